Source: an optimization exercise on an open RTL-to-GDS flow (aim: small area). Production flows keep margins and buffers that such runs may drop. At most, simulation tests tie the RTL to the original design; equivalence was not proved. The runs stand in the order in which they began. Some may have run side by side, so a run need not build on the results above it, and the first need not be the original design. Some runs may be left out. An edit can pass the tests and still lose a function that they never use. Function not checked in runs 1 and 3: the RTL went through the layout flow alone. Power figures rest on the tool's default switching activity, not on a simulated workload.

### flow/design.v
`timescale 1ns/1ps
`default_nettype none
module adc_stream_fifo #(
    parameter integer DEPTH_WORDS = 64
) (
    input  wire        clk,
    input  wire        rst,
    input  wire        push_valid,
    input  wire [31:0] push_data,
    output wire        push_ready,
    output wire        pop_valid,
    output wire [31:0] pop_data,
    input  wire        pop_ready,
    output wire [$clog2(DEPTH_WORDS+1)-1:0] level_words,
    output wire        overrun_sticky,
    input  wire        overrun_clear
);
    localparam integer COUNT_W = $clog2(DEPTH_WORDS+1);
    initial begin
        if (DEPTH_WORDS < 2) $fatal(1, "DEPTH_WORDS must be >= 2");
    end
    localparam integer ADDR_W = $clog2(DEPTH_WORDS);
    reg [31:0] mem [0:DEPTH_WORDS-1];
    reg [ADDR_W-1:0] rd_ptr;
    reg [ADDR_W-1:0] wr_ptr;
    reg [COUNT_W-1:0] count;
    reg overrun;
    wire full  = (count == DEPTH_WORDS[COUNT_W-1:0]);
    wire empty = (count == {COUNT_W{1'b0}});
    assign push_ready = ~full;
    assign pop_valid  = ~empty;
    assign pop_data   = mem[rd_ptr];
    assign level_words    = count;
    assign overrun_sticky = overrun;
    wire do_push = push_valid && push_ready;
    wire do_pop  = pop_valid && pop_ready;
    always @(posedge clk) begin
        if (rst) begin
            rd_ptr  <= {ADDR_W{1'b0}};
            wr_ptr  <= {ADDR_W{1'b0}};
            count   <= {COUNT_W{1'b0}};
            overrun <= 1'b0;
        end else begin
            if (overrun_clear) overrun <= 1'b0;
            if (push_valid && ~push_ready) overrun <= 1'b1;
            if (do_push) begin
                mem[wr_ptr] <= push_data;
                wr_ptr <= wr_ptr + {{(ADDR_W-1){1'b0}}, 1'b1};
            end
            if (do_pop) begin
                rd_ptr <= rd_ptr + {{(ADDR_W-1){1'b0}}, 1'b1};
            end
            case ({do_push, do_pop})
                2'b10: count <= count + {{(COUNT_W-1){1'b0}}, 1'b1};
                2'b01: count <= count - {{(COUNT_W-1){1'b0}}, 1'b1};
                default: count <= count;
            endcase
        end
    end
endmodule
`default_nettype wire
`timescale 1ns/1ps
`default_nettype none
module adc_spi_frame_capture #(
    parameter int unsigned BITS_PER_WORD   = 24,
    parameter int unsigned WORDS_PER_FRAME = 9,
    parameter int unsigned SCLK_DIV        = 4,
    parameter bit          CPOL            = 1'b0,
    parameter bit          CPHA            = 1'b1
) (
    input  wire                          clk,
    input  wire                          rst,
    input  wire                          start,
    output wire                          adc_sclk,
    output wire                          adc_cs_n,
    output wire                          adc_mosi,
    input  wire                          adc_miso,
    output wire                          frame_valid,
    output wire [32*WORDS_PER_FRAME-1:0]  frame_words_packed,
    output wire                          busy
);
    initial begin
        if (BITS_PER_WORD == 0) begin
            $error("adc_spi_frame_capture: BITS_PER_WORD must be > 0");
        end
        if (WORDS_PER_FRAME == 0) begin
            $error("adc_spi_frame_capture: WORDS_PER_FRAME must be > 0");
        end
        if (BITS_PER_WORD > 32) begin
            $error("adc_spi_frame_capture: BITS_PER_WORD must be <= 32 for 32b packing");
        end
        if (SCLK_DIV < 2) begin
            $error("adc_spi_frame_capture: SCLK_DIV must be >= 2");
        end
    end
    localparam int unsigned WORD_BITS_W = (BITS_PER_WORD < 2) ? 1 : $clog2(BITS_PER_WORD);
    localparam int unsigned WORDS_W     = (WORDS_PER_FRAME < 2) ? 1 : $clog2(WORDS_PER_FRAME);
    reg                         busy_r;
    reg                         frame_valid_r;
    reg                         cs_n_r;
    reg                         sclk_r;
    reg [$clog2(SCLK_DIV)-1:0]   div_ctr_r;
    reg [WORD_BITS_W:0]          bit_idx_r;    
    reg [WORDS_W:0]              word_idx_r;   
    reg [BITS_PER_WORD-1:0]      word_shift_r;
    reg [32*WORDS_PER_FRAME-1:0] frame_words_r;
    wire next_sclk = ~sclk_r;
    wire is_leading_edge  = (sclk_r == 1'b0) && (next_sclk == 1'b1);
    wire is_trailing_edge = (sclk_r == 1'b1) && (next_sclk == 1'b0);
    wire sclk_idle = CPOL;
    wire leaving_idle  = (sclk_r == sclk_idle) && (next_sclk != sclk_idle);
    wire returning_idle = (sclk_r != sclk_idle) && (next_sclk == sclk_idle);
    wire is_spi_leading  = leaving_idle;
    wire is_spi_trailing = returning_idle;
    wire sample_on_toggle = (CPHA == 1'b0) ? is_spi_leading : is_spi_trailing;
    assign adc_cs_n          = cs_n_r;
    assign adc_sclk          = sclk_r;
    assign adc_mosi          = 1'b0;   
    assign frame_valid       = frame_valid_r;
    assign frame_words_packed = frame_words_r;
    assign busy              = busy_r;
    always @(posedge clk) begin
        if (rst) begin
            busy_r        <= 1'b0;
            frame_valid_r <= 1'b0;
            cs_n_r        <= 1'b1;
            sclk_r        <= sclk_idle;
            div_ctr_r     <= '0;
            bit_idx_r     <= '0;
            word_idx_r    <= '0;
            word_shift_r  <= '0;
            frame_words_r <= '0;
        end else begin
            frame_valid_r <= 1'b0;  
            if (!busy_r) begin
                cs_n_r    <= 1'b1;
                sclk_r    <= sclk_idle;
                div_ctr_r <= '0;
                bit_idx_r  <= '0;
                word_idx_r <= '0;
                word_shift_r <= '0;
                if (start) begin
                    busy_r        <= 1'b1;
                    cs_n_r        <= 1'b0;
                    frame_words_r <= '0;
                end
            end else begin
                if (div_ctr_r == SCLK_DIV-1) begin
                    div_ctr_r <= '0;
                    sclk_r    <= next_sclk;
                    if (sample_on_toggle) begin
                        word_shift_r <= {word_shift_r[BITS_PER_WORD-2:0], adc_miso};
                        bit_idx_r    <= bit_idx_r + 1'b1;
                        if (bit_idx_r == BITS_PER_WORD-1) begin
                            frame_words_r[32*word_idx_r +: 32] <= {{(32-BITS_PER_WORD){1'b0}}, {word_shift_r[BITS_PER_WORD-2:0], adc_miso}};
                            bit_idx_r    <= '0;
                            word_shift_r <= '0;
                            word_idx_r   <= word_idx_r + 1'b1;
                            if (word_idx_r == WORDS_PER_FRAME-1) begin
                                busy_r        <= 1'b0;
                                cs_n_r        <= 1'b1;
                                sclk_r        <= sclk_idle;
                                frame_valid_r <= 1'b1;
                            end
                        end
                    end
                end else begin
                    div_ctr_r <= div_ctr_r + 1'b1;
                end
            end
        end
    end
endmodule
`default_nettype wire
`timescale 1ns/1ps
`default_nettype none
module adc_soc_frame_unpack #(
    parameter int unsigned BITS_PER_WORD   = 32,
    parameter int unsigned WORDS_PER_FRAME = 10
) (
    input  wire [32*WORDS_PER_FRAME-1:0] frame_words_packed,
    output wire [31:0] status_word,
    output wire [31:0] ch0,
    output wire [31:0] ch1,
    output wire [31:0] ch2,
    output wire [31:0] ch3,
    output wire [31:0] ch4,
    output wire [31:0] ch5,
    output wire [31:0] ch6,
    output wire [31:0] ch7
);
    initial begin
        if (BITS_PER_WORD < 1)   $fatal(1, "BITS_PER_WORD must be >= 1");
        if (BITS_PER_WORD > 32)  $fatal(1, "BITS_PER_WORD must be <= 32");
        if (WORDS_PER_FRAME < 9) $fatal(1, "WORDS_PER_FRAME must be >= 9 (STATUS + 8 channels)");
    end
    function automatic [31:0] sx_to_32(input [31:0] w);
        reg sign;
        begin
            sign = w[BITS_PER_WORD-1];
            if (BITS_PER_WORD == 32) begin
                sx_to_32 = w;
            end else begin
                sx_to_32 = {{(32-BITS_PER_WORD){sign}}, w[BITS_PER_WORD-1:0]};
            end
        end
    endfunction
    wire [31:0] w0 = frame_words_packed[ 32*0 +: 32];
    wire [31:0] w1 = frame_words_packed[ 32*1 +: 32];
    wire [31:0] w2 = frame_words_packed[ 32*2 +: 32];
    wire [31:0] w3 = frame_words_packed[ 32*3 +: 32];
    wire [31:0] w4 = frame_words_packed[ 32*4 +: 32];
    wire [31:0] w5 = frame_words_packed[ 32*5 +: 32];
    wire [31:0] w6 = frame_words_packed[ 32*6 +: 32];
    wire [31:0] w7 = frame_words_packed[ 32*7 +: 32];
    wire [31:0] w8 = frame_words_packed[ 32*8 +: 32];
    assign status_word = w0;
    assign ch0 = sx_to_32(w1);
    assign ch1 = sx_to_32(w2);
    assign ch2 = sx_to_32(w3);
    assign ch3 = sx_to_32(w4);
    assign ch4 = sx_to_32(w5);
    assign ch5 = sx_to_32(w6);
    assign ch6 = sx_to_32(w7);
    assign ch7 = sx_to_32(w8);
endmodule
`default_nettype wire
`timescale 1ns/1ps
`default_nettype none
module adc_frame_to_fifo #(
    parameter integer WORDS_IN  = 10,   
    parameter integer WORDS_OUT = 9,    
    parameter bit     SIGN_EXTEND_EN        = 1'b0,
    parameter integer SIGN_EXTEND_BITS      = 24,
    parameter integer SIGN_EXTEND_START_IDX = 1,
    parameter integer SIGN_EXTEND_END_IDX   = WORDS_OUT-1
) (
    input  wire                     clk,
    input  wire                     rst,
    input  wire                     frame_valid,   
    input  wire [32*WORDS_IN-1:0]    frame_words_packed,
    output wire                     push_valid,
    output wire [31:0]              push_data,
    input  wire                     push_ready,
    output wire                     busy,
    output reg                      frame_dropped
);
    reg [32*WORDS_OUT-1:0] latched_words;
    initial begin
        if (WORDS_IN < 1) $fatal(1, "adc_frame_to_fifo: WORDS_IN must be >= 1");
        if (WORDS_OUT < 1) $fatal(1, "adc_frame_to_fifo: WORDS_OUT must be >= 1");
        if (WORDS_OUT > WORDS_IN) $fatal(1, "adc_frame_to_fifo: WORDS_OUT must be <= WORDS_IN");
        if (SIGN_EXTEND_EN) begin
            if (SIGN_EXTEND_BITS < 1)  $fatal(1, "adc_frame_to_fifo: SIGN_EXTEND_BITS must be >= 1");
            if (SIGN_EXTEND_BITS > 32) $fatal(1, "adc_frame_to_fifo: SIGN_EXTEND_BITS must be <= 32");
            if (SIGN_EXTEND_START_IDX < 0) $fatal(1, "adc_frame_to_fifo: SIGN_EXTEND_START_IDX must be >= 0");
            if (SIGN_EXTEND_END_IDX < SIGN_EXTEND_START_IDX) $fatal(1, "adc_frame_to_fifo: SIGN_EXTEND_END_IDX must be >= SIGN_EXTEND_START_IDX");
        end
    end
    reg                   pending_valid;
    reg [32*WORDS_OUT-1:0] pending_words;
    localparam integer IDX_W = (WORDS_OUT <= 2) ? 1 : $clog2(WORDS_OUT);
    reg                  active;
    reg [IDX_W-1:0]       idx;
    assign busy = active | pending_valid;
    wire [31:0] cur_word = latched_words[32*idx +: 32];
    wire in_signext_range = (idx >= SIGN_EXTEND_START_IDX[IDX_W-1:0]) && (idx <= SIGN_EXTEND_END_IDX[IDX_W-1:0]);
    wire sign_bit = (SIGN_EXTEND_BITS >= 1) ? cur_word[SIGN_EXTEND_BITS-1] : 1'b0;
    wire [31:0] signext_word = (SIGN_EXTEND_BITS >= 32) ? cur_word
        : {{(32-SIGN_EXTEND_BITS){sign_bit}}, cur_word[SIGN_EXTEND_BITS-1:0]};
    assign push_data  = (SIGN_EXTEND_EN && in_signext_range) ? signext_word : cur_word;
    assign push_valid = active;
    always @(posedge clk) begin
        if (rst) begin
            latched_words  <= {32*WORDS_OUT{1'b0}};
            pending_valid  <= 1'b0;
            pending_words  <= {32*WORDS_OUT{1'b0}};
            active         <= 1'b0;
            idx            <= {IDX_W{1'b0}};
            frame_dropped  <= 1'b0;
        end else begin
            frame_dropped <= 1'b0;
            if (frame_valid) begin
                if (!active) begin
                    latched_words <= frame_words_packed[32*WORDS_OUT-1:0];
                    active        <= 1'b1;
                    idx           <= {IDX_W{1'b0}};
                end else if (!pending_valid) begin
                    pending_words <= frame_words_packed[32*WORDS_OUT-1:0];
                    pending_valid <= 1'b1;
                end else begin
                    frame_dropped <= 1'b1;
                end
            end
            if (active) begin
                if (idx == WORDS_OUT-1) begin
                    if (pending_valid) begin
                        latched_words <= pending_words;
                        pending_valid <= 1'b0;
                        idx           <= {IDX_W{1'b0}};
                        active        <= 1'b1;
                    end else begin
                        active <= 1'b0;
                        idx    <= {IDX_W{1'b0}};
                    end
                end else begin
                    idx <= idx + 1'b1;
                end
            end
        end
    end
endmodule
`default_nettype wire
`timescale 1ns/1ps
`default_nettype none
module adc_streaming_ingest #(
    parameter int unsigned BITS_PER_WORD   = 24,
    parameter int unsigned WORDS_PER_FRAME = 9,
    parameter int unsigned WORDS_OUT       = WORDS_PER_FRAME,
    parameter int unsigned SCLK_DIV        = 4,
    parameter bit          CPOL            = 1'b0,
    parameter bit          CPHA            = 1'b1,
    parameter int unsigned FIFO_DEPTH_WORDS = 64
) (
    input  wire        clk,
    input  wire        rst,
    input  wire        start,
    output wire        adc_sclk,
    output wire        adc_cs_n,
    output wire        adc_mosi,
    input  wire        adc_miso,
    output wire        pop_valid,
    output wire [31:0] pop_data,
    input  wire        pop_ready,
    output wire        capture_busy,
    output wire        fifo_overrun_sticky,
    input  wire        fifo_overrun_clear,
    output wire [$clog2(FIFO_DEPTH_WORDS+1)-1:0] fifo_level_words,
    output wire        tap_valid,
    output wire [32*WORDS_OUT-1:0] tap_words_packed
);
    wire                           frame_valid;
    wire [32*WORDS_PER_FRAME-1:0]  frame_words_packed;
    assign tap_valid = frame_valid;
    genvar gi;
    generate
        for (gi = 0; gi < WORDS_OUT; gi = gi + 1) begin : gen_tap_words
            wire [31:0] w_raw = frame_words_packed[32*gi +: 32];
            if (gi == 0) begin : gen_status
                assign tap_words_packed[32*gi +: 32] = w_raw;
            end else begin : gen_ch
                if (BITS_PER_WORD < 32) begin : gen_sext
                    assign tap_words_packed[32*gi +: 32] = {{(32-BITS_PER_WORD){w_raw[BITS_PER_WORD-1]}}, w_raw[BITS_PER_WORD-1:0]};
                end else begin : gen_nosext
                    assign tap_words_packed[32*gi +: 32] = w_raw;
                end
            end
        end
    endgenerate
    adc_spi_frame_capture #(
        .BITS_PER_WORD(BITS_PER_WORD),
        .WORDS_PER_FRAME(WORDS_PER_FRAME),
        .SCLK_DIV(SCLK_DIV),
        .CPOL(CPOL),
        .CPHA(CPHA)
    ) u_cap (
        .clk(clk),
        .rst(rst),
        .start(start),
        .adc_sclk(adc_sclk),
        .adc_cs_n(adc_cs_n),
        .adc_mosi(adc_mosi),
        .adc_miso(adc_miso),
        .frame_valid(frame_valid),
        .frame_words_packed(frame_words_packed),
        .busy(capture_busy)
    );
    wire        push_valid;
    wire [31:0] push_data;
    wire        push_ready;
    wire        push_seq_busy;
    wire        frame_dropped;
    initial begin
        if (WORDS_OUT < 1) $fatal(1, "WORDS_OUT must be >= 1");
        if (WORDS_OUT > WORDS_PER_FRAME) $fatal(1, "WORDS_OUT must be <= WORDS_PER_FRAME");
    end
    adc_frame_to_fifo #(
        .WORDS_IN(WORDS_PER_FRAME),
        .WORDS_OUT(WORDS_OUT),
        .SIGN_EXTEND_EN(BITS_PER_WORD < 32),
        .SIGN_EXTEND_BITS(BITS_PER_WORD),
        .SIGN_EXTEND_START_IDX(1),
        .SIGN_EXTEND_END_IDX(WORDS_OUT-1)
    ) u_frame_to_fifo (
        .clk(clk),
        .rst(rst),
        .frame_valid(frame_valid),
        .frame_words_packed(frame_words_packed),
        .push_valid(push_valid),
        .push_data(push_data),
        .push_ready(push_ready),
        .busy(push_seq_busy),
        .frame_dropped(frame_dropped)
    );
    adc_stream_fifo #(
        .DEPTH_WORDS(FIFO_DEPTH_WORDS)
    ) u_fifo (
        .clk(clk),
        .rst(rst),
        .push_valid(push_valid),
        .push_data(push_data),
        .push_ready(push_ready),
        .pop_valid(pop_valid),
        .pop_data(pop_data),
        .pop_ready(pop_ready),
        .level_words(fifo_level_words),
        .overrun_sticky(fifo_overrun_sticky),
        .overrun_clear(fifo_overrun_clear)
    );
    wire _unused_frame_dropped = frame_dropped;
    wire _unused_push_seq_busy = push_seq_busy;
endmodule
`default_nettype wire
`timescale 1ns/1ps
`default_nettype none
module home_inventory_event_detector (
    input  wire        clk,
    input  wire        rst,
    input  wire        sample_valid,
    input  wire [31:0] ts_now,
    input  wire [7:0]  evt_en,
    input  wire        clear_counts,
    input  wire        clear_history,
    input  wire [7:0]  count_wr,
    input  wire [31:0] count_wr_data,
    input  wire [31:0] thresh_ch0,
    input  wire [31:0] thresh_ch1,
    input  wire [31:0] thresh_ch2,
    input  wire [31:0] thresh_ch3,
    input  wire [31:0] thresh_ch4,
    input  wire [31:0] thresh_ch5,
    input  wire [31:0] thresh_ch6,
    input  wire [31:0] thresh_ch7,
    input  wire [31:0] sample_ch0,
    input  wire [31:0] sample_ch1,
    input  wire [31:0] sample_ch2,
    input  wire [31:0] sample_ch3,
    input  wire [31:0] sample_ch4,
    input  wire [31:0] sample_ch5,
    input  wire [31:0] sample_ch6,
    input  wire [31:0] sample_ch7,
    output reg  [31:0] evt_count_ch0,
    output reg  [31:0] evt_count_ch1,
    output reg  [31:0] evt_count_ch2,
    output reg  [31:0] evt_count_ch3,
    output reg  [31:0] evt_count_ch4,
    output reg  [31:0] evt_count_ch5,
    output reg  [31:0] evt_count_ch6,
    output reg  [31:0] evt_count_ch7,
    output reg  [31:0] last_delta_ch0,
    output reg  [31:0] last_delta_ch1,
    output reg  [31:0] last_delta_ch2,
    output reg  [31:0] last_delta_ch3,
    output reg  [31:0] last_delta_ch4,
    output reg  [31:0] last_delta_ch5,
    output reg  [31:0] last_delta_ch6,
    output reg  [31:0] last_delta_ch7,
    output reg  [31:0] last_ts,
    output reg  [31:0] last_ts_ch0,
    output reg  [31:0] last_ts_ch1,
    output reg  [31:0] last_ts_ch2,
    output reg  [31:0] last_ts_ch3,
    output reg  [31:0] last_ts_ch4,
    output reg  [31:0] last_ts_ch5,
    output reg  [31:0] last_ts_ch6,
    output reg  [31:0] last_ts_ch7
);
    reg [7:0] prev_evt_en;
    reg [7:0] en_rise_pending;
    reg [7:0] seen_event;
    function automatic [31:0] sat_inc32(input [31:0] v);
        begin
            sat_inc32 = (v == 32'hFFFF_FFFF) ? 32'hFFFF_FFFF : (v + 32'h1);
        end
    endfunction
    wire hit0 = evt_en[0] && ($signed(sample_ch0) >= $signed(thresh_ch0));
    wire hit1 = evt_en[1] && ($signed(sample_ch1) >= $signed(thresh_ch1));
    wire hit2 = evt_en[2] && ($signed(sample_ch2) >= $signed(thresh_ch2));
    wire hit3 = evt_en[3] && ($signed(sample_ch3) >= $signed(thresh_ch3));
    wire hit4 = evt_en[4] && ($signed(sample_ch4) >= $signed(thresh_ch4));
    wire hit5 = evt_en[5] && ($signed(sample_ch5) >= $signed(thresh_ch5));
    wire hit6 = evt_en[6] && ($signed(sample_ch6) >= $signed(thresh_ch6));
    wire hit7 = evt_en[7] && ($signed(sample_ch7) >= $signed(thresh_ch7));
    always @(posedge clk) begin
        if (rst) begin
            prev_evt_en     <= 8'h00;
            en_rise_pending <= 8'h00;
            seen_event      <= 8'h00;
            evt_count_ch0 <= 32'h0; evt_count_ch1 <= 32'h0; evt_count_ch2 <= 32'h0; evt_count_ch3 <= 32'h0;
            evt_count_ch4 <= 32'h0; evt_count_ch5 <= 32'h0; evt_count_ch6 <= 32'h0; evt_count_ch7 <= 32'h0;
            last_delta_ch0 <= 32'h0; last_delta_ch1 <= 32'h0; last_delta_ch2 <= 32'h0; last_delta_ch3 <= 32'h0;
            last_delta_ch4 <= 32'h0; last_delta_ch5 <= 32'h0; last_delta_ch6 <= 32'h0; last_delta_ch7 <= 32'h0;
            last_ts <= 32'h0;
            last_ts_ch0 <= 32'h0; last_ts_ch1 <= 32'h0; last_ts_ch2 <= 32'h0; last_ts_ch3 <= 32'h0;
            last_ts_ch4 <= 32'h0; last_ts_ch5 <= 32'h0; last_ts_ch6 <= 32'h0; last_ts_ch7 <= 32'h0;
        end else begin
            if (clear_counts || clear_history) begin
                if (clear_counts) begin
                    evt_count_ch0 <= 32'h0; evt_count_ch1 <= 32'h0; evt_count_ch2 <= 32'h0; evt_count_ch3 <= 32'h0;
                    evt_count_ch4 <= 32'h0; evt_count_ch5 <= 32'h0; evt_count_ch6 <= 32'h0; evt_count_ch7 <= 32'h0;
                end
                if (clear_history) begin
                    en_rise_pending <= 8'h00;
                    seen_event      <= 8'h00;
                    last_delta_ch0 <= 32'h0; last_delta_ch1 <= 32'h0; last_delta_ch2 <= 32'h0; last_delta_ch3 <= 32'h0;
                    last_delta_ch4 <= 32'h0; last_delta_ch5 <= 32'h0; last_delta_ch6 <= 32'h0; last_delta_ch7 <= 32'h0;
                    last_ts <= 32'h0;
                    last_ts_ch0 <= 32'h0; last_ts_ch1 <= 32'h0; last_ts_ch2 <= 32'h0; last_ts_ch3 <= 32'h0;
                    last_ts_ch4 <= 32'h0; last_ts_ch5 <= 32'h0; last_ts_ch6 <= 32'h0; last_ts_ch7 <= 32'h0;
                end
                prev_evt_en <= evt_en;
            end else begin
                begin : en_rise_track
                reg [7:0] en_rise_new;
                reg [7:0] en_rise_pending_next;
                en_rise_new          = (~prev_evt_en) & evt_en;
                en_rise_pending_next = (en_rise_pending | en_rise_new) & evt_en;
                if (sample_valid) begin
                    if (en_rise_pending_next[0]) begin
                        seen_event[0]  <= 1'b0;
                        last_ts_ch0    <= 32'h0;
                        last_delta_ch0 <= 32'h0;
                    end
                    if (hit0) begin
                        evt_count_ch0  <= sat_inc32(evt_count_ch0);
                        last_delta_ch0 <= (en_rise_pending_next[0]) ? 32'h0 : (seen_event[0] ? (ts_now - last_ts_ch0) : 32'h0);
                        last_ts_ch0    <= ts_now;
                        seen_event[0]  <= 1'b1;
                    end
                    if (en_rise_pending_next[1]) begin
                        seen_event[1]  <= 1'b0;
                        last_ts_ch1    <= 32'h0;
                        last_delta_ch1 <= 32'h0;
                    end
                    if (hit1) begin
                        evt_count_ch1  <= sat_inc32(evt_count_ch1);
                        last_delta_ch1 <= (en_rise_pending_next[1]) ? 32'h0 : (seen_event[1] ? (ts_now - last_ts_ch1) : 32'h0);
                        last_ts_ch1    <= ts_now;
                        seen_event[1]  <= 1'b1;
                    end
                    if (en_rise_pending_next[2]) begin
                        seen_event[2]  <= 1'b0;
                        last_ts_ch2    <= 32'h0;
                        last_delta_ch2 <= 32'h0;
                    end
                    if (hit2) begin
                        evt_count_ch2  <= sat_inc32(evt_count_ch2);
                        last_delta_ch2 <= (en_rise_pending_next[2]) ? 32'h0 : (seen_event[2] ? (ts_now - last_ts_ch2) : 32'h0);
                        last_ts_ch2    <= ts_now;
                        seen_event[2]  <= 1'b1;
                    end
                    if (en_rise_pending_next[3]) begin
                        seen_event[3]  <= 1'b0;
                        last_ts_ch3    <= 32'h0;
                        last_delta_ch3 <= 32'h0;
                    end
                    if (hit3) begin
                        evt_count_ch3  <= sat_inc32(evt_count_ch3);
                        last_delta_ch3 <= (en_rise_pending_next[3]) ? 32'h0 : (seen_event[3] ? (ts_now - last_ts_ch3) : 32'h0);
                        last_ts_ch3    <= ts_now;
                        seen_event[3]  <= 1'b1;
                    end
                    if (en_rise_pending_next[4]) begin
                        seen_event[4]  <= 1'b0;
                        last_ts_ch4    <= 32'h0;
                        last_delta_ch4 <= 32'h0;
                    end
                    if (hit4) begin
                        evt_count_ch4  <= sat_inc32(evt_count_ch4);
                        last_delta_ch4 <= (en_rise_pending_next[4]) ? 32'h0 : (seen_event[4] ? (ts_now - last_ts_ch4) : 32'h0);
                        last_ts_ch4    <= ts_now;
                        seen_event[4]  <= 1'b1;
                    end
                    if (en_rise_pending_next[5]) begin
                        seen_event[5]  <= 1'b0;
                        last_ts_ch5    <= 32'h0;
                        last_delta_ch5 <= 32'h0;
                    end
                    if (hit5) begin
                        evt_count_ch5  <= sat_inc32(evt_count_ch5);
                        last_delta_ch5 <= (en_rise_pending_next[5]) ? 32'h0 : (seen_event[5] ? (ts_now - last_ts_ch5) : 32'h0);
                        last_ts_ch5    <= ts_now;
                        seen_event[5]  <= 1'b1;
                    end
                    if (en_rise_pending_next[6]) begin
                        seen_event[6]  <= 1'b0;
                        last_ts_ch6    <= 32'h0;
                        last_delta_ch6 <= 32'h0;
                    end
                    if (hit6) begin
                        evt_count_ch6  <= sat_inc32(evt_count_ch6);
                        last_delta_ch6 <= (en_rise_pending_next[6]) ? 32'h0 : (seen_event[6] ? (ts_now - last_ts_ch6) : 32'h0);
                        last_ts_ch6    <= ts_now;
                        seen_event[6]  <= 1'b1;
                    end
                    if (en_rise_pending_next[7]) begin
                        seen_event[7]  <= 1'b0;
                        last_ts_ch7    <= 32'h0;
                        last_delta_ch7 <= 32'h0;
                    end
                    if (hit7) begin
                        evt_count_ch7  <= sat_inc32(evt_count_ch7);
                        last_delta_ch7 <= (en_rise_pending_next[7]) ? 32'h0 : (seen_event[7] ? (ts_now - last_ts_ch7) : 32'h0);
                        last_ts_ch7    <= ts_now;
                        seen_event[7]  <= 1'b1;
                    end
                    if (hit0 | hit1 | hit2 | hit3 | hit4 | hit5 | hit6 | hit7) begin
                        last_ts <= ts_now;
                    end
                    en_rise_pending_next = en_rise_pending_next & ~evt_en;
                end
                en_rise_pending <= en_rise_pending_next;
            end
            prev_evt_en <= evt_en;
            end
            if (count_wr[0]) evt_count_ch0 <= count_wr_data;
            if (count_wr[1]) evt_count_ch1 <= count_wr_data;
            if (count_wr[2]) evt_count_ch2 <= count_wr_data;
            if (count_wr[3]) evt_count_ch3 <= count_wr_data;
            if (count_wr[4]) evt_count_ch4 <= count_wr_data;
            if (count_wr[5]) evt_count_ch5 <= count_wr_data;
            if (count_wr[6]) evt_count_ch6 <= count_wr_data;
            if (count_wr[7]) evt_count_ch7 <= count_wr_data;
        end
    end
endmodule
`default_nettype wire
`timescale 1ns/1ps
`default_nettype none
module home_inventory_wb (
    input  wire        wb_clk_i,
    input  wire        wb_rst_i,
    input  wire        wbs_stb_i,
    input  wire        wbs_cyc_i,
    input  wire        wbs_we_i,
    input  wire [3:0]  wbs_sel_i,
    input  wire [31:0] wbs_dat_i,
    input  wire [31:0] wbs_adr_i,
    output reg         wbs_ack_o,
    output reg  [31:0] wbs_dat_o,
    input  wire [7:0]  core_status,
    output wire        ctrl_enable,
    output wire        ctrl_start,
    output wire [2:0]  irq_en
    ,
    output wire        adc_sclk,
    output wire        adc_cs_n,
    output wire        adc_mosi,
    input  wire        adc_miso
);
localparam [31:0] ADR_ID                 = 32'h00000000;
localparam [31:0] ADR_VERSION            = 32'h00000004;
localparam [31:0] ADR_CTRL               = 32'h00000100;
localparam [31:0] ADR_IRQ_EN             = 32'h00000104;
localparam [31:0] ADR_STATUS             = 32'h00000108;
localparam [31:0] ADR_TIME_NOW           = 32'h0000010C;
localparam [31:0] ADR_ADC_CFG            = 32'h00000200;
localparam [31:0] ADR_ADC_CMD            = 32'h00000204;
localparam [31:0] ADR_ADC_FIFO_STATUS    = 32'h00000208;
localparam [31:0] ADR_ADC_FIFO_DATA      = 32'h0000020C;
localparam [31:0] ADR_ADC_RAW_CH0        = 32'h00000210;
localparam [31:0] ADR_ADC_RAW_CH1        = 32'h00000214;
localparam [31:0] ADR_ADC_RAW_CH2        = 32'h00000218;
localparam [31:0] ADR_ADC_RAW_CH3        = 32'h0000021C;
localparam [31:0] ADR_ADC_RAW_CH4        = 32'h00000220;
localparam [31:0] ADR_ADC_RAW_CH5        = 32'h00000224;
localparam [31:0] ADR_ADC_RAW_CH6        = 32'h00000228;
localparam [31:0] ADR_ADC_RAW_CH7        = 32'h0000022C;
localparam [31:0] ADR_ADC_SNAPSHOT_COUNT = 32'h00000230;
localparam [31:0] ADR_TARE_CH0           = 32'h00000300;
localparam [31:0] ADR_TARE_CH1           = 32'h00000304;
localparam [31:0] ADR_TARE_CH2           = 32'h00000308;
localparam [31:0] ADR_TARE_CH3           = 32'h0000030C;
localparam [31:0] ADR_TARE_CH4           = 32'h00000310;
localparam [31:0] ADR_TARE_CH5           = 32'h00000314;
localparam [31:0] ADR_TARE_CH6           = 32'h00000318;
localparam [31:0] ADR_TARE_CH7           = 32'h0000031C;
localparam [31:0] ADR_SCALE_CH0          = 32'h00000320;
localparam [31:0] ADR_SCALE_CH1          = 32'h00000324;
localparam [31:0] ADR_SCALE_CH2          = 32'h00000328;
localparam [31:0] ADR_SCALE_CH3          = 32'h0000032C;
localparam [31:0] ADR_SCALE_CH4          = 32'h00000330;
localparam [31:0] ADR_SCALE_CH5          = 32'h00000334;
localparam [31:0] ADR_SCALE_CH6          = 32'h00000338;
localparam [31:0] ADR_SCALE_CH7          = 32'h0000033C;
localparam [31:0] ADR_EVT_COUNT_CH0      = 32'h00000400;
localparam [31:0] ADR_EVT_COUNT_CH1      = 32'h00000404;
localparam [31:0] ADR_EVT_COUNT_CH2      = 32'h00000408;
localparam [31:0] ADR_EVT_COUNT_CH3      = 32'h0000040C;
localparam [31:0] ADR_EVT_COUNT_CH4      = 32'h00000410;
localparam [31:0] ADR_EVT_COUNT_CH5      = 32'h00000414;
localparam [31:0] ADR_EVT_COUNT_CH6      = 32'h00000418;
localparam [31:0] ADR_EVT_COUNT_CH7      = 32'h0000041C;
localparam [31:0] ADR_EVT_LAST_DELTA_CH0 = 32'h00000420;
localparam [31:0] ADR_EVT_LAST_DELTA_CH1 = 32'h00000424;
localparam [31:0] ADR_EVT_LAST_DELTA_CH2 = 32'h00000428;
localparam [31:0] ADR_EVT_LAST_DELTA_CH3 = 32'h0000042C;
localparam [31:0] ADR_EVT_LAST_DELTA_CH4 = 32'h00000430;
localparam [31:0] ADR_EVT_LAST_DELTA_CH5 = 32'h00000434;
localparam [31:0] ADR_EVT_LAST_DELTA_CH6 = 32'h00000438;
localparam [31:0] ADR_EVT_LAST_DELTA_CH7 = 32'h0000043C;
localparam [31:0] ADR_EVT_LAST_TS        = 32'h00000440;
localparam [31:0] ADR_EVT_CFG            = 32'h00000444;
localparam [31:0] ADR_EVT_LAST_TS_CH0    = 32'h00000448;
localparam [31:0] ADR_EVT_LAST_TS_CH1    = 32'h0000044C;
localparam [31:0] ADR_EVT_LAST_TS_CH2    = 32'h00000450;
localparam [31:0] ADR_EVT_LAST_TS_CH3    = 32'h00000454;
localparam [31:0] ADR_EVT_LAST_TS_CH4    = 32'h00000458;
localparam [31:0] ADR_EVT_LAST_TS_CH5    = 32'h0000045C;
localparam [31:0] ADR_EVT_LAST_TS_CH6    = 32'h00000460;
localparam [31:0] ADR_EVT_LAST_TS_CH7    = 32'h00000464;
localparam [31:0] ADR_EVT_THRESH_CH0     = 32'h00000480;
localparam [31:0] ADR_EVT_THRESH_CH1     = 32'h00000484;
localparam [31:0] ADR_EVT_THRESH_CH2     = 32'h00000488;
localparam [31:0] ADR_EVT_THRESH_CH3     = 32'h0000048C;
localparam [31:0] ADR_EVT_THRESH_CH4     = 32'h00000490;
localparam [31:0] ADR_EVT_THRESH_CH5     = 32'h00000494;
localparam [31:0] ADR_EVT_THRESH_CH6     = 32'h00000498;
localparam [31:0] ADR_EVT_THRESH_CH7     = 32'h0000049C;
    reg        r_enable;
    reg        r_start_pulse;
    reg        r_start_pending;
    reg [31:0] r_irq_en;
    reg [31:0] r_time_now;
    reg [3:0]  r_adc_num_ch;
    reg [31:0] r_adc_snapshot_count;
    reg [31:0] r_adc_raw [0:7];
    localparam integer ADC_FIFO_DEPTH   = 16;
    localparam integer ADC_FIFO_LEVEL_W = $clog2(ADC_FIFO_DEPTH+1);
    wire        adc_fifo_push_valid;
    wire [31:0] adc_fifo_push_data;
    wire        adc_fifo_push_ready;
    wire        adc_fifo_pop_valid;
    wire [31:0] adc_fifo_pop_data;
    wire        adc_fifo_pop_ready;
    wire [ADC_FIFO_LEVEL_W-1:0] adc_fifo_level_words;
    wire        adc_fifo_overrun_sticky;
    wire        adc_fifo_overrun_clear;
    reg [31:0] r_tare  [0:7];
    reg [31:0] r_scale [0:7];
    wire [31:0] evt_count_ch0, evt_count_ch1, evt_count_ch2, evt_count_ch3;
    wire [31:0] evt_count_ch4, evt_count_ch5, evt_count_ch6, evt_count_ch7;
    wire [31:0] last_delta_ch0, last_delta_ch1, last_delta_ch2, last_delta_ch3;
    wire [31:0] last_delta_ch4, last_delta_ch5, last_delta_ch6, last_delta_ch7;
    wire [31:0] evt_last_ts;
    wire [31:0] evt_last_ts_ch0, evt_last_ts_ch1, evt_last_ts_ch2, evt_last_ts_ch3;
    wire [31:0] evt_last_ts_ch4, evt_last_ts_ch5, evt_last_ts_ch6, evt_last_ts_ch7;
    reg [7:0]  r_evt_en;            
    reg [31:0] r_evt_thresh [0:7];  
    assign ctrl_enable = r_enable;
    assign ctrl_start  = r_start_pulse;
    assign irq_en      = r_irq_en[2:0];
    wire wb_valid = wbs_cyc_i & wbs_stb_i;
    wire wb_fire  = wb_valid & ~wbs_ack_o;  
    function automatic [31:0] apply_wstrb(
        input [31:0] oldv,
        input [31:0] newv,
        input [3:0]  sel
    );
        begin
            apply_wstrb = oldv;
            if (sel[0]) apply_wstrb[7:0]   = newv[7:0];
            if (sel[1]) apply_wstrb[15:8]  = newv[15:8];
            if (sel[2]) apply_wstrb[23:16] = newv[23:16];
            if (sel[3]) apply_wstrb[31:24] = newv[31:24];
        end
    endfunction
wire adc_capture_busy;
    wire        adc_tap_valid;
    wire [32*9-1:0] adc_tap_words_packed;  
    adc_streaming_ingest #(
        .BITS_PER_WORD(24),
        .WORDS_PER_FRAME(10),
        .WORDS_OUT(9),
        .FIFO_DEPTH_WORDS(ADC_FIFO_DEPTH)
    ) u_adc_ingest (
        .clk(wb_clk_i),
        .rst(wb_rst_i),
        .start(ctrl_start),
        .adc_sclk(adc_sclk),
        .adc_cs_n(adc_cs_n),
        .adc_mosi(adc_mosi),
        .adc_miso(adc_miso),
        .pop_valid(adc_fifo_pop_valid),
        .pop_data(adc_fifo_pop_data),
        .pop_ready(adc_fifo_pop_ready),
        .capture_busy(adc_capture_busy),
        .fifo_overrun_sticky(adc_fifo_overrun_sticky),
        .fifo_overrun_clear(adc_fifo_overrun_clear),
        .fifo_level_words(adc_fifo_level_words),
        .tap_valid(adc_tap_valid),
        .tap_words_packed(adc_tap_words_packed)
    );
    assign adc_fifo_push_ready = 1'b0;
    wire [31:0] wb_adr_aligned = {wbs_adr_i[31:2], 2'b00};
    wire ctrl_start_fire   = (wb_fire && wbs_we_i && (wb_adr_aligned == ADR_CTRL)    && wbs_sel_i[0] && wbs_dat_i[1]);
    wire adc_snapshot_fire = (wb_fire && wbs_we_i && (wb_adr_aligned == ADR_ADC_CMD) && wbs_sel_i[0] && wbs_dat_i[0]);
    wire evt_clear_counts_fire  = (wb_fire && wbs_we_i && (wb_adr_aligned == ADR_EVT_CFG) && wbs_sel_i[1] && wbs_dat_i[8]);
    wire evt_clear_history_fire = (wb_fire && wbs_we_i && (wb_adr_aligned == ADR_EVT_CFG) && wbs_sel_i[1] && wbs_dat_i[9]);
    assign adc_fifo_pop_ready     = (wb_fire && ~wbs_we_i && (wb_adr_aligned == ADR_ADC_FIFO_DATA));
    assign adc_fifo_overrun_clear = (wb_fire && wbs_we_i  && (wb_adr_aligned == ADR_ADC_FIFO_STATUS) && wbs_sel_i[2] && wbs_dat_i[16]);
    wire [31:0] evt_ts_now = r_time_now;
    wire [31:0] adc_tap_status_word;
    wire [31:0] adc_tap_ch0;
    wire [31:0] adc_tap_ch1;
    wire [31:0] adc_tap_ch2;
    wire [31:0] adc_tap_ch3;
    wire [31:0] adc_tap_ch4;
    wire [31:0] adc_tap_ch5;
    wire [31:0] adc_tap_ch6;
    wire [31:0] adc_tap_ch7;
    adc_soc_frame_unpack #(
        .BITS_PER_WORD(32),
        .WORDS_PER_FRAME(9)
    ) u_adc_tap_unpack (
        .frame_words_packed(adc_tap_words_packed),
        .status_word(adc_tap_status_word),
        .ch0(adc_tap_ch0),
        .ch1(adc_tap_ch1),
        .ch2(adc_tap_ch2),
        .ch3(adc_tap_ch3),
        .ch4(adc_tap_ch4),
        .ch5(adc_tap_ch5),
        .ch6(adc_tap_ch6),
        .ch7(adc_tap_ch7)
    );
    wire        evt_sample_valid_stub = adc_tap_valid;
    wire [31:0] evt_sample_ch0_stub   = adc_tap_ch0;
    wire [31:0] evt_sample_ch1_stub   = adc_tap_ch1;
    wire [31:0] evt_sample_ch2_stub   = adc_tap_ch2;
    wire [31:0] evt_sample_ch3_stub   = adc_tap_ch3;
    wire [31:0] evt_sample_ch4_stub   = adc_tap_ch4;
    wire [31:0] evt_sample_ch5_stub   = adc_tap_ch5;
    wire [31:0] evt_sample_ch6_stub   = adc_tap_ch6;
    wire [31:0] evt_sample_ch7_stub   = adc_tap_ch7;
    assign adc_fifo_push_valid = 1'b0;
    assign adc_fifo_push_data  = 32'h0;
    wire        evt_sample_valid = evt_sample_valid_stub;
    wire [31:0] evt_sample_ch0   = evt_sample_ch0_stub;
    wire [31:0] evt_sample_ch1   = evt_sample_ch1_stub;
    wire [31:0] evt_sample_ch2   = evt_sample_ch2_stub;
    wire [31:0] evt_sample_ch3   = evt_sample_ch3_stub;
    wire [31:0] evt_sample_ch4   = evt_sample_ch4_stub;
    wire [31:0] evt_sample_ch5   = evt_sample_ch5_stub;
    wire [31:0] evt_sample_ch6   = evt_sample_ch6_stub;
    wire [31:0] evt_sample_ch7   = evt_sample_ch7_stub;
    wire       evt_count_wr_any = wb_fire && wbs_we_i && (wb_adr_aligned[31:5] == ADR_EVT_COUNT_CH0[31:5]);
    wire [7:0] evt_count_wr     = evt_count_wr_any ? (8'h01 << wb_adr_aligned[4:2]) : 8'h00;
    reg [31:0] evt_count_cur;
    always @(*) begin
        case (wb_adr_aligned[4:2])
            3'd0: evt_count_cur = evt_count_ch0;
            3'd1: evt_count_cur = evt_count_ch1;
            3'd2: evt_count_cur = evt_count_ch2;
            3'd3: evt_count_cur = evt_count_ch3;
            3'd4: evt_count_cur = evt_count_ch4;
            3'd5: evt_count_cur = evt_count_ch5;
            3'd6: evt_count_cur = evt_count_ch6;
            default: evt_count_cur = evt_count_ch7;
        endcase
    end
    wire [31:0] evt_count_wr_data = apply_wstrb(evt_count_cur, wbs_dat_i, wbs_sel_i);
    home_inventory_event_detector u_evt (
        .clk(wb_clk_i),
        .rst(wb_rst_i),
        .sample_valid(evt_sample_valid),
        .ts_now(evt_ts_now),
        .evt_en(r_evt_en),
        .clear_counts(evt_clear_counts_fire),
        .clear_history(evt_clear_history_fire),
        .count_wr(evt_count_wr),
        .count_wr_data(evt_count_wr_data),
        .thresh_ch0(r_evt_thresh[0]),
        .thresh_ch1(r_evt_thresh[1]),
        .thresh_ch2(r_evt_thresh[2]),
        .thresh_ch3(r_evt_thresh[3]),
        .thresh_ch4(r_evt_thresh[4]),
        .thresh_ch5(r_evt_thresh[5]),
        .thresh_ch6(r_evt_thresh[6]),
        .thresh_ch7(r_evt_thresh[7]),
        .sample_ch0(evt_sample_ch0),
        .sample_ch1(evt_sample_ch1),
        .sample_ch2(evt_sample_ch2),
        .sample_ch3(evt_sample_ch3),
        .sample_ch4(evt_sample_ch4),
        .sample_ch5(evt_sample_ch5),
        .sample_ch6(evt_sample_ch6),
        .sample_ch7(evt_sample_ch7),
        .evt_count_ch0(evt_count_ch0),
        .evt_count_ch1(evt_count_ch1),
        .evt_count_ch2(evt_count_ch2),
        .evt_count_ch3(evt_count_ch3),
        .evt_count_ch4(evt_count_ch4),
        .evt_count_ch5(evt_count_ch5),
        .evt_count_ch6(evt_count_ch6),
        .evt_count_ch7(evt_count_ch7),
        .last_delta_ch0(last_delta_ch0),
        .last_delta_ch1(last_delta_ch1),
        .last_delta_ch2(last_delta_ch2),
        .last_delta_ch3(last_delta_ch3),
        .last_delta_ch4(last_delta_ch4),
        .last_delta_ch5(last_delta_ch5),
        .last_delta_ch6(last_delta_ch6),
        .last_delta_ch7(last_delta_ch7),
        .last_ts(evt_last_ts),
        .last_ts_ch0(evt_last_ts_ch0),
        .last_ts_ch1(evt_last_ts_ch1),
        .last_ts_ch2(evt_last_ts_ch2),
        .last_ts_ch3(evt_last_ts_ch3),
        .last_ts_ch4(evt_last_ts_ch4),
        .last_ts_ch5(evt_last_ts_ch5),
        .last_ts_ch6(evt_last_ts_ch6),
        .last_ts_ch7(evt_last_ts_ch7)
    );
    reg [31:0] rd_data;
    always @(*) begin
        rd_data = 32'h0;
        case (wb_adr_aligned)
            ADR_ID:      rd_data = 32'h4849_4348;  
            ADR_VERSION: rd_data = 32'h0000_0001;
            ADR_CTRL:    rd_data = {30'h0, 1'b0, r_enable};
            ADR_IRQ_EN:  rd_data = {29'h0, r_irq_en[2:0]};
            ADR_STATUS:    rd_data = {24'h0, core_status};
            ADR_TIME_NOW:  rd_data = r_time_now;
            ADR_ADC_CFG:        rd_data = {28'h0, r_adc_num_ch};
            ADR_ADC_CMD:        rd_data = 32'h0;  
            ADR_ADC_FIFO_STATUS: rd_data = {14'h0, adc_capture_busy, adc_fifo_overrun_sticky, {{(16-ADC_FIFO_LEVEL_W){1'b0}}, adc_fifo_level_words}};
            ADR_ADC_FIFO_DATA:   rd_data = adc_fifo_pop_valid ? adc_fifo_pop_data : 32'h0;
            ADR_ADC_RAW_CH0:    rd_data = r_adc_raw[0];
            ADR_ADC_RAW_CH1:    rd_data = r_adc_raw[1];
            ADR_ADC_RAW_CH2:    rd_data = r_adc_raw[2];
            ADR_ADC_RAW_CH3:    rd_data = r_adc_raw[3];
            ADR_ADC_RAW_CH4:    rd_data = r_adc_raw[4];
            ADR_ADC_RAW_CH5:    rd_data = r_adc_raw[5];
            ADR_ADC_RAW_CH6:           rd_data = r_adc_raw[6];
            ADR_ADC_RAW_CH7:           rd_data = r_adc_raw[7];
            ADR_ADC_SNAPSHOT_COUNT:    rd_data = r_adc_snapshot_count;
            ADR_TARE_CH0:  rd_data = r_tare[0];
            ADR_TARE_CH1:  rd_data = r_tare[1];
            ADR_TARE_CH2:  rd_data = r_tare[2];
            ADR_TARE_CH3:  rd_data = r_tare[3];
            ADR_TARE_CH4:  rd_data = r_tare[4];
            ADR_TARE_CH5:  rd_data = r_tare[5];
            ADR_TARE_CH6:  rd_data = r_tare[6];
            ADR_TARE_CH7:  rd_data = r_tare[7];
            ADR_SCALE_CH0: rd_data = r_scale[0];
            ADR_SCALE_CH1: rd_data = r_scale[1];
            ADR_SCALE_CH2: rd_data = r_scale[2];
            ADR_SCALE_CH3: rd_data = r_scale[3];
            ADR_SCALE_CH4: rd_data = r_scale[4];
            ADR_SCALE_CH5: rd_data = r_scale[5];
            ADR_SCALE_CH6: rd_data = r_scale[6];
            ADR_SCALE_CH7: rd_data = r_scale[7];
            ADR_EVT_COUNT_CH0:      rd_data = evt_count_ch0;
            ADR_EVT_COUNT_CH1:      rd_data = evt_count_ch1;
            ADR_EVT_COUNT_CH2:      rd_data = evt_count_ch2;
            ADR_EVT_COUNT_CH3:      rd_data = evt_count_ch3;
            ADR_EVT_COUNT_CH4:      rd_data = evt_count_ch4;
            ADR_EVT_COUNT_CH5:      rd_data = evt_count_ch5;
            ADR_EVT_COUNT_CH6:      rd_data = evt_count_ch6;
            ADR_EVT_COUNT_CH7:      rd_data = evt_count_ch7;
            ADR_EVT_LAST_DELTA_CH0: rd_data = last_delta_ch0;
            ADR_EVT_LAST_DELTA_CH1: rd_data = last_delta_ch1;
            ADR_EVT_LAST_DELTA_CH2: rd_data = last_delta_ch2;
            ADR_EVT_LAST_DELTA_CH3: rd_data = last_delta_ch3;
            ADR_EVT_LAST_DELTA_CH4: rd_data = last_delta_ch4;
            ADR_EVT_LAST_DELTA_CH5: rd_data = last_delta_ch5;
            ADR_EVT_LAST_DELTA_CH6: rd_data = last_delta_ch6;
            ADR_EVT_LAST_DELTA_CH7: rd_data = last_delta_ch7;
            ADR_EVT_LAST_TS:        rd_data = evt_last_ts;
            ADR_EVT_LAST_TS_CH0:    rd_data = evt_last_ts_ch0;
            ADR_EVT_LAST_TS_CH1:    rd_data = evt_last_ts_ch1;
            ADR_EVT_LAST_TS_CH2:    rd_data = evt_last_ts_ch2;
            ADR_EVT_LAST_TS_CH3:    rd_data = evt_last_ts_ch3;
            ADR_EVT_LAST_TS_CH4:    rd_data = evt_last_ts_ch4;
            ADR_EVT_LAST_TS_CH5:    rd_data = evt_last_ts_ch5;
            ADR_EVT_LAST_TS_CH6:    rd_data = evt_last_ts_ch6;
            ADR_EVT_LAST_TS_CH7:    rd_data = evt_last_ts_ch7;
            ADR_EVT_CFG:            rd_data = {24'h0, r_evt_en};
            ADR_EVT_THRESH_CH0:     rd_data = r_evt_thresh[0];
            ADR_EVT_THRESH_CH1:     rd_data = r_evt_thresh[1];
            ADR_EVT_THRESH_CH2:     rd_data = r_evt_thresh[2];
            ADR_EVT_THRESH_CH3:     rd_data = r_evt_thresh[3];
            ADR_EVT_THRESH_CH4:     rd_data = r_evt_thresh[4];
            ADR_EVT_THRESH_CH5:     rd_data = r_evt_thresh[5];
            ADR_EVT_THRESH_CH6:     rd_data = r_evt_thresh[6];
            ADR_EVT_THRESH_CH7:     rd_data = r_evt_thresh[7];
            default:     rd_data = 32'h0;
        endcase
    end
    integer i;
    always @(posedge wb_clk_i) begin
        if (wb_rst_i) begin
            wbs_ack_o       <= 1'b0;
            wbs_dat_o       <= 32'h0;
            r_enable        <= 1'b0;
            r_start_pulse   <= 1'b0;
            r_start_pending <= 1'b0;
            r_irq_en        <= 32'h0;
            r_time_now      <= 32'h0;
            r_adc_num_ch    <= 4'h8;
            r_adc_snapshot_count <= 32'h0;
            r_evt_en      <= 8'h00;
            for (i = 0; i < 8; i = i + 1) begin
                r_adc_raw[i] <= 32'h0;
                r_tare[i]    <= 32'h0;
                r_scale[i]   <= 32'h0001_0000;  
                r_evt_thresh[i] <= 32'h0;
            end
        end else begin
            r_start_pulse   <= r_start_pending;
            r_start_pending <= ctrl_start_fire;
            r_time_now <= r_time_now + 32'h1;
            wbs_ack_o <= wb_valid & ~wbs_ack_o;
            if (wb_fire) begin
                wbs_dat_o <= rd_data;
            end
            if (wb_fire && wbs_we_i) begin
                case (wb_adr_aligned)
                    ADR_CTRL: begin
                        if (wbs_sel_i[0]) r_enable <= wbs_dat_i[0];
                    end
                    ADR_TIME_NOW:  r_time_now <= apply_wstrb(r_time_now, wbs_dat_i, wbs_sel_i);
                    ADR_IRQ_EN: begin
                        r_irq_en <= apply_wstrb(r_irq_en, wbs_dat_i, wbs_sel_i) & 32'h0000_0007;
                    end
                    ADR_ADC_CFG: begin
                        if (wbs_sel_i[0]) r_adc_num_ch <= wbs_dat_i[3:0];
                    end
                    ADR_ADC_CMD: begin
                    end
                    ADR_ADC_FIFO_STATUS: begin
                    end
                    ADR_TARE_CH0:  r_tare[0]  <= apply_wstrb(r_tare[0],  wbs_dat_i, wbs_sel_i);
                    ADR_TARE_CH1:  r_tare[1]  <= apply_wstrb(r_tare[1],  wbs_dat_i, wbs_sel_i);
                    ADR_TARE_CH2:  r_tare[2]  <= apply_wstrb(r_tare[2],  wbs_dat_i, wbs_sel_i);
                    ADR_TARE_CH3:  r_tare[3]  <= apply_wstrb(r_tare[3],  wbs_dat_i, wbs_sel_i);
                    ADR_TARE_CH4:  r_tare[4]  <= apply_wstrb(r_tare[4],  wbs_dat_i, wbs_sel_i);
                    ADR_TARE_CH5:  r_tare[5]  <= apply_wstrb(r_tare[5],  wbs_dat_i, wbs_sel_i);
                    ADR_TARE_CH6:  r_tare[6]  <= apply_wstrb(r_tare[6],  wbs_dat_i, wbs_sel_i);
                    ADR_TARE_CH7:  r_tare[7]  <= apply_wstrb(r_tare[7],  wbs_dat_i, wbs_sel_i);
                    ADR_SCALE_CH0: r_scale[0] <= apply_wstrb(r_scale[0], wbs_dat_i, wbs_sel_i);
                    ADR_SCALE_CH1: r_scale[1] <= apply_wstrb(r_scale[1], wbs_dat_i, wbs_sel_i);
                    ADR_SCALE_CH2: r_scale[2] <= apply_wstrb(r_scale[2], wbs_dat_i, wbs_sel_i);
                    ADR_SCALE_CH3: r_scale[3] <= apply_wstrb(r_scale[3], wbs_dat_i, wbs_sel_i);
                    ADR_SCALE_CH4: r_scale[4] <= apply_wstrb(r_scale[4], wbs_dat_i, wbs_sel_i);
                    ADR_SCALE_CH5: r_scale[5] <= apply_wstrb(r_scale[5], wbs_dat_i, wbs_sel_i);
                    ADR_SCALE_CH6: r_scale[6] <= apply_wstrb(r_scale[6], wbs_dat_i, wbs_sel_i);
                    ADR_SCALE_CH7: r_scale[7] <= apply_wstrb(r_scale[7], wbs_dat_i, wbs_sel_i);
                    ADR_EVT_CFG: begin
                        if (wbs_sel_i[0]) begin
                            r_evt_en <= wbs_dat_i[7:0];
                        end
                    end
                    ADR_EVT_THRESH_CH0: r_evt_thresh[0] <= apply_wstrb(r_evt_thresh[0], wbs_dat_i, wbs_sel_i);
                    ADR_EVT_THRESH_CH1: r_evt_thresh[1] <= apply_wstrb(r_evt_thresh[1], wbs_dat_i, wbs_sel_i);
                    ADR_EVT_THRESH_CH2: r_evt_thresh[2] <= apply_wstrb(r_evt_thresh[2], wbs_dat_i, wbs_sel_i);
                    ADR_EVT_THRESH_CH3: r_evt_thresh[3] <= apply_wstrb(r_evt_thresh[3], wbs_dat_i, wbs_sel_i);
                    ADR_EVT_THRESH_CH4: r_evt_thresh[4] <= apply_wstrb(r_evt_thresh[4], wbs_dat_i, wbs_sel_i);
                    ADR_EVT_THRESH_CH5: r_evt_thresh[5] <= apply_wstrb(r_evt_thresh[5], wbs_dat_i, wbs_sel_i);
                    ADR_EVT_THRESH_CH6: r_evt_thresh[6] <= apply_wstrb(r_evt_thresh[6], wbs_dat_i, wbs_sel_i);
                    ADR_EVT_THRESH_CH7: r_evt_thresh[7] <= apply_wstrb(r_evt_thresh[7], wbs_dat_i, wbs_sel_i);
                    default: ;
                endcase
            end
            if (adc_tap_valid) begin
                r_adc_snapshot_count <= r_adc_snapshot_count + 32'h1;
                r_adc_raw[0] <= adc_tap_ch0;
                r_adc_raw[1] <= adc_tap_ch1;
                r_adc_raw[2] <= adc_tap_ch2;
                r_adc_raw[3] <= adc_tap_ch3;
                r_adc_raw[4] <= adc_tap_ch4;
                r_adc_raw[5] <= adc_tap_ch5;
                r_adc_raw[6] <= adc_tap_ch6;
                r_adc_raw[7] <= adc_tap_ch7;
            end
            if (wb_fire && wbs_we_i && (wb_adr_aligned == ADR_ADC_SNAPSHOT_COUNT)) begin
                r_adc_snapshot_count <= apply_wstrb(r_adc_snapshot_count, wbs_dat_i, wbs_sel_i);
            end
        end
    end
endmodule
`default_nettype wire
`timescale 1ns/1ps
`default_nettype none
module home_inventory_top (
    input  wire        wb_clk_i,
    input  wire        wb_rst_i,
    input  wire        wbs_stb_i,
    input  wire        wbs_cyc_i,
    input  wire        wbs_we_i,
    input  wire [3:0]  wbs_sel_i,
    input  wire [31:0] wbs_dat_i,
    input  wire [31:0] wbs_adr_i,
    output wire        wbs_ack_o,
    output wire [31:0] wbs_dat_o,
    input  wire [7:0]  core_status,
    output wire        ctrl_enable,
    output wire        ctrl_start,
    output wire [2:0]  irq_en
    ,
    output wire        adc_sclk,
    output wire        adc_cs_n,
    output wire        adc_mosi,
    input  wire        adc_miso
);
    home_inventory_wb u_wb (
        .wb_clk_i(wb_clk_i),
        .wb_rst_i(wb_rst_i),
        .wbs_stb_i(wbs_stb_i),
        .wbs_cyc_i(wbs_cyc_i),
        .wbs_we_i (wbs_we_i),
        .wbs_sel_i(wbs_sel_i),
        .wbs_dat_i(wbs_dat_i),
        .wbs_adr_i(wbs_adr_i),
        .wbs_ack_o(wbs_ack_o),
        .wbs_dat_o(wbs_dat_o),
        .core_status(core_status),
        .ctrl_enable(ctrl_enable),
        .ctrl_start (ctrl_start),
        .irq_en     (irq_en)
        ,
        .adc_sclk(adc_sclk),
        .adc_cs_n(adc_cs_n),
        .adc_mosi(adc_mosi),
        .adc_miso(adc_miso)
    );
endmodule
`default_nettype wire
localparam [31:0] ADR_ID                 = 32'h00000000;
localparam [31:0] ADR_VERSION            = 32'h00000004;
localparam [31:0] ADR_CTRL               = 32'h00000100;
localparam [31:0] ADR_IRQ_EN             = 32'h00000104;
localparam [31:0] ADR_STATUS             = 32'h00000108;
localparam [31:0] ADR_TIME_NOW           = 32'h0000010C;
localparam [31:0] ADR_ADC_CFG            = 32'h00000200;
localparam [31:0] ADR_ADC_CMD            = 32'h00000204;
localparam [31:0] ADR_ADC_FIFO_STATUS    = 32'h00000208;
localparam [31:0] ADR_ADC_FIFO_DATA      = 32'h0000020C;
localparam [31:0] ADR_ADC_RAW_CH0        = 32'h00000210;
localparam [31:0] ADR_ADC_RAW_CH1        = 32'h00000214;
localparam [31:0] ADR_ADC_RAW_CH2        = 32'h00000218;
localparam [31:0] ADR_ADC_RAW_CH3        = 32'h0000021C;
localparam [31:0] ADR_ADC_RAW_CH4        = 32'h00000220;
localparam [31:0] ADR_ADC_RAW_CH5        = 32'h00000224;
localparam [31:0] ADR_ADC_RAW_CH6        = 32'h00000228;
localparam [31:0] ADR_ADC_RAW_CH7        = 32'h0000022C;
localparam [31:0] ADR_ADC_SNAPSHOT_COUNT = 32'h00000230;
localparam [31:0] ADR_TARE_CH0           = 32'h00000300;
localparam [31:0] ADR_TARE_CH1           = 32'h00000304;
localparam [31:0] ADR_TARE_CH2           = 32'h00000308;
localparam [31:0] ADR_TARE_CH3           = 32'h0000030C;
localparam [31:0] ADR_TARE_CH4           = 32'h00000310;
localparam [31:0] ADR_TARE_CH5           = 32'h00000314;
localparam [31:0] ADR_TARE_CH6           = 32'h00000318;
localparam [31:0] ADR_TARE_CH7           = 32'h0000031C;
localparam [31:0] ADR_SCALE_CH0          = 32'h00000320;
localparam [31:0] ADR_SCALE_CH1          = 32'h00000324;
localparam [31:0] ADR_SCALE_CH2          = 32'h00000328;
localparam [31:0] ADR_SCALE_CH3          = 32'h0000032C;
localparam [31:0] ADR_SCALE_CH4          = 32'h00000330;
localparam [31:0] ADR_SCALE_CH5          = 32'h00000334;
localparam [31:0] ADR_SCALE_CH6          = 32'h00000338;
localparam [31:0] ADR_SCALE_CH7          = 32'h0000033C;
localparam [31:0] ADR_EVT_COUNT_CH0      = 32'h00000400;
localparam [31:0] ADR_EVT_COUNT_CH1      = 32'h00000404;
localparam [31:0] ADR_EVT_COUNT_CH2      = 32'h00000408;
localparam [31:0] ADR_EVT_COUNT_CH3      = 32'h0000040C;
localparam [31:0] ADR_EVT_COUNT_CH4      = 32'h00000410;
localparam [31:0] ADR_EVT_COUNT_CH5      = 32'h00000414;
localparam [31:0] ADR_EVT_COUNT_CH6      = 32'h00000418;
localparam [31:0] ADR_EVT_COUNT_CH7      = 32'h0000041C;
localparam [31:0] ADR_EVT_LAST_DELTA_CH0 = 32'h00000420;
localparam [31:0] ADR_EVT_LAST_DELTA_CH1 = 32'h00000424;
localparam [31:0] ADR_EVT_LAST_DELTA_CH2 = 32'h00000428;
localparam [31:0] ADR_EVT_LAST_DELTA_CH3 = 32'h0000042C;
localparam [31:0] ADR_EVT_LAST_DELTA_CH4 = 32'h00000430;
localparam [31:0] ADR_EVT_LAST_DELTA_CH5 = 32'h00000434;
localparam [31:0] ADR_EVT_LAST_DELTA_CH6 = 32'h00000438;
localparam [31:0] ADR_EVT_LAST_DELTA_CH7 = 32'h0000043C;
localparam [31:0] ADR_EVT_LAST_TS        = 32'h00000440;
localparam [31:0] ADR_EVT_CFG            = 32'h00000444;
localparam [31:0] ADR_EVT_LAST_TS_CH0    = 32'h00000448;
localparam [31:0] ADR_EVT_LAST_TS_CH1    = 32'h0000044C;
localparam [31:0] ADR_EVT_LAST_TS_CH2    = 32'h00000450;
localparam [31:0] ADR_EVT_LAST_TS_CH3    = 32'h00000454;
localparam [31:0] ADR_EVT_LAST_TS_CH4    = 32'h00000458;
localparam [31:0] ADR_EVT_LAST_TS_CH5    = 32'h0000045C;
localparam [31:0] ADR_EVT_LAST_TS_CH6    = 32'h00000460;
localparam [31:0] ADR_EVT_LAST_TS_CH7    = 32'h00000464;
localparam [31:0] ADR_EVT_THRESH_CH0     = 32'h00000480;
localparam [31:0] ADR_EVT_THRESH_CH1     = 32'h00000484;
localparam [31:0] ADR_EVT_THRESH_CH2     = 32'h00000488;
localparam [31:0] ADR_EVT_THRESH_CH3     = 32'h0000048C;
localparam [31:0] ADR_EVT_THRESH_CH4     = 32'h00000490;
localparam [31:0] ADR_EVT_THRESH_CH5     = 32'h00000494;
localparam [31:0] ADR_EVT_THRESH_CH6     = 32'h00000498;
localparam [31:0] ADR_EVT_THRESH_CH7     = 32'h0000049C;
### flow/run.sh
#!/bin/bash
# synth_recipe.tcl (not shown) runs the flow's synth.tcl, then flattens the netlist and writes it again
# the make line also repeats each setting of config.mk as NAME=value (left out here)
make -C /OpenROAD-flow-scripts/flow DESIGN_CONFIG=/design/flow/config.mk WORK_HOME=/design/flow/orfs CLKGATE_MAP_FILE= SYNTH_SCRIPT=/design/flow/synth_recipe.tcl finish
### flow/config.mk
export PLATFORM = sky130hd
export DESIGN_NAME = home_inventory_top
export DESIGN_NICKNAME = home_inventory_top
export VERILOG_FILES = /design/flow/design.v
export SDC_FILE = /design/flow/constraint.sdc
export NUM_CORES = 8
export LEC_CHECK = 0
export CAP_MARGIN = 30
export CORE_MARGIN = 2
export CORE_UTILIZATION = 40
export PLACE_DENSITY = 0.6
export SLEW_MARGIN = 35
### flow/constraint.sdc
create_clock -name core_clock -period 15.0 [get_ports {wb_clk_i}]
set_input_delay 3.0000 -clock core_clock [delete_from_list [all_inputs] [get_ports {wb_clk_i}]]
set_output_delay 3.0000 -clock core_clock [all_outputs]
set_load 0.01 [all_outputs]
==> out/metrics.yaml, run 1 <==
status:
  status: "finished clean"
yosys:
  avgSynthCellArea_um2: 8.49
  synth-main-ff-cell: "dfxtp_1"
  synth_edf_count: 512
  synth_xor_area_frac: 0.0220
  ys_seq_elements: 3243
  synth_nets: 19200
  syn_inst: 18600
  synth_top_family_by_area: "compound AO/OA/AOI/OAI gates"
  synth-adder-area-share: 0.0433
  yosys_warnings: 15
  synth_simple_gate_area_frac: 0.188
  postSynth.asyncResetShare: 0
  synth_compound_area_frac: 0.204
  synth_cell_types: 97
  ys_seq_area_frac: 0.444
  mappedNetlistArea_um2: 158000
  muxShareOfSynthArea: 0.0498
floorplanning:
  core_um2: 393000
  die_h_um: 632
  io_pins: 123
  rows: 230
  start_util: 0.402
  die_x_um: 632
  dieArea_um2: 400000
worst_setup_path:
  critical_path.startpoint_type: "input port"
  cp_slowest_cell: "nor2_4"
  worst-setup-path-type: "in2reg"
  cp_max_fo: 23
  path_cells: "clkdlybuf4s50_1 > nor4_2 > nor2b_1 > nand3_2 > nor2_4 > buf_4 > a222oi_1 > nand4_1 > nor4_1 > and3_1 > o21ai_0"
  cp.required_ns: 15.91
  cpLargestDelayFamily: "simple AND/OR/NAND/NOR gates"
  arrival_ns: 9.50
  max_stage_delay_ns: 1.05
  crit_path_end_kind: "flop"
  path_buf_inv: 2
pwr:
  p_int_mw: 14.3
  power.switching_mw: 4.54
  p_per_area_nw_per_um2: 105
  power_frac_seq: 0.468
  p_leak_nw: 60.8
  swShare: 0.241
  comb_power_share: 0.036
  total_power_mw: 18.8
  ir_worst_vdd_v: 0.0000983
  power_frac_clock: 0.496
grt:
  gr-total-overflow: 0
  grt_usage: 0.415
  grt_max_degree: 207
  grt_pass1_wl_mm: 1160
  grt_pass1_vias: 138000
  antenna_found_initial: 121
clock_network:
  htreeDepth: 5
  cts_tree: "yes"
  cts.sinks: 3243
  cts.reportedPaths.clkPinSlew_ns: 0.06
  cts_hold_buf: 0
  cts_buffers: 364
  postCtsSetupRepairBufs: 0
  post_cts_resized: 0
  cts.path.max_buffers: 4
  clock-root-buffer: "clkbuf_16"
  clk_latency_ns: 1.06
route:
  drt-total-wl_mm: 862
  vias_per_cell: 6.66
  first_iter_violations: 28100
  wire_per_inst_um: 36.2
  drc: 0
  drtAntennaViolNets: 0
  vias: 159000
  first_pass_iters: 13
final_layout:
  final_cell_mix: "nand2_1 (3717), dfxtp_1 (2717), a21oi_1 (1774), nor2_1 (1408), a22oi_1 (793)"
  drive_gt1_frac: 0.0923
  fin_nets: 18800
  layout_commonest_cell: "nand2_1"
  fin_area_um2: 179000
  utilization: 0.456
  area_growth_pct: 13.4
sta:
  period_share: 0.573
  hold_viol: 0
  max_freq_mhz: 116
  rsz0062_at_grt: "false"
  whs_ns: 0.425
  skew_ns: 0.115
  slew_headroom: 0.215
  period_needed_ns: 8.59
  worstMarginPinSlew_ns: 1.17
  setup_tns_ns: 0
  finalMaxSlewViolations: 0
  finalSetupViolations: 0
hold_path:
  min_path_type: "reg2reg"
place:
  dpl.hpwl_mm: 610
  dpl_cell_area_um2: 166000
  place_congestion: 1.11
  port_buffers: 119
flow_run:
  maxCapViolCount: 0
worst reg2reg max path, stage by stage (launching register included):
cell	delay (ns)
dfxtp_1	0.52
buf_4	0.38
ha_1	0.62
nand4_1	0.93
nor4_1	0.67
nand2_1	0.57
a21oi_1	1.03
or3_1	0.22
o221a_2	0.43
and3_2	0.24
buf_4	0.68
and2_1	0.72
buf_4	0.54
a22oi_1	0.16
nor2_1	0.14
flip-flops by register name (all words and copies together) (netlist names), 192 cells and up, named ones only:
register,count
u_wb.r_adc_raw,192
u_wb.u_adc_ingest.u_frame_to_fifo.latched_words,256
u_wb.r_scale,256
u_wb.u_adc_ingest.u_frame_to_fifo.pending_words,256
u_wb.r_evt_thresh,256
u_wb.u_adc_ingest.u_fifo.mem,512
u_wb.r_tare,256
u_wb.u_adc_ingest.u_cap.frame_words_r,256
cell families (layout without fill, tap and decap cells):
family | after synthesis | in the layout
AND/OR/NAND/NOR | 6966 | 6966
other | 1 | 126
multiplexers | 512 | 512
buffers and inverters | 2000 | 1916
flip-flops | 3243 | 3243
AO/OA/AOI/OAI | 4938 | 4938
adder cells (fa/ha/maj) | 541 | 541
XOR/XNOR | 396 | 396
per-layer routing:
metal | vias up | share of wire | routed length [um] | global-route usage
met3 | 3372 | 0.14 | 118000 | 0.156
met2 | 12500 | 0.39 | 336000 | 0.563
met1 | 77100 | 0.36 | 313000 | 0.508
met5 | - | 0.00078 | 669 | 0.00411
met4 | 58 | 0.11 | 95200 | 0.366
li1 | 66000 | - | - | -
final cells by class:
type / count / area (um2)
Multi-Input combinational cell: 13400 / 81900
Clock buffer: 525 / 10500
Tap cell: 5220 / 6530
Sequential cell: 3243 / 70100
Inverter: 608 / 2280
Clock inverter: 141 / 1640
Timing Repair Buffer: 642 / 5650
Antenna cell: 125 / 313
Fill cell: 38400 / 214000
synthesized netlist by cell type, drive strengths merged (273+ instances only):
cell type	count	area (um2)
nand3	680	3410
inv	608	2280
buf	285	1270
a221oi	274	2400
dfxtp	2731	54700
mux2i	273	2730
ha	532	6660
o21ai	640	3210
clkbuf	1107	4160
nor2	1520	5740
nand2	3735	14000
edfxtp	512	15400
a21oi	1785	8930
a22oi	793	5950
power by group through the flow:
stage               Sequential [mW]  Combinational [mW]  Clock, mW
floorplan                      9.00               0.339          0
global placement               8.99               0.626          0
detailed placement             8.99               0.630          0
CTS                            8.80               0.632       9.33
global route                   8.80               0.677       9.67
finish                         8.80               0.679       9.34
worst paths after layout:
path	from	end	slack, ns	cells past startpoint
setup reg to reg	u_wb.u_adc_ingest.u_cap.frame_words_r[183]	u_wb.u_evt.last_delta_ch4[7]	7.04	14
hold reg to reg	u_wb.u_adc_ingest.u_cap.div_ctr_r[0]	u_wb.u_adc_ingest.u_cap.div_ctr_r[0]	0.43	1
setup / recovery	wbs_adr_i[27]	u_wb.wbs_dat_o[2]	6.41	11
hold / removal	u_wb.u_adc_ingest.u_cap.div_ctr_r[0]	u_wb.u_adc_ingest.u_cap.div_ctr_r[0]	0.43	1
per-stage QoR:
step                      worst slack (ns)  instances
after floorplan                       8.04      18600
after global placement                6.09      23000
after detailed placement              6.07      23000
after CTS                             7.06      23700
after global routing                  6.73      23700
final                                 6.41      23900
==> run 2, diff against run 1 <==
==> flow/design.v (replaced) <==
`timescale 1ns/1ps
`default_nettype none
module home_inventory_top (
    input  wire        wb_clk_i,
    input  wire        wb_rst_i,
    input  wire        wbs_stb_i,
    input  wire        wbs_cyc_i,
    input  wire        wbs_we_i,
    input  wire [3:0]  wbs_sel_i,
    input  wire [31:0] wbs_dat_i,
    input  wire [31:0] wbs_adr_i,
    output wire        wbs_ack_o,
    output wire [31:0] wbs_dat_o,
    input  wire [7:0]  core_status,
    output wire        ctrl_enable,
    output wire        ctrl_start,
    output wire [2:0]  irq_en
    ,
    output wire        adc_sclk,
    output wire        adc_cs_n,
    output wire        adc_mosi,
    input  wire        adc_miso
);
    wire clk = wb_clk_i;
    wire rst = wb_rst_i;
    reg         ack_r;
    reg  [31:0] dat_r;
    wire        wb_valid = wbs_cyc_i & wbs_stb_i;
    wire        wb_fire  = wb_valid & ~ack_r;
    wire        hi_ok    = (wbs_adr_i[31:11] == 21'h0);
    wire [8:0]  wa       = wbs_adr_i[10:2];           
    wire        wr       = wb_fire & wbs_we_i & hi_ok;
    wire        rd       = wb_fire & ~wbs_we_i & hi_ok;
    wire [3:0]  sel      = wbs_sel_i;
    wire [31:0] din      = wbs_dat_i;
    wire wr_ctrl   = wr & (wa == 9'h040);
    wire wr_irq    = wr & (wa == 9'h041);
    wire wr_time   = wr & (wa == 9'h043);
    wire wr_adccfg = wr & (wa == 9'h080);
    wire wr_fstat  = wr & (wa == 9'h082);
    wire wr_snap   = wr & (wa == 9'h08C);
    wire wr_evtcfg = wr & (wa == 9'h111);
    wire rd_fdata  = rd & (wa == 9'h083);
    wire start_fire = wr_ctrl & sel[0] & din[1];
    wire clr_cnt    = wr_evtcfg & sel[1] & din[8];
    wire clr_hist   = wr_evtcfg & sel[1] & din[9];
    wire any_clr    = clr_cnt | clr_hist;
    wire [31:0] wdat = rst ? 32'h0 : din;
    reg        enable_r;
    reg  [2:0] irq_r;
    reg  [3:0] numch_r;
    reg        st_pend_r;
    reg        st_pulse_r;
    reg  [7:0] evt_en_r;
    assign ctrl_enable = enable_r;
    assign ctrl_start  = st_pulse_r;
    assign irq_en      = irq_r;
    assign wbs_ack_o   = ack_r;
    assign wbs_dat_o   = dat_r;
    always @(posedge clk) begin
        if (rst | (wr_ctrl & sel[0]))   enable_r <= wdat[0];
        if (rst | (wr_irq & sel[0]))    irq_r    <= wdat[2:0];
        if (rst | (wr_adccfg & sel[0])) numch_r  <= rst ? 4'h8 : din[3:0];
        if (rst | (wr_evtcfg & sel[0])) evt_en_r <= wdat[7:0];
    end
    always @(posedge clk) begin
        if (rst) begin
            ack_r      <= 1'b0;
            st_pend_r  <= 1'b0;
            st_pulse_r <= 1'b0;
        end else begin
            ack_r      <= wb_valid & ~ack_r;
            st_pend_r  <= start_fire;
            st_pulse_r <= st_pend_r;
        end
    end
    reg [31:0] time_r;
    always @(posedge clk) begin
        if (rst)
            time_r <= 32'h0;
        else if (wr_time) begin
            if (sel[0]) time_r[ 7: 0] <= din[ 7: 0];
            if (sel[1]) time_r[15: 8] <= din[15: 8];
            if (sel[2]) time_r[23:16] <= din[23:16];
            if (sel[3]) time_r[31:24] <= din[31:24];
        end else
            time_r <= time_r + 32'h1;
    end
    reg [255:0] tare_r;
    reg [255:0] scale_r;
    reg [255:0] thr_r;
    genvar gk, gb;
    generate
        for (gk = 0; gk < 8; gk = gk + 1) begin : g_cal
            wire wr_tare  = wr & (wa == (9'h0C0 + gk));
            wire wr_scale = wr & (wa == (9'h0C8 + gk));
            wire wr_thr   = wr & (wa == (9'h120 + gk));
            for (gb = 0; gb < 4; gb = gb + 1) begin : g_byte
                always @(posedge clk) begin
                    if (rst | (wr_tare & sel[gb]))
                        tare_r[32*gk + 8*gb +: 8] <= wdat[8*gb +: 8];
                    if (rst | (wr_thr & sel[gb]))
                        thr_r[32*gk + 8*gb +: 8]  <= wdat[8*gb +: 8];
                    if (rst | (wr_scale & sel[gb]))
                        scale_r[32*gk + 8*gb +: 8] <= (gb == 2) ? {wdat[23:17], rst | din[16]} : wdat[8*gb +: 8];
                end
            end
        end
    endgenerate
    reg          busy_r;
    reg          fv_r;
    reg  [10:0]  cap_cnt;
    reg  [215:0] frame_r;
    assign adc_sclk = cap_cnt[2];
    assign adc_cs_n = ~busy_r;
    assign adc_mosi = 1'b0;
    wire cap_last = (cap_cnt == 11'd1919);
    always @(posedge clk) begin
        if (rst) begin
            busy_r  <= 1'b0;
            fv_r    <= 1'b0;
            cap_cnt <= 11'd0;
        end else begin
            fv_r <= busy_r & cap_last;
            if (!busy_r) begin
                if (st_pulse_r) busy_r <= 1'b1;
            end else if (cap_last) begin
                busy_r  <= 1'b0;
                cap_cnt <= 11'd0;
            end else begin
                cap_cnt <= cap_cnt + 11'd1;
            end
        end
    end
    always @(posedge clk) begin
        if (busy_r && (cap_cnt[2:0] == 3'd7) && (cap_cnt[10:3] < 8'd216))
            frame_r <= {frame_r[214:0], adc_miso};
    end
    wire [23:0] f_status = frame_r[215:192];
    wire [23:0] f_ch [0:7];
    generate
        for (gk = 0; gk < 8; gk = gk + 1) begin : g_fch
            assign f_ch[gk] = frame_r[191 - 24*gk -: 24];
        end
    endgenerate
    reg [191:0] raw_r;
    reg         raw_ok;
    always @(posedge clk) begin
        if (fv_r) raw_r <= frame_r[191:0];
        if (rst)       raw_ok <= 1'b0;
        else if (fv_r) raw_ok <= 1'b1;
    end
    reg [31:0] snap_r;
    always @(posedge clk) begin
        if (rst)
            snap_r <= 32'h0;
        else if (wr_snap) begin
            if (sel[0]) snap_r[ 7: 0] <= din[ 7: 0];
            if (sel[1]) snap_r[15: 8] <= din[15: 8];
            if (sel[2]) snap_r[23:16] <= din[23:16];
            if (sel[3]) snap_r[31:24] <= din[31:24];
        end else if (fv_r)
            snap_r <= snap_r + 32'h1;
    end
    reg [3:0] seq_r;    
    always @(posedge clk) begin
        if (rst)                 seq_r <= 4'd0;
        else if (fv_r)           seq_r <= 4'd1;
        else if (seq_r == 4'd9)  seq_r <= 4'd0;
        else if (seq_r != 4'd0)  seq_r <= seq_r + 4'd1;
    end
    reg [24:0] push_w;
    always @(*) begin
        case (seq_r)
            4'd2:    push_w = {raw_r[191], raw_r[191:168]};
            4'd3:    push_w = {raw_r[167], raw_r[167:144]};
            4'd4:    push_w = {raw_r[143], raw_r[143:120]};
            4'd5:    push_w = {raw_r[119], raw_r[119: 96]};
            4'd6:    push_w = {raw_r[ 95], raw_r[ 95: 72]};
            4'd7:    push_w = {raw_r[ 71], raw_r[ 71: 48]};
            4'd8:    push_w = {raw_r[ 47], raw_r[ 47: 24]};
            4'd9:    push_w = {raw_r[ 23], raw_r[ 23:  0]};
            default: push_w = {1'b0, f_status};
        endcase
    end
    reg [24:0] fifo_mem [0:15];
    reg [3:0]  rp_r, wp_r;
    reg [4:0]  lvl_r;
    reg        ovr_r;
    wire push_v  = (seq_r != 4'd0);
    wire f_full  = lvl_r[4];
    wire f_empty = (lvl_r == 5'd0);
    wire do_push = push_v & ~f_full;
    wire do_pop  = rd_fdata & ~f_empty;
    always @(posedge clk) begin
        if (do_push) fifo_mem[wp_r] <= push_w;
    end
    always @(posedge clk) begin
        if (rst) begin
            rp_r  <= 4'd0;
            wp_r  <= 4'd0;
            lvl_r <= 5'd0;
            ovr_r <= 1'b0;
        end else begin
            if (wr_fstat & sel[2] & din[16]) ovr_r <= 1'b0;
            if (push_v & f_full)             ovr_r <= 1'b1;
            if (do_push) wp_r <= wp_r + 4'd1;
            if (do_pop)  rp_r <= rp_r + 4'd1;
            if (do_push & ~do_pop)      lvl_r <= lvl_r + 5'd1;
            else if (~do_push & do_pop) lvl_r <= lvl_r - 5'd1;
        end
    end
    wire [24:0] fifo_out = fifo_mem[rp_r];
    reg [7:0]   prev_en_r;
    reg [7:0]   pend_r;
    reg [7:0]   seen_r;
    reg [7:0]   zd_r;        
    reg         lts_ok;      
    reg [31:0]  lts_r;
    reg [255:0] ts_r;        
    reg [255:0] pts_r;       
    reg [255:0] cnt_r;
    wire [7:0] hit;
    generate
        for (gk = 0; gk < 8; gk = gk + 1) begin : g_hit
            assign hit[gk] = evt_en_r[gk] &
                ($signed({{8{f_ch[gk][23]}}, f_ch[gk]}) >= $signed(thr_r[32*gk +: 32]));
        end
    endgenerate
    wire       smp      = fv_r & ~any_clr;
    wire [7:0] pend_nx  = (pend_r | (~prev_en_r & evt_en_r)) & evt_en_r;
    wire [7:0] evt      = hit & {8{smp}};
    integer k;
    always @(posedge clk) begin
        if (rst) begin
            prev_en_r <= 8'h00;
            pend_r    <= 8'h00;
            seen_r    <= 8'h00;
            zd_r      <= 8'hFF;
            lts_ok    <= 1'b0;
        end else begin
            prev_en_r <= evt_en_r;
            if (any_clr) begin
                if (clr_hist) begin
                    pend_r <= 8'h00;
                    seen_r <= 8'h00;
                    zd_r   <= 8'hFF;
                    lts_ok <= 1'b0;
                end
            end else if (fv_r) begin
                pend_r <= 8'h00;
                for (k = 0; k < 8; k = k + 1) begin
                    if (hit[k]) begin
                        seen_r[k] <= 1'b1;
                        zd_r[k]   <= pend_nx[k] | ~seen_r[k];
                    end else if (pend_nx[k]) begin
                        seen_r[k] <= 1'b0;
                        zd_r[k]   <= 1'b1;
                    end
                end
                if (|hit) lts_ok <= 1'b1;
            end else begin
                pend_r <= pend_nx;
            end
        end
    end
    always @(posedge clk) begin
        if (|evt) lts_r <= time_r;
    end
    wire cnt_wr = wr & (wa[8:3] == 6'b100000);
    generate
        for (gk = 0; gk < 8; gk = gk + 1) begin : g_evt
            always @(posedge clk) begin
                if (evt[gk]) begin
                    ts_r[32*gk +: 32]  <= time_r;
                    pts_r[32*gk +: 32] <= ts_r[32*gk +: 32];
                end
            end
            wire [31:0] c    = cnt_r[32*gk +: 32];
            wire        cwr  = cnt_wr & (wa[2:0] == gk);
            always @(posedge clk) begin
                if (rst)
                    cnt_r[32*gk +: 32] <= 32'h0;
                else if (cwr) begin
                    if (sel[0]) cnt_r[32*gk +  0 +: 8] <= din[ 7: 0];
                    if (sel[1]) cnt_r[32*gk +  8 +: 8] <= din[15: 8];
                    if (sel[2]) cnt_r[32*gk + 16 +: 8] <= din[23:16];
                    if (sel[3]) cnt_r[32*gk + 24 +: 8] <= din[31:24];
                end else if (clr_cnt)
                    cnt_r[32*gk +: 32] <= 32'h0;
                else if (evt[gk] && !clr_hist && (c != 32'hFFFF_FFFF))
                    cnt_r[32*gk +: 32] <= c + 32'h1;
            end
        end
    endgenerate
    wire [2:0]  dch   = wa[2:0];
    wire [31:0] d_ts  = ts_r[32*dch +: 32];
    wire [31:0] d_pts = pts_r[32*dch +: 32];
    wire [31:0] delta = zd_r[dch] ? 32'h0 : (d_ts - d_pts);
    reg [31:0] rdata;
    always @(*) begin
        rdata = 32'h0;
        casez (wa)
            9'h000: rdata = 32'h4849_4348;
            9'h001: rdata = 32'h0000_0001;
            9'h040: rdata = {31'h0, enable_r};
            9'h041: rdata = {29'h0, irq_r};
            9'h042: rdata = {24'h0, core_status};
            9'h043: rdata = time_r;
            9'h080: rdata = {28'h0, numch_r};
            9'h082: rdata = {14'h0, busy_r, ovr_r, 11'h0, lvl_r};
            9'h083: rdata = f_empty ? 32'h0 : {{8{fifo_out[24]}}, fifo_out[23:0]};
            9'h084, 9'h085, 9'h086, 9'h087,
            9'h088, 9'h089, 9'h08A, 9'h08B: begin
                rdata = raw_ok ? {{8{raw_r[191 - 24*(wa[3:0]-4'd4)]}}, raw_r[191 - 24*(wa[3:0]-4'd4) -: 24]} : 32'h0;
            end
            9'h08C: rdata = snap_r;
            9'b0_1100_0???: rdata = tare_r[32*wa[2:0] +: 32];
            9'b0_1100_1???: rdata = scale_r[32*wa[2:0] +: 32];
            9'b1_0000_0???: rdata = cnt_r[32*wa[2:0] +: 32];
            9'b1_0000_1???: rdata = delta;
            9'h110: rdata = lts_ok ? lts_r : 32'h0;
            9'h111: rdata = {24'h0, evt_en_r};
            9'h112, 9'h113, 9'h114, 9'h115,
            9'h116, 9'h117, 9'h118, 9'h119: begin
                rdata = seen_r[wa[3:0]-4'd2] ? ts_r[32*(wa[3:0]-4'd2) +: 32] : 32'h0;
            end
            9'b1_0010_0???: rdata = thr_r[32*wa[2:0] +: 32];
            default: rdata = 32'h0;
        endcase
        if (!hi_ok) rdata = 32'h0;
    end
    always @(posedge clk) begin
        if (rst | wb_fire) dat_r <= rst ? 32'h0 : rdata;
    end
endmodule
`default_nettype wire
localparam [31:0] ADR_ID                 = 32'h00000000;
localparam [31:0] ADR_VERSION            = 32'h00000004;
localparam [31:0] ADR_CTRL               = 32'h00000100;
localparam [31:0] ADR_IRQ_EN             = 32'h00000104;
localparam [31:0] ADR_STATUS             = 32'h00000108;
localparam [31:0] ADR_TIME_NOW           = 32'h0000010C;
localparam [31:0] ADR_ADC_CFG            = 32'h00000200;
localparam [31:0] ADR_ADC_CMD            = 32'h00000204;
localparam [31:0] ADR_ADC_FIFO_STATUS    = 32'h00000208;
localparam [31:0] ADR_ADC_FIFO_DATA      = 32'h0000020C;
localparam [31:0] ADR_ADC_RAW_CH0        = 32'h00000210;
localparam [31:0] ADR_ADC_RAW_CH1        = 32'h00000214;
localparam [31:0] ADR_ADC_RAW_CH2        = 32'h00000218;
localparam [31:0] ADR_ADC_RAW_CH3        = 32'h0000021C;
localparam [31:0] ADR_ADC_RAW_CH4        = 32'h00000220;
localparam [31:0] ADR_ADC_RAW_CH5        = 32'h00000224;
localparam [31:0] ADR_ADC_RAW_CH6        = 32'h00000228;
localparam [31:0] ADR_ADC_RAW_CH7        = 32'h0000022C;
localparam [31:0] ADR_ADC_SNAPSHOT_COUNT = 32'h00000230;
localparam [31:0] ADR_TARE_CH0           = 32'h00000300;
localparam [31:0] ADR_TARE_CH1           = 32'h00000304;
localparam [31:0] ADR_TARE_CH2           = 32'h00000308;
localparam [31:0] ADR_TARE_CH3           = 32'h0000030C;
localparam [31:0] ADR_TARE_CH4           = 32'h00000310;
localparam [31:0] ADR_TARE_CH5           = 32'h00000314;
localparam [31:0] ADR_TARE_CH6           = 32'h00000318;
localparam [31:0] ADR_TARE_CH7           = 32'h0000031C;
localparam [31:0] ADR_SCALE_CH0          = 32'h00000320;
localparam [31:0] ADR_SCALE_CH1          = 32'h00000324;
localparam [31:0] ADR_SCALE_CH2          = 32'h00000328;
localparam [31:0] ADR_SCALE_CH3          = 32'h0000032C;
localparam [31:0] ADR_SCALE_CH4          = 32'h00000330;
localparam [31:0] ADR_SCALE_CH5          = 32'h00000334;
localparam [31:0] ADR_SCALE_CH6          = 32'h00000338;
localparam [31:0] ADR_SCALE_CH7          = 32'h0000033C;
localparam [31:0] ADR_EVT_COUNT_CH0      = 32'h00000400;
localparam [31:0] ADR_EVT_COUNT_CH1      = 32'h00000404;
localparam [31:0] ADR_EVT_COUNT_CH2      = 32'h00000408;
localparam [31:0] ADR_EVT_COUNT_CH3      = 32'h0000040C;
localparam [31:0] ADR_EVT_COUNT_CH4      = 32'h00000410;
localparam [31:0] ADR_EVT_COUNT_CH5      = 32'h00000414;
localparam [31:0] ADR_EVT_COUNT_CH6      = 32'h00000418;
localparam [31:0] ADR_EVT_COUNT_CH7      = 32'h0000041C;
localparam [31:0] ADR_EVT_LAST_DELTA_CH0 = 32'h00000420;
localparam [31:0] ADR_EVT_LAST_DELTA_CH1 = 32'h00000424;
localparam [31:0] ADR_EVT_LAST_DELTA_CH2 = 32'h00000428;
localparam [31:0] ADR_EVT_LAST_DELTA_CH3 = 32'h0000042C;
localparam [31:0] ADR_EVT_LAST_DELTA_CH4 = 32'h00000430;
localparam [31:0] ADR_EVT_LAST_DELTA_CH5 = 32'h00000434;
localparam [31:0] ADR_EVT_LAST_DELTA_CH6 = 32'h00000438;
localparam [31:0] ADR_EVT_LAST_DELTA_CH7 = 32'h0000043C;
localparam [31:0] ADR_EVT_LAST_TS        = 32'h00000440;
localparam [31:0] ADR_EVT_CFG            = 32'h00000444;
localparam [31:0] ADR_EVT_LAST_TS_CH0    = 32'h00000448;
localparam [31:0] ADR_EVT_LAST_TS_CH1    = 32'h0000044C;
localparam [31:0] ADR_EVT_LAST_TS_CH2    = 32'h00000450;
localparam [31:0] ADR_EVT_LAST_TS_CH3    = 32'h00000454;
localparam [31:0] ADR_EVT_LAST_TS_CH4    = 32'h00000458;
localparam [31:0] ADR_EVT_LAST_TS_CH5    = 32'h0000045C;
localparam [31:0] ADR_EVT_LAST_TS_CH6    = 32'h00000460;
localparam [31:0] ADR_EVT_LAST_TS_CH7    = 32'h00000464;
localparam [31:0] ADR_EVT_THRESH_CH0     = 32'h00000480;
localparam [31:0] ADR_EVT_THRESH_CH1     = 32'h00000484;
localparam [31:0] ADR_EVT_THRESH_CH2     = 32'h00000488;
localparam [31:0] ADR_EVT_THRESH_CH3     = 32'h0000048C;
localparam [31:0] ADR_EVT_THRESH_CH4     = 32'h00000490;
localparam [31:0] ADR_EVT_THRESH_CH5     = 32'h00000494;
localparam [31:0] ADR_EVT_THRESH_CH6     = 32'h00000498;
localparam [31:0] ADR_EVT_THRESH_CH7     = 32'h0000049C;
==> run 2 against run 1 <==
  * Critical path depth increased by 4
  * Largest cell class is now flip-flops and latches
  * Total power decreased by 13%
  * Routed wire length decreased by 44%
  * Area after synthesis decreased by 22%
  * Non-clock buffer count decreased by 176
  * Synthesized cell count decreased by 50%
  * First-iteration DRC count decreased by 46%
==> out/metrics.yaml, run 2 <==
status:
  status: "finished clean"
floorplanning:
  dieArea_um2: 310000  # -22%
  rows: 203  # -12%
  core_um2: 305000  # -22%
  die_h_um: 557  # -12%
  die_x_um: 557  # -12%
  start_util: 0.401  # -0.000774
  io_pins: 123  # unchanged
route:
  vias_per_cell: 6.59  # -1.0%
  first_iter_violations: 15200  # -46%
  wire_per_inst_um: 35.1  # -2.8%
  drc: 0  # unchanged
  drt-total-wl_mm: 486  # -44%
  vias: 91100  # -43%
  drtAntennaViolNets: 0  # unchanged
  first_pass_iters: 11  # -2
yosys:
  synth_area_leaders: "edfxtp_1 (53%), mux4_2 (8.4%), dfxtp_1 (6.4%)"
  synth-main-ff-cell: "edfxtp_1"
  yosys_warnings: 1  # -14
  netlist_top_cells_count: "edfxtp_1 (2168), nand2_1 (627), a21oi_1 (587)"
  syn_inst: 9320  # -50%
  synth.top_cell.area_share: 0.532  # +0.186
  ys_seq_elements: 2560  # -21%
  synth_top_area_cell: "edfxtp_1"
  avgSynthCellArea_um2: 13.1  # +55%
  synth_nets: 9733  # -49%
  synth_cell_types: 107  # +10%
  synth.most_common_cell: "edfxtp_1"
  synth_edf_count: 2168  # +320%
  mappedNetlistArea_um2: 122000  # -22%
  ys_seq_area_frac: 0.596  # +0.152
  postSynth.asyncResetShare: 0  # unchanged
pwr:
  power_frac_clock: 0.428  # -0.068
  ir_worst_vdd_v: 0.0000918  # -6.6%
  p_leak_nw: 44.8  # -26%
  p_per_area_nw_per_um2: 118  # +12%
  p_int_mw: 12.4  # -13%
  power.switching_mw: 4.00  # -12%
  comb_power_share: 0.086  # +0.050
  swShare: 0.244  # +0.00286
  power_frac_seq: 0.487  # +0.019
  total_power_mw: 16.4  # -13%
sta:
  skew_ns: 0.0529  # -0.0621 ns
  worstMarginPinSlew_ns: 1.11  # -0.0612 ns
  setup_tns_ns: 0  # unchanged
  period_needed_ns: 9.15  # +0.552 ns
  period_share: 0.610  # +0.0368
  whs_ns: 0.447  # +0.0220 ns
  finalSetupViolations: 0  # unchanged
  max_freq_mhz: 109  # -6.0%
  rsz0062_at_grt: "false"
  hold_viol: 0  # unchanged
  finalMaxSlewViolations: 0  # unchanged
  slew_headroom: 0.254  # +0.0392
grt:
  grt_pass1_vias: 85800  # -38%
  grt_pass1_wl_mm: 669  # -42%
  grt_max_degree: 137  # -34%
  gr-total-overflow: 0  # unchanged
  antenna_found_initial: 59  # -51%
  grt_usage: 0.305  # -0.109
worst_setup_path:
  r2r_slack_ns: 9.22  # +2.18 ns
  critical_path.startpoint_type: "input port"
  cp_max_fo: 45  # +96%
  ff2ff_path_depth: 11  # -3
  crit_path_end_kind: "flop"
  worst-setup-path-type: "in2reg"
  reg2reg_to: "lts_r[14]"
  startpoint: "wbs_adr_i[4]"
  arrival_ns: 9.76  # +0.26 ns
  cp.required_ns: 15.61  # -0.30 ns
  reg2reg_from: "frame_r[167]"
clock_network:
  htreeDepth: 5  # unchanged
  cts.path.max_buffers: 4  # unchanged
  postCtsSetupRepairBufs: 0  # unchanged
  cts_buffers: 283  # -22%
  cts_hold_buf: 0  # unchanged
  cts.sinks: 2560  # -21%
  cts.reportedPaths.clkPinSlew_ns: 0.06  # about the same
  cts_tree: "yes"
  clock-root-buffer: "clkbuf_16"
  post_cts_resized: 0  # unchanged
  clk_latency_ns: 0.92  # -0.14 ns
final_layout:
  top_register: "fifo_mem"
  largest_reg_flops: 400  # -22%
  final_cell_mix: "edfxtp_1 (2168), nand2_1 (625), a21oi_1 (578), nor2_1 (515), mux4_2 (458)"
  drive_gt1_frac: 0.151  # +0.0590
  layout_commonest_cell: "edfxtp_1"
  area_growth_pct: 13.8
  fin_nets: 9888  # -48%
hold_path:
  min_to: "frame_r[209]"
  min_path_type: "reg2reg"
  hp-start: "frame_r[208]"
  hold-path-cell-count: 0  # -1
place:
  port_buffers: 119  # unchanged
  place_congestion: 1.03  # -6.6%
  dpl.hpwl_mm: 349  # -43%
flow_run:
  maxCapViolCount: 0  # unchanged
## run 2: cell count changes in the layout (fill, tap and decap cells not counted), moves of 477 or more
cell / before / now
nand3_1: 670 / 193
nand2_1: 3717 / 625
dfxtp_1: 2717 / 387
edfxtp_1: 512 / 2168
a22oi_1: 793 / 211
a21oi_1: 1774 / 578
nor2_1: 1408 / 515
## run 2: worst max path at each step
| stage | to | cells after the start |
|---|---|---|
| finish | lts_r[14] | 15 |
| global route | lts_r[6] | 15 |
| CTS | dat_r[15] | 21 |
| detailed placement | dat_r[15] | 21 |
| global placement | dat_r[22] | 14 |
| floorplan | lts_r[0] | 14 |
## run 2: cell families after synthesis
kind of cell    Yosys count  synth area share
flops                  2560             0.596
compound gates         2378             0.134
simple gates           2218            0.0874
buf+inv                 958            0.0311
mux                     714             0.106
fa+ha+maj               331            0.0340
xor+xnor                160            0.0117
other cells               1         0.0000306
## run 2: final cells by class
cell class              count  area (um2)
diodes                     25        62.6
clock buffers             358        7620
clock inverters           149        1540
fillers                 26900      166000
inverters                 362        1380
multi-input cells        5802       46300
flip-flops and latches   2560       73000
well taps                4100        5130
repair buffers            466        4170
## run 2: stage by stage
| step | setup WS [ns] | util | cells | instance area [um2] |
|---|---|---|---|---|
| 2_1_floorplan | 5.22 | - | 9320 | 122000 |
| 3_3_place_gp | 4.85 | 0.424 | 13300 | 129000 |
| 3_5_place_dp | 5.05 | 0.425 | 13300 | 130000 |
| 4_1_cts | 5.99 | 0.455 | 13800 | 139000 |
| 5_1_grt | 5.79 | 0.456 | 13800 | 139000 |
| 6_report | 5.85 | 0.456 | 13800 | 139000 |
## run 2: metal layers
layer  vias to the layer above  GRT usage  part of all wire
li1                      37500          -                 -
met4                        38      0.192             0.075
met5                         -          0           0.00052
met2                      6439      0.446              0.43
met3                      1341     0.0902              0.12
met1                     45800      0.397              0.37
## run 2: critical path, stage by stage
cell and delay [ns]:
buf_4 0.21, inv_6 0.48, buf_4 0.60, ha_1 0.75
nand2_1 0.10, buf_4 0.32, nor3_2 0.72, nand3_1 0.65
nand2_1 0.43, buf_4 0.40, nor2_4 0.06, buf_4 0.27
nor4_1 0.43, nand4_1 0.61, buf_4 0.49
## run 2: power by group through the flow
stage / logic (mW) / registers (mW) / clock network [mW]
after detailed placement: 1.34 / 8.13 / 0
after CTS: 1.34 / 7.98 / 7.07
after global routing: 1.45 / 7.99 / 7.35
after global placement: 1.32 / 8.12 / 0
after floorplan: 0.763 / 8.07 / 0
final: 1.40 / 7.98 / 7.02
==> run 3, diff against run 2 <==
--- a/flow/design.v
+++ b/flow/design.v
@@ -24,4 +24,12 @@
     wire clk = wb_clk_i;
     wire rst = wb_rst_i;
+    function automatic [2:0] lowest8(input [7:0] v);
+        integer i;
+        begin
+            lowest8 = 3'd0;
+            for (i = 7; i >= 0; i = i - 1)
+                if (v[i]) lowest8 = i[2:0];
+        end
+    endfunction
     reg         ack_r;
     reg  [31:0] dat_r;
@@ -42,4 +50,6 @@
     wire wr_evtcfg = wr & (wa == 9'h111);
     wire rd_fdata  = rd & (wa == 9'h083);
+    wire wr_cnt    = wr & (wa[8:3] == 6'b100000);
+    wire wr_thr    = wr & (wa[8:3] == 6'b100100);
     wire start_fire = wr_ctrl & sel[0] & din[1];
     wire clr_cnt    = wr_evtcfg & sel[1] & din[8];
@@ -95,10 +105,10 @@
             wire wr_tare  = wr & (wa == (9'h0C0 + gk));
             wire wr_scale = wr & (wa == (9'h0C8 + gk));
-            wire wr_thr   = wr & (wa == (9'h120 + gk));
+            wire wr_thr_k = wr_thr & (wa[2:0] == gk);
             for (gb = 0; gb < 4; gb = gb + 1) begin : g_byte
                 always @(posedge clk) begin
                     if (rst | (wr_tare & sel[gb]))
                         tare_r[32*gk + 8*gb +: 8] <= wdat[8*gb +: 8];
-                    if (rst | (wr_thr & sel[gb]))
+                    if (rst | (wr_thr_k & sel[gb]))
                         thr_r[32*gk + 8*gb +: 8]  <= wdat[8*gb +: 8];
                     if (rst | (wr_scale & sel[gb]))
@@ -116,4 +126,5 @@
     assign adc_mosi = 1'b0;
     wire cap_last = (cap_cnt == 11'd1919);
+    wire cap_chans_done = busy_r & (cap_cnt == 11'd1727);
     always @(posedge clk) begin
         if (rst) begin
@@ -138,10 +149,4 @@
     end
     wire [23:0] f_status = frame_r[215:192];
-    wire [23:0] f_ch [0:7];
-    generate
-        for (gk = 0; gk < 8; gk = gk + 1) begin : g_fch
-            assign f_ch[gk] = frame_r[191 - 24*gk -: 24];
-        end
-    endgenerate
     reg [191:0] raw_r;
     reg         raw_ok;
@@ -211,5 +216,25 @@
         end
     end
-    wire [24:0] fifo_out = fifo_mem[rp_r];
+    reg  [7:0] dirty_r;
+    reg  [7:0] cmp_r;
+    wire [2:0] cmp_ch = lowest8(dirty_r);
+    wire [7:0] cmp_oh = 8'h01 << cmp_ch;
+    reg [23:0] cmp_s;
+    reg [31:0] cmp_t;
+    always @(*) begin
+        cmp_s = frame_r[191 - 24*cmp_ch -: 24];
+        cmp_t = thr_r[32*cmp_ch +: 32];
+    end
+    wire cmp_ge = $signed({{8{cmp_s[23]}}, cmp_s}) >= $signed(cmp_t);
+    wire [7:0] thr_wr_oh = wr_thr ? (8'h01 << wa[2:0]) : 8'h00;
+    always @(posedge clk) begin
+        if (cap_chans_done)
+            dirty_r <= 8'hFF;
+        else
+            dirty_r <= (dirty_r & ~cmp_oh) | thr_wr_oh;
+        if (|dirty_r)
+            cmp_r[cmp_ch] <= cmp_ge;
+    end
+    wire [7:0] ge_now = (dirty_r & cmp_oh) ? (cmp_oh & {8{cmp_ge}}) | (cmp_r & ~cmp_oh) : cmp_r;
     reg [7:0]   prev_en_r;
     reg [7:0]   pend_r;
@@ -217,15 +242,8 @@
     reg [7:0]   zd_r;        
     reg         lts_ok;      
-    reg [31:0]  lts_r;
+    reg [2:0]   lts_ch;      
     reg [255:0] ts_r;        
     reg [255:0] pts_r;       
-    reg [255:0] cnt_r;
-    wire [7:0] hit;
-    generate
-        for (gk = 0; gk < 8; gk = gk + 1) begin : g_hit
-            assign hit[gk] = evt_en_r[gk] &
-                ($signed({{8{f_ch[gk][23]}}, f_ch[gk]}) >= $signed(thr_r[32*gk +: 32]));
-        end
-    endgenerate
+    wire [7:0] hit      = evt_en_r & ge_now;
     wire       smp      = fv_r & ~any_clr;
     wire [7:0] pend_nx  = (pend_r | (~prev_en_r & evt_en_r)) & evt_en_r;
@@ -266,9 +284,8 @@
     end
     always @(posedge clk) begin
-        if (|evt) lts_r <= time_r;
+        if (|evt) lts_ch <= lowest8(evt);
     end
-    wire cnt_wr = wr & (wa[8:3] == 6'b100000);
     generate
-        for (gk = 0; gk < 8; gk = gk + 1) begin : g_evt
+        for (gk = 0; gk < 8; gk = gk + 1) begin : g_ts
             always @(posedge clk) begin
                 if (evt[gk]) begin
@@ -277,56 +294,93 @@
                 end
             end
-            wire [31:0] c    = cnt_r[32*gk +: 32];
-            wire        cwr  = cnt_wr & (wa[2:0] == gk);
+        end
+    endgenerate
+    reg [255:0] cnt_r;
+    reg [7:0]   cinc_r;      
+    wire        commit  = ~wb_fire & (|cinc_r);
+    wire [2:0]  cpend   = lowest8(cinc_r);
+    wire [2:0]  cidx    = wb_fire ? wa[2:0] : cpend;
+    reg  [31:0] cm;
+    wire [7:0]  cidx_oh = 8'h01 << cidx;
+    integer jc;
+    always @(*) begin
+        cm = 32'h0;
+        for (jc = 0; jc < 8; jc = jc + 1)
+            if (cidx_oh[jc]) cm = cm | cnt_r[32*jc +: 32];
+    end
+    wire [31:0] cm_inc  = (&cm) ? cm : cm + 32'h1;
+    wire [31:0] cvis    = cinc_r[cidx] ? cm_inc : cm;
+    wire [31:0] cnt_wmerge = {sel[3] ? din[31:24] : cvis[31:24],
+                              sel[2] ? din[23:16] : cvis[23:16],
+                              sel[1] ? din[15: 8] : cvis[15: 8],
+                              sel[0] ? din[ 7: 0] : cvis[ 7: 0]};
+    wire [31:0] cnt_bus = (rst | clr_cnt) ? 32'h0 : (wr_cnt ? cnt_wmerge : cm_inc);
+    wire [7:0] cwr_oh = wr_cnt ? (8'h01 << wa[2:0]) : 8'h00;
+    wire [7:0] ccm_oh = commit ? (8'h01 << cpend) : 8'h00;
+    generate
+        for (gk = 0; gk < 8; gk = gk + 1) begin : g_cnt
             always @(posedge clk) begin
-                if (rst)
-                    cnt_r[32*gk +: 32] <= 32'h0;
-                else if (cwr) begin
-                    if (sel[0]) cnt_r[32*gk +  0 +: 8] <= din[ 7: 0];
-                    if (sel[1]) cnt_r[32*gk +  8 +: 8] <= din[15: 8];
-                    if (sel[2]) cnt_r[32*gk + 16 +: 8] <= din[23:16];
-                    if (sel[3]) cnt_r[32*gk + 24 +: 8] <= din[31:24];
-                end else if (clr_cnt)
-                    cnt_r[32*gk +: 32] <= 32'h0;
-                else if (evt[gk] && !clr_hist && (c != 32'hFFFF_FFFF))
-                    cnt_r[32*gk +: 32] <= c + 32'h1;
+                if (rst | clr_cnt | cwr_oh[gk] | ccm_oh[gk])
+                    cnt_r[32*gk +: 32] <= cnt_bus;
             end
         end
     endgenerate
-    wire [2:0]  dch   = wa[2:0];
-    wire [31:0] d_ts  = ts_r[32*dch +: 32];
-    wire [31:0] d_pts = pts_r[32*dch +: 32];
-    wire [31:0] delta = zd_r[dch] ? 32'h0 : (d_ts - d_pts);
-    reg [31:0] rdata;
+    always @(posedge clk) begin
+        if (rst | clr_cnt)
+            cinc_r <= 8'h00;
+        else
+            cinc_r <= ((cinc_r & ~ccm_oh) | evt) & ~cwr_oh;
+    end
+    wire [7:0] wa_oh = 8'h01 << wa[2:0];
+    wire        is_delta = (wa[8:3] == 6'b100001);
+    wire        is_lts   = (wa == 9'h110);
+    wire [7:0]  lts_oh   = 8'h01 << lts_ch;
+    wire [7:0]  tsch_oh;
+    genvar gr;
+    generate
+        for (gr = 0; gr < 8; gr = gr + 1) begin : g_tsch
+            assign tsch_oh[gr] = (wa == 9'h112 + gr);
+        end
+    endgenerate
+    wire [7:0]  tsel_oh  = ({8{is_delta}} & wa_oh) | ({8{is_lts}} & lts_oh) | tsch_oh;
+    reg  [31:0] ts_sel, pts_sel;
+    reg  [31:0] rdata;
+    integer j;
+    always @(*) begin
+        ts_sel = 32'h0;
+        pts_sel = 32'h0;
+        for (j = 0; j < 8; j = j + 1) begin
+            if (tsel_oh[j]) ts_sel = ts_sel | ts_r[32*j +: 32];
+            if (wa_oh[j])   pts_sel = pts_sel | pts_r[32*j +: 32];
+        end
+    end
+    wire [31:0] delta    = ts_sel - pts_sel;
+    wire        delta_ok = is_delta & ~(|(zd_r & wa_oh));
+    wire        ts_ok    = (is_lts & lts_ok) | (|(tsch_oh & seen_r));
     always @(*) begin
         rdata = 32'h0;
-        casez (wa)
-            9'h000: rdata = 32'h4849_4348;
-            9'h001: rdata = 32'h0000_0001;
-            9'h040: rdata = {31'h0, enable_r};
-            9'h041: rdata = {29'h0, irq_r};
-            9'h042: rdata = {24'h0, core_status};
-            9'h043: rdata = time_r;
-            9'h080: rdata = {28'h0, numch_r};
-            9'h082: rdata = {14'h0, busy_r, ovr_r, 11'h0, lvl_r};
-            9'h083: rdata = f_empty ? 32'h0 : {{8{fifo_out[24]}}, fifo_out[23:0]};
-            9'h084, 9'h085, 9'h086, 9'h087,
-            9'h088, 9'h089, 9'h08A, 9'h08B: begin
-                rdata = raw_ok ? {{8{raw_r[191 - 24*(wa[3:0]-4'd4)]}}, raw_r[191 - 24*(wa[3:0]-4'd4) -: 24]} : 32'h0;
-            end
-            9'h08C: rdata = snap_r;
-            9'b0_1100_0???: rdata = tare_r[32*wa[2:0] +: 32];
-            9'b0_1100_1???: rdata = scale_r[32*wa[2:0] +: 32];
-            9'b1_0000_0???: rdata = cnt_r[32*wa[2:0] +: 32];
-            9'b1_0000_1???: rdata = delta;
-            9'h110: rdata = lts_ok ? lts_r : 32'h0;
-            9'h111: rdata = {24'h0, evt_en_r};
-            9'h112, 9'h113, 9'h114, 9'h115,
-            9'h116, 9'h117, 9'h118, 9'h119: begin
-                rdata = seen_r[wa[3:0]-4'd2] ? ts_r[32*(wa[3:0]-4'd2) +: 32] : 32'h0;
-            end
-            9'b1_0010_0???: rdata = thr_r[32*wa[2:0] +: 32];
-            default: rdata = 32'h0;
-        endcase
+        if (wa == 9'h000) rdata = rdata | 32'h4849_4348;
+        if (wa == 9'h001) rdata = rdata | 32'h0000_0001;
+        if (wa == 9'h040) rdata = rdata | {31'h0, enable_r};
+        if (wa == 9'h041) rdata = rdata | {29'h0, irq_r};
+        if (wa == 9'h042) rdata = rdata | {24'h0, core_status};
+        if (wa == 9'h043) rdata = rdata | time_r;
+        if (wa == 9'h080) rdata = rdata | {28'h0, numch_r};
+        if (wa == 9'h082) rdata = rdata | {14'h0, busy_r, ovr_r, 11'h0, lvl_r};
+        for (j = 0; j < 16; j = j + 1)
+            if ((wa == 9'h083) && !f_empty && (rp_r == j))
+                rdata = rdata | {{8{fifo_mem[j][24]}}, fifo_mem[j][23:0]};
+        for (j = 0; j < 8; j = j + 1) begin
+            if ((wa == 9'h084 + j) && raw_ok)
+                rdata = rdata | {{8{raw_r[191 - 24*j]}}, raw_r[191 - 24*j -: 24]};
+            if (wa == 9'h0C0 + j) rdata = rdata | tare_r[32*j +: 32];
+            if (wa == 9'h0C8 + j) rdata = rdata | scale_r[32*j +: 32];
+            if (wa == 9'h120 + j) rdata = rdata | thr_r[32*j +: 32];
+        end
+        if (wa == 9'h08C) rdata = rdata | snap_r;
+        if (wa[8:3] == 6'b100000) rdata = rdata | cvis;
+        if (delta_ok) rdata = rdata | delta;
+        if (ts_ok) rdata = rdata | ts_sel;
+        if (wa == 9'h111) rdata = rdata | {24'h0, evt_en_r};
         if (!hi_ok) rdata = 32'h0;
     end
--- a/flow/config.mk
+++ b/flow/config.mk
@@ -6,7 +6,8 @@
 export NUM_CORES = 8
 export LEC_CHECK = 0
-export CAP_MARGIN = 30
+export CAP_MARGIN = 20
 export CORE_MARGIN = 2
-export CORE_UTILIZATION = 40
-export PLACE_DENSITY = 0.6
-export SLEW_MARGIN = 35
+export CORE_UTILIZATION = 60
+export CTS_BUF_LIST = sky130_fd_sc_hd__clkbuf_4 sky130_fd_sc_hd__clkbuf_8
+export PLACE_DENSITY = 0.75
+export SLEW_MARGIN = 20
==> run 3 against run 2 <==
  * Fmax decreased by 25%
  * Highest routed layer unchanged
  * Critical path depth increased by 20
  * Clock-buffer cell count increased by 209
  * Core utilization increased by 22 points
==> out/metrics.yaml, run 3 <==
place:
  pre_cts_ws_ns: 3.33  # -1.72 ns
  dpl.hpwl_mm: 290  # -17%
  port_buffers: 119  # unchanged
  place_congestion: 1.09  # +5.2%
final_layout:
  largest_reg_flops: 400  # unchanged
  area_growth_pct: 12.5
  drive_gt1_frac: 0.175  # +0.0233
  top_register: "fifo_mem"
  final_cell_mix: "edfxtp_1 (2403), a22oi_1 (544), nand2_1 (496), clkbuf_8 (426), buf_4 (336)"
  fin_nets: 8084  # -18%
  layout_commonest_cell: "edfxtp_1"
grt:
  grt_pass1_wl_mm: 596  # -11%
  gr-total-overflow: 0  # unchanged
  grt_usage: 0.465  # +0.160
  grt_pass1_vias: 75800  # -12%
  antenna_found_initial: 61  # +3.4%
  grt_max_degree: 169  # +23%
worst_setup_path:
  arrival_ns: 12.96  # +3.20 ns
  cp_slowest_cell: "nor2_1"
  max_stage_delay_ns: 0.94  # +0.19 ns
  cp.required_ns: 15.82  # +0.21 ns
  crit_path_end_kind: "flop"
  cp_max_fo: 93  # +110%
  critical_path.startpoint_type: "flop"
  crit_top_cell: "a21oi_1"
  worst-setup-path-type: "reg2reg"
clock_network:
  post_cts_resized: 0  # unchanged
  cts.reportedPaths.clkPinSlew_ns: 0.06  # about the same
  cts.sinks: 2551  # -0.35%
  postCtsSetupRepairBufs: 0  # unchanged
  clk_latency_ns: 1.14  # +0.22 ns
  cts.path.max_buffers: 4  # unchanged
  cts_buffers: 406  # +43%
  htreeDepth: 5  # unchanged
  cts_tree: "yes"
  clock-root-buffer: "clkbuf_8"
  cts_hold_buf: 0  # unchanged
floorplanning:
  core_um2: 181000  # -41%
  die_x_um: 432  # -23%
  start_util: 0.605  # +0.204
  die_h_um: 432  # -23%
  rows: 156  # -23%
  io_pins: 123  # unchanged
  dieArea_um2: 186000  # -40%
pwr:
  swShare: 0.231  # -0.0129
  p_int_mw: 11.4  # -7.6%
  p_per_area_nw_per_um2: 121  # +2.3%
  power.switching_mw: 3.44  # -14%
  ir_worst_vdd_v: 0.000113  # +23%
  comb_power_share: 0.053  # -0.033
  power_frac_clock: 0.400  # -0.028
  p_leak_nw: 39.7  # -11%
  power_frac_seq: 0.547  # +0.060
sta:
  worst_slack_ns: 2.85  # -3.00 ns
  skew_ns: 0.0885  # +0.0356 ns
  hold_viol: 0  # unchanged
  finalSetupViolations: 0  # unchanged
  setup_tns_ns: 0  # unchanged
  period_needed_ns: 12.15  # +3.00 ns
  finalMaxSlewViolations: 0  # unchanged
  rsz0062_at_grt: "false"
  worstMarginPinSlew_ns: 1.43  # +0.313 ns
  slew_headroom: 0.0416  # -0.212
  max_freq_mhz: 82.3  # -25%
  period_share: 0.810  # +0.200
route:
  drc: 0  # unchanged
  wire_per_inst_um: 41.2  # +17%
  drtAntennaViolNets: 0  # unchanged
  first_iter_violations: 15700  # +3.6%
  vias_per_cell: 7.72  # +17%
  vias: 82200  # -9.8%
  drt-total-wl_mm: 439  # -9.6%
  first_pass_iters: 9  # -2
yosys:
  synth_cell_types: 107  # unchanged
  syn_inst: 7530  # -19%
  ys_seq_elements: 2551  # -0.35%
  synth.most_common_cell: "edfxtp_1"
  ys_seq_area_frac: 0.684  # +0.0883
  netlist_top_cells_count: "edfxtp_1 (2403), a22oi_1 (544), nand2_1 (500)"
  synth-main-ff-cell: "edfxtp_1"
  mappedNetlistArea_um2: 110000  # -10%
  yosys_warnings: 1  # unchanged
  synth.top_cell.area_share: 0.657  # +0.125
  synth_edf_count: 2403  # +11%
  avgSynthCellArea_um2: 14.6  # +11%
  synth_nets: 7711  # -21%
  postSynth.asyncResetShare: 0  # unchanged
  synth_top_area_cell: "edfxtp_1"
  synth_area_leaders: "edfxtp_1 (66%), a22oi_1 (3.7%), mux4_2 (3.6%)"
flow_run:
  maxCapViolCount: 0  # unchanged
status:
  status: "finished clean"
hold_path:
  min_path_type: "reg2reg"
==> run 3: area by class of cell <==
cell class	instances	area, um2
Fill cell	12300	57800
Timing Repair Buffer	461	3760
Antenna cell	61	153
Clock buffer	567	6920
Tap cell	2370	2970
Clock inverter	151	1020
Sequential cell	2551	75100
Inverter	87	343
Multi-Input combinational cell	4396	33200
==> run 3: path summary, 6_finish.rpt <==
path | slack [ns] | cells past startpoint | to | start
setup reg to reg | 2.85 | 35 | lts_ch[2] | dirty_r[6]
hold / removal | 0.41 | 0 | pts_r[147] | ts_r[147]
setup / recovery | 2.85 | 35 | lts_ch[2] | dirty_r[6]
hold reg to reg | 0.41 | 0 | pts_r[147] | ts_r[147]
==> run 3: kinds of logic (layout without fill, tap and decap cells) <==
family | count (synthesis) | after routing | synth area share
DFF | 2551 | 2551 | 0.684
AOI/OAI and AO/OA | 2110 | 2110 | 0.141
and+or+nand+nor | 1697 | 1697 | 0.0771
buffers and inverters | 583 | 1266 | 0.0213
muxes | 393 | 393 | 0.0566
adders and majority gates | 99 | 99 | 0.0115
xor gates and xnor gates | 96 | 96 | 0.00766
other | 1 | 62 | 0.0000342
==> run 3: critical path: cells and delay by family (launching register included) <==
kind,cells,cell delay [ns]
compound gates,13,3.49
xor+xnor,1,0.16
fa+ha+maj,4,1.65
buf+inv,6,2.41
flops,1,0.41
simple gates,11,3.61
==> run 3: power groups by stage <==
| stage | clock network (mW) | logic, mW | registers [mW] |
|---|---|---|---|
| global placement | 0 | 0.736 | 8.26 |
| floorplan | 0 | 0.402 | 8.23 |
| global route | 6.23 | 0.808 | 8.15 |
| finish | 5.96 | 0.793 | 8.14 |
| detailed placement | 0 | 0.751 | 8.28 |
| CTS | 5.93 | 0.755 | 8.13 |
==> run 3: per-stage QoR <==
stage | area (um2) | hold WS [ns] | power [mW] | utilization | instances
finish | 123000 | 0.412 | 14.9 | 0.681 | 10600
global route | 123000 | 0.421 | 15.2 | 0.681 | 10600
CTS | 123000 | 0.409 | 14.8 | 0.680 | 10600
detailed placement | 115000 | 0.432 | 9.03 | 0.636 | 9862
global placement | 115000 | 0.429 | 9.00 | 0.636 | 9860
floorplan | 110000 | 0.414 | 8.64 | - | 7530
==> run 3: metal layers <==
metal	part of all wire	global-route usage	vias up
met4	0.10	0.360	48
met1	0.31	0.566	39800
met3	0.17	0.196	2147
li1	-	-	31800
met2	0.42	0.655	8465
met5	0.0014	0.0190	-
==> run 4, diff against run 3 <==
--- a/flow/design.v
+++ b/flow/design.v
@@ -223,6 +223,14 @@
     reg [31:0] cmp_t;
     always @(*) begin
-        cmp_s = frame_r[191 - 24*cmp_ch -: 24];
-        cmp_t = thr_r[32*cmp_ch +: 32];
+        case (cmp_ch)
+            3'd0:    begin cmp_s = frame_r[191:168]; cmp_t = thr_r[ 31:  0]; end
+            3'd1:    begin cmp_s = frame_r[167:144]; cmp_t = thr_r[ 63: 32]; end
+            3'd2:    begin cmp_s = frame_r[143:120]; cmp_t = thr_r[ 95: 64]; end
+            3'd3:    begin cmp_s = frame_r[119: 96]; cmp_t = thr_r[127: 96]; end
+            3'd4:    begin cmp_s = frame_r[ 95: 72]; cmp_t = thr_r[159:128]; end
+            3'd5:    begin cmp_s = frame_r[ 71: 48]; cmp_t = thr_r[191:160]; end
+            3'd6:    begin cmp_s = frame_r[ 47: 24]; cmp_t = thr_r[223:192]; end
+            default: begin cmp_s = frame_r[ 23:  0]; cmp_t = thr_r[255:224]; end
+        endcase
     end
     wire cmp_ge = $signed({{8{cmp_s[23]}}, cmp_s}) >= $signed(cmp_t);
==> flow/flow/run.sh (new file) <==
#!/bin/bash
set -euo pipefail
W=$PWD
S=$W/orfs_scripts
rm -rf "$S"
cp -r "$FLOW_HOME/scripts" "$S"
cp "$W/flow/abc_area.script" "$S/abc_speed.script"
sed -i 's/-sink_clustering_enable \\/-sink_clustering_enable -dont_use_dummy_load \\/' "$S/cts.tcl"
grep -q dont_use_dummy_load "$S/cts.tcl"
bash standard.sh SCRIPTS_DIR="$S" RECOVER_POWER=100 finish > "$W/standard_finish.log" 2>&1
==> flow/flow/abc_area.script (new file) <==
&get -n
&st
&dch
&nf
&st
&dch
&nf
&st
&dch
&nf
&st
&dch
&nf
&put
topo
stime -c
==> flow/standard.sh (new file) <==
#!/bin/bash
# synth_recipe.tcl (not shown) runs the flow's synth.tcl, then flattens the netlist and writes it again
# the make line also repeats each setting of config.mk as NAME=value (left out here)
make -C /OpenROAD-flow-scripts/flow DESIGN_CONFIG=/design/flow/config.mk WORK_HOME=/design/flow/orfs CLKGATE_MAP_FILE= SYNTH_SCRIPT=/design/flow/synth_recipe.tcl "${@:-finish}"
--- a/flow/config.mk
+++ b/flow/config.mk
@@ -9,5 +9,7 @@
 export CORE_MARGIN = 2
 export CORE_UTILIZATION = 60
-export CTS_BUF_LIST = sky130_fd_sc_hd__clkbuf_4 sky130_fd_sc_hd__clkbuf_8
+export CTS_BUF_LIST = sky130_fd_sc_hd__clkbuf_16
+export CTS_CLUSTER_DIAMETER = 60
+export CTS_CLUSTER_SIZE = 24
 export PLACE_DENSITY = 0.75
 export SLEW_MARGIN = 20
removed: flow/run.sh
==> run 4 against run 3 <==
  * First-iteration DRC count rose by 4.5%
  * Worst hold slack better by 0.013 ns
  * Area after synthesis shrank 8.9%
  * Fmax decreased by 5.7%
  * Clock skew increased by 0.00099 ns
  * Now fails the layout checks on capacitance limit, slew limit
  * Critical endpoint is now lts_ch[1]
  * Largest power group unchanged
  * Register-to-register slack worse by 0.73 ns
==> out/metrics.yaml, run 4 <==
clock_network:
  clock-root-buffer: "clkbuf_16"
  clk_latency_ns: 0.87  # -0.27 ns
  cts.reportedPaths.clkPinSlew_ns: 0.09  # +0.03 ns
  cts_buffers: 150  # -63%
  postCtsSetupRepairBufs: 0  # unchanged
  cts_hold_buf: 0  # unchanged
  cts.sinks: 2551  # unchanged
  cts.path.max_buffers: 3  # -1
  post_cts_resized: 0  # unchanged
  htreeDepth: 4  # -1
  cts_tree: "yes"
sta:
  skew_ns: 0.0895  # +0.000988 ns
  slew_headroom: -3.26  # -3.31
  period_share: 0.858  # +0.0485
  finalSetupViolations: 0  # unchanged
  period_needed_ns: 12.87  # +0.727 ns
  worst_slack_ns: 2.13  # -0.727 ns
  hold_viol: 0  # unchanged
  max_freq_mhz: 77.7  # -5.7%
  worstMarginPinSlew_ns: 6.40  # +4.97 ns
  setup_tns_ns: 0  # unchanged
  finalMaxSlewViolations: 2267  # +2267
  rsz0062_at_grt: "false"
worst_setup_path:
  crit_path_end_kind: "flop"
  cp.required_ns: 15.48  # -0.34 ns
  worst-setup-path-type: "reg2reg"
  ff2ff_path_depth: 26  # -26%
  arrival_ns: 13.35  # +0.39 ns
  critical_path.startpoint_type: "flop"
  reg2reg_to: "lts_ch[1]"
  cp_max_fo: 56  # -40%
  reg2reg_from: "dirty_r[4]"
  r2r_slack_ns: 2.13  # -0.73 ns
floorplanning:
  core_um2: 165000  # -8.9%
  start_util: 0.605  # about the same
  die_h_um: 412  # -4.5%
  rows: 149  # -4.5%
  dieArea_um2: 170000  # -8.8%
  die_x_um: 412  # -4.5%
  io_pins: 123  # unchanged
yosys:
  ys_seq_elements: 2551  # unchanged
  ys_seq_area_frac: 0.751  # +0.0669
  synth.top_cell.area_share: 0.722  # +0.0643
  synth_nets: 6511  # -16%
  netlist_top_cells_count: "edfxtp_1 (2403), nand2_1 (602), a22oi_1 (430)"
  mappedNetlistArea_um2: 100000  # -8.9%
  synth_top_area_cell: "edfxtp_1"
  yosys_warnings: 1  # unchanged
  avgSynthCellArea_um2: 15.8  # +8.2%
  synth.most_common_cell: "edfxtp_1"
  syn_inst: 6337  # -16%
  synth_edf_count: 2403  # unchanged
  postSynth.asyncResetShare: 0  # unchanged
  synth-main-ff-cell: "edfxtp_1"
  synth_area_leaders: "edfxtp_1 (72%), a222oi_1 (4.1%), a22oi_1 (3.2%)"
  synth_cell_types: 67  # -37%
route:
  first_pass_iters: 14  # +5
  vias: 71400  # -13%
  drtAntennaViolNets: 0  # unchanged
  vias_per_cell: 7.84  # +1.5%
  first_iter_violations: 16400  # +4.5%
  drc: 0  # unchanged
  wire_per_inst_um: 39.8  # -3.5%
  drt-total-wl_mm: 362  # -17%
grt:
  antenna_found_initial: 36  # -41%
  gr-total-overflow: 0  # unchanged
  grt_max_degree: 91  # -46%
  grt_pass1_wl_mm: 496  # -17%
  grt_usage: 0.421  # -0.0446
  grt_pass1_vias: 66100  # -13%
place:
  port_buffers: 119  # unchanged
  pre_cts_ws_ns: 3.16  # -0.172 ns
  placed_cells: 8906  # -9.7%
  dpl_cell_area_um2: 107000  # -7.6%
  place_congestion: 1.02  # -6.0%
  dpl.hpwl_mm: 228  # -21%
final_layout:
  fin_cells: 9106  # -14%
  drive_gt1_frac: 0.0641  # -0.110
  largest_reg_flops: 400  # unchanged
  layout_commonest_cell: "edfxtp_1"
  final_cell_mix: "edfxtp_1 (2403), nand2_1 (600), a22oi_1 (430), a222oi_1 (410), nor2_1 (243)"
  top_register: "fifo_mem"
  fin_area_um2: 110000  # -11%
  area_growth_pct: 9.99
  fin_nets: 7051  # -13%
pwr:
  p_per_area_nw_per_um2: 123  # +2.3%
  total_power_mw: 13.6  # -8.9%
  ir_worst_vdd_v: 0.000148  # +31%
  p_leak_nw: 34.4  # -13%
status:
  status: "complete, but fails checks"
  check.faults: "capacitance limit, slew limit"
hold_path:
  hold-path-cell-count: 0  # unchanged
  min_path_type: "reg2reg"
  min_to: "pts_r[97]"
  hp-start: "ts_r[97]"
flow_run:
  maxCapViolCount: 76  # +76
-- run 4: changes by cell type after synthesis, sizes merged, moves of 104 or more --
cell,before,now
clkbuf,391,0
a222oi,63,410
mux4,176,0
o21ai,296,147
mux2i,158,29
a22oi,544,430
buf,105,1
-- run 4: logic make-up (layout without fill, tap and decap cells) --
| group | count (synthesis) | count (layout) | synth area share |
|---|---|---|---|
| DFF | 2551 | 2551 | 0.751 |
| AOI/OAI and AO/OA | 1841 | 1841 | 0.144 |
| and+or+nand+nor | 1699 | 1699 | 0.0814 |
| adders and majority gates | 92 | 92 | 0.0117 |
| xor gates and xnor gates | 68 | 68 | 0.00596 |
| buffers and inverters | 52 | 590 | 0.00199 |
| muxes | 33 | 33 | 0.00335 |
| other | 1 | 43 | 0.0000375 |
-- run 4: area by class of cell --
| class | count | area, um2 |
|---|---|---|
| inverter | 51 | 193 |
| timing repair buffer | 389 | 2860 |
| sequential | 2551 | 75100 |
| tap | 2189 | 2740 |
| antenna | 42 | 105 |
| clock buffer | 150 | 3750 |
| fill | 11400 | 55200 |
| multi-input combinational | 3734 | 25200 |
-- run 4: stage by stage --
stage,hold slack [ns],util
6_report,0.425,0.666
2_1_floorplan,0.414,-
3_3_place_gp,0.430,0.645
4_1_cts,0.418,0.668
5_1_grt,0.431,0.665
3_5_place_dp,0.434,0.645
-- run 4: report_power, final --
group | switching, mW | internal [mW] | leakage (nW)
Sequential | 0.137 | 8.33 | 23.2
Combinational | 0.938 | 0.241 | 9.35
Clock | 2.15 | 1.77 | 1.85
Total | 3.22 | 10.3 | 34.4
-- run 4: per-layer routing --
| metal | routed length [um] | up-vias | global-route usage |
|---|---|---|---|
| met4 | 30700 | 40 | 0.282 |
| met2 | 150000 | 7294 | 0.585 |
| li1 | - | 28000 | - |
| met1 | 116000 | 34500 | 0.542 |
| met5 | 555 | - | 0.00763 |
| met3 | 64700 | 1512 | 0.173 |
-- run 4: critical path, stage by stage (launching register included) --
cell,delay [ns]
dfxtp_1,0.35
nor4_1,0.40
nand2b_1,0.41
clkinv_1,0.47
ha_1,0.37
nor4_1,0.42
and2_2,0.24
clkbuf_1,1.94
a221o_1,0.29
a221oi_1,0.06
a21oi_1,0.58
ha_1,0.39
nand4_1,0.12
nand3_1,0.09
a21o_1,0.19
a21oi_1,0.37
o21ai_0,0.24
a221oi_1,0.51
o21ai_0,0.23
o21ai_0,0.54
clkbuf_1,0.56
o211ai_1,0.36
nor2_1,1.20
clkbuf_2,1.61
nor2_1,0.24
o21ai_0,0.20
a211oi_1,0.12
-- run 4: how the worst max path moves through the flow --
stage	start	end	slack, ns	depth (start not counted)
6_report	dirty_r[4]	lts_ch[1]	2.13	26
5_1_grt	dirty_r[4]	lts_ch[1]	2.01	26
4_1_cts	wbs_adr_i[7]	dat_r[26]	3.99	32
3_5_place_dp	wbs_adr_i[7]	dat_r[28]	3.16	32
3_3_place_gp	wbs_adr_i[7]	dat_r[26]	3.23	32
2_1_floorplan	cap_cnt[7]	frame_r[0]	2.10	1
==> run 5, diff against run 4 <==
==> flow/run.sh (new file) <==
#!/bin/bash
# synth_recipe.tcl (not shown) runs the flow's synth.tcl, then flattens the netlist and writes it again
# the make line also repeats each setting of config.mk as NAME=value (left out here)
make -C /OpenROAD-flow-scripts/flow DESIGN_CONFIG=/design/flow/config.mk WORK_HOME=/design/flow/orfs CLKGATE_MAP_FILE= SYNTH_SCRIPT=/design/flow/synth_recipe.tcl finish
removed: flow/flow/run.sh
removed: flow/flow/abc_area.script
removed: flow/standard.sh
==> run 5 against run 4 <==
  * Now clean on timing, DRC and antenna
  * Clock power up 18%
  * Final cell count up 6.3%
  * Fmax up 30%
  * Combinational power down 36%
  * Total power down 0.45%
  * Cell area up 4.4%
  * Worst setup slack better by 3.0 ns
  * Sequential share of layout area down 2.9 points
  * Routed wire length down 1.7%
  * Die area up 4.9%
  * Non-clock buffer count down 45
  * Clock-buffer cell count up 8
  * Largest power group unchanged
==> out/metrics.yaml, run 5 <==
status:
  status: "finished clean"
sta:
  worstMarginPinSlew_ns: 1.27  # -5.12 ns
  finalSetupViolations: 0  # unchanged
  rsz0062_at_grt: "false"
  slew_headroom: 0.148  # +3.41
  period_needed_ns: 9.89  # -2.98 ns
  skew_ns: 0.0325  # -0.0570 ns
  hold_viol: 0  # unchanged
  max_freq_mhz: 101  # +30%
  finalMaxSlewViolations: 0  # -100%
  worst_slack_ns: 5.11  # +2.98 ns
  period_share: 0.659  # -0.199
  setup_tns_ns: 0  # unchanged
place:
  port_buffers: 119  # unchanged
  place_congestion: 0.991  # -3.1%
  dpl.hpwl_mm: 231  # +1.3%
  pre_cts_ws_ns: 4.78  # +1.62 ns
route:
  drc: 0  # unchanged
  wire_per_inst_um: 36.8  # -7.5%
  drtAntennaViolNets: 0  # unchanged
  first_pass_iters: 10  # -4
  drt-total-wl_mm: 356  # -1.7%
  first_iter_violations: 14600  # -11%
  vias_per_cell: 7.53  # -4.0%
  vias: 72900  # +2.0%
final_layout:
  drive_gt1_frac: 0.102  # +0.0378
  largest_reg_flops: 400  # unchanged
  fill_cells: 12000  # +5.8%
  top_register: "fifo_mem"
  final_cell_mix: "edfxtp_1 (2403), nand2_1 (617), a22oi_1 (559), nor2_1 (249), a221oi_1 (230)"
  layout_commonest_cell: "edfxtp_1"
  fin_nets: 7381  # +4.7%
  area_growth_pct: 9.36
worst_setup_path:
  max_stage_delay_ns: 0.90  # -1.04 ns
  crit_path_end_kind: "flop"
  cp_slowest_cell: "ha_2"
  cpLargestDelayFamily: "buffers and inverters"
  crit_top_cell: "buf_4"
  cp_max_fo: 71  # +27%
  arrival_ns: 10.48  # -2.87 ns
  worst-setup-path-type: "reg2reg"
  critical_path.startpoint_type: "flop"
  path_buf_inv: 7  # +3
  cp.required_ns: 15.59  # +0.11 ns
yosys:
  synth_cell_types: 107  # +60%
  synth-main-ff-cell: "edfxtp_1"
  postSynth.asyncResetShare: 0  # unchanged
  synth.most_common_cell: "edfxtp_1"
  ys_seq_elements: 2551  # unchanged
  avgSynthCellArea_um2: 14.6  # -7.2%
  synth_top_area_cell: "edfxtp_1"
  synth_edf_count: 2403  # unchanged
  synth.top_cell.area_share: 0.688  # -0.0341
  synth_nets: 7339  # +13%
  yosys_warnings: 1  # unchanged
  synth_area_leaders: "edfxtp_1 (69%), a22oi_1 (4.0%), dfxtp_1 (2.8%)"
  syn_inst: 7165  # +13%
  ys_seq_area_frac: 0.716  # -0.0355
  netlist_top_cells_count: "edfxtp_1 (2403), nand2_1 (617), a22oi_1 (559)"
  mappedNetlistArea_um2: 105000  # +5.0%
pwr:
  ir_worst_vdd_v: 0.000111  # -25%
  p_per_area_nw_per_um2: 118  # -4.6%
  p_leak_nw: 36.8  # +7.2%
grt:
  grt_max_degree: 182  # +100%
  grt_pass1_wl_mm: 497  # about the same
  antenna_found_initial: 38  # +5.6%
  gr-total-overflow: 0  # unchanged
  grt_pass1_vias: 68000  # +2.8%
  grt_usage: 0.391  # -0.0298
floorplanning:
  die_x_um: 422  # +2.4%
  dieArea_um2: 178000  # +4.9%
  rows: 153  # +2.7%
  io_pins: 123  # unchanged
  core_um2: 174000  # +5.2%
  die_h_um: 422  # +2.4%
  start_util: 0.604  # -0.00157
clock_network:
  clock-root-buffer: "clkbuf_16"
  cts_buffers: 153  # +2.0%
  postCtsSetupRepairBufs: 0  # unchanged
  post_cts_resized: 0  # unchanged
  cts_hold_buf: 0  # unchanged
  clk_latency_ns: 0.85  # -0.02 ns
  cts_tree: "yes"
  htreeDepth: 4  # unchanged
  cts.sinks: 2551  # unchanged
  cts.reportedPaths.clkPinSlew_ns: 0.10  # about the same
  cts.path.max_buffers: 3  # unchanged
flow_run:
  maxCapViolCount: 0  # -100%
hold_path:
  min_path_type: "reg2reg"
-- run 5: cell types whose count changed after synthesis, sizes merged, moves of 46 or more --
| cell | delta |
|---|---|
| clkbuf | +373 |
| a222oi | -291 |
| a22oi | +130 |
| a22o | +94 |
| mux2i | +89 |
| buf | +83 |
| mux2 | +65 |
| a21o | +64 |
| inv | +62 |
| o21bai | +52 |
| clkinv | -51 |
| a221oi | +46 |
-- run 5: path summary, 6_finish.rpt --
kind / slack, ns / depth (start not counted) / endpoint / startpoint
setup / recovery: 5.11 / 27 / lts_ch[1] / dirty_r[3]
hold / removal: 0.44 / 0 / frame_r[205] / frame_r[204]
setup reg to reg: 5.11 / 27 / lts_ch[1] / dirty_r[3]
hold reg to reg: 0.44 / 0 / frame_r[205] / frame_r[204]
-- run 5: area by class of cell --
type,count,area (um2),share of cell area
sequential,2551,75100,0.655
multi-input combinational,4095,28400,0.247
clock buffer,158,3950,0.0344
tap,2325,2910,0.0253
timing repair buffer,344,2900,0.0252
clock inverter,117,1190,0.0104
inverter,62,238,0.00207
antenna,24,60.1,0.000523
-- run 5: cell families (layout without fill, tap and decap cells) --
family | count (synthesis) | after routing | share of synthesized area
fa+ha+maj | 92 | 92 | 0.0111
compound gates | 2031 | 2031 | 0.147
simple gates | 1692 | 1692 | 0.0783
flops | 2551 | 2551 | 0.716
other cells | 1 | 25 | 0.0000357
mux | 194 | 194 | 0.0202
xor+xnor | 85 | 85 | 0.00709
buf+inv | 519 | 681 | 0.0204
-- run 5: routing by layer --
layer	GRT usage	vias up	part of all wire
li1	-	29200	-
met1	0.508	35300	0.33
met2	0.567	6888	0.43
met3	0.126	1435	0.16
met4	0.258	38	0.080
met5	0	-	0.0010
-- run 5: power by group --
group,leakage (nW),internal (mW),switching [mW]
combinational,11.3,0.221,0.529
sequential,23.0,8.01,0.109
clock,2.57,2.14,2.50
-- run 5: stage by stage --
step | power, mW | hold slack (ns) | cells | util | instance area, um2
after floorplan | 8.65 | 0.414 | 7165 | - | 105000
after global placement | 8.96 | 0.422 | 9374 | 0.630 | 109000
after detailed placement | 8.99 | 0.430 | 9375 | 0.630 | 110000
after CTS | 13.4 | 0.439 | 9650 | 0.660 | 115000
after global routing | 13.8 | 0.441 | 9657 | 0.660 | 115000
final | 13.5 | 0.439 | 9676 | 0.660 | 115000
==> run 6, diff against run 5 <==
--- a/flow/design.v
+++ b/flow/design.v
@@ -156,16 +156,4 @@
         else if (fv_r) raw_ok <= 1'b1;
     end
-    reg [31:0] snap_r;
-    always @(posedge clk) begin
-        if (rst)
-            snap_r <= 32'h0;
-        else if (wr_snap) begin
-            if (sel[0]) snap_r[ 7: 0] <= din[ 7: 0];
-            if (sel[1]) snap_r[15: 8] <= din[15: 8];
-            if (sel[2]) snap_r[23:16] <= din[23:16];
-            if (sel[3]) snap_r[31:24] <= din[31:24];
-        end else if (fv_r)
-            snap_r <= snap_r + 32'h1;
-    end
     reg [3:0] seq_r;    
     always @(posedge clk) begin
@@ -305,25 +293,34 @@
     endgenerate
     reg [255:0] cnt_r;
-    reg [7:0]   cinc_r;      
+    reg [31:0]  snap_r;
+    reg [8:0]   cinc_r;      
+    function automatic [3:0] lowest9(input [8:0] v);
+        integer i;
+        begin
+            lowest9 = 4'd0;
+            for (i = 8; i >= 0; i = i - 1)
+                if (v[i]) lowest9 = i[3:0];
+        end
+    endfunction
     wire        commit  = ~wb_fire & (|cinc_r);
-    wire [2:0]  cpend   = lowest8(cinc_r);
-    wire [2:0]  cidx    = wb_fire ? wa[2:0] : cpend;
+    wire [3:0]  cpend   = lowest9(cinc_r);
+    wire [3:0]  cidx    = wb_fire ? (wr_snap | (wa == 9'h08C) ? 4'd8 : {1'b0, wa[2:0]}) : cpend;
+    wire [8:0]  cidx_oh = 9'h001 << cidx;
     reg  [31:0] cm;
-    wire [7:0]  cidx_oh = 8'h01 << cidx;
     integer jc;
     always @(*) begin
-        cm = 32'h0;
+        cm = cidx_oh[8] ? snap_r : 32'h0;
         for (jc = 0; jc < 8; jc = jc + 1)
             if (cidx_oh[jc]) cm = cm | cnt_r[32*jc +: 32];
     end
-    wire [31:0] cm_inc  = (&cm) ? cm : cm + 32'h1;
-    wire [31:0] cvis    = cinc_r[cidx] ? cm_inc : cm;
+    wire [31:0] cm_inc  = ((&cm) & ~cidx_oh[8]) ? cm : cm + 32'h1;
+    wire [31:0] cvis    = (|(cinc_r & cidx_oh)) ? cm_inc : cm;
     wire [31:0] cnt_wmerge = {sel[3] ? din[31:24] : cvis[31:24],
                               sel[2] ? din[23:16] : cvis[23:16],
                               sel[1] ? din[15: 8] : cvis[15: 8],
                               sel[0] ? din[ 7: 0] : cvis[ 7: 0]};
-    wire [31:0] cnt_bus = (rst | clr_cnt) ? 32'h0 : (wr_cnt ? cnt_wmerge : cm_inc);
-    wire [7:0] cwr_oh = wr_cnt ? (8'h01 << wa[2:0]) : 8'h00;
-    wire [7:0] ccm_oh = commit ? (8'h01 << cpend) : 8'h00;
+    wire [31:0] cnt_bus = (rst | clr_cnt) ? 32'h0 : ((wr_cnt | wr_snap) ? cnt_wmerge : cm_inc);
+    wire [8:0] cwr_oh = {wr_snap, wr_cnt ? (8'h01 << wa[2:0]) : 8'h00};
+    wire [8:0] ccm_oh = commit ? cidx_oh : 9'h000;
     generate
         for (gk = 0; gk < 8; gk = gk + 1) begin : g_cnt
@@ -335,8 +332,14 @@
     endgenerate
     always @(posedge clk) begin
-        if (rst | clr_cnt)
-            cinc_r <= 8'h00;
-        else
-            cinc_r <= ((cinc_r & ~ccm_oh) | evt) & ~cwr_oh;
+        if (rst | cwr_oh[8] | ccm_oh[8])
+            snap_r <= cnt_bus;
+    end
+    always @(posedge clk) begin
+        if (rst)
+            cinc_r <= 9'h000;
+        else begin
+            cinc_r <= ((cinc_r & ~ccm_oh) | {fv_r, evt}) & ~cwr_oh;
+            if (clr_cnt) cinc_r[7:0] <= 8'h00;
+        end
     end
     wire [7:0] wa_oh = 8'h01 << wa[2:0];
@@ -386,6 +389,5 @@
             if (wa == 9'h120 + j) rdata = rdata | thr_r[32*j +: 32];
         end
-        if (wa == 9'h08C) rdata = rdata | snap_r;
-        if (wa[8:3] == 6'b100000) rdata = rdata | cvis;
+        if ((wa == 9'h08C) || (wa[8:3] == 6'b100000)) rdata = rdata | cvis;
         if (delta_ok) rdata = rdata | delta;
         if (ts_ok) rdata = rdata | ts_sel;
==> run 6 against run 5 <==
  * Still clean on timing, DRC and antenna
  * Total power rose by 1.1%
  * Routed wire length rose by 1.1%
  * Clock skew is 0.0089 ns higher
  * Die area is 0.82% lower
  * First-iteration DRC count up 0.34%
  * Non-clock buffer count up 21
  * Clock power increased by 3%
  * Critical endpoint is now snap_r[21]
  * Largest cell class unchanged
  * Largest power group unchanged
==> out/metrics.yaml, run 6 <==
status:
  status: "finished clean"
route:
  first_iter_violations: 14700  # +0.34%
  vias: 72400  # -0.64%
  drt-total-wl_mm: 360  # +1.1%
  wire_per_inst_um: 37.7  # +2.5%
  drtAntennaViolNets: 0  # unchanged
  drc: 0  # unchanged
  first_pass_iters: 9  # -1
  vias_per_cell: 7.59  # +0.81%
yosys:
  synth_top_area_cell: "edfxtp_1"
  netlist_top_cells_count: "edfxtp_1 (2435), nand2_1 (594), a22oi_1 (575)"
  mappedNetlistArea_um2: 104000  # -0.83%
  synth_edf_count: 2435  # +1.3%
  yosys_warnings: 1  # unchanged
  synth_area_leaders: "edfxtp_1 (70%), a22oi_1 (4.1%), dfxtp_1 (2.3%)"
  synth.most_common_cell: "edfxtp_1"
  postSynth.asyncResetShare: 0  # unchanged
  synth_nets: 7171  # -2.3%
  synth.top_cell.area_share: 0.703  # +0.0150
  ys_seq_elements: 2552  # +0.039%
  synth-main-ff-cell: "edfxtp_1"
  syn_inst: 6998  # -2.3%
  ys_seq_area_frac: 0.725  # +0.00923
  avgSynthCellArea_um2: 14.9  # +1.5%
  synth_cell_types: 105  # -1.9%
worst_setup_path:
  worst-setup-path-type: "in2reg"
  reg2reg_from: "dirty_r[7]"
  arrival_ns: 10.66  # +0.18 ns
  critical_path.startpoint_type: "input port"
  crit_path_end_kind: "flop"
  startpoint: "wbs_adr_i[2]"
  ff2ff_path_depth: 24  # -11%
  crit_end: "snap_r[21]"
  cp.required_ns: 15.54  # -0.05 ns
  cp_max_fo: 35  # -51%
  r2r_slack_ns: 5.62  # +0.51 ns
  reg2reg_to: "lts_ch[0]"
final_layout:
  fin_nets: 7256  # -1.7%
  final_cell_mix: "edfxtp_1 (2435), nand2_1 (594), a22oi_1 (575), a221oi_1 (244), buf_4 (241)"
  top_register: "fifo_mem"
  fill_cells: 11800  # -2.2%
  fin_cells: 9536  # -1.4%
  layout_commonest_cell: "edfxtp_1"
  area_growth_pct: 10.0
  drive_gt1_frac: 0.107  # +0.00510
  largest_reg_flops: 400  # unchanged
hold_path:
  min_path_type: "reg2reg"
clock_network:
  clk_latency_ns: 0.86  # about the same
  cts_tree: "yes"
  clock-root-buffer: "clkbuf_16"
  cts_buffers: 157  # +2.6%
  cts.reportedPaths.clkPinSlew_ns: 0.08  # -0.02 ns
  post_cts_resized: 0  # unchanged
  htreeDepth: 4  # unchanged
  cts.path.max_buffers: 3  # unchanged
  cts_hold_buf: 0  # unchanged
  cts.sinks: 2552  # +0.039%
  postCtsSetupRepairBufs: 0  # unchanged
pwr:
  ir_worst_vdd_v: 0.000121  # +9.1%
  power.switching_mw: 3.18  # +1.6%
  swShare: 0.233  # +0.00117
  power_frac_seq: 0.597  # -0.004
  p_int_mw: 10.5  # +0.93%
  p_leak_nw: 36.3  # -1.5%
  p_per_area_nw_per_um2: 119  # +1.3%
  power_frac_clock: 0.350  # +0.007
  comb_power_share: 0.053  # -0.003
floorplanning:
  start_util: 0.605  # +0.00162
  io_pins: 123  # unchanged
  core_um2: 172000  # -1.1%
  die_h_um: 420  # -0.41%
  rows: 152  # -0.65%
  dieArea_um2: 177000  # -0.82%
  die_x_um: 420  # -0.41%
grt:
  antenna_found_initial: 39  # +2.6%
  grt_pass1_wl_mm: 497  # about the same
  gr-total-overflow: 0  # unchanged
  grt_usage: 0.402  # +0.0109
  grt_pass1_vias: 67100  # -1.2%
  grt_max_degree: 105  # -42%
sta:
  max_freq_mhz: 98.8  # -2.2%
  rsz0062_at_grt: "false"
  finalSetupViolations: 0  # unchanged
  skew_ns: 0.0413  # +0.00889 ns
  slew_headroom: 0.122  # -0.0264
  setup_tns_ns: 0  # unchanged
  worst_slack_ns: 4.88  # -0.227 ns
  worstMarginPinSlew_ns: 1.31  # +0.0319 ns
  period_share: 0.675  # +0.0151
  period_needed_ns: 10.12  # +0.227 ns
  finalMaxSlewViolations: 0  # unchanged
  hold_viol: 0  # unchanged
place:
  placed_cells: 9231  # -1.5%
  dpl.hpwl_mm: 231  # about the same
  port_buffers: 119  # unchanged
  place_congestion: 0.982  # -0.90%
  pre_cts_ws_ns: 4.33  # -0.444 ns
flow_run:
  maxCapViolCount: 0  # unchanged
[run 6: worst max-delay path, stage by stage]
cell	delay [ns]
clkdlybuf4s50_1	0.39
buf_4	0.23
or2_1	0.43
o311ai_4	0.70
nand2_4	0.33
buf_4	0.40
nor4_4	0.68
a22o_1	0.23
or4_1	0.27
ha_1	0.29
a21boi_0	0.31
nand4bb_1	0.22
nor2_1	0.43
nand3_1	0.79
o21ai_1	0.70
nor3_1	0.22
or2_2	0.32
a31oi_1	0.62
[run 6: metrics by stage]
stage / area [um2] / hold WS [ns] / power [mW] / util
2_1_floorplan: 104000 / 0.414 / 8.64 / -
3_3_place_gp: 109000 / 0.423 / 8.96 / 0.634
3_5_place_dp: 109000 / 0.433 / 9.00 / 0.634
4_1_cts: 114000 / 0.442 / 13.6 / 0.665
5_1_grt: 114000 / 0.450 / 13.9 / 0.666
6_report: 115000 / 0.449 / 13.7 / 0.666
[run 6: worst min path at each step]
stage	start	slack [ns]	end	depth (start not counted)
final	frame_r[198]	0.45	frame_r[199]	0
after detailed placement	ts_r[44]	0.43	pts_r[44]	0
after CTS	ts_r[37]	0.44	pts_r[37]	0
after global placement	st_pend_r	0.42	st_pulse_r	1
after global routing	ts_r[168]	0.45	pts_r[168]	0
after floorplan	st_pend_r	0.41	st_pulse_r	1
[run 6: cell families after synthesis]
logic type / count (synthesis) / synth area share
DFF: 2552 / 0.725
AOI/OAI and AO/OA: 1995 / 0.146
and+or+nand+nor: 1668 / 0.0801
buffers and inverters: 498 / 0.0190
muxes: 111 / 0.0113
adders and majority gates: 91 / 0.0111
xor gates and xnor gates: 82 / 0.00690
other: 1 / 0.0000360
[run 6: power groups by stage]
stage | sequential [mW] | clock (mW) | combinational, mW
after floorplan | 8.26 | 0 | 0.383
after global placement | 8.28 | 0 | 0.681
after detailed placement | 8.30 | 0 | 0.697
after CTS | 8.14 | 4.76 | 0.700
after global routing | 8.16 | 5.00 | 0.751
final | 8.15 | 4.78 | 0.730
[run 6: per-layer routing]
layer	GRT usage	vias to the layer above	routed length [um]
li1	-	28800	-
met1	0.508	35100	115000
met2	0.584	6949	154000
met3	0.130	1489	58500
met4	0.291	32	32000
met5	0	-	202
[run 6: layout make-up]
type                            instances  area (um2)  share of cell area
Sequential cell                      2552       75500               0.659
Multi-Input combinational cell       3948       27400               0.240
Clock buffer                          162        4050              0.0354
Timing Repair Buffer                  365        3050              0.0266
Tap cell                             2310        2890              0.0252
Clock inverter                        116        1340              0.0117
Inverter                               59         229             0.00200
Antenna cell                           24        60.1            0.000524
==> run 7, diff against run 6 <==
==> flow/flow/run.sh (new file) <==
#!/bin/bash
set -euo pipefail
W=$PWD
S=$W/orfs_scripts
rm -rf "$S"
cp -r "$FLOW_HOME/scripts" "$S"
cp "$W/flow/abc_area.script" "$S/abc_speed.script"
sed -i 's/-sink_clustering_enable \\/-sink_clustering_enable -dont_use_dummy_load \\/' "$S/cts.tcl"
grep -q dont_use_dummy_load "$S/cts.tcl"
bash standard.sh SCRIPTS_DIR="$S" "BUFFER_PORTS_ARGS=-buffer_cell sky130_fd_sc_hd__buf_2" finish > "$W/standard_finish.log" 2>&1
==> flow/flow/abc_area.script (new file) <==
&get -n
&st
&dch
&nf
&st
&dch
&nf
&st
&dch
&nf
&st
&dch
&nf
&put
topo
stime -c
==> flow/standard.sh (new file) <==
#!/bin/bash
# synth_recipe.tcl (not shown) runs the flow's synth.tcl, then flattens the netlist and writes it again
# the make line also repeats each setting of config.mk as NAME=value (left out here)
make -C /OpenROAD-flow-scripts/flow DESIGN_CONFIG=/design/flow/config.mk WORK_HOME=/design/flow/orfs CLKGATE_MAP_FILE= SYNTH_SCRIPT=/design/flow/synth_recipe.tcl "${@:-finish}"
removed: flow/run.sh
==> run 7 against run 6 <==
  * Clock skew is 0.058 ns higher
  * Die area decreased by 4.7%
  * Fmax decreased by 10%
  * Final cell count shrank 8.6%
  * Total power rose by 0.40%
  * Clock power shrank 17%
  * Register-to-register slack worse by 1.9 ns
  * Area after synthesis is 4.8% lower
  * Critical path type is now reg2reg
  * Largest cell class unchanged
==> out/metrics.yaml, run 7 <==
clock_network:
  cts_tree: "yes"
  clk_latency_ns: 0.85  # about the same
  cts_hold_buf: 0  # unchanged
  cts_buffers: 151  # -3.8%
  cts.reportedPaths.clkPinSlew_ns: 0.09  # about the same
  cts.sinks: 2552  # unchanged
  cts.path.max_buffers: 3  # unchanged
  htreeDepth: 4  # unchanged
  postCtsSetupRepairBufs: 0  # unchanged
  post_cts_resized: 0  # unchanged
  clock-root-buffer: "clkbuf_16"
floorplanning:
  die_x_um: 410  # -2.4%
  start_util: 0.603  # -0.00250
  rows: 149  # -2.0%
  io_pins: 123  # unchanged
  die_h_um: 410  # -2.4%
  dieArea_um2: 168000  # -4.7%
  core_um2: 164000  # -4.4%
sta:
  hold_viol: 0  # unchanged
  finalMaxSlewViolations: 0  # unchanged
  period_share: 0.753  # +0.0784
  finalSetupViolations: 0  # unchanged
  slew_headroom: 0.105  # -0.0165
  skew_ns: 0.0994  # +0.0580 ns
  max_freq_mhz: 88.5  # -10%
  rsz0062_at_grt: "false"
  whs_ns: 0.424  # -0.0256 ns
  worstMarginPinSlew_ns: 1.33  # +0.0283 ns
  period_needed_ns: 11.29  # +1.18 ns
  setup_tns_ns: 0  # unchanged
grt:
  gr-total-overflow: 0  # unchanged
  grt_max_degree: 82  # -22%
  grt_usage: 0.417  # +0.0156
  grt_pass1_vias: 63600  # -5.2%
  antenna_found_initial: 33  # -15%
  grt_pass1_wl_mm: 489  # -1.7%
yosys:
  synth_top_area_cell: "edfxtp_1"
  postSynth.asyncResetShare: 0  # unchanged
  synth_cell_types: 66  # -37%
  yosys_warnings: 1  # unchanged
  ys_seq_area_frac: 0.761  # +0.0362
  synth-main-ff-cell: "edfxtp_1"
  ys_seq_elements: 2552  # unchanged
  synth_area_leaders: "edfxtp_1 (74%), a222oi_1 (4.6%), a22oi_1 (2.6%)"
  avgSynthCellArea_um2: 16.5  # +11%
  synth_nets: 6179  # -14%
  synth.most_common_cell: "edfxtp_1"
  syn_inst: 6006  # -14%
  synth_edf_count: 2435  # unchanged
  netlist_top_cells_count: "edfxtp_1 (2435), a222oi_1 (458), a22oi_1 (344)"
  synth.top_cell.area_share: 0.738  # +0.0351
  mappedNetlistArea_um2: 99100  # -4.8%
worst_setup_path:
  arrival_ns: 11.83  # +1.17 ns
  cp.required_ns: 15.54  # about the same
  worst-setup-path-type: "reg2reg"
  critical_path.startpoint_type: "flop"
  cp_max_fo: 39  # +11%
  crit_path_end_kind: "flop"
route:
  wire_per_inst_um: 41.2  # +9.1%
  drt-total-wl_mm: 359  # -0.20%
  vias: 69300  # -4.3%
  vias_per_cell: 7.94  # +4.6%
  first_pass_iters: 13  # +4
  drtAntennaViolNets: 0  # unchanged
  first_iter_violations: 15900  # +8.8%
  drc: 0  # unchanged
place:
  dpl.hpwl_mm: 231  # +0.13%
  port_buffers: 119  # unchanged
  place_congestion: 1.03  # +5.1%
final_layout:
  fin_nets: 6696  # -7.7%
  multi_input_comb_area_um2: 24100  # -12%
  fill_cells: 11200  # -4.6%
  area_growth_pct: 9.83
  layout_commonest_cell: "edfxtp_1"
  drive_gt1_frac: 0.103  # -0.00431
  top_register: "fifo_mem"
  final_cell_mix: "edfxtp_1 (2435), a222oi_1 (458), a22oi_1 (344), nand2_1 (340), buf_4 (243)"
  largest_reg_flops: 400  # unchanged
  ff_latch_area_um2: 75500  # unchanged
pwr:
  p_leak_nw: 34.5  # -5.0%
  ir_worst_vdd_v: 0.000129  # +6.4%
  p_per_area_nw_per_um2: 126  # +5.6%
status:
  status: "finished clean"
flow_run:
  maxCapViolCount: 0  # unchanged
hold_path:
  min_path_type: "reg2reg"
## run 7: cell types whose count changed after synthesis, sizes merged, moves of 50 or more
cell	previous run	this run
a222oi	119	458
clkinv	1	92
clkbuf	369	0
a21oi	182	233
inv	58	0
a22o	204	102
buf	70	1
mux2i	74	24
o21ai	189	94
a22oi	576	344
nand4	188	128
nand2	596	343
a221oi	245	192
## run 7: power by group
part / switching (mW) / total [mW] / leakage [nW] / internal [mW]
Combinational: 1.02 / 1.29 / 9.47 / 0.267
Sequential: 0.140 / 8.47 / 23.1 / 8.33
Clock: 2.16 / 3.95 / 1.86 / 1.79
Total: 3.32 / 13.7 / 34.5 / 10.4
## run 7: path summary, 6_finish.rpt
| check | endpoint | slack, ns | cells past startpoint | startpoint |
|---|---|---|---|---|
| max reg2reg | lts_ch[2] | 3.71 | 25 | dirty_r[4] |
| min | raw_r[83] | 0.42 | 0 | frame_r[83] |
| min reg2reg | raw_r[83] | 0.42 | 0 | frame_r[83] |
| max | lts_ch[2] | 3.71 | 25 | dirty_r[4] |
## run 7: layer usage
metal | track usage | part of all wire | vias up
met1 | 0.533 | 0.32 | 33700
met3 | 0.168 | 0.18 | 1442
met5 | 0.0144 | 0.0016 | -
met2 | 0.595 | 0.42 | 7133
met4 | 0.263 | 0.081 | 40
li1 | - | - | 27000
## run 7: per-stage QoR
stage / power, mW / setup slack [ns] / instances / util / area (um2)
after floorplan: 9.12 / 2.29 / 6006 / - / 99100
after global placement: 9.77 / 4.07 / 8556 / 0.639 / 105000
after detailed placement: 9.82 / 3.90 / 8556 / 0.639 / 105000
after CTS: 13.6 / 4.49 / 8707 / 0.662 / 109000
after global routing: 13.9 / 3.73 / 8711 / 0.662 / 109000
final: 13.7 / 3.71 / 8720 / 0.662 / 109000
## run 7: layout make-up
| class | count | area share |
|---|---|---|
| inverters | 92 | 0.00326 |
| flip-flops and latches | 2552 | 0.693 |
| multi-input cells | 3361 | 0.221 |
| repair buffers | 365 | 0.0224 |
| well taps | 2189 | 0.0252 |
| clock buffers | 151 | 0.0347 |
| diodes | 10 | 0.000230 |
## run 7: worst max-delay path, stage by stage, from the launching register on
cell	delay, ns
dfxtp_1	0.35
nor4_1	0.39
nand2b_1	0.42
clkinv_1	0.40
ha_2	0.60
nor4_1	0.58
and2_2	0.76
buf_4	0.70
a221oi_1	0.11
nand3_1	0.16
o21ai_0	0.13
ha_1	0.39
nand2_1	0.09
nor4_1	0.99
nand2_1	0.45
a21oi_1	0.71
nor3_1	0.12
xor2_1	0.57
a21oi_1	0.09
buf_4	0.24
a311oi_1	0.62
nand2_1	0.45
clkinv_2	0.57
buf_4	0.63
nor3_1	0.16
nand2_1	0.16
## run 7: kinds of logic after synthesis
group,Yosys count,synth area share
other cells,1,0.0000378
compound gates,1865,0.150
flops,2552,0.761
xor+xnor,59,0.00521
buf+inv,93,0.00356
simple gates,1317,0.0653
mux,28,0.00288
fa+ha+maj,91,0.0116
==> run 8, diff against run 7 <==
==> flow/flow/abc_area.script (replaced) <==
&get -n
&st
&dch
&nf -R 1000
&st
&dch
&nf -R 1000
&st
&dch
&nf -R 1000
&st
&dch
&nf -R 1000
&st
&dch
&nf -R 1000
&st
&dch
&nf -R 1000
&st
&dch
&nf -R 1000
&put
topo
stime -c
--- a/flow/config.mk
+++ b/flow/config.mk
@@ -10,6 +10,6 @@
 export CORE_UTILIZATION = 60
 export CTS_BUF_LIST = sky130_fd_sc_hd__clkbuf_16
-export CTS_CLUSTER_DIAMETER = 60
-export CTS_CLUSTER_SIZE = 24
+export CTS_CLUSTER_DIAMETER = 50
+export CTS_CLUSTER_SIZE = 28
 export PLACE_DENSITY = 0.75
 export SLEW_MARGIN = 20
==> run 8 against run 7 <==
  * Still clean
  * Register-to-register slack better by 1.8 ns
  * Core utilization is 0.48 points higher
  * Worst setup slack worse by 0.077 ns
  * Clock-buffer cell count up 22
  * Critical endpoint is now cnt_r[59]
  * Largest cell class unchanged
  * Highest routed layer unchanged
==> out/metrics.yaml, run 8 <==
place:
  pre_cts_ws_ns: 3.30  # -0.600 ns
  port_buffers: 119  # unchanged
  dpl_cell_area_um2: 104000  # -0.65%
  dpl.hpwl_mm: 226  # -2.1%
  place_congestion: 0.997  # -3.4%
  placed_cells: 8607  # +0.60%
clock_network:
  clk_latency_ns: 0.86  # about the same
  postCtsSetupRepairBufs: 0  # unchanged
  cts.sinks: 2552  # unchanged
  post_cts_resized: 0  # unchanged
  cts_buffers: 173  # +15%
  htreeDepth: 4  # unchanged
  cts.reportedPaths.clkPinSlew_ns: 0.09  # about the same
  cts.path.max_buffers: 3  # unchanged
  cts_hold_buf: 0  # unchanged
  cts_tree: "yes"
  clock-root-buffer: "clkbuf_16"
worst_setup_path:
  path_cells: "buf_2 > nand2b_1 > or3_1 > a32oi_1 > nand2_1 > nor3_2 > buf_4 > a222oi_1 > nand3_1 > nor3b_1 > clkinv_1 > nor4b_1 > nand4_1 > a211oi_1 > and2_0 > nand2_1 > o21ai_0 > o21ai_0 > mux2i_1 > nand2_1 > a221oi_1"
  worst-setup-path-type: "in2reg"
  max_stage_delay_ns: 0.92  # -0.07 ns
  arrival_ns: 11.86  # +0.03 ns
  crit_path_end_kind: "flop"
  crit_top_cell: "nand2_1"
  path_buf_inv: 3  # -2
  critical_path.startpoint_type: "input port"
  cp.required_ns: 15.49  # -0.05 ns
  cpLargestDelayFamily: "simple AND/OR/NAND/NOR gates"
  cp_slowest_cell: "a221oi_1"
  cp_max_fo: 34  # -13%
sta:
  worst_slack_ns: 3.63  # -0.0774 ns
  finalMaxSlewViolations: 0  # unchanged
  finalSetupViolations: 0  # unchanged
  slew_headroom: 0.0949  # -0.0104
  period_needed_ns: 11.37  # +0.0774 ns
  setup_tns_ns: 0  # unchanged
  rsz0062_at_grt: "false"
  whs_ns: 0.419  # -0.00469 ns
  hold_viol: 0  # unchanged
  max_freq_mhz: 87.9  # -0.68%
  worstMarginPinSlew_ns: 1.32  # -0.0113 ns
  skew_ns: 0.0980  # -0.00134 ns
  period_share: 0.758  # +0.00516
final_layout:
  layout_commonest_cell: "edfxtp_1"
  utilization: 0.667  # +0.00484
  fin_nets: 6785  # +1.3%
  fin_cells: 8807  # +1.0%
  drive_gt1_frac: 0.0986  # -0.00411
  final_cell_mix: "edfxtp_1 (2435), nand2_1 (560), a222oi_1 (448), a22oi_1 (377), nor2_1 (240)"
  fin_area_um2: 109000  # about the same
  top_register: "fifo_mem"
  area_growth_pct: 10.1
  largest_reg_flops: 400  # unchanged
grt:
  grt_usage: 0.416  # -0.00102
  grt_pass1_wl_mm: 487  # -0.41%
  antenna_found_initial: 37  # +12%
  gr-total-overflow: 0  # unchanged
  grt_max_degree: 86  # +4.9%
  grt_pass1_vias: 64000  # +0.57%
pwr:
  power_frac_seq: 0.607  # -0.011
  power.switching_mw: 3.34  # +0.52%
  total_power_mw: 14.0  # +1.8%
  p_int_mw: 10.6  # +2.3%
  comb_power_share: 0.089  # -0.005
  p_per_area_nw_per_um2: 128  # +1.9%
  power_frac_clock: 0.305  # +0.017
  p_leak_nw: 34.4  # -0.36%
  ir_worst_vdd_v: 0.000144  # +12%
  swShare: 0.239  # -0.00314
yosys:
  synth_top_area_cell: "edfxtp_1"
  mappedNetlistArea_um2: 98800  # -0.30%
  synth.most_common_cell: "edfxtp_1"
  synth_area_leaders: "edfxtp_1 (74%), a222oi_1 (4.5%), a22oi_1 (2.9%)"
  synth_edf_count: 2435  # unchanged
  postSynth.asyncResetShare: 0  # unchanged
  avgSynthCellArea_um2: 16.2  # -2.0%
  ys_seq_elements: 2552  # unchanged
  netlist_top_cells_count: "edfxtp_1 (2435), nand2_1 (567), a222oi_1 (448)"
  synth_nets: 6285  # +1.7%
  synth_cell_types: 66  # unchanged
  synth-main-ff-cell: "edfxtp_1"
  ys_seq_area_frac: 0.764  # +0.00232
  yosys_warnings: 1  # unchanged
  synth.top_cell.area_share: 0.740  # +0.00225
  syn_inst: 6112  # +1.8%
floorplanning:
  start_util: 0.606  # +0.00291
  core_um2: 163000  # -0.78%
  die_h_um: 410  # -0.15%
  dieArea_um2: 168000  # -0.30%
  io_pins: 123  # unchanged
  rows: 148  # -0.67%
  die_x_um: 410  # -0.15%
route:
  drc: 0  # unchanged
  vias: 69200  # -0.052%
  first_pass_iters: 13  # unchanged
  wire_per_inst_um: 40.4  # -1.8%
  drtAntennaViolNets: 0  # unchanged
  vias_per_cell: 7.86  # -1.0%
  first_iter_violations: 17000  # +6.4%
  drt-total-wl_mm: 356  # -0.84%
status:
  status: "finished clean"
hold_path:
  min_path_type: "reg2reg"
flow_run:
  maxCapViolCount: 0  # unchanged
==> run 8: cell count changes after synthesis, moves of 25 or more <==
cell	before	now
clkinv_1	92	64
a21o_1	117	20
a2111oi_0	65	20
nand2_1	343	567
nor2_1	271	296
a22oi_1	344	377
==> run 8: cell type report <==
| class | count | area [um2] |
|---|---|---|
| fillers | 10900 | 54300 |
| diodes | 22 | 55.1 |
| repair buffers | 326 | 2160 |
| multi-input cells | 3495 | 23800 |
| well taps | 2175 | 2720 |
| inverters | 64 | 250 |
| clock buffers | 173 | 4330 |
| flip-flops and latches | 2552 | 75500 |
==> run 8: routing by layer <==
metal,share of wire,track usage,up-vias
met2,0.41,0.578,7060
met3,0.19,0.188,1469
met5,0.0014,0.00747,-
li1,-,-,27100
met4,0.084,0.268,44
met1,0.32,0.530,33600
==> run 8: cells by family after synthesis <==
logic type	synth area share
other	0.0000379
buffers and inverters	0.00251
adders and majority gates	0.0117
xor gates and xnor gates	0.00461
and+or+nand+nor	0.0750
AOI/OAI and AO/OA	0.141
muxes	0.00184
DFF	0.764
==> run 8: power by group through the flow <==
stage	Combinational [mW]	Sequential [mW]	Clock, mW
CTS	1.15	8.46	4.22
floorplan	0.555	8.58	0
finish	1.24	8.47	4.25
global route	1.25	8.49	4.46
detailed placement	1.14	8.62	0
global placement	1.10	8.60	0
==> run 8: final timing paths <==
check	slack, ns	start	cells after the start	endpoint
worst max-delay path	3.63	wbs_adr_i[5]	21	cnt_r[59]
worst min register to register	0.42	ts_r[244]	0	pts_r[244]
worst max register to register	5.49	dirty_r[5]	25	ts_r[253]
worst min-delay path	0.42	ts_r[244]	0	pts_r[244]
==> run 9, diff against run 8 <==
--- a/flow/config.mk
+++ b/flow/config.mk
@@ -6,10 +6,10 @@
 export NUM_CORES = 8
 export LEC_CHECK = 0
-export CAP_MARGIN = 20
+export CAP_MARGIN = 30
 export CORE_MARGIN = 2
 export CORE_UTILIZATION = 60
 export CTS_BUF_LIST = sky130_fd_sc_hd__clkbuf_16
-export CTS_CLUSTER_DIAMETER = 50
-export CTS_CLUSTER_SIZE = 28
+export CTS_CLUSTER_DIAMETER = 80
+export CTS_CLUSTER_SIZE = 26
 export PLACE_DENSITY = 0.75
 export SLEW_MARGIN = 20
==> run 9 against run 8 <==
  * Sequential cell count unchanged
  * Critical endpoint is now cnt_r[123]
  * Clock-buffer cell count is 56 lower
  * Largest power group unchanged
  * Clock skew down 0.0061 ns
  * Total power shrank 5.5%
  * Area after synthesis stayed put
  * First-iteration DRC count up 0.32%
  * Sequential share of layout area rose by 0.46 points
  * Routed wire length about the same
  * Final cell count is essentially flat
  * Worst setup slack worse by 0.11 ns
  * Clock power decreased by 18%
==> out/metrics.yaml, run 9 <==
yosys:
  synth.most_common_cell: "edfxtp_1"
  postSynth.asyncResetShare: 0  # unchanged
  synth_edf_count: 2435  # unchanged
  ys_seq_area_frac: 0.764  # unchanged
  syn_inst: 6112  # unchanged
  synth_area_leaders: "edfxtp_1 (74%), a222oi_1 (4.5%), a22oi_1 (2.9%)"
  synth_cell_types: 66  # unchanged
  netlist_top_cells_count: "edfxtp_1 (2435), nand2_1 (567), a222oi_1 (448)"
  synth_top_area_cell: "edfxtp_1"
  yosys_warnings: 1  # unchanged
  avgSynthCellArea_um2: 16.2  # unchanged
  mappedNetlistArea_um2: 98800  # unchanged
  synth-main-ff-cell: "edfxtp_1"
  synth_nets: 6285  # unchanged
  synth.top_cell.area_share: 0.740  # unchanged
  ys_seq_elements: 2552  # unchanged
route:
  first_pass_iters: 13  # unchanged
  drt-total-wl_mm: 356  # about the same
  vias_per_cell: 7.88  # +0.27%
  drtAntennaViolNets: 0  # unchanged
  wire_per_inst_um: 40.4  # about the same
  first_iter_violations: 17000  # +0.32%
  drc: 0  # unchanged
  vias: 69400  # +0.21%
sta:
  period_needed_ns: 11.48  # +0.112 ns
  finalSetupViolations: 0  # unchanged
  slew_headroom: 0.185  # +0.0896
  period_share: 0.766  # +0.00749
  worstMarginPinSlew_ns: 1.22  # -0.100 ns
  rsz0062_at_grt: "false"
  setup_tns_ns: 0  # unchanged
  finalMaxSlewViolations: 0  # unchanged
  worst_slack_ns: 3.52  # -0.112 ns
  hold_viol: 0  # unchanged
  max_freq_mhz: 87.1  # -0.98%
  whs_ns: 0.447  # +0.0277 ns
  skew_ns: 0.0919  # -0.00614 ns
clock_network:
  cts_hold_buf: 0  # unchanged
  cts.reportedPaths.clkPinSlew_ns: 0.10  # about the same
  htreeDepth: 3  # -1
  cts_buffers: 117  # -32%
  clk_latency_ns: 0.81  # -0.05 ns
  post_cts_resized: 0  # unchanged
  cts_tree: "yes"
  postCtsSetupRepairBufs: 0  # unchanged
  cts.sinks: 2552  # unchanged
  clock-root-buffer: "clkbuf_16"
  cts.path.max_buffers: 3  # unchanged
worst_setup_path:
  path_cells: "buf_2 > nand2b_1 > or3_1 > a32oi_1 > nand2_1 > nor3_2 > buf_4 > a222oi_1 > nand3_1 > nor3b_1 > clkinv_1 > nor4b_1 > nand4_1 > a211oi_1 > and2_0 > nand2_1 > o21ai_0 > o21ai_0 > mux2i_1 > nand2_1 > a221oi_1"
  cp_slowest_cell: "a221oi_1"
  ff2ff_path_depth: 25  # unchanged
  cpLargestDelayFamily: "simple AND/OR/NAND/NOR gates"
  cp.required_ns: 15.45  # -0.04 ns
  path_buf_inv: 3  # unchanged
  cp_max_fo: 34  # unchanged
  crit_top_cell: "nand2_1"
  max_stage_delay_ns: 0.97  # +0.05 ns
  arrival_ns: 11.93  # +0.07 ns
  worst-setup-path-type: "in2reg"
  worst-path-stages: 21  # unchanged
  crit_path_end_kind: "flop"
  critical_path.startpoint_type: "input port"
pwr:
  power_frac_seq: 0.641  # +0.034
  total_power_mw: 13.2  # -5.5%
  ir_worst_vdd_v: 0.000101  # -30%
  p_int_mw: 9.99  # -6.0%
  p_per_area_nw_per_um2: 122  # -4.9%
  power.switching_mw: 3.21  # -3.8%
  swShare: 0.243  # +0.00416
  comb_power_share: 0.095  # +0.006
  p_leak_nw: 34.0  # -0.97%
  power_frac_clock: 0.263  # -0.042
grt:
  gr-total-overflow: 0  # unchanged
  grt_pass1_vias: 63700  # -0.49%
  grt_pass1_wl_mm: 486  # about the same
  use_met1: 0.531  # +0.00110
  grt_usage: 0.415  # -0.00163
  met3_usage: 0.181  # -0.00695
  grt_max_degree: 86  # unchanged
  antenna_found_initial: 46  # +24%
  use_met2: 0.574  # -0.00454
  top_usage_layer: "met2"
place:
  place_congestion: 0.997  # unchanged
  pre_cts_ws_ns: 3.25  # -0.0511 ns
  dpl_cell_area_um2: 105000  # +0.34%
  port_buffers: 119  # unchanged
  placed_cells: 8624  # +0.20%
  dpl.hpwl_mm: 229  # +1.0%
final_layout:
  utilization: 0.663  # -0.00437
  fin_area_um2: 108000  # -0.66%
  top_register: "fifo_mem"
  fill_cells: 11000  # +1.0%
  area_growth_pct: 9.38
  final_cell_mix: "edfxtp_1 (2435), nand2_1 (560), a222oi_1 (448), a22oi_1 (377), nor2_1 (240)"
  fin_cells: 8802  # -0.057%
  layout_commonest_cell: "edfxtp_1"
  largest_reg_flops: 400  # unchanged
  fin_nets: 6773  # -0.18%
  drive_gt1_frac: 0.0970  # -0.00164
hold_path:
  hold-path-cell-count: 0  # unchanged
  min_path_type: "reg2reg"
floorplanning:
  dieArea_um2: 168000  # unchanged
  core_um2: 163000  # unchanged
  die_h_um: 410  # unchanged
  io_pins: 123  # unchanged
  start_util: 0.606  # unchanged
  die_x_um: 410  # unchanged
  rows: 148  # unchanged
flow_run:
  maxCapViolCount: 0  # unchanged
status:
  status: "finished clean"
[run 9: cell counts after synthesis]
Identical to the previous run, type by type.
[run 9: power by group through the flow]
stage	registers (mW)	clock network, mW	logic [mW]
floorplan	8.58	0	0.555
global placement	8.60	0	1.10
detailed placement	8.62	0	1.15
CTS	8.46	3.44	1.16
global route	8.49	3.66	1.27
finish	8.47	3.47	1.26
[run 9: final cells by class]
type                       instances  area [um2]  area share
timing repair buffer             370        2840      0.0262
antenna                           29        72.6    0.000671
sequential                      2552       75500       0.698
multi-input combinational       3495       23800       0.220
clock buffer                     117        2930      0.0271
tap                             2175        2720      0.0252
inverter                          64         250     0.00232
[run 9: layer usage]
| layer | wire length (um) | up-vias | part of all wire |
|---|---|---|---|
| li1 | - | 27000 | - |
| met1 | 113000 | 33600 | 0.32 |
| met2 | 146000 | 7244 | 0.41 |
| met3 | 66300 | 1477 | 0.19 |
| met4 | 29400 | 62 | 0.083 |
| met5 | 685 | - | 0.0019 |
[run 9: final timing paths]
kind,from,slack (ns),end
max reg2reg,dirty_r[4],5.52,ts_r[247]
min reg2reg,ts_r[234],0.45,pts_r[234]
max,wbs_adr_i[5],3.52,cnt_r[123]
min,ts_r[234],0.45,pts_r[234]
[run 9: kinds of logic (layout without fill, tap and decap cells)]
kind of cell	count (synthesis)	count (layout)	share of synthesized area
DFF	2552	2552	0.764
xor gates and xnor gates	52	52	0.00461
muxes	18	18	0.00184
and+or+nand+nor	1578	1578	0.0750
adders and majority gates	91	91	0.0117
AOI/OAI and AO/OA	1755	1755	0.141
buffers and inverters	65	551	0.00251
other	1	30	0.0000379
[run 9: worst reg2reg max path, stage by stage (launching register included)]
cell and delay (ns):
dfxtp_1 0.35, nor4_1 0.36, nand2b_1 0.42, clkinv_1 0.42, ha_2 0.56, nor4_1 0.50
and2_2 0.39, buf_4 0.83, a221o_1 0.25, a221oi_1 0.07, a21oi_1 0.52, ha_1 0.24
clkinv_1 0.05, a21oi_1 0.14, o21ai_0 0.09, a21oi_1 0.16, o211ai_1 0.32, a221o_1 0.56
a211o_1 0.34, xnor2_1 0.14, a31oi_1 0.07, buf_4 0.26, a21oi_1 0.43, nand2_1 0.35
clkinv_2 0.59, buf_4 0.63
==> run 10, diff against run 9 <==
--- a/flow/config.mk
+++ b/flow/config.mk
@@ -6,5 +6,5 @@
 export NUM_CORES = 8
 export LEC_CHECK = 0
-export CAP_MARGIN = 30
+export CAP_MARGIN = 15
 export CORE_MARGIN = 2
 export CORE_UTILIZATION = 60
@@ -12,4 +12,4 @@
 export CTS_CLUSTER_DIAMETER = 80
 export CTS_CLUSTER_SIZE = 26
-export PLACE_DENSITY = 0.75
-export SLEW_MARGIN = 20
+export PLACE_DENSITY = 0.85
+export SLEW_MARGIN = 15
==> run 10 against run 9 <==
  * Clock power is essentially flat
  * Sequential cell count is the same
  * Final cell count shrank 0.23%
  * Clock-buffer cell count shrank 1
  * Worst hold slack lost 0.035 ns
  * First-iteration DRC count grew 17%
  * Non-clock buffer count shrank 15
  * Fmax grew 4.5%
  * Critical path type unchanged
  * Highest routed layer unchanged
==> out/metrics.yaml, run 10 <==
clock_network:
  cts_tree: "yes"
  postCtsSetupRepairBufs: 0  # unchanged
  post_cts_resized: 0  # unchanged
  cts.reportedPaths.clkPinSlew_ns: 0.10  # about the same
  cts_hold_buf: 0  # unchanged
  cts.path.max_buffers: 3  # unchanged
  clk_latency_ns: 0.83  # +0.02 ns
  htreeDepth: 3  # unchanged
  cts_buffers: 116  # -0.85%
  cts.sinks: 2552  # unchanged
  clock-root-buffer: "clkbuf_16"
floorplanning:
  io_pins: 123  # unchanged
  die_h_um: 410  # unchanged
  start_util: 0.606  # unchanged
  core_um2: 163000  # unchanged
  rows: 148  # unchanged
  die_x_um: 410  # unchanged
  dieArea_um2: 168000  # unchanged
yosys:
  postSynth.asyncResetShare: 0  # unchanged
  ys_seq_elements: 2552  # unchanged
  yosys_warnings: 1  # unchanged
  netlist_top_cells_count: "edfxtp_1 (2435), nand2_1 (567), a222oi_1 (448)"
  synth_top_area_cell: "edfxtp_1"
  avgSynthCellArea_um2: 16.2  # unchanged
  ys_seq_area_frac: 0.764  # unchanged
  synth_cell_types: 66  # unchanged
  mappedNetlistArea_um2: 98800  # unchanged
  syn_inst: 6112  # unchanged
  synth_nets: 6285  # unchanged
  synth.top_cell.area_share: 0.740  # unchanged
  synth.most_common_cell: "edfxtp_1"
  synth_edf_count: 2435  # unchanged
  synth-main-ff-cell: "edfxtp_1"
  synth_area_leaders: "edfxtp_1 (74%), a222oi_1 (4.5%), a22oi_1 (2.9%)"
grt:
  grt_pass1_vias: 65400  # +2.7%
  gr-total-overflow: 0  # unchanged
  grt_pass1_wl_mm: 489  # +0.51%
  grt_usage: 0.415  # about the same
  grt_max_degree: 93  # +8.1%
  use_met2: 0.574  # about the same
  top_usage_layer: "met2"
  use_met1: 0.514  # -0.0174
  antenna_found_initial: 45  # -2.2%
  met3_usage: 0.205  # +0.0237
final_layout:
  area_growth_pct: 8.76
  layout_commonest_cell: "edfxtp_1"
  drive_gt1_frac: 0.0921  # -0.00493
  fin_cells: 8782  # -0.23%
  fin_nets: 6757  # -0.24%
  ff_latch_area_um2: 75500  # unchanged
  final_cell_mix: "edfxtp_1 (2435), nand2_1 (564), a222oi_1 (448), a22oi_1 (377), nor2_1 (240)"
  largest_reg_flops: 400  # unchanged
  multi_input_comb_area_um2: 23700  # -0.39%
  top_register: "fifo_mem"
  fill_cells: 10600  # -3.4%
sta:
  whs_ns: 0.412  # -0.0351 ns
  worstMarginPinSlew_ns: 1.37  # +0.149 ns
  setup_tns_ns: 0  # unchanged
  hold_viol: 0  # unchanged
  finalMaxSlewViolations: 0  # unchanged
  max_freq_mhz: 91.0  # +4.5%
  rsz0062_at_grt: "false"
  slew_headroom: 0.0813  # -0.103
  skew_ns: 0.0978  # +0.00593 ns
  period_needed_ns: 10.99  # -0.495 ns
  finalSetupViolations: 0  # unchanged
  period_share: 0.733  # -0.0330
pwr:
  power_frac_seq: 0.643  # +0.002
  p_per_area_nw_per_um2: 123  # +0.46%
  power_frac_clock: 0.262  # about the same
  p_leak_nw: 33.8  # -0.75%
  comb_power_share: 0.095  # about the same
  total_power_mw: 13.2  # -0.10%
  p_int_mw: 9.96  # -0.23%
  ir_worst_vdd_v: 0.000106  # +5.1%
  swShare: 0.244  # +0.000970
  power.switching_mw: 3.22  # +0.30%
worst_setup_path:
  crit_top_cell: "nand2_1"
  cp_slowest_cell: "a221oi_1"
  cpLargestDelayFamily: "simple AND/OR/NAND/NOR gates"
  critical_path.startpoint_type: "input port"
  cp_max_fo: 34  # unchanged
  worst-setup-path-type: "in2reg"
  cp.required_ns: 15.45  # about the same
  path_cells: "buf_2 > nand2b_1 > or3_1 > a32oi_1 > nand2_1 > nor3_2 > a222oi_1 > nand3_1 > nor3b_1 > clkinv_1 > nor4b_1 > nand4_1 > a211oi_1 > and2_0 > nand2_1 > o21ai_0 > o21ai_0 > mux2i_1 > nand2_1 > a221oi_1"
  crit_path_end_kind: "flop"
  arrival_ns: 11.44  # -0.49 ns
  path_buf_inv: 2  # -1
  max_stage_delay_ns: 0.85  # -0.12 ns
place:
  port_buffers: 119  # unchanged
  place_congestion: 1.08  # +8.6%
  dpl.hpwl_mm: 229  # about the same
  placed_cells: 8638  # +0.16%
flow_run:
  maxCapViolCount: 0  # unchanged
hold_path:
  min_path_type: "reg2reg"
route:
  drc: 0  # unchanged
  wire_per_inst_um: 40.5  # +0.34%
  drt-total-wl_mm: 356  # +0.11%
  vias_per_cell: 8.10  # +2.8%
  first_pass_iters: 19  # +6
  drtAntennaViolNets: 0  # unchanged
  vias: 71100  # +2.5%
  first_iter_violations: 20000  # +17%
status:
  status: "finished clean"
run 10: path summary, 6_finish.rpt:
path           startpoint    endpoint  slack [ns]  cells after the start
min             ts_r[236]  pts_r[236]        0.41                      0
max reg2reg    dirty_r[4]   pts_r[47]        5.21                     29
min reg2reg     ts_r[236]  pts_r[236]        0.41                      0
max          wbs_adr_i[5]   cnt_r[27]        4.01                     20
run 10: cell families after synthesis:
kind of cell / after synthesis / synth area share
simple gates: 1578 / 0.0750
mux: 18 / 0.00184
other cells: 1 / 0.0000379
xor+xnor: 52 / 0.00461
flops: 2552 / 0.764
buf+inv: 65 / 0.00251
fa+ha+maj: 91 / 0.0117
compound gates: 1755 / 0.141
run 10: per-stage QoR:
stage / worst slack, ns / util / area, um2
floorplan: 2.29 / - / 98800
global placement: 3.70 / 0.640 / 104000
detailed placement: 3.66 / 0.640 / 104000
CTS: 4.38 / 0.658 / 107000
global route: 3.62 / 0.658 / 107000
finish: 4.01 / 0.659 / 107000
run 10: cell type report:
| type | instances | share of cell area |
|---|---|---|
| well taps | 2175 | 0.0253 |
| diodes | 25 | 0.000582 |
| repair buffers | 355 | 0.0220 |
| inverters | 64 | 0.00227 |
| multi-input cells | 3495 | 0.221 |
| flip-flops and latches | 2552 | 0.702 |
| clock buffers | 116 | 0.0270 |
run 10: power by group through the flow:
stage | Combinational [mW] | Clock, mW | Sequential, mW
final | 1.25 | 3.46 | 8.48
after global routing | 1.25 | 3.62 | 8.50
after CTS | 1.14 | 3.41 | 8.46
after detailed placement | 1.13 | 0 | 8.62
after global placement | 1.09 | 0 | 8.60
after floorplan | 0.555 | 0 | 8.58
run 10: layer usage:
layer  up-vias  wire length [um]
met5         -               939
met4        55             33100
met3      1981             70800
met2      8269            144000
met1     33900            107000
li1      27000                 -

[static timing again, ports no longer ideal]
The flow's constraints put no driver on any port. The routed layouts listed below were extracted and timed again, unchanged, in two steps.
Step 1, drivers: a clkbuf_16 drives wb_clk_i and a buf_2 each remaining input, both assumed.
Step 2 adds t to the input delays and takes it off the output delays; t is the mean of the earliest and latest rising clock arrival at the registers after step 1. Input paths then give back, and output paths get back, about the clock's delay inside the block.
Three values: ideal ports, drivers, drivers and shift; two values: the first two.
| run | t, ns | setup slack, ns | worst hold slack (ns) | clock arrival spread, ns |
|---|---|---|---|---|
| run 1 | 1.115 | 6.406 / 6.494 / 5.378 | 0.425 / 0.425 / 0.425 | 0.119 / 0.119 |
| run 2 | 0.992 | 5.854 / 5.928 / 4.936 | 0.447 / 0.447 / 0.447 | 0.056 / 0.056 |
| run 3 | 1.195 | 2.854 / 2.854 / 2.854 | 0.412 / 0.412 / 0.412 | 0.100 / 0.101 |
| run 4 | 0.922 | 2.126 / 2.126 / 1.460 | 0.425 / 0.425 / 0.425 | 0.101 / 0.100 |
| run 5 | 0.930 | 5.108 / 5.108 / 4.485 | 0.439 / 0.439 / 0.439 | 0.041 / 0.041 |
| run 6 | 0.924 | 4.881 / 4.944 / 4.019 | 0.449 / 0.449 / 0.449 | 0.050 / 0.051 |
| run 7 | 0.890 | 3.705 / 3.705 / 3.282 | 0.424 / 0.424 / 0.424 | 0.106 / 0.105 |
| run 8 | 0.914 | 3.628 / 3.555 / 2.641 | 0.419 / 0.419 / 0.419 | 0.128 / 0.129 |
| run 9 | 0.860 | 3.516 / 3.442 / 2.582 | 0.447 / 0.447 / 0.447 | 0.096 / 0.096 |
| run 10 | 0.878 | 4.011 / 3.903 / 3.024 | 0.412 / 0.412 / 0.412 | 0.119 / 0.119 |
For run 1, which loses most, drivers alone change the setup slack by +0.088 ns; drivers and shift together by -1.028 ns.
